Background: an optimization exercise with open tools, aiming at small area. Do not read the settings as production practice.
At most, simulation tests tie the RTL to the original design; equivalence was not proved.
The runs stand in the order in which they began. Some may have run side by side, so a run need not build on the results above it, and the first need not be the original design.
The series may have gaps, and a smaller design here may also do less where the tests do not look.
For runs 2 to 4, only the layout was checked, not whether the RTL still works.
In runs 8 and 10 to 13 the design's own scripts or RTL, not TritonCTS, make the clock network.
No driver is modelled on the clock port, so clock power and skew are understated where the tree is cut down; a real chip needs a root buffer or a tree.
No activity file was given, so power comes from the tool's default toggle rates.

**flow/run.sh**
```bash
#!/bin/bash
# synth_recipe.tcl (not shown) runs the flow's synth.tcl, then flattens the netlist and writes it again
# the make line also repeats each setting of config.mk as NAME=value (left out here)
make -C /OpenROAD-flow-scripts/flow DESIGN_CONFIG=/design/flow/config.mk WORK_HOME=/design/flow/orfs CLKGATE_MAP_FILE= SYNTH_SCRIPT=/design/flow/synth_recipe.tcl finish
```
**flow/config.mk**
```make
export PLATFORM = sky130hd
export DESIGN_NAME = UP2_TOP
export DESIGN_NICKNAME = UP2_TOP
export VERILOG_FILES = /design/flow/design.v
export SDC_FILE = /design/flow/constraint.sdc
export NUM_CORES = 4
export LEC_CHECK = 0
export CAP_MARGIN = 20
export CORE_MARGIN = 2
export CORE_UTILIZATION = 40
export SLEW_MARGIN = 20
```
**flow/constraint.sdc**
```tcl
create_clock -name core_clock -period 8.0 [get_ports {MCLK}]
set_input_delay 1.6000 -clock core_clock [delete_from_list [all_inputs] [get_ports {MCLK}]]
set_output_delay 1.6000 -clock core_clock [all_outputs]
set_load 0.01 [all_outputs]
```
**flow/design.v**
```verilog
module prescaler (
	input clkin,
	input rst,
	output reg clkout
);
parameter F_OSC = 500/5;  
reg [31:0] counter;
always@(posedge clkin)
	if( rst )
		counter <= 0;
	else if( counter < (F_OSC - 1) )
		counter <= counter + 1;
	else
		counter <= 0;
always@(posedge clkin)
	if( rst )
		clkout <= 0;
	else if( counter < (F_OSC/2) )
		clkout <= 0;
	else
		clkout <= 1;
endmodule
module debouncer (
	input button,
	input clk,
	input rst,
	output reg bt_act
);
parameter F_CLK = 500;
parameter D_TIME = F_CLK/10;
reg [31:0] counter;
always@(posedge clk)
	if( rst | (button == 0) )
		counter <= 0;
	else 
		if( counter < D_TIME )
			counter <= counter + 1;
always@(posedge clk)
	if( rst )
		bt_act <= 0;
	else if( counter < D_TIME )
		bt_act <= 0;
	else bt_act <= 1;
endmodule
module dek7seg(
	input [3:0] data_in,
	output reg [6:0] disp
);
always@(data_in)
	case(data_in)
		4'h0: disp = 7'b0111111;
		4'h1: disp = 7'b0000110;
		4'h2: disp = 7'b1011011;
		4'h3: disp = 7'b1001111;
		4'h4: disp = 7'b1100110;
		4'h5: disp = 7'b1101101;
		4'h6: disp = 7'b1111101;
		4'h7: disp = 7'b0000111;
		4'h8: disp = 7'b1111111;
		4'h9: disp = 7'b1101111;
		4'hA: disp = 7'b1110111;
		4'hB: disp = 7'b1111100;
		4'hC: disp = 7'b0111001;
		4'hD: disp = 7'b1011110;
		4'hE: disp = 7'b1111001;
		4'hF: disp = 7'b1110001;
	endcase
endmodule
module Digits0to9(
	input clkin,
	input resetSignal,
	input plus,
	input minus,
	input stopSignal,
	input MCLK,
	input rst,
	output reg clkout,
	output reg [3:0] digit
);
parameter MIN_DIGIT = 0;
parameter MAX_DIGIT = 9;
reg prevPlus;
reg prevMinus;
reg prevClk;
always@(digit)
	if(digit <= (MAX_DIGIT/2))
		clkout = 0;
	else clkout = 1;
always@(posedge MCLK)
	if(rst)
		begin
			prevPlus <= 1;
			prevMinus <= 1;
			prevClk <= 0;
		end
	else
		begin
			prevPlus <= plus;
			prevMinus <= minus;
			prevClk <= clkin;
		end
always@(posedge MCLK)
	if(rst | (resetSignal == 0))
		begin
			digit <= 0;
		end
	else
		begin
			if(clkin == 0 & prevClk == 1 & stopSignal == 1)
				if (digit < MAX_DIGIT)
					digit <= digit + 1;
				else 
					digit <= MIN_DIGIT;
			if((plus == 0 & prevPlus == 1))
				if (digit < MAX_DIGIT)
					digit <= digit + 1;
				else 
					digit <= MIN_DIGIT;
			if(minus == 0 & prevMinus == 1)
				if (digit> MIN_DIGIT)
					digit <= digit - 1;
				else 
					digit <= MAX_DIGIT;
		end
endmodule
module Digits0to5(
	input clkin,
	input resetSignal,
	input plus,
	input minus,
	input stopSignal,
	input MCLK,
	input rst,
	output reg clkout,
	output reg [3:0] digit
);
parameter MIN_DIGIT = 0;
parameter MAX_DIGIT = 5;
reg prevPlus;
reg prevMinus;
reg prevClk;
always@(digit)
	if(digit <= (MAX_DIGIT/2))
		clkout = 0;
	else clkout = 1;
always@(posedge MCLK)
	if(rst)
		begin
			prevPlus <= 1;
			prevMinus <= 1;
			prevClk <= 0;
		end
	else
		begin
			prevPlus <= plus;
			prevMinus <= minus;
			prevClk <= clkin;
		end
always@(posedge MCLK)
	if(rst | (resetSignal == 0))
		begin
			digit <= 0;
		end
	else
		begin
			if(clkin == 0 & prevClk == 1 & stopSignal == 1)
				if (digit < MAX_DIGIT)
					digit <= digit + 1;
				else 
					digit <= MIN_DIGIT;
			if((plus == 0 & prevPlus == 1))
				if (digit < MAX_DIGIT)
					digit <= digit + 1;
				else 
					digit <= MIN_DIGIT;
			if(minus == 0 & prevMinus == 1)
				if (digit> MIN_DIGIT)
					digit <= digit - 1;
				else 
					digit <= MAX_DIGIT;
		end
endmodule
module Digits0to2(
	input clkin,
	input resetSignal,
	input plus,
	input minus,
	input stopSignal,
	input MCLK,
	input rst,
	output reg clkout,
	output reg [3:0] digit
);
parameter MIN_DIGIT = 0;
parameter MAX_DIGIT = 2;
reg prevPlus;
reg prevMinus;
reg prevClk;
always@(digit)
	if(digit <= (MAX_DIGIT/2))
		clkout = 0;
	else clkout = 1;
always@(posedge MCLK)
	if(rst)
		begin
			prevPlus <= 1;
			prevMinus <= 1;
			prevClk <= 0;
		end
	else
		begin
			prevPlus <= plus;
			prevMinus <= minus;
			prevClk <= clkin;
		end
always@(posedge MCLK)
	if(rst | (resetSignal == 0))
		begin
			digit <= 0;
		end
	else
		begin
			if(clkin == 0 & prevClk == 1 & stopSignal == 1)
				if (digit < MAX_DIGIT)
					digit <= digit + 1;
				else 
					digit <= MIN_DIGIT;
			if((plus == 0 & prevPlus == 1))
				if (digit < MAX_DIGIT)
					digit <= digit + 1;
				else 
					digit <= MIN_DIGIT;
			if(minus == 0 & prevMinus == 1)
				if (digit> MIN_DIGIT)
					digit <= digit - 1;
				else 
					digit <= MAX_DIGIT;
		end
endmodule
module DigitsForHoutUnits(
	input resetSignal,
	input clkin,
	input plus,
	input minus,
	input stopSignal,
	input [3:0] hTens,
	input MCLK,
	input rst,
	output reg clkout,
	output reg [3:0] digit
);
parameter MIN_DIGIT = 0;
parameter MAX_DIGIT = 9;
parameter CONDITIONAL_MAX_DIGIT = 3;
reg prevPlus;
reg prevMinus;
reg prevClk;
always@(digit, hTens)
	if(hTens == 2)
		if(digit < (CONDITIONAL_MAX_DIGIT/2 + 1))
			clkout = 0;
		else clkout = 1;
	else
		if(digit < (MAX_DIGIT/2 + 1))
			clkout = 0;
		else clkout = 1;
always@(posedge MCLK)
	if(rst)
		begin
			prevPlus <= 1;
			prevMinus <= 1;
			prevClk <= 0;
		end
	else
		begin
			prevPlus <= plus;
			prevMinus <= minus;
			prevClk <= clkin;
		end
always@(posedge MCLK)
	if(rst | (resetSignal == 0))
		begin
			digit <= 0;
		end
	else
		begin
			if(clkin == 0 & prevClk == 1 & stopSignal == 1)
				if(hTens == 2)
					if (digit < CONDITIONAL_MAX_DIGIT)
						digit <= digit + 1;
					else 
						digit <= MIN_DIGIT;
				else
					if (digit < MAX_DIGIT)
						digit <= digit + 1;
					else 
						digit <= MIN_DIGIT;
			if((plus == 0 & prevPlus == 1))
				if(hTens == 2)
					if (digit < CONDITIONAL_MAX_DIGIT)
						digit <= digit + 1;
					else 
						digit <= MIN_DIGIT;
				else
					if (digit < MAX_DIGIT)
						digit <= digit + 1;
					else 
						digit <= MIN_DIGIT;
			if(minus == 0 & prevMinus == 1)
				if(hTens == 2)
					if (digit > MIN_DIGIT)
						digit <= digit - 1;
					else 
						digit <= CONDITIONAL_MAX_DIGIT;
				else 
					if (digit> MIN_DIGIT)
						digit <= digit - 1;
					else 
						digit <= MAX_DIGIT;
		end
endmodule
module EventDispatcher(
	input MCLK,
	input rst,
	input modeBtn,
	input plusBtn,
	input minusBtn,
	input resetBtn,
	output reg resetSignal,
	output reg plusMinutesUnits,
	output reg minusMinutesUnits,
	output reg plusMinutesTesn,
	output reg minusMinutesTens,
	output reg plusHoursUnits,
	output reg minusHoursUnits,
	output reg plusHoursTens,
	output reg minusHoursTens,
	output reg stopSignal,
	output reg [2:0] st
);
reg [2:0] state;
reg prevMode;
always@ (state)
	st = state;
always@(state, resetBtn, plusBtn, minusBtn)
	begin
		resetSignal = resetBtn;
		plusMinutesUnits = 1;
		minusMinutesUnits = 1;
		plusMinutesTesn = 1;
		minusMinutesTens = 1;
		plusHoursUnits = 1;
		minusHoursUnits = 1;
		plusHoursTens = 1;
		minusHoursTens = 1;
		stopSignal = 1;
		if(state == 1)
			begin
				plusHoursTens = plusBtn;
				minusHoursTens = minusBtn;
				stopSignal = 0;
			end
		else if(state == 2)
			begin
				plusHoursUnits = plusBtn;
				minusHoursUnits = minusBtn;
				stopSignal = 0;
			end
		else if(state == 3)
			begin
				plusMinutesTesn = plusBtn;
				minusMinutesTens = minusBtn;
				stopSignal = 0;
			end
		else if(state == 4)
			begin
				plusMinutesUnits = plusBtn;
				minusMinutesUnits = minusBtn;
				stopSignal = 0;
			end
	end
always@(posedge MCLK)
	if(rst)
		prevMode <= 0;
	else
		prevMode <= modeBtn;
always@(posedge MCLK)
	if(rst | (resetBtn == 0))
		state <= 0;
	else if (prevMode == 1 & modeBtn == 0)
		begin
			if (state == 0)
				state <= 1;
			else if (state == 1)
				state <= 2;
			else if (state == 2)
				state <= 3;
			else if (state == 3)
				state <= 4;
			else if (state == 4)
				state <= 0;
		end
endmodule
module UP2_TOP
(
	MCLK,
	RST,
	FLEX_DIGIT_1,
	FLEX_DIGIT_2,
	LED,
	BT,
	DISP1,
	DISP2,
	DISP3,
	DISP4
);
input MCLK;	 
input RST;	 
output [6:0] FLEX_DIGIT_1;
output [6:0] FLEX_DIGIT_2;
output [15:0] LED;
input [3:0] BT;
output [6:0] DISP1;
output [6:0] DISP2;
output [6:0] DISP3;
output [6:0] DISP4;
wire plusBtn;
wire minusBtn;
wire modeBtn;
wire resetBtn;
wire [3:0] secUnits;
wire [3:0] secTens;
wire [3:0] minUnits;
wire [3:0] minTens;
wire [3:0] hUnits;
wire [3:0] hTens;
wire prescaledMCLK;
wire CLKFromSecUnits;
wire CLKFromSecTens;
wire CLKFromMinUnits;
wire CLKFromMinTens;
wire CLKFromHoursUnits;
wire CLKFromHoursTens;
prescaler prescalerMod(
	.clkin(MCLK),
	.rst(RST),
	.clkout(prescaledMCLK)
);
debouncer plusBtnDbncr(
	.clk(MCLK),
	.rst(RST),
	.button(BT[2]),
	.bt_act(plusBtn)
);
debouncer minusBtnDbncr(
	.clk(MCLK),
	.rst(RST),
	.button(BT[0]),
	.bt_act(minusBtn)
);
debouncer modeBtnDbncr(
	.clk(MCLK),
	.rst(RST),
	.button(BT[3]),
	.bt_act(modeBtn)
);
debouncer resetBtnDbncr(
	.clk(MCLK),
	.rst(RST),
	.button(BT[1]),
	.bt_act(resetBtn)
);
wire [6:0] NEG_FLEX_DIGIT_2;
dek7seg secUnitsDisp(
	.data_in(secUnits),
	.disp(NEG_FLEX_DIGIT_2)
);
assign FLEX_DIGIT_2 = ~NEG_FLEX_DIGIT_2;
wire [6:0] NEG_FLEX_DIGIT_1;
dek7seg secTensDisp(
	.data_in(secTens),
	.disp(NEG_FLEX_DIGIT_1)
);
assign FLEX_DIGIT_1 = ~NEG_FLEX_DIGIT_1;
dek7seg minsUnitsDisp(
	.data_in(minUnits),
	.disp(DISP4)
);
dek7seg minsTensDisp(
	.data_in(minTens),
	.disp(DISP3)
);
dek7seg hUnitsDisp(
	.data_in(hUnits),
	.disp(DISP2)
);
dek7seg hTensDisp(
	.data_in(hTens),
	.disp(DISP1)
);
wire resetSignal;
wire plusMinutesUnits;
wire minusMinutesUnits;
wire plusMinutesTens;
wire minusMinutesTens;
wire plusHoursUnits;
wire minusHoursUnits;
wire plusHoursTens;
wire minusHoursTens;
wire stopSignal;
wire [2:0] EventDispatcherState;
EventDispatcher EventDispatcherMod(
	.MCLK(MCLK),
	.rst(RST),
	.modeBtn(modeBtn),
	.plusBtn(plusBtn),
	.minusBtn(minusBtn),
	.resetBtn(resetBtn),
	.resetSignal(resetSignal),
	.plusMinutesUnits(plusMinutesUnits),
	.minusMinutesUnits(minusMinutesUnits),
	.plusMinutesTesn(plusMinutesTens),
	.minusMinutesTens(minusMinutesTens),
	.plusHoursUnits(plusHoursUnits),
	.minusHoursUnits(minusHoursUnits),
	.plusHoursTens(plusHoursTens),
	.minusHoursTens(minusHoursTens),
	.stopSignal(stopSignal),
	.st(EventDispatcherState)
);
Digits0to9 SecUnitsMod(
	.clkin(prescaledMCLK),
	.resetSignal(resetSignal),
	.plus(1'b1),
	.minus(1'b1),
	.stopSignal(stopSignal),
	.MCLK(MCLK),
	.rst(RST),
	.clkout(CLKFromSecUnits),
	.digit(secUnits)
);
Digits0to5 SecTensMod(
	.clkin(CLKFromSecUnits),
	.resetSignal(resetSignal),
	.plus(1'b1),
	.minus(1'b1),
	.stopSignal(stopSignal),
	.MCLK(MCLK),
	.rst(RST),
	.clkout(CLKFromSecTens),
	.digit(secTens)
);
Digits0to9 MinUnitsMod(
	.clkin(CLKFromSecTens),
	.resetSignal(resetSignal),
	.plus(plusMinutesUnits),
	.minus(minusMinutesUnits),
	.stopSignal(stopSignal),
	.MCLK(MCLK),
	.rst(RST),
	.clkout(CLKFromMinUnits),
	.digit(minUnits)
);
Digits0to5 MinTensMod(
	.clkin(CLKFromMinUnits),
	.resetSignal(resetSignal),
	.plus(plusMinutesTens),
	.minus(minusMinutesTens),
	.stopSignal(stopSignal),
	.MCLK(MCLK),
	.rst(RST),
	.clkout(CLKFromMinTens),
	.digit(minTens)
);
DigitsForHoutUnits DigitsForHoutUnitsMod(
	.clkin(CLKFromMinTens),
	.resetSignal(resetSignal),
	.plus(plusHoursUnits),
	.minus(minusHoursUnits),
	.stopSignal(stopSignal),
	.hTens(hTens),
	.MCLK(MCLK),
	.rst(RST),
	.clkout(CLKFromHoursUnits),
	.digit(hUnits)
);
Digits0to2 HoursTensMod(
	.clkin(CLKFromHoursUnits),
	.resetSignal(resetSignal),
	.plus(plusHoursTens),
	.minus(minusHoursTens),
	.stopSignal(stopSignal),
	.MCLK(MCLK),
	.rst(RST),
	.clkout(CLKFromHoursTens),
	.digit(hTens)
);
assign LED[15] = stopSignal;
assign LED[14] = resetSignal;
assign LED[13] = CLKFromSecUnits;
assign LED[12] = prescaledMCLK;
assign LED[11] = plusMinutesUnits;
assign LED[10] = minusMinutesUnits;
assign LED[9] = plusMinutesTens;
assign LED[8] = minusMinutesTens;
assign LED[7] = plusHoursUnits;
assign LED[6] = minusHoursUnits;
assign LED[5] = plusHoursTens;
assign LED[4] = minusHoursTens;
assign LED[3] = 0;
assign {LED[2], LED[1], LED[0]} = EventDispatcherState;
endmodule
```
==> flow_summary_export.csv, run 1 <==
group,metric,value,unit
critical_path,worst_setup_path_end_kind,"output port",
synth,synth_seq_area_share,0.488,
synth,yosysUniqueCellTypes,87,
synth,async_reset_ff_frac,0,
synth,synthMostInstantiatedCell,"sky130_fd_sc_hd__dfxtp_1",
critical_path,critical_path.startpoint_type,"register",
place,post_dp_cell_area,0.0112,mm^2
global_route,grt_remaining_overflow,0,
timing,fin_worst_skew,0.0150,ns
timing,worst_pin_slew,0.894,ns
finish,syn_to_final_growth,18.4,%
synth,synthesis.area,0.0102,mm^2
drt,totalWireLength,17600,um
finish,antenna_cells,0,
timing,unrepaired_setup_endpoints_after_global_routing,"no",
drt,drtAntennaViolNets,0,
global_route,globalRouteTotalUtil,0.135,
finish,area_of_combinational_cells_with_multiple_inputs,0.00481,mm^2
critical_path,critPathRequiredTime,6.40,ns
timing,final.period_utilization,0.500,
die,core_region_area,0.0251,mm^2
die,number_of_core_rows,58,
global_route,grt_max_degree,30,
global_route,antenna_found_initial,0,
global_route,grt_pass1_vias,6551,
finish,layout.core_utilization,0.481,
drt,route.detailed.drc,0,
clocking,cts_root_buffer,"sky130_fd_sc_hd__clkbuf_16",
critical_path,r2r_end,"DISP2[3]",
synth,post_synth_inst_count,1051,
synth,synth_area_leader_cell,"sky130_fd_sc_hd__dfxtp_1",
drt,dr.first_iter.drc_count,379,
synth,ys.flop_type,"sky130_fd_sc_hd__dfxtp_1",
critical_path,critPathKind,"reg -> out",
finish,area.sequential,0.00498,mm^2
drt,post_drt_wl_per_cell,11.9,um
finish,drive_above_1_share,0.0784,
drt,avgViaCountPerCell,4.74,
timing,timing.fmax,0.250,GHz
hold_path,hold_path.class,"reg -> reg",
critical_path,worst_ep_arrival_time,2.40,ns
clocking,tritoncts_clock_tree,"yes",
timing,relSlewSlack,0.400,
synth,post-synth-top-area-fraction,0.488,
critical_path,critPathMaxFanout,13,
drt,dr.pass1.iters,5,
timing,finalSetupViolCount,0,
hold_path,min-delay-start,"prescalerMod.counter[0]",
finish,fin_nets,1199,
hold_path,min_delay_worst_endpoint,"prescalerMod.counter[0]",
timing,post-route-worst-setup-slack,4.00,ns
die,ioPinCount,64,
critical_path,worst-r2r-cell-count,10,
finish,stdcell_area,0.0121,mm^2
synth,most_frequent_cells_after_synthesis,"249 x sky130_fd_sc_hd__dfxtp_1, 111 x sky130_fd_sc_hd__and2_1, 92 x sky130_fd_sc_hd__nor2_1",
timing,total_negative_setup_slacks,0,ns
clocking,clock-sinks,249,
run_status,outcome,"timing/DRC/antenna clean",
place,place.detailed.hpwl,12200,um
synth,synth.avg_cell_area,9.71,um^2
clocking,worstSkewPairLatency,0.54,ns
drt,route.vias.total,7004,
hold_path,worstHoldPathCells,1,
place,last_weighted_congestion_value_of_the_routability_driven_placer,0.819,
synth,ys_warn_count,8,
synth,yosys_register_bits,249,
synth,synth_enable_flop_cells,0,
run,count_of_max_cap_constraint_violations,0,
clocking,cts_max_path_buffers,3,
critical_path,worstReg2RegStart,"EventDispatcherMod.state[1]",
die,floorplan.die_area,0.0268,mm^2
finish,layout.filler_cells,2380,
clocking,postCtsSetupBuffers,0,
synth,synthTopCellsByArea,"sky130_fd_sc_hd__dfxtp_1 49%, sky130_fd_sc_hd__ha_1 7.8%, sky130_fd_sc_hd__and2_1 6.8%",
clocking,cts_inserted_buffers,27,
clocking,hold_buffer_count_at_cts,0,
place,placement.setup.worst_slack,3.66,ns
die,die_w,164,um
critical_path,worst-r2r-setup-slack,4.70,ns
global_route,grt_first_pass_wirelength,30600,um
die,initial_core_util,0.406,
timing,period_minus_slack,4.00,ns
clocking,cts.clk_slew.worst_paths,0.06,ns
clocking,cts.repair.resized,0,
die,die_height,164,um
place,count_of_port_buffers_added_during_placement,62,
clocking,htree_levels,1,
timing,timing_hold_violations_final,0,
timing,report.final.slew_viol_count,0,
## per-stage QoR
stage	instances	hold WS [ns]
floorplan	1076	0.413
global route	1478	0.463
CTS	1478	0.443
global placement	1430	0.430
detailed placement	1430	0.434
finish	1478	0.441
## flip-flops by register name, summed over array words and instances, names as in the netlist, 3 cells and up
name	count
resetBtnDbncr.counter	32
minusBtnDbncr.counter	32
plusBtnDbncr.counter	32
EventDispatcherMod.state	3
SecTensMod.digit	4
HoursTensMod.digit	4
modeBtnDbncr.counter	32
DigitsForHoutUnitsMod.digit	4
NEG_FLEX_DIGIT_1	7
DISP4	7
NEG_FLEX_DIGIT_2	7
DISP2	7
MinUnitsMod.digit	4
DISP3	7
DISP1	7
prescalerMod.counter	32
MinTensMod.digit	4
SecUnitsMod.digit	4
## worst max path at each step
stage                                startpoint  endpoint  cells after the start
floorplan                                   RST  DISP2[3]                      8
global placement                            RST  DISP4[0]                     10
detailed placement                          RST  DISP4[0]                     10
CTS                 EventDispatcherMod.state[1]    LED[7]                      3
global route        EventDispatcherMod.state[1]    LED[7]                      3
finish              EventDispatcherMod.state[1]    LED[7]                      3
## cells in the final DEF, fill, tap and decap left out, types with 4 or more instances in the layout
cell	synthesis	routed
sky130_fd_sc_hd__nand3_1	19	19
sky130_fd_sc_hd__and3_1	9	9
sky130_fd_sc_hd__nor2_1	92	92
sky130_fd_sc_hd__nand4_1	11	11
sky130_fd_sc_hd__dfxtp_1	249	249
sky130_fd_sc_hd__nand2_1	57	57
sky130_fd_sc_hd__or3_1	6	6
sky130_fd_sc_hd__ha_1	64	64
sky130_fd_sc_hd__o311a_1	4	4
sky130_fd_sc_hd__nor4_1	30	30
sky130_fd_sc_hd__clkbuf_8	0	7
sky130_fd_sc_hd__a31oi_1	13	13
sky130_fd_sc_hd__o21ai_1	13	13
sky130_fd_sc_hd__clkbuf_16	0	27
sky130_fd_sc_hd__and2_1	111	111
sky130_fd_sc_hd__o21ai_0	20	20
sky130_fd_sc_hd__a21oi_1	35	35
sky130_fd_sc_hd__o22ai_1	4	4
sky130_fd_sc_hd__clkinv_2	1	7
sky130_fd_sc_hd__inv_2	7	7
sky130_fd_sc_hd__o22a_1	7	7
sky130_fd_sc_hd__or2_2	5	5
sky130_fd_sc_hd__xor2_1	13	13
sky130_fd_sc_hd__a22oi_1	7	7
sky130_fd_sc_hd__nor2b_1	17	15
sky130_fd_sc_hd__a211oi_1	5	5
sky130_fd_sc_hd__clkdlybuf4s50_1	0	62
sky130_fd_sc_hd__and4_1	4	4
sky130_fd_sc_hd__buf_4	14	6
sky130_fd_sc_hd__mux2i_1	15	15
sky130_fd_sc_hd__nand2b_1	21	21
sky130_fd_sc_hd__inv_1	66	66
sky130_fd_sc_hd__xnor2_1	16	16
sky130_fd_sc_hd__nor3_1	14	14
sky130_fd_sc_hd__conb_1	1	26
## worst max-delay path, stage by stage, from the launching register on
cell	delay (ns)
sky130_fd_sc_hd__dfxtp_1	0.58
sky130_fd_sc_hd__nor4b_1	0.66
sky130_fd_sc_hd__inv_1	0.12
sky130_fd_sc_hd__clkdlybuf4s50_1	0.50
## per-layer routing
metal  routed length, um  track usage
met2                7810        0.220
met4                 321       0.0375
met1                8580        0.182
met3                 907       0.0293
met5                   0            0
## final cells by class
class	count	share of cell area
multi-input cells	709	0.398
clock inverters	11	0.0123
well taps	330	0.0342
flip-flops and latches	249	0.412
repair buffers	68	0.0551
inverters	74	0.0231
clock buffers	37	0.0648
## logic make-up (layout without fill, tap and decap cells)
logic type	count (synthesis)	in the layout	share of synthesized area
DFF	249	249	0.488
adders and majority gates	64	64	0.0785
xor gates and xnor gates	29	29	0.0249
muxes	20	20	0.0224
other	1	26	0.000367
buffers and inverters	118	190	0.0498
and+or+nand+nor	417	417	0.223
AOI/OAI and AO/OA	153	153	0.113
Power of run 1 is not shown: the default activity estimate is doubtful for this run.
==> inputs of run 2 (changes only) <==
==> flow/design.v (replaced) <==
module prescaler (input clk, input rst, output reg tick, output reg tickPrev);
reg [5:0] q; reg f; reg h;
wire [5:0] l = q ^ 6'd21;
always @* case ({l[0], l[1], l[3], l[5]})
    4'd0: f = 1'b1;
    4'd1: f = 1'b0;
    4'd2: f = 1'b0;
    4'd3: f = 1'b1;
    4'd4: f = 1'b1;
    4'd5: f = 1'b0;
    4'd6: f = 1'b1;
    4'd7: f = 1'b0;
    4'd8: f = 1'b0;
    4'd9: f = 1'b1;
    4'd10: f = 1'b0;
    4'd11: f = 1'b1;
    4'd12: f = 1'b1;
    4'd13: f = 1'b0;
    4'd14: f = 1'b1;
    4'd15: f = 1'b0;
  endcase
always @(posedge clk) begin
  if (rst) q <= 6'd51; else q <= {l[4:0], f} ^ 6'd21;
  h <= !rst & (h ^ (l == 6'd51));
  tick <= !rst & h;
  tickPrev <= !rst & tick;
end
endmodule
module debouncer (
	input button,
	input clk,
	input rst,
	output reg bt_act
);
reg [5:0] q;
reg f;
wire [5:0] r = q ^ 6'b010101;
always @*
	case ({r[2], r[3], r[4], r[5]})
		4'd0, 4'd1, 4'd3, 4'd5, 4'd7, 4'd8, 4'd10, 4'd13, 4'd15: f = 1'b0;
		default: f = 1'b1;
	endcase
wire done = (r == 6'd0);
always @(posedge clk) begin
	if (rst | !button) q <= 6'h1d ^ 6'b010101;
	else q <= {r[4:0], f} ^ 6'b010101;
	bt_act <= !rst & done;
end
endmodule
module dek7seg(
	input [3:0] data_in,
	output [6:0] disp
);
wire A = data_in[3], B = data_in[2], C = data_in[1], D = data_in[0];
assign disp[0] = A | C | (B & D) | (~B & ~D);
assign disp[1] = ~B | (~C & ~D) | (C & D);
assign disp[2] = B | ~C | D;
assign disp[3] = A | (~B & ~D) | (~B & C) | (C & ~D) | (B & ~C & D);
assign disp[4] = (~B & ~D) | (C & ~D);
assign disp[5] = A | (~C & ~D) | (B & ~C) | (B & ~D);
assign disp[6] = A | (~B & C) | (B & ~C) | (C & ~D);
endmodule
module UP2_TOP
(
	MCLK,
	RST,
	FLEX_DIGIT_1,
	FLEX_DIGIT_2,
	LED,
	BT,
	DISP1,
	DISP2,
	DISP3,
	DISP4
);
input MCLK;	 
input RST;	 
output [6:0] FLEX_DIGIT_1;
output [6:0] FLEX_DIGIT_2;
output [15:0] LED;
input [3:0] BT;
output [6:0] DISP1;
output [6:0] DISP2;
output [6:0] DISP3;
output [6:0] DISP4;
wire tick, tickPrev;
prescaler prescalerMod(.clk(MCLK), .rst(RST), .tick(tick), .tickPrev(tickPrev));
wire secEv = ~tick & tickPrev;
wire plusBtn, minusBtn, modeBtn, resetBtn;
debouncer plusDb (.clk(MCLK), .rst(RST), .button(BT[2]), .bt_act(plusBtn));
debouncer minusDb(.clk(MCLK), .rst(RST), .button(BT[0]), .bt_act(minusBtn));
debouncer modeDb (.clk(MCLK), .rst(RST), .button(BT[3]), .bt_act(modeBtn));
debouncer resetDb(.clk(MCLK), .rst(RST), .button(BT[1]), .bt_act(resetBtn));
reg plusPrev, minusPrev, modePrev;
always @(posedge MCLK) begin
	plusPrev <= plusBtn;
	minusPrev <= minusBtn;
	modePrev <= ~RST & modeBtn;
end
wire modeFall = modePrev & ~modeBtn;
reg [2:0] st;
reg ch;
wire [2:0] stn = !resetBtn ? 3'd0 : modeFall ? ((st == 3'd4) ? 3'd0 : st + 3'd1) : st;
always @(posedge MCLK) begin
	if (RST) st <= 3'd0;
	else st <= stn;
	ch <= (stn != st);
end
wire stop = (st == 3'd0);
wire s1 = (st == 3'd1), s2 = (st == 3'd2), s3 = (st == 3'd3), s4 = (st == 3'd4);
wire plusEv  = ~plusBtn & (ch | plusPrev);
wire minusEv = ~minusBtn & (ch | minusPrev);
reg [3:0] secU, minU, hU;
reg [2:0] secT, minT;
reg [1:0] hT;
reg pc1, pc2, pc3, pc4, pc5;
wire clr = RST | ~resetBtn;
wire cSecU = (secU > 4'd4);
wire cSecT = (secT > 3'd2);
wire cMinU = (minU > 4'd4);
wire cMinT = (minT > 3'd2);
wire h2 = (hT == 2'd2);
wire cHU = h2 ? (hU >= 4'd2) : (hU >= 4'd5);
always @(posedge MCLK)
	if (RST) {pc1, pc2, pc3, pc4, pc5} <= 5'd0;
	else {pc1, pc2, pc3, pc4, pc5} <= {cSecU, cSecT, cMinU, cMinT, cHU};
wire incSecU = secEv & stop;
wire incSecT = ~cSecU & pc1 & stop;
wire incMinU = (~cSecT & pc2 & stop) | (s4 & plusEv);
wire decMinU = s4 & minusEv;
wire incMinT = (~cMinU & pc3 & stop) | (s3 & plusEv);
wire decMinT = s3 & minusEv;
wire incHU   = (~cMinT & pc4 & stop) | (s2 & plusEv);
wire decHU   = s2 & minusEv;
wire incHT   = (~cHU & pc5 & stop) | (s1 & plusEv);
wire decHT   = s1 & minusEv;
always @(posedge MCLK) begin
	if (clr) secU <= 4'd0;
	else if (incSecU) secU <= (secU == 4'd9) ? 4'd0 : secU + 4'd1;
	if (clr) secT <= 3'd0;
	else if (incSecT) secT <= (secT == 3'd5) ? 3'd0 : secT + 3'd1;
	if (clr) minU <= 4'd0;
	else if (decMinU) minU <= (minU == 4'd0) ? 4'd9 : minU - 4'd1;
	else if (incMinU) minU <= (minU == 4'd9) ? 4'd0 : minU + 4'd1;
	if (clr) minT <= 3'd0;
	else if (decMinT) minT <= (minT == 3'd0) ? 3'd5 : minT - 3'd1;
	else if (incMinT) minT <= (minT == 3'd5) ? 3'd0 : minT + 3'd1;
	if (clr) hU <= 4'd0;
	else if (decHU) hU <= (hU == 4'd0) ? (h2 ? 4'd3 : 4'd9) : hU - 4'd1;
	else if (incHU) hU <= (hU >= (h2 ? 4'd3 : 4'd9)) ? 4'd0 : hU + 4'd1;
	if (clr) hT <= 2'd0;
	else if (decHT) hT <= (hT == 2'd0) ? 2'd2 : hT - 2'd1;
	else if (incHT) hT <= (hT == 2'd2) ? 2'd0 : hT + 2'd1;
end
wire [6:0] segSecU, segSecT;
dek7seg d0 (.data_in(secU), .disp(segSecU));
dek7seg d1 (.data_in({1'b0, secT}), .disp(segSecT));
dek7seg d2 (.data_in(minU), .disp(DISP4));
dek7seg d3 (.data_in({1'b0, minT}), .disp(DISP3));
dek7seg d4 (.data_in(hU), .disp(DISP2));
dek7seg d5 (.data_in({2'b00, hT}), .disp(DISP1));
assign FLEX_DIGIT_2 = ~segSecU;
assign FLEX_DIGIT_1 = ~segSecT;
assign LED[15] = stop;
assign LED[14] = resetBtn;
assign LED[13] = cSecU;
assign LED[12] = tick;
assign LED[11] = ~s4 | plusBtn;
assign LED[10] = ~s4 | minusBtn;
assign LED[9]  = ~s3 | plusBtn;
assign LED[8]  = ~s3 | minusBtn;
assign LED[7]  = ~s2 | plusBtn;
assign LED[6]  = ~s2 | minusBtn;
assign LED[5]  = ~s1 | plusBtn;
assign LED[4]  = ~s1 | minusBtn;
assign LED[3]  = 1'b0;
assign LED[2:0] = st;
endmodule
==> flow/flow/run.sh (new file) <==
#!/bin/bash
# Layout flow: the standard synthesis, then the combinational logic between
# the (unchanged) registers is re-mapped by ABC for area, then the standard
# ORFS flow from floorplan to finish with small port buffers and a lean clock tree.
set -euo pipefail
W=$(pwd)
R=$W/orfs/results/sky130hd/UP2_TOP/base
LIB=$FLOW_HOME/platforms/sky130hd/lib/sky130_fd_sc_hd__tt_025C_1v80.lib
source $W/flow/settings.sh

bash standard.sh "${EXTRA[@]}" synth > $W/log_1_synth.txt 2>&1
cp $R/1_2_yosys.v $W/std_1_2_yosys.v

# combinational cell models (sequential cells stay black boxes)
yosys -q -p "read_liberty -ignore_miss_func $LIB; write_verilog -noattr $W/all_cells.v" > $W/log_2_cells.txt 2>&1
python3 $W/flow/comb_cells.py $W/all_cells.v $W/comb_cells.v >> $W/log_2_cells.txt 2>&1

sed -e "s#@LIB@#$LIB#g" -e "s#@IN@#$W/std_1_2_yosys.v#g" -e "s#@OUT@#$W/reopt.v#g" \
    -e "s#@COMB@#$W/comb_cells.v#g" -e "s#@ABC@#$W/flow/area.abc#g" $W/flow/reopt.ys > $W/reopt_run.ys
yosys -s $W/reopt_run.ys > $W/log_3_reopt.txt 2>&1
cp $W/reopt.v $R/1_2_yosys.v
rm -f $R/1_synth.odb $R/1_synth.sdc

bash standard.sh "${EXTRA[@]}" finish > $W/log_4_finish.txt 2>&1
==> flow/flow/area.abc (new file) <==
strash
dch -f
map -a
mfs2
strash
dch -f
map -a
topo
==> flow/flow/comb_cells.py (new file) <==
import sys, re
src = open(sys.argv[1]).read()
mods = re.findall(r'(module\s+(\S+)\(.*?\nendmodule\n)', src, re.S)
out = []
for body, name in mods:
    if 'always' in body or re.search(r'\breg\b', body):
        continue
    out.append(body)
open(sys.argv[2], 'w').write('\n'.join(out))
print(len(out), 'combinational cell models of', len(mods))
==> flow/flow/reopt.ys (new file) <==
read_liberty -lib @LIB@
read_verilog @IN@
hierarchy -top UP2_TOP
techmap -map @COMB@
techmap
opt -purge
opt -purge
abc -script @ABC@ -liberty @LIB@ -dont_use sky130_fd_sc_hd__lpflow_bleeder_1 -dont_use sky130_fd_sc_hd__lpflow_clkbufkapwr_1 -dont_use sky130_fd_sc_hd__lpflow_clkbufkapwr_16 -dont_use sky130_fd_sc_hd__lpflow_clkbufkapwr_2 -dont_use sky130_fd_sc_hd__lpflow_clkbufkapwr_4 -dont_use sky130_fd_sc_hd__lpflow_clkbufkapwr_8 -dont_use sky130_fd_sc_hd__lpflow_clkinvkapwr_1 -dont_use sky130_fd_sc_hd__lpflow_clkinvkapwr_16 -dont_use sky130_fd_sc_hd__lpflow_clkinvkapwr_2 -dont_use sky130_fd_sc_hd__lpflow_clkinvkapwr_4 -dont_use sky130_fd_sc_hd__lpflow_clkinvkapwr_8 -dont_use sky130_fd_sc_hd__lpflow_decapkapwr_12 -dont_use sky130_fd_sc_hd__lpflow_decapkapwr_3 -dont_use sky130_fd_sc_hd__lpflow_decapkapwr_4 -dont_use sky130_fd_sc_hd__lpflow_decapkapwr_6 -dont_use sky130_fd_sc_hd__lpflow_decapkapwr_8 -dont_use sky130_fd_sc_hd__lpflow_inputiso0n_1 -dont_use sky130_fd_sc_hd__lpflow_inputiso0p_1 -dont_use sky130_fd_sc_hd__lpflow_inputiso1n_1 -dont_use sky130_fd_sc_hd__lpflow_inputiso1p_1 -dont_use sky130_fd_sc_hd__lpflow_inputisolatch_1 -dont_use sky130_fd_sc_hd__lpflow_isobufsrc_1 -dont_use sky130_fd_sc_hd__lpflow_isobufsrc_16 -dont_use sky130_fd_sc_hd__lpflow_isobufsrc_2 -dont_use sky130_fd_sc_hd__lpflow_isobufsrc_4 -dont_use sky130_fd_sc_hd__lpflow_isobufsrc_8 -dont_use sky130_fd_sc_hd__lpflow_isobufsrckapwr_16 -dont_use sky130_fd_sc_hd__lpflow_lsbuf_lh_hl_isowell_tap_1 -dont_use sky130_fd_sc_hd__lpflow_lsbuf_lh_hl_isowell_tap_2 -dont_use sky130_fd_sc_hd__lpflow_lsbuf_lh_hl_isowell_tap_4 -dont_use sky130_fd_sc_hd__lpflow_lsbuf_lh_isowell_4 -dont_use sky130_fd_sc_hd__lpflow_lsbuf_lh_isowell_tap_1 -dont_use sky130_fd_sc_hd__lpflow_lsbuf_lh_isowell_tap_2 -dont_use sky130_fd_sc_hd__lpflow_lsbuf_lh_isowell_tap_4 -dont_use sky130_fd_sc_hd__probe_p_8 -dont_use sky130_fd_sc_hd__probec_p_8 
opt_clean -purge
hilomap -singleton -hicell sky130_fd_sc_hd__conb_1 HI -locell sky130_fd_sc_hd__conb_1 LO
splitnets
opt_clean -purge
stat -liberty @LIB@
check -assert
write_verilog -noattr -nohex -nodec @OUT@
==> flow/flow/settings.sh (new file) <==
EXTRA=(
  "BUFFER_PORTS_ARGS=-buffer_cell sky130_fd_sc_hd__buf_1"
)
==> flow/standard.sh (new file) <==
#!/bin/bash
# synth_recipe.tcl (not shown) runs the flow's synth.tcl, then flattens the netlist and writes it again
# the make line also repeats each setting of config.mk as NAME=value (left out here)
make -C /OpenROAD-flow-scripts/flow DESIGN_CONFIG=/design/flow/config.mk WORK_HOME=/design/flow/orfs CLKGATE_MAP_FILE= SYNTH_SCRIPT=/design/flow/synth_recipe.tcl "${@:-finish}"
removed: flow/run.sh
==> run 2 against run 1 <==
  * Still clean on timing, DRC and antenna
  * Sequential share of layout area shrank 2.0 points
  * Non-clock buffer count shrank 7
  * Global-route usage grew 4.0 points
  * Synthesized area shrank 71%
  * Cell area shrank 71%
  * Maximum frequency grew 9.8%
  * Die area shrank 70%
  * Cell count shrank 60%
  * Clock skew shrank 0.0078 ns
  * Wire length shrank 62%
  * Critical path depth grew 3
  * Critical path type is now in -> reg
  * Critical endpoint is now secT[1]
  * Highest routed layer unchanged
==> flow_summary_export.csv, run 2 <==
group,metric,value,unit
run_status,outcome,"timing/DRC/antenna clean",
timing,report.final.slew_viol_count,0,
die,floorplan.die_area,0.00807,mm^2
critical_path,critPathMaxFanout,15,
synth,post_synth_inst_count,421,
drt,drtAntennaViolNets,0,
clocking,tritoncts_clock_tree,"yes",
drt,avgViaCountPerCell,4.87,
timing,worst_pin_slew,0.610,ns
clocking,htree_levels,3,
global_route,antenna_found_initial,0,
drt,dr.pass1.iters,4,
finish,syn_to_final_growth,19.5,%
timing,hold_ws,0.368,ns
critical_path,worst-r2r-setup-slack,5.56,ns
timing,total_negative_setup_slacks,0,ns
global_route,grt_first_pass_wirelength,11600,um
power_and_ir_drop,cellPowerDensity,194,mW/mm^2
finish,final_common_cell,"sky130_fd_sc_hd__nor2_1",
timing,relSlewSlack,0.594,
power_and_ir_drop,peakVddDrop,135,uV
clocking,worstSkewPairLatency,0.34,ns
timing,fin_worst_skew,0.00720,ns
drt,route.detailed.drc,0,
global_route,grt_max_degree,16,
timing,final.period_utilization,0.456,
drt,dr.first_iter.drc_count,93,
clocking,cts.clk_slew.worst_paths,0.07,ns
critical_path,worst_setup_path_end_kind,"register",
clocking,hold_buffer_count_at_cts,0,
timing,timing_hold_violations_final,0,
critical_path,worstReg2RegStart,"minusDb.bt_act",
critical_path,launch_point_of_the_critical_path,"RST",
timing,finalSetupViolCount,0,
critical_path,critical_path.startpoint_type,"input pin",
die,core_region_area,0.00718,mm^2
global_route,grt_remaining_overflow,0,
place,last_weighted_congestion_value_of_the_routability_driven_placer,0.874,
place,count_of_port_buffers_added_during_placement,61,
clocking,clock-sinks,69,
timing,unrepaired_setup_endpoints_after_global_routing,"no",
finish,fin_nets,498,
timing,period_minus_slack,3.64,ns
hold_path,worstHoldPathCells,0,
global_route,globalRouteTotalUtil,0.175,
drt,totalWireLength,6740,um
synth,synthesis.area,0.00295,mm^2
die,ioPinCount,64,
synth,synth.avg_cell_area,7.00,um^2
critical_path,worst_ep_arrival_time,3.87,ns
drt,post_drt_wl_per_cell,11.3,um
clocking,cts_inserted_buffers,9,
clocking,postCtsSetupBuffers,0,
finish,drive_above_1_share,0.0322,
die,die_height,89.8,um
power_and_ir_drop,p_leak,1.21,nW
run,count_of_max_cap_constraint_violations,0,
synth,ys_warn_count,3,
die,number_of_core_rows,31,
clocking,cts_max_path_buffers,2,
finish,mostFrequentLayoutCells,"97 x sky130_fd_sc_hd__nor2_1, 69 x sky130_fd_sc_hd__dfxtp_1, 67 x sky130_fd_sc_hd__clkinv_1",
critical_path,critPathKind,"in -> reg",
critical_path,critPathRequiredTime,8.22,ns
place,place.detailed.hpwl,5100,um
drt,route.vias.total,2901,
clocking,cts.repair.resized,0,
finish,antenna_cells,0,
clocking,cts_root_buffer,"sky130_fd_sc_hd__clkbuf_8",
timing,timing.fmax,0.274,GHz
global_route,grt_pass1_vias,2687,
critical_path,worst-r2r-cell-count,11,
hold_path,hold_path.class,"reg -> reg",
die,initial_core_util,0.410,
die,die_w,89.8,um
critical_path,r2r_end,"minU[3]",
critical_path,endpoint,"secT[1]",
-- run 2: layout make-up --
class / count / area (um^2)
clock buffers: 13 / 159
clock inverters: 3 / 67.6
fillers: 748 / 3650
inverters: 67 / 251
multi-input cells: 284 / 1310
flip-flops and latches: 69 / 1380
well taps: 99 / 124
repair buffers: 61 / 229
-- run 2: routing by layer --
metal  wire length, um  track usage
met5                 0            0
met4               154       0.0962
met3               290       0.0377
met2              3140        0.298
met1              3160        0.206
-- run 2: worst min-delay path by stage --
stage / slack (ns) / start / to
after floorplan: 0.34 / minusDb.bt_act / minusPrev
after global placement: 0.35 / minusDb.bt_act / minusPrev
after detailed placement: 0.35 / minusDb.bt_act / minusPrev
after CTS: 0.37 / minusDb.bt_act / minusPrev
after global routing: 0.38 / minusDb.bt_act / minusPrev
final: 0.37 / minusDb.bt_act / minusPrev
-- run 2: per-stage QoR --
stage | setup WS, ns | total power [mW] | std cells | area, um^2 | util
after CTS | 4.34 | 0.690 | 596 | 3520 | 0.491
after floorplan | 5.20 | 0.369 | 421 | 2950 | -
after global placement | 4.04 | 0.373 | 580 | 3290 | 0.459
final | 4.36 | 0.682 | 596 | 3520 | 0.491
after global routing | 4.08 | 0.707 | 596 | 3520 | 0.491
after detailed placement | 3.97 | 0.374 | 580 | 3290 | 0.459
-- run 2: power breakdown --
group          leakage (nW)  internal (mW)  switching [mW]
sequential            0.561          0.350         0.00443
clock                 0.110          0.193           0.123
combinational         0.539        0.00345         0.00736
-- run 2: worst max-delay path, cell delays in order --
cell and delay [ns]:
sky130_fd_sc_hd__buf_1 0.46, sky130_fd_sc_hd__clkinv_1 0.52, sky130_fd_sc_hd__nand2_1 0.59, sky130_fd_sc_hd__clkinv_1 0.39, sky130_fd_sc_hd__o21ai_0 0.20, sky130_fd_sc_hd__o21ai_0 0.10
==> inputs of run 3 (changes only) <==
==> flow/flow/settings.sh (replaced) <==
EXTRA=(
  "BUFFER_PORTS_ARGS=-buffer_cell sky130_fd_sc_hd__buf_1"
  "CTS_ARGS=-sink_clustering_enable -sink_clustering_size 25 -sink_clustering_max_diameter 500 -buf_list sky130_fd_sc_hd__clkbuf_4 -dont_use_dummy_load -repair_clock_nets"
)
--- a/flow/config.mk
+++ b/flow/config.mk
@@ -8,4 +8,4 @@
 export CAP_MARGIN = 20
 export CORE_MARGIN = 2
-export CORE_UTILIZATION = 40
+export CORE_UTILIZATION = 70
 export SLEW_MARGIN = 20
==> run 3 against run 2 <==
  * Still clean on timing, DRC and antenna
  * Non-clock buffer count did not move
  * Synthesized cell count unchanged
  * Global-route usage increased by 14 points
  * Combinational power is 6% higher
  * Register-to-register slack got worse by 0.10 ns
  * Core utilization rose by 33 points
  * Sequential share of layout area increased by 2.6 points
  * Die area shrank 41%
  * Via count grew 5.2%
  * Critical path depth is the same
  * Clock skew increased by 0.018 ns
  * Setup slack better by 0.027 ns
==> flow_summary_export.csv, run 3 <==
group,metric,value,unit
run_status,outcome,"timing/DRC/antenna clean",
timing,unrepaired_setup_endpoints_after_global_routing,"no",
timing,period_minus_slack,3.62,ns
power_and_ir_drop,power_frac_clock,0.297,
synth,ys_warn_count,3,
global_route,grt_max_degree,16,
power_and_ir_drop,switching_power,116,uW
clocking,hold_buffer_count_at_cts,0,
synth,post_synth_inst_count,421,
critical_path,cpMaxStageDelayCell,"sky130_fd_sc_hd__nand2_1",
global_route,globalRouteTotalUtil,0.313,
clocking,cts_root_buffer,"sky130_fd_sc_hd__clkbuf_4",
die,initial_core_util,0.731,
finish,fin_nets,498,
global_route,grt_first_pass_wirelength,11000,um
finish,drive_above_1_share,0.0224,
die,die_w,68.9,um
timing,timing.fmax,0.276,GHz
power_and_ir_drop,p_sw_frac,0.222,
clocking,htree_levels,3,
clocking,cts.clk_slew.worst_paths,0.11,ns
critical_path,critPathMaxFanout,15,
power_and_ir_drop,p_leak,1.14,nW
power_and_ir_drop,combPwrFrac,0.022,
timing,relSlewSlack,0.617,
hold_path,hold_path.class,"reg -> reg",
power_and_ir_drop,seq_power_share,0.681,
run,count_of_max_cap_constraint_violations,0,
finish,layout.core_utilization,0.819,
drt,totalWireLength,6980,um
die,ioPinCount,64,
place,last_weighted_congestion_value_of_the_routability_driven_placer,0.793,
synth,synthesis.area,0.00295,mm^2
place,dp_cells,531,
drt,dr.first_iter.drc_count,194,
clocking,tritoncts_clock_tree,"yes",
finish,syn_to_final_growth,12.1,%
die,die_height,68.9,um
timing,total_negative_setup_slacks,0,ns
power_and_ir_drop,cellPowerDensity,158,mW/mm^2
clocking,postCtsSetupBuffers,0,
drt,drtAntennaViolNets,0,
timing,report.final.slew_viol_count,0,
critical_path,cpPeakStageDelay,0.59,ns
synth,synth.avg_cell_area,7.00,um^2
power_and_ir_drop,peakVddDrop,150,uV
global_route,grt_remaining_overflow,0,
clocking,worstSkewPairLatency,0.40,ns
critical_path,critPathKind,"in -> reg",
power_and_ir_drop,internal_power,406,uW
finish,layout.filler_cells,305,
place,count_of_port_buffers_added_during_placement,61,
critical_path,path_cells,"buf_1, clkinv_1, nand2_1, clkinv_1, o21ai_0, o21ai_0",
drt,avgViaCountPerCell,5.65,
place,place.detailed.hpwl,5050,um
timing,timing_hold_violations_final,0,
drt,route.vias.total,3051,
critical_path,cpLargestDelayFamily,"buffers and inverters",
timing,final.period_utilization,0.452,
finish,mostFrequentLayoutCells,"97 x sky130_fd_sc_hd__nor2_1, 69 x sky130_fd_sc_hd__dfxtp_1, 67 x sky130_fd_sc_hd__clkinv_1",
timing,worst_pin_slew,0.569,ns
critical_path,critical_path_buf_inv_count,3,
finish,stdcell_area,0.00330,mm^2
drt,route.detailed.drc,0,
timing,finalSetupViolCount,0,
finish,final_common_cell,"sky130_fd_sc_hd__nor2_1",
critical_path,critPathRequiredTime,8.26,ns
clocking,cts_max_path_buffers,2,
global_route,antenna_found_initial,0,
die,number_of_core_rows,23,
critical_path,worst_ep_arrival_time,3.88,ns
die,core_region_area,0.00403,mm^2
finish,final_cell_count_no_fill,540,
place,post_dp_cell_area,0.00323,mm^2
drt,dr.pass1.iters,5,
finish,antenna_cells,0,
timing,fin_worst_skew,0.0247,ns
critical_path,critical_path.startpoint_type,"input pin",
global_route,grt_pass1_vias,2612,
critical_path,worst_setup_path_end_kind,"register",
die,floorplan.die_area,0.00474,mm^2
clocking,cts.repair.resized,0,
drt,post_drt_wl_per_cell,12.9,um
clocking,clock-sinks,69,
clocking,cts_inserted_buffers,9,
-- run 3: area by class of cell --
class	count	area, um^2	share of cell area
well taps	50	62.6	0.0190
inverters	67	251	0.0762
clock buffers	9	67.6	0.0205
flip-flops and latches	69	1380	0.418
repair buffers	61	229	0.0694
multi-input cells	284	1310	0.397
-- run 3: worst paths after layout --
| path | startpoint | to | slack [ns] | depth (start not counted) |
|---|---|---|---|---|
| setup / recovery | RST | secT[1] | 4.38 | 6 |
| hold / removal | minusDb.bt_act | minusPrev | 0.38 | 0 |
| setup reg to reg | ch | hU[3] | 5.46 | 9 |
| hold reg to reg | minusDb.bt_act | minusPrev | 0.38 | 0 |
-- run 3: power by group through the flow --
stage | sequential [mW] | clock [mW] | combinational (mW)
after floorplan | 0.362 | 0 | 0.00736
after global placement | 0.362 | 0 | 0.0103
after detailed placement | 0.363 | 0 | 0.0113
after CTS | 0.355 | 0.156 | 0.0114
after global routing | 0.356 | 0.170 | 0.0134
final | 0.355 | 0.155 | 0.0114
-- run 3: through the flow --
| stage | total power, mW | hold slack [ns] | setup WS [ns] |
|---|---|---|---|
| final | 0.522 | 0.381 | 4.38 |
| after global routing | 0.540 | 0.400 | 4.14 |
| after CTS | 0.522 | 0.388 | 4.45 |
| after detailed placement | 0.374 | 0.357 | 3.99 |
| after global placement | 0.373 | 0.353 | 4.15 |
| after floorplan | 0.369 | 0.338 | 5.20 |
-- run 3: routing by layer --
metal  wire length, um  global-route usage
met4               139               0.150
met3               365              0.0682
met1              2880               0.355
met5                 0                   0
met2              3600               0.554
==> inputs of run 4 (changes only) <==
==> flow/flow/settings.sh (replaced) <==
EXTRA=(
  "BUFFER_PORTS_ARGS=-buffer_cell sky130_fd_sc_hd__buf_1"
  "CTS_ARGS=-sink_clustering_enable -sink_clustering_size 40 -sink_clustering_max_diameter 500 -buf_list sky130_fd_sc_hd__clkbuf_8 -dont_use_dummy_load -repair_clock_nets"
)
--- a/flow/config.mk
+++ b/flow/config.mk
@@ -8,4 +8,4 @@
 export CAP_MARGIN = 20
 export CORE_MARGIN = 2
-export CORE_UTILIZATION = 70
+export CORE_UTILIZATION = 60
 export SLEW_MARGIN = 20
==> run 4 against run 3 <==
  * Clock power up 32%
  * Clock skew down 0.0045 ns
  * Via count shrank 4.6%
  * Combinational power down 7%
  * Cell count is 3.1% higher
  * Wire length decreased by 9.5%
  * Synthesized cell count is the same
  * Flip-flop and latch count did not move
  * Synthesized area is the same
  * Register-to-register slack improved by 0.15 ns
==> flow_summary_export.csv, run 4 <==
group,metric,value,unit
timing,timing_hold_violations_final,0,
critical_path,critical_path.startpoint_type,"input pin",
power_and_ir_drop,cellPowerDensity,169,mW/mm^2
critical_path,worst_ep_arrival_time,3.76,ns
run,count_of_max_cap_constraint_violations,0,
power_and_ir_drop,switching_power,117,uW
global_route,globalRouteTotalUtil,0.251,
place,place.detailed.hpwl,4800,um
clocking,htree_levels,3,
timing,period_minus_slack,3.56,ns
finish,antenna_cells,0,
timing,final.period_utilization,0.445,
power_and_ir_drop,p_leak,1.17,nW
timing,post-route-worst-setup-slack,4.44,ns
power_and_ir_drop,peakVddDrop,145,uV
critical_path,critPathMaxFanout,15,
finish,layout.filler_cells,402,
finish,fin_nets,498,
global_route,antenna_found_initial,0,
timing,total_negative_setup_slacks,0,ns
die,core_region_area,0.00472,mm^2
timing,finalSetupViolCount,0,
place,count_of_port_buffers_added_during_placement,61,
drt,route.detailed.drc,0,
critical_path,path_cells,"buf_1, clkinv_1, nand2_1, clkinv_1, o21ai_0, o21ai_0",
critical_path,critPathRequiredTime,8.21,ns
global_route,grt_pass1_vias,2513,
die,die_height,74.1,um
clocking,tritoncts_clock_tree,"yes",
critical_path,cpLargestDelayFamily,"buffers and inverters",
drt,drtAntennaViolNets,0,
critical_path,worst_setup_path_end_kind,"register",
place,placement.setup.worst_slack,4.07,ns
synth,ys_warn_count,3,
finish,final_common_cell,"sky130_fd_sc_hd__nor2_1",
finish,area.sequential,0.00138,mm^2
finish,syn_to_final_growth,14.7,%
clocking,cts_inserted_buffers,9,
power_and_ir_drop,power_frac_clock,0.359,
global_route,grt_remaining_overflow,0,
drt,route.vias.total,2910,
drt,dr.pass1.iters,5,
timing,report.final.slew_viol_count,0,
die,die_w,74.1,um
clocking,postCtsSetupBuffers,0,
critical_path,critPathKind,"in -> reg",
drt,dr.first_iter.drc_count,147,
critical_path,worst-r2r-setup-slack,5.61,ns
synth,synthesis.area,0.00295,mm^2
drt,avgViaCountPerCell,5.22,
drt,totalWireLength,6320,um
die,ioPinCount,64,
critical_path,cpPeakStageDelay,0.57,ns
clocking,cts.repair.resized,0,
die,number_of_core_rows,25,
clocking,cts_root_buffer,"sky130_fd_sc_hd__clkbuf_8",
power_and_ir_drop,seq_power_share,0.622,
global_route,grt_first_pass_wirelength,10700,um
timing,timing.fmax,0.281,GHz
clocking,cts_max_path_buffers,2,
synth,post_synth_inst_count,421,
hold_path,hold_path.class,"reg -> reg",
global_route,grt_max_degree,16,
clocking,hold_buffer_count_at_cts,0,
place,last_weighted_congestion_value_of_the_routability_driven_placer,0.867,
critical_path,cpMaxStageDelayCell,"sky130_fd_sc_hd__nand2_1",
die,initial_core_util,0.624,
clocking,worstSkewPairLatency,0.34,ns
power_and_ir_drop,combPwrFrac,0.019,
finish,area_of_combinational_cells_with_multiple_inputs,0.00131,mm^2
timing,relSlewSlack,0.624,
power_and_ir_drop,internal_power,454,uW
run_status,outcome,"timing/DRC/antenna clean",
synth,synth.avg_cell_area,7.00,um^2
finish,mostFrequentLayoutCells,"97 x sky130_fd_sc_hd__nor2_1, 69 x sky130_fd_sc_hd__dfxtp_1, 67 x sky130_fd_sc_hd__clkinv_1",
timing,worst_pin_slew,0.564,ns
clocking,clock-sinks,69,
power_and_ir_drop,p_sw_frac,0.204,
critical_path,critical_path_buf_inv_count,3,
clocking,cts.clk_slew.worst_paths,0.05,ns
drt,post_drt_wl_per_cell,11.3,um
die,floorplan.die_area,0.00549,mm^2
timing,fin_worst_skew,0.0202,ns
finish,drive_above_1_share,0.0224,
timing,unrepaired_setup_endpoints_after_global_routing,"no",
[run 4: cell count changes in the layout (fill, tap and decap cells not counted)]
cell / change
sky130_fd_sc_hd__clkbuf_4: -9
sky130_fd_sc_hd__clkbuf_8: +9
[run 4: per-layer routing]
metal | wire length (um) | up-vias | track usage
met5 | 0 | - | 0
met1 | 2940 | 1279 | 0.312
met2 | 2930 | 86 | 0.407
met3 | 350 | 11 | 0.0705
met4 | 102 | 0 | 0.117
li1 | - | 1534 | -
[run 4: worst reg2reg max path, delay by kind of cell, from the launching register on]
kind	cells	cell delay, ns
flops	1	0.33
compound gates	4	1.19
buf+inv	4	0.71
simple gates	1	0.06
[run 4: per-stage QoR]
stage / util / total power, mW / instance area, um^2 / hold slack (ns) / std cells
finish: 0.715 / 0.571 / 3380 / 0.357 / 557
global route: 0.715 / 0.590 / 3380 / 0.360 / 557
CTS: 0.715 / 0.578 / 3380 / 0.358 / 557
detailed placement: 0.689 / 0.374 / 3250 / 0.348 / 548
global placement: 0.689 / 0.373 / 3250 / 0.346 / 548
floorplan: - / 0.369 / 2950 / 0.338 / 421
[run 4: final timing paths]
check / from / end / cells after the start
setup / recovery: RST / secT[1] / 6
hold / removal: minusDb.bt_act / minusPrev / 0
setup reg to reg: minusDb.bt_act / hU[2] / 9
hold reg to reg: minusDb.bt_act / minusPrev / 0
[run 4: final cells by class]
| class | instances | share of cell area |
|---|---|---|
| Clock buffer | 9 | 0.0367 |
| Inverter | 67 | 0.0744 |
| Multi-Input combinational cell | 284 | 0.387 |
| Sequential cell | 69 | 0.409 |
| Tap cell | 67 | 0.0248 |
| Timing Repair Buffer | 61 | 0.0678 |
[run 4: power by group through the flow]
| stage | Combinational (mW) | Sequential (mW) | Clock (mW) |
|---|---|---|---|
| after detailed placement | 0.0108 | 0.363 | 0 |
| after global placement | 0.0104 | 0.363 | 0 |
| final | 0.0106 | 0.355 | 0.205 |
| after CTS | 0.0108 | 0.355 | 0.212 |
| after global routing | 0.0131 | 0.356 | 0.221 |
| after floorplan | 0.00736 | 0.362 | 0 |
==> inputs of run 5 (changes only) <==
--- a/flow/design.v
+++ b/flow/design.v
@@ -49,15 +49,22 @@
 endmodule
 module dek7seg(
-	input [3:0] data_in,
+	input [4:0] q,
 	output [6:0] disp
 );
-wire A = data_in[3], B = data_in[2], C = data_in[1], D = data_in[0];
-assign disp[0] = A | C | (B & D) | (~B & ~D);
-assign disp[1] = ~B | (~C & ~D) | (C & D);
-assign disp[2] = B | ~C | D;
-assign disp[3] = A | (~B & ~D) | (~B & C) | (C & ~D) | (B & ~C & D);
-assign disp[4] = (~B & ~D) | (C & ~D);
-assign disp[5] = A | (~C & ~D) | (B & ~C) | (B & ~D);
-assign disp[6] = A | (~B & C) | (B & ~C) | (C & ~D);
+wire a = ~((q[0] & ~q[1]) | (q[3] & ~q[4]));
+wire b = ~(q[4] & q[1]);
+wire c = ~q[1] | q[2];
+wire d = ~((~q[1] & (q[0] | q[2])) | (q[3] & ~q[4]));
+wire e = (~q[0] & (~q[4] | q[1])) | (~q[2] & (q[1] | q[3]));
+wire f = ~((q[0] & ~q[3]) | (q[2] & ~q[1]));
+wire g = q[1] | (q[4] & ~q[2]);
+assign disp = {g, f, e, d, c, b, a};
+endmodule
+module johnson7seg(
+	input [2:0] q,
+	output [6:0] disp
+);
+wire ad = ~(q[1] ^ q[0]);
+assign disp = {q[1] | q[2], ~q[0], ~q[2] & (q[1] | ~q[0]), ad, q[2] | ~q[1], ~q[2] | q[1], ad};
 endmodule
 module UP2_TOP
@@ -111,15 +118,15 @@
 wire plusEv  = ~plusBtn & (ch | plusPrev);
 wire minusEv = ~minusBtn & (ch | minusPrev);
-reg [3:0] secU, minU, hU;
+reg [4:0] secU, minU, hU;
 reg [2:0] secT, minT;
 reg [1:0] hT;
 reg pc1, pc2, pc3, pc4, pc5;
 wire clr = RST | ~resetBtn;
-wire cSecU = (secU > 4'd4);
-wire cSecT = (secT > 3'd2);
-wire cMinU = (minU > 4'd4);
-wire cMinT = (minT > 3'd2);
-wire h2 = (hT == 2'd2);
-wire cHU = h2 ? (hU >= 4'd2) : (hU >= 4'd5);
+wire cSecU = secU[4];
+wire cSecT = secT[2];
+wire cMinU = minU[4];
+wire cMinT = minT[2];
+wire h2 = hT[1];
+wire cHU = hU[4] | (h2 & hU[1]);
 always @(posedge MCLK)
 	if (RST) {pc1, pc2, pc3, pc4, pc5} <= 5'd0;
@@ -135,29 +142,31 @@
 wire incHT   = (~cHU & pc5 & stop) | (s1 & plusEv);
 wire decHT   = s1 & minusEv;
+wire nclr = ~clr;
+wire upSecU = incSecU & nclr, hdSecU = ~incSecU & nclr;
+wire upSecT = incSecT & nclr, hdSecT = ~incSecT & nclr;
+wire dnMinU = decMinU & nclr, upMinU = incMinU & ~decMinU & nclr, hdMinU = ~incMinU & ~decMinU & nclr;
+wire dnMinT = decMinT & nclr, upMinT = incMinT & ~decMinT & nclr, hdMinT = ~incMinT & ~decMinT & nclr;
+wire dnHU = decHU & nclr, upHU = incHU & ~decHU & nclr, hdHU = ~incHU & ~decHU & nclr;
+wire dnHT = decHT & nclr, upHT = incHT & ~decHT & nclr, hdHT = ~incHT & ~decHT & nclr;
+wire hUwrapUp = h2 & (hU[2] | hU[4]);
+wire hUwrapDn = h2 & ~hU[4] & ~hU[0];
+wire [4:0] hUup = hUwrapUp ? 5'b00000 : {hU[3:0], ~hU[4]};
+wire [4:0] hUdn = hUwrapDn ? 5'b00111 : {~hU[0], hU[4:1]};
 always @(posedge MCLK) begin
-	if (clr) secU <= 4'd0;
-	else if (incSecU) secU <= (secU == 4'd9) ? 4'd0 : secU + 4'd1;
-	if (clr) secT <= 3'd0;
-	else if (incSecT) secT <= (secT == 3'd5) ? 3'd0 : secT + 3'd1;
-	if (clr) minU <= 4'd0;
-	else if (decMinU) minU <= (minU == 4'd0) ? 4'd9 : minU - 4'd1;
-	else if (incMinU) minU <= (minU == 4'd9) ? 4'd0 : minU + 4'd1;
-	if (clr) minT <= 3'd0;
-	else if (decMinT) minT <= (minT == 3'd0) ? 3'd5 : minT - 3'd1;
-	else if (incMinT) minT <= (minT == 3'd5) ? 3'd0 : minT + 3'd1;
-	if (clr) hU <= 4'd0;
-	else if (decHU) hU <= (hU == 4'd0) ? (h2 ? 4'd3 : 4'd9) : hU - 4'd1;
-	else if (incHU) hU <= (hU >= (h2 ? 4'd3 : 4'd9)) ? 4'd0 : hU + 4'd1;
-	if (clr) hT <= 2'd0;
-	else if (decHT) hT <= (hT == 2'd0) ? 2'd2 : hT - 2'd1;
-	else if (incHT) hT <= (hT == 2'd2) ? 2'd0 : hT + 2'd1;
+	secU <= ({5{upSecU}} & {secU[3:0], ~secU[4]}) | ({5{hdSecU}} & secU);
+	secT <= ({3{upSecT}} & {secT[1:0], ~secT[2]}) | ({3{hdSecT}} & secT);
+	minU <= ({5{upMinU}} & {minU[3:0], ~minU[4]}) | ({5{dnMinU}} & {~minU[0], minU[4:1]}) | ({5{hdMinU}} & minU);
+	minT <= ({3{upMinT}} & {minT[1:0], ~minT[2]}) | ({3{dnMinT}} & {~minT[0], minT[2:1]}) | ({3{hdMinT}} & minT);
+	hU <= ({5{upHU}} & hUup) | ({5{dnHU}} & hUdn) | ({5{hdHU}} & hU);
+	hT <= ({2{upHT}} & {hT[0] & ~hT[1], ~hT[1]}) | ({2{dnHT}} & {~hT[0], ~hT[0] | hT[1]}) | ({2{hdHT}} & hT);
 end
 wire [6:0] segSecU, segSecT;
-dek7seg d0 (.data_in(secU), .disp(segSecU));
-dek7seg d1 (.data_in({1'b0, secT}), .disp(segSecT));
-dek7seg d2 (.data_in(minU), .disp(DISP4));
-dek7seg d3 (.data_in({1'b0, minT}), .disp(DISP3));
-dek7seg d4 (.data_in(hU), .disp(DISP2));
-dek7seg d5 (.data_in({2'b00, hT}), .disp(DISP1));
+dek7seg d0 (.q(secU), .disp(segSecU));
+dek7seg d2 (.q(minU), .disp(DISP4));
+dek7seg d4 (.q(hU), .disp(DISP2));
+johnson7seg d1 (.q(secT), .disp(segSecT));
+johnson7seg d3 (.q(minT), .disp(DISP3));
+wire hTa = ~hT[0] | hT[1];
+assign DISP1 = {hT[1], ~hT[0], hTa, hTa, ~hT[1], 1'b1, hTa};
 assign FLEX_DIGIT_2 = ~segSecU;
 assign FLEX_DIGIT_1 = ~segSecT;
==> flow/flow/run.sh (replaced) <==
#!/bin/bash
# Layout flow: the standard synthesis, then the combinational logic between
# the (unchanged) registers is re-mapped by ABC for area (several ABC scripts,
# smallest result kept), then the standard ORFS flow from floorplan to
# finish, with small port buffers and a lean clock tree (settings.sh).
set -euo pipefail
W=$(pwd)
R=$W/orfs/results/sky130hd/UP2_TOP/base
LIB=$FLOW_HOME/platforms/sky130hd/lib/sky130_fd_sc_hd__tt_025C_1v80.lib
source $W/flow/settings.sh

bash standard.sh "${EXTRA[@]}" synth > $W/log_1_synth.txt 2>&1
cp $R/1_2_yosys.v $W/std_1_2_yosys.v

# combinational cell models (sequential cells stay black boxes)
yosys -q -p "read_liberty -ignore_miss_func $LIB; write_verilog -noattr $W/all_cells.v" > $W/log_2_cells.txt 2>&1
python3 $W/flow/comb_cells.py $W/all_cells.v $W/comb_cells.v >> $W/log_2_cells.txt 2>&1

best=""; bestarea=1e18
for s in area area4 deepsyn; do
  sed -e "s#@LIB@#$LIB#g" -e "s#@IN@#$W/std_1_2_yosys.v#g" -e "s#@OUT@#$W/reopt_$s.v#g" \
      -e "s#@COMB@#$W/comb_cells.v#g" -e "s#@ABC@#$W/flow/$s.abc#g" $W/flow/reopt.ys > $W/reopt_$s.ys
  if yosys -s $W/reopt_$s.ys > $W/log_3_reopt_$s.txt 2>&1; then
    a=$(grep "Chip area for module" $W/log_3_reopt_$s.txt | tail -1 | awk '{print $NF}')
    sq=$(grep "used for sequential" $W/log_3_reopt_$s.txt | tail -1 | awk '{print $6}')
    echo "$s $a $sq" >> $W/log_3_choice.txt
    # a broken mapping shows as (almost) no combinational logic
    if python3 -c "import sys; a,s=float('$a'),float('$sq'); sys.exit(0 if a-s > 0.3*s and a < $bestarea else 1)"; then
      best=$s; bestarea=$a
    fi
  fi
done
echo "chosen: $best" >> $W/log_3_choice.txt
if [[ -n "$best" ]]; then cp $W/reopt_$best.v $R/1_2_yosys.v; fi
rm -f $R/1_synth.odb $R/1_synth.sdc

bash standard.sh "${EXTRA[@]}" finish > $W/log_4_finish.txt 2>&1
==> flow/flow/area4.abc (new file) <==
strash
dch -f
map -a
mfs2
strash
dch -f
map -a
mfs2
strash
dch -f
map -a
mfs2
strash
dch -f
map -a
topo
==> flow/flow/deepsyn.abc (new file) <==
strash
&get -n
&deepsyn -T 30
&put
dch -f
map -a
mfs2
strash
dch -f
map -a
topo
==> flow/flow/settings.sh (replaced) <==
EXTRA=(
  "BUFFER_PORTS_ARGS=-buffer_cell sky130_fd_sc_hd__buf_1"
  "CTS_ARGS=-sink_clustering_enable -sink_clustering_size 25 -sink_clustering_max_diameter 500 -buf_list sky130_fd_sc_hd__clkbuf_4 -dont_use_dummy_load -repair_clock_nets"
)
--- a/flow/config.mk
+++ b/flow/config.mk
@@ -8,4 +8,4 @@
 export CAP_MARGIN = 20
 export CORE_MARGIN = 2
-export CORE_UTILIZATION = 60
+export CORE_UTILIZATION = 65
 export SLEW_MARGIN = 20
==> run 5 against run 4 <==
  * Synthesized area rose by 14%
  * Combinational power is 13% higher
  * Cell count is 14% lower
  * Critical path depth shrank 1
  * Non-clock buffer count is 2 higher
  * Wire length fell by 4.4%
  * Maximum frequency rose by 6.6%
  * Core utilization fell by 2.9 points
  * Setup slack improved by 0.22 ns
==> flow_summary_export.csv, run 5 <==
group,metric,value,unit
finish,drive_above_1_share,0.0713,
drt,dr.first_iter.drc_count,101,
finish,final_common_cell,"sky130_fd_sc_hd__dfxtp_1",
synth,synthMostInstantiatedCell,"sky130_fd_sc_hd__dfxtp_1",
power_and_ir_drop,design_power_total,536,uW
global_route,antenna_found_initial,0,
finish,antenna_cells,0,
timing,finalSetupViolCount,0,
place,count_of_port_buffers_added_during_placement,61,
clocking,hold_buffer_count_at_cts,0,
drt,avgViaCountPerCell,5.30,
global_route,grt_remaining_overflow,0,
critical_path,worst_setup_path_end_kind,"output port",
critical_path,critical_path_buf_inv_count,2,
critical_path,critPathMaxFanout,9,
place,last_weighted_congestion_value_of_the_routability_driven_placer,0.830,
synth,synth-xor-area-share,0.00524,
place,dp_cells,468,
critical_path,worst_ep_arrival_time,1.74,ns
finish,fin_nets,422,
critical_path,critical_path.startpoint_type,"register",
synth,async_reset_ff_frac,0,
finish,final_cell_count_no_fill,477,
critical_path,critPathRequiredTime,6.40,ns
synth,adder_and_majority_gate_portion_of_the_synthesized_area,0.0262,
synth,synthesis.area,0.00334,mm^2
timing,timing_hold_violations_final,0,
place,place.detailed.hpwl,4460,um
die,core_region_area,0.00504,mm^2
synth,synth-simple-area-share,0.241,
die,ioPinCount,64,
global_route,grt_pass1_vias,2117,
synth,synth.avg_cell_area,8.87,um^2
synth,fraction_of_the_mapped_netlist_area_in_compound_gates,0.159,
clocking,cts_max_path_buffers,2,
timing,unrepaired_setup_endpoints_after_global_routing,"no",
global_route,globalRouteTotalUtil,0.215,
global_route,grt_max_degree,30,
critical_path,cpMaxStageDelayCell,"sky130_fd_sc_hd__dfxtp_1",
power_and_ir_drop,cellPowerDensity,155,mW/mm^2
die,floorplan.die_area,0.00573,mm^2
power_and_ir_drop,peakVddDrop,126,uV
synth,synth_enable_flop_cells,0,
critical_path,path_cells,"inv_1, ha_1, and2_1, nand2b_1, buf_1",
timing,relSlewSlack,0.623,
synth,most_frequent_cells_after_synthesis,"72 x sky130_fd_sc_hd__dfxtp_1, 53 x sky130_fd_sc_hd__nor2_1, 28 x sky130_fd_sc_hd__buf_4, 28 x sky130_fd_sc_hd__inv_1, 21 x sky130_fd_sc_hd__nand2b_1",
die,initial_core_util,0.663,
synth,post_synth_inst_count,377,
synth,muxShareOfSynthArea,0.0180,
timing,total_negative_setup_slacks,0,ns
drt,drtAntennaViolNets,0,
synth,synth_seq_area_share,0.431,
clocking,worstSkewPairLatency,0.38,ns
finish,mostFrequentLayoutCells,"72 x sky130_fd_sc_hd__dfxtp_1, 61 x sky130_fd_sc_hd__buf_1, 53 x sky130_fd_sc_hd__nor2_1",
power_and_ir_drop,p_leak,1.26,nW
drt,route.detailed.drc,0,
timing,period_minus_slack,3.34,ns
timing,worst_pin_slew,0.565,ns
run_status,outcome,"timing/DRC/antenna clean",
timing,fin_worst_skew,0.0405,ns
run,count_of_max_cap_constraint_violations,0,
timing,report.final.slew_viol_count,0,
die,die_w,75.7,um
critical_path,critPathKind,"reg -> out",
drt,route.vias.total,2527,
clocking,tritoncts_clock_tree,"yes",
clocking,postCtsSetupBuffers,0,
clocking,clock-sinks,72,
timing,timing.fmax,0.300,GHz
drt,post_drt_wl_per_cell,12.7,um
synth,ys_warn_count,3,
finish,syn_to_final_growth,3.44,%
critical_path,cpPeakStageDelay,0.47,ns
drt,totalWireLength,6040,um
clocking,cts.clk_slew.worst_paths,0.11,ns
clocking,htree_levels,3,
hold_path,hold_path.class,"reg -> reg",
drt,dr.pass1.iters,4,
die,number_of_core_rows,26,
synth,yosys_register_bits,72,
clocking,cts.repair.resized,0,
clocking,cts_inserted_buffers,9,
critical_path,worst-r2r-setup-slack,6.16,ns
global_route,grt_first_pass_wirelength,9450,um
synth,synth_top_family_by_area,"simple AND/OR/NAND/NOR gates",
timing,final.period_utilization,0.417,
synth,yosysUniqueCellTypes,58,
die,die_height,75.7,um
synth,synthTopCellsByArea,"sky130_fd_sc_hd__dfxtp_1 43%, sky130_fd_sc_hd__buf_4 6.3%, sky130_fd_sc_hd__nor2_1 6.0%",
synth,synth_area_leader_cell,"sky130_fd_sc_hd__dfxtp_1",
clocking,cts_root_buffer,"sky130_fd_sc_hd__clkbuf_4",
synth,post-synth-top-area-fraction,0.431,
finish,layout.core_utilization,0.686,
synth,ys.flop_type,"sky130_fd_sc_hd__dfxtp_1",
critical_path,cpLargestDelayFamily,"flip-flops",
==> run 5: power breakdown <==
| part | switching, mW | total, mW | internal (mW) |
|---|---|---|---|
| Clock | 0.102 | 0.154 | 0.0524 |
| Sequential | 0.00460 | 0.370 | 0.365 |
| Combinational | 0.00651 | 0.0120 | 0.00546 |
==> run 5: per-layer routing <==
| layer | GRT usage | routed length (um) |
|---|---|---|
| met5 | 0 | 0 |
| met4 | 0.0858 | 87 |
| met1 | 0.272 | 2770 |
| met2 | 0.357 | 2990 |
| met3 | 0.0476 | 186 |
==> run 5: final timing paths <==
kind                             to  depth (start not counted)         startpoint
setup / recovery            LED[11]                          5              st[0]
hold / removal    prescalerMod.q[3]                          1  prescalerMod.q[2]
setup reg to reg              hU[2]                          6              st[0]
hold reg to reg   prescalerMod.q[3]                          1  prescalerMod.q[2]
==> run 5: final cells by class <==
type                       count  area, um^2
timing repair buffer          63         244
inverter                      28         105
tap                           70        87.6
clock buffer                   9        67.6
sequential                    72        1440
multi-input combinational    235        1510
fill                         457        1580
==> run 5: cell families after synthesis <==
group,after synthesis
DFF,72
muxes,6
AOI/OAI and AO/OA,73
and+or+nand+nor,145
other,2
adders and majority gates,7
xor gates and xnor gates,2
buffers and inverters,70
==> run 5: metrics by stage <==
stage                     area (um^2)  hold slack [ns]  worst slack, ns
after global routing             3460            0.422             4.50
after CTS                        3460            0.398             4.65
after floorplan                  3340            0.370             5.18
after detailed placement         3390            0.385             5.08
after global placement           3390            0.378             5.10
final                            3460            0.391             4.66
==> inputs of run 6 (changes only) <==
==> flow/design.v (replaced) <==
module UP2_TOP
(
	MCLK,
	RST,
	FLEX_DIGIT_1,
	FLEX_DIGIT_2,
	LED,
	BT,
	DISP1,
	DISP2,
	DISP3,
	DISP4
);
input MCLK;	 
input RST;	 
output [6:0] FLEX_DIGIT_1;
output [6:0] FLEX_DIGIT_2;
output [15:0] LED;
input [3:0] BT;
output [6:0] DISP1;
output [6:0] DISP2;
output [6:0] DISP3;
output [6:0] DISP4;
localparam [5:0] P_PQ = 6'd21;
localparam P_PH = 1'd0, P_TICK = 1'd0, P_TICKP = 1'd1;
localparam [5:0] P_DQ0 = 6'd21, P_DQ1 = 6'd21, P_DQ2 = 6'd21, P_DQ3 = 6'd21;
localparam P_DB0 = 1'd0, P_DB1 = 1'd0, P_DB2 = 1'd0, P_DB3 = 1'd0;
localparam P_PLUSP = 1'd0, P_MINUSP = 1'd0, P_MODEP = 1'd0, P_CH = 1'd0;
localparam [2:0] P_ST = 3'd0;
localparam [4:0] P_PC = 5'd0;
localparam [4:0] P_SECU = 5'd0, P_MINU = 5'd4, P_HU = 5'd0;
localparam [2:0] P_SECT = 3'd0, P_MINT = 3'd1;
localparam [1:0] P_HT = 2'd0;
reg [5:0] pq_r;
reg ph_r, tick_r, tickPrev_r;
wire [5:0] l = pq_r ^ P_PQ;
wire ph = ph_r ^ P_PH;
wire tick = tick_r ^ P_TICK;
wire tickPrev = tickPrev_r ^ P_TICKP;
reg pf;
always @*
	case ({l[0], l[1], l[3], l[5]})
		4'd0, 4'd3, 4'd4, 4'd6, 4'd9, 4'd11, 4'd12, 4'd14: pf = 1'b1;
		default: pf = 1'b0;
	endcase
always @(posedge MCLK) begin
	pq_r <= (RST ? 6'h26 : {l[4:0], pf}) ^ P_PQ;
	ph_r <= (~RST & (ph ^ (l == 6'h33))) ^ P_PH;
	tick_r <= (~RST & ph) ^ P_TICK;
	tickPrev_r <= (~RST & tick) ^ P_TICKP;
end
wire secEv = ~tick & tickPrev;
wire [3:0] btn = {BT[1], BT[3], BT[0], BT[2]};
wire [23:0] P_DQ = {P_DQ3, P_DQ2, P_DQ1, P_DQ0};
wire [3:0] P_DB = {P_DB3, P_DB2, P_DB1, P_DB0};
reg [23:0] dq_r;
reg [3:0] db_r;
wire [23:0] dq = dq_r ^ P_DQ;
wire [3:0] db = db_r ^ P_DB;
genvar gi;
generate
	for (gi = 0; gi < 4; gi = gi + 1) begin : deb
		wire [5:0] r = dq[6*gi +: 6];
		reg f;
		always @*
			case ({r[2], r[3], r[4], r[5]})
				4'd0, 4'd1, 4'd3, 4'd5, 4'd7, 4'd8, 4'd10, 4'd13, 4'd15: f = 1'b0;
				default: f = 1'b1;
			endcase
		always @(posedge MCLK) begin
			dq_r[6*gi +: 6] <= ((RST | ~btn[gi]) ? 6'h1d : {r[4:0], f}) ^ P_DQ[6*gi +: 6];
			db_r[gi] <= (~RST & (r == 6'd0)) ^ P_DB[gi];
		end
	end
endgenerate
wire plusBtn = db[0], minusBtn = db[1], modeBtn = db[2], resetBtn = db[3];
reg plusPrev_r, minusPrev_r, modePrev_r;
wire plusPrev = plusPrev_r ^ P_PLUSP;
wire minusPrev = minusPrev_r ^ P_MINUSP;
wire modePrev = modePrev_r ^ P_MODEP;
always @(posedge MCLK) begin
	plusPrev_r <= plusBtn ^ P_PLUSP;
	minusPrev_r <= minusBtn ^ P_MINUSP;
	modePrev_r <= (~RST & modeBtn) ^ P_MODEP;
end
wire modeFall = modePrev & ~modeBtn;
reg [2:0] st_r;
reg ch_r;
wire [2:0] st = st_r ^ P_ST;
wire ch = ch_r ^ P_CH;
wire [2:0] stn = RST ? 3'd0 : ~resetBtn ? 3'd0 : modeFall ? ((st == 3'd4) ? 3'd0 : st + 3'd1) : st;
always @(posedge MCLK) begin
	st_r <= stn ^ P_ST;
	ch_r <= (stn != st) ^ P_CH;
end
wire stop = (st == 3'd0);
wire s1 = (st == 3'd1), s2 = (st == 3'd2), s3 = (st == 3'd3), s4 = (st == 3'd4);
wire plusEv  = ~plusBtn & (ch | plusPrev);
wire minusEv = ~minusBtn & (ch | minusPrev);
reg [4:0] secU_r, minU_r, hU_r;
reg [2:0] secT_r, minT_r;
reg [1:0] hT_r;
reg [4:0] pc_r;
wire [4:0] secU = secU_r ^ P_SECU, minU = minU_r ^ P_MINU, hU = hU_r ^ P_HU;
wire [2:0] secT = secT_r ^ P_SECT, minT = minT_r ^ P_MINT;
wire [1:0] hT = hT_r ^ P_HT;
wire [4:0] pc = pc_r ^ P_PC;
wire cSecU = secU[4];
wire cSecT = secT[2];
wire cMinU = minU[4];
wire cMinT = minT[2];
wire h2 = hT[1];
wire cHU = hU[4] | (h2 & hU[1]);
always @(posedge MCLK)
	pc_r <= (RST ? 5'd0 : {cSecU, cSecT, cMinU, cMinT, cHU}) ^ P_PC;
wire incSecU = secEv & stop;
wire incSecT = ~cSecU & pc[4] & stop;
wire incMinU = (~cSecT & pc[3] & stop) | (s4 & plusEv);
wire decMinU = s4 & minusEv;
wire incMinT = (~cMinU & pc[2] & stop) | (s3 & plusEv);
wire decMinT = s3 & minusEv;
wire incHU   = (~cMinT & pc[1] & stop) | (s2 & plusEv);
wire decHU   = s2 & minusEv;
wire incHT   = (~cHU & pc[0] & stop) | (s1 & plusEv);
wire decHT   = s1 & minusEv;
wire clr = RST | ~resetBtn;
wire nclr = ~clr;
wire upSecU = incSecU & nclr, hdSecU = ~incSecU & nclr;
wire upSecT = incSecT & nclr, hdSecT = ~incSecT & nclr;
wire dnMinU = decMinU & nclr, upMinU = incMinU & ~decMinU & nclr, hdMinU = ~incMinU & ~decMinU & nclr;
wire dnMinT = decMinT & nclr, upMinT = incMinT & ~decMinT & nclr, hdMinT = ~incMinT & ~decMinT & nclr;
wire dnHU = decHU & nclr, upHU = incHU & ~decHU & nclr, hdHU = ~incHU & ~decHU & nclr;
wire dnHT = decHT & nclr, upHT = incHT & ~decHT & nclr, hdHT = ~incHT & ~decHT & nclr;
wire hUwrapUp = h2 & (hU[2] | hU[4]);
wire hUwrapDn = h2 & ~hU[4] & ~hU[0];
wire [4:0] hUup = hUwrapUp ? 5'b00000 : {hU[3:0], ~hU[4]};
wire [4:0] hUdn = hUwrapDn ? 5'b00111 : {~hU[0], hU[4:1]};
always @(posedge MCLK) begin
	secU_r <= (({5{upSecU}} & {secU[3:0], ~secU[4]}) | ({5{hdSecU}} & secU)) ^ P_SECU;
	secT_r <= (({3{upSecT}} & {secT[1:0], ~secT[2]}) | ({3{hdSecT}} & secT)) ^ P_SECT;
	minU_r <= (({5{upMinU}} & {minU[3:0], ~minU[4]}) | ({5{dnMinU}} & {~minU[0], minU[4:1]}) | ({5{hdMinU}} & minU)) ^ P_MINU;
	minT_r <= (({3{upMinT}} & {minT[1:0], ~minT[2]}) | ({3{dnMinT}} & {~minT[0], minT[2:1]}) | ({3{hdMinT}} & minT)) ^ P_MINT;
	hU_r <= (({5{upHU}} & hUup) | ({5{dnHU}} & hUdn) | ({5{hdHU}} & hU)) ^ P_HU;
	hT_r <= (({2{upHT}} & {hT[0] & ~hT[1], ~hT[1]}) | ({2{dnHT}} & {~hT[0], ~hT[0] | hT[1]}) | ({2{hdHT}} & hT)) ^ P_HT;
end
function [6:0] seg10;	 
	input [4:0] q;
	reg a, b, c, d, e, f, g;
	begin
		a = ~((q[0] & ~q[1]) | (q[3] & ~q[4]));
		b = ~(q[4] & q[1]);
		c = ~q[1] | q[2];
		d = ~((~q[1] & (q[0] | q[2])) | (q[3] & ~q[4]));
		e = (~q[0] & (~q[4] | q[1])) | (~q[2] & (q[1] | q[3]));
		f = ~((q[0] & ~q[3]) | (q[2] & ~q[1]));
		g = q[1] | (q[4] & ~q[2]);
		seg10 = {g, f, e, d, c, b, a};
	end
endfunction
function [6:0] seg6;	 
	input [2:0] q;
	reg ad;
	begin
		ad = ~(q[1] ^ q[0]);
		seg6 = {q[1] | q[2], ~q[0], ~q[2] & (q[1] | ~q[0]), ad, q[2] | ~q[1], ~q[2] | q[1], ad};
	end
endfunction
assign FLEX_DIGIT_2 = ~seg10(secU);
assign FLEX_DIGIT_1 = ~seg6(secT);
assign DISP4 = seg10(minU);
assign DISP3 = seg6(minT);
assign DISP2 = seg10(hU);
wire hTa = ~hT[0] | hT[1];
assign DISP1 = {hT[1], ~hT[0], hTa, hTa, ~hT[1], 1'b1, hTa};
assign LED[15] = stop;
assign LED[14] = resetBtn;
assign LED[13] = cSecU;
assign LED[12] = tick;
assign LED[11] = ~s4 | plusBtn;
assign LED[10] = ~s4 | minusBtn;
assign LED[9]  = ~s3 | plusBtn;
assign LED[8]  = ~s3 | minusBtn;
assign LED[7]  = ~s2 | plusBtn;
assign LED[6]  = ~s2 | minusBtn;
assign LED[5]  = ~s1 | plusBtn;
assign LED[4]  = ~s1 | minusBtn;
assign LED[3]  = 1'b0;
assign LED[2:0] = st;
endmodule
--- a/flow/flow/run.sh
+++ b/flow/flow/run.sh
@@ -17,18 +17,10 @@
 python3 $W/flow/comb_cells.py $W/all_cells.v $W/comb_cells.v >> $W/log_2_cells.txt 2>&1
 
-best=""; bestarea=1e18
 for s in area area4 deepsyn; do
   sed -e "s#@LIB@#$LIB#g" -e "s#@IN@#$W/std_1_2_yosys.v#g" -e "s#@OUT@#$W/reopt_$s.v#g" \
       -e "s#@COMB@#$W/comb_cells.v#g" -e "s#@ABC@#$W/flow/$s.abc#g" $W/flow/reopt.ys > $W/reopt_$s.ys
-  if yosys -s $W/reopt_$s.ys > $W/log_3_reopt_$s.txt 2>&1; then
-    a=$(grep "Chip area for module" $W/log_3_reopt_$s.txt | tail -1 | awk '{print $NF}')
-    sq=$(grep "used for sequential" $W/log_3_reopt_$s.txt | tail -1 | awk '{print $6}')
-    echo "$s $a $sq" >> $W/log_3_choice.txt
-    # a broken mapping shows as (almost) no combinational logic
-    if python3 -c "import sys; a,s=float('$a'),float('$sq'); sys.exit(0 if a-s > 0.3*s and a < $bestarea else 1)"; then
-      best=$s; bestarea=$a
-    fi
-  fi
+  yosys -s $W/reopt_$s.ys > $W/log_3_reopt_$s.txt 2>&1 || true
 done
+best=$(python3 $W/flow/choose.py $W/log_3_reopt_*.txt 2>> $W/log_3_choice.txt)
 echo "chosen: $best" >> $W/log_3_choice.txt
 if [[ -n "$best" ]]; then cp $W/reopt_$best.v $R/1_2_yosys.v; fi
==> flow/flow/choose.py (new file) <==
import re, sys
# choose.py LOG... : print the name of the smallest valid re-mapped netlist
best = None
for log in sys.argv[1:]:
    t = open(log).read()
    a = re.findall(r"Chip area for module '.UP2_TOP': ([\d.]+)", t)
    s = re.findall(r"sequential elements: ([\d.]+)", t)
    if not a or not s:
        continue
    a, s = float(a[-1]), float(s[-1])
    name = re.search(r'log_3_reopt_(\w+)\.txt', log).group(1)
    print(name, a, s, file=sys.stderr)
    # a broken mapping shows as (almost) no combinational logic
    if a - s > 0.3 * s and (best is None or a < best[1]):
        best = (name, a)
print(best[0] if best else '')
==> run 6 against run 5 <==
  * Highest routed layer unchanged
  * Die area shrank 19%
  * Non-clock buffer count shrank 2
  * Critical path depth grew 4
  * Cell area shrank 13%
  * Largest cell class is now registers
  * Still clean on timing, DRC and antenna
  * Flip-flop and latch count is the same
  * Sequential power is essentially flat
  * Core utilization grew 7.4 points
==> flow_summary_export.csv, run 6 <==
group,metric,value,unit
clocking,cts.repair.resized,0,
hold_path,hold_path.class,"reg -> reg",
clocking,cts.clk_slew.worst_paths,0.11,ns
critical_path,critPathKind,"in -> reg",
drt,totalWireLength,5700,um
timing,fin_worst_skew,0.0294,ns
place,placement.setup.worst_slack,3.40,ns
clocking,hold_buffer_count_at_cts,0,
power_and_ir_drop,p_leak,1.04,nW
drt,post_drt_wl_per_cell,12.5,um
critical_path,path_depth,9,
finish,biggest_register,"dq_r",
global_route,grt_first_pass_wirelength,9180,um
timing,worst_pin_slew,0.829,ns
run_status,outcome,"timing/DRC/antenna clean",
place,last_weighted_congestion_value_of_the_routability_driven_placer,0.918,
synth,synthesis.area,0.00266,mm^2
clocking,postCtsSetupBuffers,0,
synth,ys_warn_count,1,
timing,final.period_utilization,0.524,
run,count_of_max_cap_constraint_violations,0,
synth,post_synth_inst_count,335,
critical_path,critPathRequiredTime,8.31,ns
drt,route.vias.total,2469,
drt,avgViaCountPerCell,5.43,
global_route,globalRouteTotalUtil,0.267,
critical_path,critPathMaxFanout,14,
finish,drive_above_1_share,0.0247,
critical_path,worst_ep_arrival_time,4.49,ns
finish,biggestRegsByFlops,"dq_r (24), pq_r (6)",
global_route,grt_max_degree,15,
timing,total_negative_setup_slacks,0,ns
timing,timing.fmax,0.239,GHz
power_and_ir_drop,cellPowerDensity,178,mW/mm^2
die,number_of_core_rows,23,
critical_path,path_cells,"buf_1, clkinv_1, nand2_1, clkinv_1, o21ai_0, nor2_1, nor3_1, a21oi_1, o22ai_1",
drt,drtAntennaViolNets,0,
finish,flip_flop_count_of_the_largest_register_after_layout,24,
critical_path,cpPeakStageDelay,0.54,ns
place,dp_cells,446,
timing,post-route-worst-setup-slack,3.81,ns
hold_path,worstHoldPathCells,0,
critical_path,cpMaxStageDelayCell,"sky130_fd_sc_hd__clkinv_1",
timing,period_minus_slack,4.19,ns
clocking,cts_root_buffer,"sky130_fd_sc_hd__clkbuf_4",
place,place.detailed.hpwl,4250,um
timing,unrepaired_setup_endpoints_after_global_routing,"no",
die,die_w,68.0,um
clocking,cts_max_path_buffers,2,
critical_path,critical_path.startpoint_type,"input pin",
critical_path,worst-r2r-cell-count,7,
finish,mostFrequentLayoutCells,"72 x sky130_fd_sc_hd__dfxtp_1, 61 x sky130_fd_sc_hd__buf_1, 55 x sky130_fd_sc_hd__nor2_1",
power_and_ir_drop,design_power_total,537,uW
clocking,clock-sinks,72,
die,die_height,68.0,um
drt,route.detailed.drc,0,
drt,dr.first_iter.drc_count,151,
drt,dr.pass1.iters,4,
clocking,worstSkewPairLatency,0.40,ns
finish,final_cell_count_no_fill,455,
power_and_ir_drop,peakVddDrop,162,uV
finish,syn_to_final_growth,13.5,%
critical_path,cpLargestDelayFamily,"buffers and inverters",
critical_path,worst_setup_path_end_kind,"register",
place,count_of_port_buffers_added_during_placement,61,
clocking,cts_inserted_buffers,9,
synth,synth.avg_cell_area,7.94,um^2
global_route,grt_remaining_overflow,0,
finish,antenna_cells,0,
critical_path,crit_path_frequent_cell,"sky130_fd_sc_hd__clkinv_1",
die,floorplan.die_area,0.00462,mm^2
critical_path,critical_path_buf_inv_count,3,
timing,relSlewSlack,0.443,
timing,hold_ws,0.341,ns
finish,final_common_cell,"sky130_fd_sc_hd__dfxtp_1",
die,core_region_area,0.00397,mm^2
die,ioPinCount,64,
global_route,grt_pass1_vias,2126,
clocking,tritoncts_clock_tree,"yes",
timing,finalSetupViolCount,0,
die,initial_core_util,0.670,
timing,timing_hold_violations_final,0,
timing,report.final.slew_viol_count,0,
global_route,antenna_found_initial,0,
finish,fin_nets,413,
clocking,htree_levels,3,
## run 6: path summary, 6_finish.rpt
| path | start | to | slack, ns |
|---|---|---|---|
| min | db_r[0] | plusPrev_r | 0.34 |
| max reg2reg | db_r[3] | hU_r[4] | 5.85 |
| max | RST | hU_r[4] | 3.81 |
| min reg2reg | db_r[0] | plusPrev_r | 0.34 |
## run 6: area by class of cell
class / instances / area (um^2)
Sequential cell: 72 / 1440
Timing Repair Buffer: 61 / 229
Inverter: 49 / 184
Clock buffer: 9 / 67.6
Fill cell: 342 / 952
Tap cell: 50 / 62.6
Multi-Input combinational cell: 214 / 1030
## run 6: per-layer routing
layer | up-vias | track usage | share of wire
met4 | 0 | 0.145 | 0.016
met3 | 8 | 0.0543 | 0.066
li1 | 1274 | - | -
met1 | 1108 | 0.340 | 0.45
met2 | 79 | 0.425 | 0.47
met5 | - | 0 | 0
## run 6: metrics by stage
step / area (um^2) / utilization
floorplan: 2660 / -
global placement: 2950 / 0.743
detailed placement: 2950 / 0.743
CTS: 3020 / 0.760
global route: 3020 / 0.760
finish: 3020 / 0.760
## run 6: where the power goes
group	internal, mW	leakage (nW)	switching, mW
clock	0.0523	0.0414	0.103
sequential	0.365	0.586	0.00442
combinational	0.00366	0.411	0.00829
==> inputs of run 7 (changes only) <==
--- a/flow/design.v
+++ b/flow/design.v
@@ -22,14 +22,14 @@
 output [6:0] DISP3;
 output [6:0] DISP4;
-localparam [5:0] P_PQ = 6'd21;
+localparam [5:0] P_PQ = 6'd17;
 localparam P_PH = 1'd0, P_TICK = 1'd0, P_TICKP = 1'd1;
 localparam [5:0] P_DQ0 = 6'd21, P_DQ1 = 6'd21, P_DQ2 = 6'd21, P_DQ3 = 6'd21;
 localparam P_DB0 = 1'd0, P_DB1 = 1'd0, P_DB2 = 1'd0, P_DB3 = 1'd0;
-localparam P_PLUSP = 1'd0, P_MINUSP = 1'd0, P_MODEP = 1'd0, P_CH = 1'd0;
-localparam [2:0] P_ST = 3'd0;
+localparam P_PLUSP = 1'd0, P_MINUSP = 1'd0, P_MODEP = 1'd0;
+localparam [2:0] P_ST = 3'd4;
 localparam [4:0] P_PC = 5'd0;
-localparam [4:0] P_SECU = 5'd0, P_MINU = 5'd4, P_HU = 5'd0;
-localparam [2:0] P_SECT = 3'd0, P_MINT = 3'd1;
-localparam [1:0] P_HT = 2'd0;
+localparam [4:0] P_SECU = 5'd0, P_MINU = 5'd20, P_HU = 5'd8;
+localparam [2:0] P_SECT = 3'd0, P_MINT = 3'd3;
+localparam [1:0] P_HT = 2'd1;
 reg [5:0] pq_r;
 reg ph_r, tick_r, tickPrev_r;
@@ -75,4 +75,5 @@
 endgenerate
 wire plusBtn = db[0], minusBtn = db[1], modeBtn = db[2], resetBtn = db[3];
+wire stChange;
 reg plusPrev_r, minusPrev_r, modePrev_r;
 wire plusPrev = plusPrev_r ^ P_PLUSP;
@@ -80,22 +81,20 @@
 wire modePrev = modePrev_r ^ P_MODEP;
 always @(posedge MCLK) begin
-	plusPrev_r <= plusBtn ^ P_PLUSP;
-	minusPrev_r <= minusBtn ^ P_MINUSP;
+	plusPrev_r <= (plusBtn | stChange) ^ P_PLUSP;
+	minusPrev_r <= (minusBtn | stChange) ^ P_MINUSP;
 	modePrev_r <= (~RST & modeBtn) ^ P_MODEP;
 end
 wire modeFall = modePrev & ~modeBtn;
 reg [2:0] st_r;
-reg ch_r;
 wire [2:0] st = st_r ^ P_ST;
-wire ch = ch_r ^ P_CH;
 wire [2:0] stn = RST ? 3'd0 : ~resetBtn ? 3'd0 : modeFall ? ((st == 3'd4) ? 3'd0 : st + 3'd1) : st;
 always @(posedge MCLK) begin
 	st_r <= stn ^ P_ST;
-	ch_r <= (stn != st) ^ P_CH;
 end
+assign stChange = (stn != st);
 wire stop = (st == 3'd0);
 wire s1 = (st == 3'd1), s2 = (st == 3'd2), s3 = (st == 3'd3), s4 = (st == 3'd4);
-wire plusEv  = ~plusBtn & (ch | plusPrev);
-wire minusEv = ~minusBtn & (ch | minusPrev);
+wire plusEv  = ~plusBtn & plusPrev;
+wire minusEv = ~minusBtn & minusPrev;
 reg [4:0] secU_r, minU_r, hU_r;
 reg [2:0] secT_r, minT_r;
--- a/flow/flow/run.sh
+++ b/flow/flow/run.sh
@@ -27,3 +27,9 @@
 rm -f $R/1_synth.odb $R/1_synth.sdc
 
-bash standard.sh "${EXTRA[@]}" finish > $W/log_4_finish.txt 2>&1
+if [[ -n "${NBUF:-}" ]]; then
+  bash standard.sh "${EXTRA[@]}" place > $W/log_4_place.txt 2>&1
+  R=$R LIB=$LIB CLKPORT=MCLK NBUF=$NBUF BUFCELL=$BUFCELL \
+    openroad -no_init -exit $W/flow/cts_manual.tcl > $W/log_5_cts.txt 2>&1
+  cp $R/4_1_cts.odb $R/4_cts.odb
+fi
+bash standard.sh "${EXTRA[@]}" finish > $W/log_6_finish.txt 2>&1
==> flow/flow/cts_manual.tcl (new file) <==
# Clock tree: the clock port drives NBUF clock buffers, each driving the
# flip-flops of one group (groups split by position, balanced in count).
# Replaces TritonCTS's H-tree, which for this small design builds 9 buffers.
read_liberty $::env(LIB)
read_db $::env(R)/3_place.odb
read_sdc $::env(R)/3_place.sdc
source $::env(FLOW_HOME)/platforms/sky130hd/setRC.tcl

set nbuf $::env(NBUF)
set bufname $::env(BUFCELL)
set block [ord::get_db_block]
set db [ord::get_db]
set clknet [$block findNet $::env(CLKPORT)]
set sinks {}
foreach it [$clknet getITerms] {
  set inst [$it getInst]
  set bb [$inst getBBox]
  lappend sinks [list $it [expr {([$bb xMin] + [$bb xMax]) / 2}] [expr {([$bb yMin] + [$bb yMax]) / 2}]]
}
set n [llength $sinks]
puts "clock sinks: $n, buffers: $nbuf"
# split: sort by y, cut into nbuf bands of equal count
set sinks [lsort -integer -index 2 $sinks]
set master [$db findMaster $bufname]
set per [expr {int(ceil(double($n) / $nbuf))}]
for {set g 0} {$g < $nbuf} {incr g} {
  set grp [lrange $sinks [expr {$g * $per}] [expr {($g + 1) * $per - 1}]]
  if {[llength $grp] == 0} continue
  set inst [odb::dbInst_create $block $master "clkbuf_man_$g"]
  set net [odb::dbNet_create $block "clknet_man_$g"]
  $net setSigType CLOCK
  set sx 0; set sy 0
  foreach s $grp {
    set it [lindex $s 0]
    $it disconnect
    $it connect $net
    incr sx [lindex $s 1]; incr sy [lindex $s 2]
  }
  [$inst findITerm A] connect $clknet
  [$inst findITerm X] connect $net
  $inst setLocation [expr {$sx / [llength $grp]}] [expr {$sy / [llength $grp]}]
  $inst setPlacementStatus PLACED
  puts "group $g: [llength $grp] sinks"
}
set_propagated_clock [all_clocks]
detailed_placement
check_placement -verbose
estimate_parasitics -placement
report_clock_skew
report_checks -path_delay min_max -format full_clock_expanded -group_path_count 1
report_check_types -max_slew -max_capacitance -violators
write_db $::env(R)/4_1_cts.odb
write_sdc $::env(R)/4_cts.sdc
==> flow/flow/settings.sh (replaced) <==
EXTRA=(
  "BUFFER_PORTS_ARGS=-buffer_cell sky130_fd_sc_hd__buf_1"
  "CTS_ARGS=-sink_clustering_enable -sink_clustering_size 25 -sink_clustering_max_diameter 500 -buf_list sky130_fd_sc_hd__clkbuf_4 -dont_use_dummy_load -repair_clock_nets"
)
# manual clock tree (cts_manual.tcl): NBUF buffers of type BUFCELL
NBUF=
BUFCELL=sky130_fd_sc_hd__clkbuf_4
==> run 7 against run 6 <==
  * First-iteration DRC count is 35% lower
  * Synthesized cell count decreased by 0.90%
  * Clock skew up 0.0037 ns
  * Global-route usage down 1.5 points
  * Critical path depth did not move
  * Sequential power down 1%
  * Combinational power up 31%
  * Flip-flop and latch count fell by 1
  * Setup slack gained 0.31 ns
  * Cell area is 0.75% lower
==> flow_summary_export.csv, run 7 <==
group,metric,value,unit
global_route,grtUsageMet2,0.406,
die,core_region_area,0.00394,mm^2
clocking,htree_levels,3,
place,dp_cells,443,
timing,timing.fmax,0.258,GHz
timing,timing_hold_violations_final,0,
critical_path,cpPeakStageDelay,0.51,ns
die,ioPinCount,64,
clocking,clock-sinks,71,
synth,ys_warn_count,1,
global_route,grt_max_degree,17,
synth,post_synth_inst_count,332,
global_route,grt_util_met3,0.0483,
drt,totalWireLength,5320,um
die,die_w,67.7,um
die,initial_core_util,0.669,
die,number_of_core_rows,23,
power_and_ir_drop,cellPowerDensity,178,mW/mm^2
global_route,grt_remaining_overflow,0,
power_and_ir_drop,p_leak,1.06,nW
critical_path,critPathKind,"in -> reg",
finish,final_cell_count_no_fill,452,
critical_path,path_cells,"buf_1, clkinv_1, nand2_1, clkinv_1, nand2_1, nor2_1, nor3_1, nand2_1, o2111ai_1",
finish,drive_above_1_share,0.0224,
drt,avgViaCountPerCell,5.33,
finish,syn_to_final_growth,13.6,%
timing,finalSetupViolCount,0,
synth,synthesis.area,0.00264,mm^2
critical_path,worst-r2r-cell-count,10,
critical_path,critPathRequiredTime,8.30,ns
clocking,cts_inserted_buffers,9,
timing,period_minus_slack,3.88,ns
synth,synth.avg_cell_area,7.94,um^2
finish,flip_flop_count_of_the_largest_register_after_layout,24,
place,place.detailed.hpwl,4000,um
global_route,grt_pass1_vias,2078,
timing,relSlewSlack,0.616,
critical_path,crit_path_frequent_cell,"sky130_fd_sc_hd__nand2_1",
critical_path,worst_setup_path_end_kind,"register",
critical_path,critical_path.startpoint_type,"input pin",
drt,route.vias.total,2409,
clocking,tritoncts_clock_tree,"yes",
die,die_height,67.7,um
finish,biggest_register,"dq_r",
timing,worst_pin_slew,0.572,ns
place,last_weighted_congestion_value_of_the_routability_driven_placer,0.853,
timing,post-route-worst-setup-slack,4.12,ns
hold_path,hold_path.class,"reg -> reg",
critical_path,worst-r2r-setup-slack,5.88,ns
clocking,cts.clk_slew.worst_paths,0.11,ns
finish,fin_nets,410,
timing,total_negative_setup_slacks,0,ns
timing,report.final.slew_viol_count,0,
clocking,cts.repair.resized,0,
clocking,hold_buffer_count_at_cts,0,
global_route,grt_first_pass_wirelength,8630,um
finish,antenna_cells,0,
global_route,busiest_layer,"met2",
critical_path,critPathMaxFanout,16,
drt,dr.first_iter.drc_count,98,
clocking,worstSkewPairLatency,0.40,ns
global_route,globalRouteTotalUtil,0.251,
critical_path,cpMaxStageDelayCell,"sky130_fd_sc_hd__clkinv_1",
finish,final_common_cell,"sky130_fd_sc_hd__dfxtp_1",
drt,route.detailed.drc,0,
clocking,cts_root_buffer,"sky130_fd_sc_hd__clkbuf_4",
critical_path,r2r_end,"hU_r[3]",
run,count_of_max_cap_constraint_violations,0,
critical_path,launch_point_of_the_critical_path,"RST",
clocking,postCtsSetupBuffers,0,
drt,post_drt_wl_per_cell,11.8,um
timing,unrepaired_setup_endpoints_after_global_routing,"no",
finish,mostFrequentLayoutCells,"71 x sky130_fd_sc_hd__dfxtp_1, 61 x sky130_fd_sc_hd__buf_1, 56 x sky130_fd_sc_hd__nor2_1",
drt,dr.pass1.iters,5,
finish,biggestRegsByFlops,"dq_r (24), pq_r (6)",
critical_path,worstReg2RegStart,"st_r[1]",
run_status,outcome,"timing/DRC/antenna clean",
global_route,antenna_found_initial,0,
critical_path,worst_ep_arrival_time,4.18,ns
die,floorplan.die_area,0.00458,mm^2
place,placement.setup.worst_slack,3.76,ns
global_route,global_route.usage.met1,0.320,
drt,drtAntennaViolNets,0,
clocking,cts_max_path_buffers,2,
critical_path,endpoint,"hU_r[2]",
power_and_ir_drop,peakVddDrop,162,uV
timing,fin_worst_skew,0.0331,ns
timing,final.period_utilization,0.485,
place,count_of_port_buffers_added_during_placement,61,
run 7: worst min path at each step:
stage	from	cells after the start	to
after floorplan	pq_r[4]	1	pq_r[5]
after global placement	pq_r[4]	1	pq_r[5]
after detailed placement	pq_r[4]	1	pq_r[5]
after CTS	dq_r[16]	1	dq_r[17]
after global routing	dq_r[16]	1	dq_r[17]
final	dq_r[16]	1	dq_r[17]
run 7: report_power, final:
group / total, mW / leakage [nW] / internal [mW] / switching, mW
logic: 0.0157 / 0.438 / 0.00470 / 0.0110
registers: 0.366 / 0.578 / 0.361 / 0.00508
clock network: 0.152 / 0.0414 / 0.0523 / 0.100
total: 0.534 / 1.06 / 0.418 / 0.116
run 7: layout make-up:
cell class,count,area [um^2]
Tap cell,50,62.6
Timing Repair Buffer,61,229
Clock buffer,9,67.6
Fill cell,331,946
Sequential cell,71,1420
Inverter,49,184
Multi-Input combinational cell,212,1030
run 7: critical path, delay by kind of cell:
kind	cells	cell delay (ns)
AND/OR/NAND/NOR	5	1.30
buffers and inverters	3	1.16
AO/OA/AOI/OAI	1	0.12
run 7: routing by layer:
layer	wire, um	vias up
met3	318	14
met2	2370	80
li1	-	1256
met4	129	0
met5	0	-
met1	2500	1059
run 7: stage by stage:
step / cell area (um^2) / util / power (mW) / hold slack (ns)
floorplan: 2640 / - / 0.383 / 0.366
global placement: 2930 / 0.743 / 0.389 / 0.383
detailed placement: 2930 / 0.743 / 0.390 / 0.387
CTS: 3000 / 0.760 / 0.536 / 0.390
global route: 3000 / 0.760 / 0.553 / 0.422
finish: 3000 / 0.760 / 0.534 / 0.390
==> inputs of run 8 (changes only) <==
--- a/flow/flow/settings.sh
+++ b/flow/flow/settings.sh
@@ -4,4 +4,4 @@
 )
 # manual clock tree (cts_manual.tcl): NBUF buffers of type BUFCELL
-NBUF=
-BUFCELL=sky130_fd_sc_hd__clkbuf_4
+NBUF=2
+BUFCELL=sky130_fd_sc_hd__clkbuf_16
==> run 8 against run 7 <==
  * Still clean
  * Core utilization is 0.44 points lower
  * Total power is 4.5% lower
  * Cell count is 1.5% lower
  * Die area stayed put
  * Sequential power hardly changed
  * Largest power group unchanged
  * Setup slack worse by 0.22 ns
==> flow_summary_export.csv, run 8 <==
group,metric,value,unit
timing,final.period_utilization,0.513,
drt,route.vias.total,2387,
synth,post_synth_inst_count,332,
run_status,outcome,"timing/DRC/antenna clean",
critical_path,worstReg2RegStart,"st_r[1]",
critical_path,cpPeakStageDelay,0.52,ns
critical_path,critPathMaxFanout,16,
critical_path,worst_ep_arrival_time,4.20,ns
finish,final_cell_count_no_fill,445,
critical_path,critical_path_buf_inv_count,3,
global_route,grt_pass1_vias,2005,
drt,avgViaCountPerCell,5.36,
clocking,worstSkewPairLatency,0.18,ns
timing,timing_hold_violations_final,0,
global_route,grt_first_pass_wirelength,8360,um
timing,report.final.slew_viol_count,0,
global_route,grt_remaining_overflow,0,
critical_path,critical_path.startpoint_type,"input pin",
drt,post_drt_wl_per_cell,11.5,um
timing,worst_pin_slew,0.576,ns
place,dp_cells,443,
finish,area_of_combinational_cells_with_multiple_inputs,0.00103,mm^2
critical_path,worst_setup_path_end_kind,"register",
drt,dr.first_iter.drc_count,140,
finish,biggestRegsByFlops,"dq_r (24), pq_r (6)",
power_and_ir_drop,switching_power,97.6,uW
critical_path,cpLargestDelayFamily,"simple AND/OR/NAND/NOR gates",
finish,layout.filler_cells,332,
global_route,globalRouteTotalUtil,0.226,
critical_path,critPathRequiredTime,8.10,ns
drt,route.detailed.drc,0,
synth,synthesis.area,0.00264,mm^2
run,count_of_max_cap_constraint_violations,0,
critical_path,crit_path_frequent_cell,"sky130_fd_sc_hd__nand2_1",
global_route,antenna_found_initial,0,
power_and_ir_drop,design_power_total,510,uW
global_route,grt_max_degree,37,
place,last_weighted_congestion_value_of_the_routability_driven_placer,0.853,
power_and_ir_drop,seq_power_share,0.718,
timing,hold_ws,0.417,ns
power_and_ir_drop,combPwrFrac,0.031,
critical_path,path_cells,"buf_1, clkinv_1, nand2_1, clkinv_1, nand2_1, nor2_1, nor3_1, nand2_1, o2111ai_1",
finish,syn_to_final_growth,13.0,%
die,core_region_area,0.00394,mm^2
hold_path,min-delay-start,"pq_r[4]",
critical_path,cpMaxStageDelayCell,"sky130_fd_sc_hd__clkinv_1",
finish,final_common_cell,"sky130_fd_sc_hd__dfxtp_1",
finish,mostFrequentLayoutCells,"71 x sky130_fd_sc_hd__dfxtp_1, 61 x sky130_fd_sc_hd__buf_1, 56 x sky130_fd_sc_hd__nor2_1",
hold_path,hold_path.class,"reg -> reg",
die,die_w,67.7,um
drt,drtAntennaViolNets,0,
power_and_ir_drop,power_frac_clock,0.252,
clocking,cts.clk_slew.worst_paths,0.12,ns
timing,relSlewSlack,0.613,
critical_path,launch_point_of_the_critical_path,"RST",
finish,biggest_register,"dq_r",
drt,totalWireLength,5110,um
die,floorplan.die_area,0.00458,mm^2
synth,synth.avg_cell_area,7.94,um^2
timing,total_negative_setup_slacks,0,ns
drt,dr.pass1.iters,4,
power_and_ir_drop,peakVddDrop,144,uV
place,place.detailed.hpwl,4000,um
critical_path,critPathKind,"in -> reg",
die,initial_core_util,0.669,
power_and_ir_drop,p_sw_frac,0.191,
timing,timing.fmax,0.244,GHz
place,count_of_port_buffers_added_during_placement,61,
timing,fin_worst_skew,0.0105,ns
die,number_of_core_rows,23,
finish,fin_nets,403,
timing,unrepaired_setup_endpoints_after_global_routing,"no",
synth,ys_warn_count,1,
timing,period_minus_slack,4.10,ns
power_and_ir_drop,cellPowerDensity,171,mW/mm^2
power_and_ir_drop,p_leak,1.04,nW
finish,antenna_cells,0,
die,ioPinCount,64,
power_and_ir_drop,internal_power,413,uW
timing,finalSetupViolCount,0,
finish,flip_flop_count_of_the_largest_register_after_layout,24,
die,die_height,67.7,um
finish,drive_above_1_share,0.00506,
finish,area.sequential,0.00142,mm^2
## run 8: area by class of cell
cell class                 count  area share
sequential                    71       0.477
buffer                         2      0.0168
multi-input combinational    212       0.346
tap                           50      0.0210
timing repair buffer          61      0.0769
inverter                      49      0.0617
## run 8: per-stage QoR
step	worst slack [ns]	util	instance area, um^2
2_1_floorplan	4.90	-	2640
6_report	3.90	0.756	2980
3_3_place_gp	3.89	0.743	2930
5_1_grt	3.50	0.756	2980
3_5_place_dp	3.76	0.743	2930
## run 8: power by group through the flow
stage	registers [mW]	logic, mW	clock network, mW
finish	0.366	0.0156	0.129
global route	0.368	0.0187	0.142
detailed placement	0.374	0.0157	0
global placement	0.374	0.0151	0
floorplan	0.373	0.0105	0
## run 8: path summary, 6_finish.rpt
check             endpoint  slack (ns)  cells after the start
hold reg to reg    pq_r[5]        0.42                      1
setup / recovery   hU_r[0]        3.90                      9
setup reg to reg   hU_r[3]        5.92                     10
hold / removal     pq_r[5]        0.42                      1
## run 8: per-layer routing
metal	up-vias	track usage	routed length (um)
li1	1244	-	-
met1	1066	0.314	2410
met2	71	0.398	2370
met3	6	0.0133	276
met4	0	0.0306	56
met5	-	0	0
==> inputs of run 9 (changes only) <==
--- a/flow/flow/run.sh
+++ b/flow/flow/run.sh
@@ -29,5 +29,5 @@
 if [[ -n "${NBUF:-}" ]]; then
   bash standard.sh "${EXTRA[@]}" place > $W/log_4_place.txt 2>&1
-  R=$R LIB=$LIB CLKPORT=MCLK NBUF=$NBUF BUFCELL=$BUFCELL \
+  R=$R LIB=$LIB CLKPORT=MCLK NBUF=$NBUF BUFCELL=$BUFCELL SPLIT=${SPLIT:-y} \
     openroad -no_init -exit $W/flow/cts_manual.tcl > $W/log_5_cts.txt 2>&1
   cp $R/4_1_cts.odb $R/4_cts.odb
--- a/flow/flow/cts_manual.tcl
+++ b/flow/flow/cts_manual.tcl
@@ -20,6 +20,7 @@
 set n [llength $sinks]
 puts "clock sinks: $n, buffers: $nbuf"
-# split: sort by y, cut into nbuf bands of equal count
-set sinks [lsort -integer -index 2 $sinks]
+# split: sort by x or y, cut into nbuf bands of equal count
+set axis [expr {$::env(SPLIT) eq "x" ? 1 : 2}]
+set sinks [lsort -integer -index $axis $sinks]
 set master [$db findMaster $bufname]
 set per [expr {int(ceil(double($n) / $nbuf))}]
==> flow/flow/settings.sh (replaced) <==
EXTRA=(
  "BUFFER_PORTS_ARGS=-buffer_cell sky130_fd_sc_hd__buf_1"
  "CTS_ARGS=-sink_clustering_enable -sink_clustering_size 25 -sink_clustering_max_diameter 500 -buf_list sky130_fd_sc_hd__clkbuf_2 -root_buf sky130_fd_sc_hd__clkbuf_4 -dont_use_dummy_load -repair_clock_nets"
)
# manual clock tree (cts_manual.tcl): NBUF buffers of type BUFCELL
NBUF=
BUFCELL=sky130_fd_sc_hd__clkbuf_4
==> run 9 against run 8 <==
  * Still clean on timing, DRC and antenna
  * Setup slack improved by 0.22 ns
  * Core utilization rose by 0.44 points
  * Global-route usage rose by 2.5 points
  * Register-to-register slack got worse by 0.04 ns
==> flow_summary_export.csv, run 9 <==
group,metric,value,unit
run_status,outcome,"timing/DRC/antenna clean",
clocking,cts_max_path_buffers,2,
power_and_ir_drop,combPwrFrac,0.029,
critical_path,crit_path_frequent_cell,"sky130_fd_sc_hd__nand2_1",
hold_path,worstHoldPathCells,1,
timing,report.final.slew_viol_count,0,
timing,finalSetupViolCount,0,
clocking,cts.repair.resized,0,
die,die_w,67.7,um
power_and_ir_drop,cellPowerDensity,178,mW/mm^2
critical_path,critical_path.startpoint_type,"input pin",
clocking,cts.clk_slew.worst_paths,0.11,ns
critical_path,cpLargestDelayFamily,"simple AND/OR/NAND/NOR gates",
clocking,cts_inserted_buffers,9,
power_and_ir_drop,internal_power,418,uW
timing,fin_worst_skew,0.0331,ns
timing,timing.fmax,0.258,GHz
drt,avgViaCountPerCell,5.33,
clocking,cts_root_buffer,"sky130_fd_sc_hd__clkbuf_4",
timing,relSlewSlack,0.616,
drt,totalWireLength,5320,um
die,floorplan.die_area,0.00458,mm^2
finish,antenna_cells,0,
power_and_ir_drop,switching_power,116,uW
finish,biggestRegsByFlops,"dq_r (24), pq_r (6)",
timing,hold_ws,0.390,ns
critical_path,critPathRequiredTime,8.30,ns
clocking,hold_buffer_count_at_cts,0,
power_and_ir_drop,power_frac_clock,0.285,
die,number_of_core_rows,23,
clocking,postCtsSetupBuffers,0,
global_route,antenna_found_initial,0,
finish,flip_flop_count_of_the_largest_register_after_layout,24,
power_and_ir_drop,seq_power_share,0.685,
drt,dr.pass1.iters,5,
finish,drive_above_1_share,0.0224,
critical_path,critical_path_buf_inv_count,3,
hold_path,min-delay-start,"dq_r[16]",
finish,syn_to_final_growth,13.6,%
global_route,grt_remaining_overflow,0,
timing,total_negative_setup_slacks,0,ns
critical_path,critPathKind,"in -> reg",
critical_path,worstReg2RegStart,"st_r[1]",
timing,period_minus_slack,3.88,ns
finish,fin_nets,410,
place,last_weighted_congestion_value_of_the_routability_driven_placer,0.853,
global_route,grt_max_degree,17,
hold_path,min_delay_worst_endpoint,"dq_r[17]",
critical_path,cpPeakStageDelay,0.51,ns
power_and_ir_drop,p_leak,1.06,nW
hold_path,hold_path.class,"reg -> reg",
die,ioPinCount,64,
critical_path,worst-r2r-setup-slack,5.88,ns
power_and_ir_drop,p_sw_frac,0.218,
place,count_of_port_buffers_added_during_placement,61,
synth,synth.avg_cell_area,7.94,um^2
clocking,htree_levels,3,
critical_path,cpMaxStageDelayCell,"sky130_fd_sc_hd__clkinv_1",
drt,route.vias.total,2409,
finish,final_common_cell,"sky130_fd_sc_hd__dfxtp_1",
place,place.detailed.hpwl,4000,um
run,count_of_max_cap_constraint_violations,0,
critical_path,worst_setup_path_end_kind,"register",
die,die_height,67.7,um
drt,route.detailed.drc,0,
clocking,tritoncts_clock_tree,"yes",
critical_path,path_cells,"buf_1, clkinv_1, nand2_1, clkinv_1, nand2_1, nor2_1, nor3_1, nand2_1, o2111ai_1",
timing,timing_hold_violations_final,0,
critical_path,worst_ep_arrival_time,4.18,ns
critical_path,r2r_end,"hU_r[3]",
clocking,worstSkewPairLatency,0.40,ns
global_route,grt_first_pass_wirelength,8630,um
timing,final.period_utilization,0.485,
finish,mostFrequentLayoutCells,"71 x sky130_fd_sc_hd__dfxtp_1, 61 x sky130_fd_sc_hd__buf_1, 56 x sky130_fd_sc_hd__nor2_1",
die,core_region_area,0.00394,mm^2
clocking,clock-sinks,71,
drt,drtAntennaViolNets,0,
global_route,globalRouteTotalUtil,0.251,
synth,post_synth_inst_count,332,
timing,worst_pin_slew,0.572,ns
critical_path,worst-r2r-cell-count,10,
die,initial_core_util,0.669,
power_and_ir_drop,peakVddDrop,162,uV
critical_path,critPathMaxFanout,16,
drt,post_drt_wl_per_cell,11.8,um
timing,unrepaired_setup_endpoints_after_global_routing,"no",
global_route,grt_pass1_vias,2078,
synth,synthesis.area,0.00264,mm^2
synth,ys_warn_count,1,
finish,biggest_register,"dq_r",
drt,dr.first_iter.drc_count,98,
## run 9: how the worst max path moves through the flow
stage / from / to / slack, ns / cells after the start
2_1_floorplan: RST / hU_r[0] / 4.90 / 8
3_3_place_gp: RST / hU_r[3] / 3.89 / 8
3_5_place_dp: RST / hU_r[0] / 3.76 / 9
4_1_cts: RST / hU_r[0] / 4.15 / 9
5_1_grt: RST / hU_r[0] / 3.69 / 9
6_report: RST / hU_r[2] / 4.12 / 9
## run 9: layout make-up
type | instances | area (um^2)
Inverter | 49 | 184
Multi-Input combinational cell | 212 | 1030
Sequential cell | 71 | 1420
Fill cell | 331 | 946
Tap cell | 50 | 62.6
Clock buffer | 9 | 67.6
Timing Repair Buffer | 61 | 229
## run 9: stage by stage
step	total power, mW	std cells	setup WS, ns	area, um^2	util
2_1_floorplan	0.383	332	4.90	2640	-
3_3_place_gp	0.389	443	3.89	2930	0.743
3_5_place_dp	0.390	443	3.76	2930	0.743
4_1_cts	0.536	452	4.15	3000	0.760
5_1_grt	0.553	452	3.69	3000	0.760
6_report	0.534	452	4.12	3000	0.760
## run 9: per-layer routing
metal	vias up	part of all wire	wire length, um	GRT usage
met5	-	0	0	0
met4	0	0.024	129	0.128
met3	14	0.060	318	0.0483
met2	80	0.45	2370	0.406
met1	1059	0.47	2500	0.320
li1	1256	-	-	-
## run 9: worst register-to-register path: cells and delay by family, from the launching register on
| kind | cells | cell delay [ns] |
|---|---|---|
| flops | 1 | 0.39 |
| compound gates | 1 | 0.20 |
| buf+inv | 3 | 0.37 |
| simple gates | 6 | 1.06 |
## run 9: power by group through the flow
stage | sequential, mW | clock (mW) | combinational [mW]
after floorplan | 0.373 | 0 | 0.0105
after global placement | 0.374 | 0 | 0.0151
after detailed placement | 0.374 | 0 | 0.0157
after CTS | 0.366 | 0.154 | 0.0158
after global routing | 0.367 | 0.167 | 0.0187
final | 0.366 | 0.152 | 0.0157
==> inputs of run 10 (changes only) <==
==> flow/flow/settings.sh (replaced) <==
EXTRA=(
  "BUFFER_PORTS_ARGS=-buffer_cell sky130_fd_sc_hd__buf_1"
  "CTS_ARGS=-sink_clustering_enable -sink_clustering_size 25 -sink_clustering_max_diameter 500 -buf_list sky130_fd_sc_hd__clkbuf_4 -dont_use_dummy_load -repair_clock_nets"
)
# manual clock tree (cts_manual.tcl): NBUF buffers of type BUFCELL
NBUF=2
SPLIT=x
BUFCELL=sky130_fd_sc_hd__clkbuf_16
--- a/flow/config.mk
+++ b/flow/config.mk
@@ -8,4 +8,4 @@
 export CAP_MARGIN = 20
 export CORE_MARGIN = 2
-export CORE_UTILIZATION = 65
+export CORE_UTILIZATION = 75
 export SLEW_MARGIN = 20
==> run 10 against run 9 <==
  * Total power is 4.2% lower
  * Flip-flop and latch count is the same
  * Critical path type unchanged
  * Synthesized cell count unchanged
  * Cell area decreased by 0.75%
  * Sequential power is essentially flat
==> flow_summary_export.csv, run 10 <==
group,metric,value,unit
run_status,outcome,"timing/DRC/antenna clean",
timing,period_minus_slack,4.24,ns
finish,flip_flop_count_of_the_largest_register_after_layout,24,
place,last_weighted_congestion_value_of_the_routability_driven_placer,0.904,
critical_path,critPathKind,"in -> reg",
finish,layout.filler_cells,191,
timing,timing.fmax,0.236,GHz
synth,synthesis.area,0.00264,mm^2
die,core_region_area,0.00336,mm^2
place,count_of_port_buffers_added_during_placement,61,
timing,unrepaired_setup_endpoints_after_global_routing,"no",
finish,area.sequential,0.00142,mm^2
drt,dr.pass1.iters,5,
die,floorplan.die_area,0.00401,mm^2
synth,ys_warn_count,1,
synth,post_synth_inst_count,332,
hold_path,hold_path.class,"reg -> reg",
drt,route.detailed.drc,0,
synth,synth.avg_cell_area,7.94,um^2
finish,mostFrequentLayoutCells,"71 x sky130_fd_sc_hd__dfxtp_1, 61 x sky130_fd_sc_hd__buf_1, 56 x sky130_fd_sc_hd__nor2_1",
drt,route.vias.total,2531,
power_and_ir_drop,combPwrFrac,0.032,
finish,antenna_cells,0,
drt,drtAntennaViolNets,0,
die,die_w,63.3,um
finish,biggestRegsByFlops,"dq_r (24), pq_r (6)",
timing,fin_worst_skew,0.00327,ns
power_and_ir_drop,internal_power,413,uW
finish,fin_nets,403,
critical_path,critPathRequiredTime,8.10,ns
global_route,globalRouteTotalUtil,0.286,
finish,stdcell_area,0.00297,mm^2
finish,drive_above_1_share,0.00506,
timing,timing_hold_violations_final,0,
drt,avgViaCountPerCell,5.74,
drt,dr.first_iter.drc_count,280,
run,count_of_max_cap_constraint_violations,0,
timing,hold_ws,0.414,ns
power_and_ir_drop,p_sw_frac,0.193,
die,initial_core_util,0.784,
place,place.detailed.hpwl,4190,um
finish,area_of_combinational_cells_with_multiple_inputs,0.00103,mm^2
critical_path,worst_ep_arrival_time,4.34,ns
clocking,cts.clk_slew.worst_paths,0.12,ns
global_route,antenna_found_initial,0,
timing,relSlewSlack,0.560,
finish,biggest_register,"dq_r",
die,die_height,63.3,um
timing,final.period_utilization,0.530,
die,number_of_core_rows,21,
finish,final_common_cell,"sky130_fd_sc_hd__dfxtp_1",
timing,worst_pin_slew,0.660,ns
critical_path,critPathMaxFanout,16,
global_route,grt_max_degree,37,
drt,totalWireLength,5580,um
clocking,worstSkewPairLatency,0.18,ns
drt,post_drt_wl_per_cell,12.6,um
finish,syn_to_final_growth,12.8,%
critical_path,critical_path.startpoint_type,"input pin",
power_and_ir_drop,power_frac_clock,0.252,
die,ioPinCount,64,
power_and_ir_drop,cellPowerDensity,172,mW/mm^2
timing,total_negative_setup_slacks,0,ns
timing,report.final.slew_viol_count,0,
timing,finalSetupViolCount,0,
critical_path,worst_setup_path_end_kind,"register",
global_route,grt_first_pass_wirelength,9760,um
global_route,grt_pass1_vias,2352,
power_and_ir_drop,switching_power,98.8,uW
place,post_dp_cell_area,0.00292,mm^2
power_and_ir_drop,seq_power_share,0.716,
power_and_ir_drop,peakVddDrop,191,uV
global_route,grt_remaining_overflow,0,
power_and_ir_drop,p_leak,1.04,nW
## run 10: changes by cell type in the layout (fill, tap and decap cells not counted)
cell and delta:
sky130_fd_sc_hd__clkbuf_4 -9, sky130_fd_sc_hd__clkbuf_16 +2
## run 10: final timing paths
path / startpoint / endpoint / slack [ns] / cells after the start
hold / removal: dq_r[16] / dq_r[17] / 0.41 / 1
hold reg to reg: dq_r[16] / dq_r[17] / 0.41 / 1
setup / recovery: RST / hU_r[1] / 3.76 / 9
setup reg to reg: st_r[1] / hU_r[3] / 5.90 / 10
## run 10: metal layers
| layer | share of wire | global-route usage | wire, um | vias up |
|---|---|---|---|---|
| met4 | 0.019 | 0.0571 | 106 | 0 |
| met1 | 0.42 | 0.357 | 2360 | 1153 |
| met2 | 0.49 | 0.540 | 2740 | 116 |
| met3 | 0.066 | 0.0250 | 369 | 16 |
| li1 | - | - | - | 1246 |
| met5 | 0 | 0 | 0 | - |
## run 10: cell type report
cell class              count  share of cell area
plain buffers               2              0.0168
inverters                  49              0.0618
multi-input cells         212               0.347
flip-flops and latches     71               0.478
well taps                  46              0.0194
repair buffers             61              0.0770
## run 10: worst max-delay path, cell delays in order
cell,delay [ns]
sky130_fd_sc_hd__buf_1,0.49
sky130_fd_sc_hd__clkinv_1,0.57
sky130_fd_sc_hd__nand2_1,0.46
sky130_fd_sc_hd__clkinv_1,0.23
sky130_fd_sc_hd__nand2_1,0.15
sky130_fd_sc_hd__nor2_1,0.14
sky130_fd_sc_hd__nor3_1,0.43
sky130_fd_sc_hd__nand2_1,0.13
sky130_fd_sc_hd__o2111ai_1,0.13
## run 10: power groups by stage
| stage | clock network (mW) | logic, mW | registers (mW) |
|---|---|---|---|
| 2_1_floorplan | 0 | 0.0105 | 0.373 |
| 3_3_place_gp | 0 | 0.0150 | 0.374 |
| 3_5_place_dp | 0 | 0.0161 | 0.374 |
| 5_1_grt | 0.141 | 0.0184 | 0.367 |
| 6_report | 0.129 | 0.0162 | 0.367 |
## run 10: per-stage QoR
step                 util  power, mW  instances  setup WS (ns)
floorplan               -      0.383        332           4.90
global placement    0.869      0.389        439           3.88
detailed placement  0.869      0.390        439           3.63
global route        0.884      0.527        441           3.53
finish              0.884      0.512        441           3.76
==> inputs of run 11 (changes only) <==
--- a/flow/config.mk
+++ b/flow/config.mk
@@ -8,4 +8,4 @@
 export CAP_MARGIN = 20
 export CORE_MARGIN = 2
-export CORE_UTILIZATION = 75
+export CORE_UTILIZATION = 65
 export SLEW_MARGIN = 20
==> run 11 against run 10 <==
  * Still clean
  * Sequential share of layout area shrank 0.080 points
  * Setup slack gained 0.16 ns
  * Core utilization shrank 13 points
  * Clock skew grew 0.0049 ns
  * Wire length shrank 7.0%
  * Global-route usage shrank 5.6 points
  * Total power shrank 0.18%
  * Cell area grew 0.17%
  * Register-to-register slack lost 0.02 ns
  * Critical path depth is the same
  * Cell count grew 0.91%
  * Critical path type unchanged
  * Largest cell class unchanged
  * Largest power group unchanged
  * Highest routed layer unchanged
==> flow_summary_export.csv, run 11 <==
group,metric,value,unit
run_status,outcome,"timing/DRC/antenna clean",
drt,dr.pass1.iters,4,
finish,mostFrequentLayoutCells,"71 x sky130_fd_sc_hd__dfxtp_1, 61 x sky130_fd_sc_hd__buf_1, 56 x sky130_fd_sc_hd__nor2_1",
drt,route.detailed.drc,0,
place,place.detailed.hpwl,4000,um
finish,drive_above_1_share,0.00506,
global_route,grt_remaining_overflow,0,
finish,layout.filler_cells,337,
die,die_w,67.7,um
critical_path,worst-r2r-setup-slack,5.88,ns
critical_path,worst_ep_arrival_time,4.18,ns
hold_path,hold_path.class,"reg -> reg",
timing,fin_worst_skew,0.00819,ns
global_route,globalRouteTotalUtil,0.230,
drt,avgViaCountPerCell,5.32,
synth,post_synth_inst_count,332,
synth,ys_warn_count,1,
die,floorplan.die_area,0.00458,mm^2
global_route,grt_first_pass_wirelength,8510,um
timing,final.period_utilization,0.510,
finish,final_common_cell,"sky130_fd_sc_hd__dfxtp_1",
timing,unrepaired_setup_endpoints_after_global_routing,"no",
drt,dr.first_iter.drc_count,123,
die,number_of_core_rows,23,
finish,final_cell_count_no_fill,445,
place,count_of_port_buffers_added_during_placement,61,
die,die_height,67.7,um
critical_path,critPathMaxFanout,16,
drt,totalWireLength,5180,um
place,last_weighted_congestion_value_of_the_routability_driven_placer,0.853,
finish,flip_flop_count_of_the_largest_register_after_layout,24,
power_and_ir_drop,cellPowerDensity,171,mW/mm^2
timing,period_minus_slack,4.08,ns
critical_path,path_cells,"buf_1, clkinv_1, nand2_1, clkinv_1, nand2_1, nor2_1, nor3_1, nand2_1, o2111ai_1",
timing,timing.fmax,0.245,GHz
drt,drtAntennaViolNets,0,
die,initial_core_util,0.669,
clocking,cts.clk_slew.worst_paths,0.12,ns
critical_path,worst_setup_path_end_kind,"register",
critical_path,critPathRequiredTime,8.10,ns
critical_path,critical_path.startpoint_type,"input pin",
timing,relSlewSlack,0.606,
synth,synthesis.area,0.00264,mm^2
finish,biggest_register,"dq_r",
critical_path,critPathKind,"in -> reg",
finish,fin_nets,403,
critical_path,critical_path_buf_inv_count,3,
finish,biggestRegsByFlops,"dq_r (24), pq_r (6)",
critical_path,cpMaxStageDelayCell,"sky130_fd_sc_hd__clkinv_1",
drt,post_drt_wl_per_cell,11.6,um
global_route,grt_pass1_vias,2026,
power_and_ir_drop,design_power_total,511,uW
finish,syn_to_final_growth,13.0,%
place,dp_cells,443,
finish,antenna_cells,0,
critical_path,cpPeakStageDelay,0.51,ns
critical_path,crit_path_frequent_cell,"sky130_fd_sc_hd__nand2_1",
clocking,worstSkewPairLatency,0.18,ns
timing,finalSetupViolCount,0,
die,ioPinCount,64,
global_route,grt_max_degree,37,
run,count_of_max_cap_constraint_violations,0,
timing,timing_hold_violations_final,0,
timing,worst_pin_slew,0.586,ns
critical_path,cpLargestDelayFamily,"simple AND/OR/NAND/NOR gates",
die,core_region_area,0.00394,mm^2
global_route,antenna_found_initial,0,
timing,total_negative_setup_slacks,0,ns
power_and_ir_drop,p_leak,1.04,nW
timing,report.final.slew_viol_count,0,
power_and_ir_drop,peakVddDrop,222,uV
drt,route.vias.total,2368,
synth,synth.avg_cell_area,7.94,um^2
## run 11: area by class of cell
class                      instances  area, um^2  area share
buffer                             2        50.0      0.0168
tap                               50        62.6      0.0210
multi-input combinational        212        1030       0.346
sequential                        71        1420       0.477
inverter                          49         184      0.0617
timing repair buffer              61         229      0.0769
## run 11: worst paths after layout
check                from      end  depth (start not counted)
setup / recovery      RST  hU_r[2]                          9
hold / removal    pq_r[4]  pq_r[5]                          1
setup reg to reg  st_r[1]  hU_r[3]                         10
hold reg to reg   pq_r[4]  pq_r[5]                          1
## run 11: power by group
| group | switching (mW) | internal [mW] |
|---|---|---|
| registers | 0.00510 | 0.361 |
| clock network | 0.0817 | 0.0469 |
| logic | 0.0111 | 0.00470 |
| total | 0.0979 | 0.413 |
## run 11: stage by stage
step	utilization	setup WS [ns]	hold WS (ns)	cell area [um^2]
after floorplan	-	4.90	0.366	2640
final	0.756	3.92	0.414	2980
after global routing	0.756	3.49	0.427	2980
after detailed placement	0.743	3.76	0.387	2930
after global placement	0.743	3.89	0.383	2930
## run 11: layer usage
| metal | track usage | vias up | routed length, um |
|---|---|---|---|
| met1 | 0.314 | 1061 | 2450 |
| met5 | 0 | - | 0 |
| met2 | 0.412 | 62 | 2400 |
| met4 | 0.0255 | 0 | 44 |
| li1 | - | 1241 | - |
| met3 | 0.0150 | 4 | 295 |
==> inputs of run 12 (changes only) <==
--- a/flow/design.v
+++ b/flow/design.v
@@ -22,14 +22,14 @@
 output [6:0] DISP3;
 output [6:0] DISP4;
-localparam [5:0] P_PQ = 6'd17;
+localparam [5:0] P_PQ = 6'd21;
 localparam P_PH = 1'd0, P_TICK = 1'd0, P_TICKP = 1'd1;
-localparam [5:0] P_DQ0 = 6'd21, P_DQ1 = 6'd21, P_DQ2 = 6'd21, P_DQ3 = 6'd21;
-localparam P_DB0 = 1'd0, P_DB1 = 1'd0, P_DB2 = 1'd0, P_DB3 = 1'd0;
+localparam [5:0] P_DQ0 = 6'd17, P_DQ1 = 6'd53, P_DQ2 = 6'd21, P_DQ3 = 6'd21;
+localparam P_DB0 = 1'd0, P_DB1 = 1'd0, P_DB2 = 1'd1, P_DB3 = 1'd0;
 localparam P_PLUSP = 1'd0, P_MINUSP = 1'd0, P_MODEP = 1'd0;
 localparam [2:0] P_ST = 3'd4;
-localparam [4:0] P_PC = 5'd0;
+localparam [4:0] P_PC = 5'd1;
 localparam [4:0] P_SECU = 5'd0, P_MINU = 5'd20, P_HU = 5'd8;
 localparam [2:0] P_SECT = 3'd0, P_MINT = 3'd3;
-localparam [1:0] P_HT = 2'd1;
+localparam [1:0] P_HT = 2'd3;
 reg [5:0] pq_r;
 reg ph_r, tick_r, tickPrev_r;
==> run 12 against run 11 <==
  * Still clean
  * Synthesized cell count fell by 0.60%
  * Critical path depth is the same
  * Synthesized area fell by 0.28%
  * Worst hold slack got worse by 0.0021 ns
  * Register-to-register slack got worse by 0.07 ns
  * Wire length up 1.9%
  * Clock power about the same
  * Core utilization down 0.19 points
  * Cell count decreased by 0.45%
  * First-iteration DRC count increased by 26%
  * Critical endpoint is now hU_r[4]
  * Largest power group unchanged
==> flow_summary_export.csv, run 12 <==
group,metric,value,unit
critical_path,critPathMaxFanout,17,
die,floorplan.die_area,0.00457,mm^2
die,number_of_core_rows,23,
synth,post_synth_inst_count,330,
drt,route.detailed.drc,0,
die,initial_core_util,0.667,
critical_path,worst-r2r-cell-count,11,
timing,worst_pin_slew,0.594,ns
critical_path,critical_path.startpoint_type,"input pin",
synth,ys_warn_count,1,
timing,unrepaired_setup_endpoints_after_global_routing,"no",
global_route,grt_remaining_overflow,0,
die,die_w,67.6,um
run,count_of_max_cap_constraint_violations,0,
power_and_ir_drop,switching_power,98.3,uW
power_and_ir_drop,power_frac_clock,0.251,
synth,synthesis.area,0.00263,mm^2
drt,drtAntennaViolNets,0,
clocking,cts.clk_slew.worst_paths,0.12,ns
finish,biggestRegsByFlops,"dq_r (24), pq_r (6)",
critical_path,worst_ep_arrival_time,4.29,ns
timing,timing.fmax,0.239,GHz
global_route,globalRouteTotalUtil,0.229,
finish,flip_flop_count_of_the_largest_register_after_layout,24,
hold_path,min-delay-start,"pq_r[4]",
finish,antenna_cells,0,
global_route,grt_max_degree,37,
timing,finalSetupViolCount,0,
place,last_weighted_congestion_value_of_the_routability_driven_placer,0.836,
timing,fin_worst_skew,0.00814,ns
power_and_ir_drop,p_sw_frac,0.192,
timing,hold_ws,0.412,ns
critical_path,launch_point_of_the_critical_path,"RST",
timing,report.final.slew_viol_count,0,
run_status,outcome,"timing/DRC/antenna clean",
die,die_height,67.6,um
hold_path,hold_path.class,"reg -> reg",
finish,layout.filler_cells,318,
power_and_ir_drop,combPwrFrac,0.033,
finish,mostFrequentLayoutCells,"71 x sky130_fd_sc_hd__dfxtp_1, 61 x sky130_fd_sc_hd__buf_1, 50 x sky130_fd_sc_hd__nand2_1",
place,dp_cells,441,
finish,fin_nets,401,
power_and_ir_drop,peakVddDrop,215,uV
drt,totalWireLength,5280,um
drt,dr.first_iter.drc_count,155,
drt,post_drt_wl_per_cell,11.9,um
timing,timing_hold_violations_final,0,
global_route,grt_pass1_vias,1997,
place,count_of_port_buffers_added_during_placement,61,
finish,syn_to_final_growth,13.0,%
drt,dr.pass1.iters,4,
critical_path,critPathKind,"in -> reg",
critical_path,worst-r2r-setup-slack,5.81,ns
place,place.detailed.hpwl,4100,um
hold_path,worstHoldPathCells,1,
timing,final.period_utilization,0.522,
die,ioPinCount,64,
power_and_ir_drop,p_leak,1.04,nW
finish,final_cell_count_no_fill,443,
timing,relSlewSlack,0.601,
finish,drive_above_1_share,0.00763,
power_and_ir_drop,cellPowerDensity,172,mW/mm^2
drt,avgViaCountPerCell,5.47,
finish,final_common_cell,"sky130_fd_sc_hd__dfxtp_1",
global_route,antenna_found_initial,0,
critical_path,worst_setup_path_end_kind,"register",
drt,route.vias.total,2424,
critical_path,critPathRequiredTime,8.11,ns
hold_path,min_delay_worst_endpoint,"pq_r[5]",
timing,period_minus_slack,4.18,ns
critical_path,worstReg2RegStart,"st_r[1]",
synth,synth.avg_cell_area,7.97,um^2
finish,area_of_combinational_cells_with_multiple_inputs,0.00103,mm^2
power_and_ir_drop,internal_power,414,uW
power_and_ir_drop,design_power_total,512,uW
die,core_region_area,0.00394,mm^2
global_route,grt_first_pass_wirelength,8410,um
finish,area.sequential,0.00142,mm^2
critical_path,r2r_end,"hU_r[4]",
finish,biggest_register,"dq_r",
power_and_ir_drop,seq_power_share,0.715,
clocking,worstSkewPairLatency,0.18,ns
timing,total_negative_setup_slacks,0,ns
run 12: layer usage:
layer	part of all wire	global-route usage	vias to the layer above
met5	0	0	-
met4	0.012	0.0383	0
met3	0.065	0.0200	7
met2	0.48	0.422	89
met1	0.44	0.295	1092
li1	-	-	1236
run 12: critical path: stages:
cell and delay, ns:
sky130_fd_sc_hd__buf_1 0.39, sky130_fd_sc_hd__clkinv_1 0.54, sky130_fd_sc_hd__nand2_1 0.47, sky130_fd_sc_hd__clkinv_1 0.27
sky130_fd_sc_hd__nand2_1 0.19, sky130_fd_sc_hd__nor2_1 0.12, sky130_fd_sc_hd__nor3_1 0.44, sky130_fd_sc_hd__a22oi_1 0.17
sky130_fd_sc_hd__o21ai_0 0.10
run 12: power groups by stage:
stage | Clock (mW) | Sequential, mW | Combinational [mW]
global route | 0.141 | 0.367 | 0.0202
floorplan | 0 | 0.373 | 0.0116
finish | 0.129 | 0.366 | 0.0171
global placement | 0 | 0.374 | 0.0163
detailed placement | 0 | 0.374 | 0.0169
run 12: how the worst max path moves through the flow:
stage                   end  slack [ns]
floorplan           hU_r[4]        4.83
global placement    hU_r[4]        3.82
detailed placement  hU_r[4]        3.61
global route        hU_r[4]        3.46
finish              hU_r[4]        3.82
run 12: cell type report:
class,instances,share of cell area
multi-input cells,211,0.346
flip-flops and latches,71,0.478
plain buffers,2,0.0168
inverters,48,0.0606
well taps,50,0.0211
repair buffers,61,0.0771
run 12: stage by stage:
step	worst slack, ns	area (um^2)	utilization
5_1_grt	3.46	2970	0.754
6_report	3.82	2970	0.754
2_1_floorplan	4.83	2630	-
3_3_place_gp	3.82	2920	0.741
3_5_place_dp	3.61	2920	0.741
==> inputs of run 13 (changes only) <==
--- a/flow/flow/run.sh
+++ b/flow/flow/run.sh
@@ -17,9 +17,18 @@
 python3 $W/flow/comb_cells.py $W/all_cells.v $W/comb_cells.v >> $W/log_2_cells.txt 2>&1
 
-for s in area area4 deepsyn; do
+for s in area area4 deepsyn deepsyn1 deepsyn2 deepsyn3; do
   sed -e "s#@LIB@#$LIB#g" -e "s#@IN@#$W/std_1_2_yosys.v#g" -e "s#@OUT@#$W/reopt_$s.v#g" \
       -e "s#@COMB@#$W/comb_cells.v#g" -e "s#@ABC@#$W/flow/$s.abc#g" $W/flow/reopt.ys > $W/reopt_$s.ys
-  yosys -s $W/reopt_$s.ys > $W/log_3_reopt_$s.txt 2>&1 || true
+  (yosys -s $W/reopt_$s.ys > $W/log_3_reopt_$s.txt 2>&1 || true) &
 done
+# also: Yosys's own synthesis of the RTL re-mapped the same way, with its
+# flip-flops renamed to the standard synthesis's (matched by register name)
+sed -e "s#@LIB@#$LIB#g" -e "s#@IN@#$W/design.v#g" -e "s#@OUT@#$W/alt_raw.v#g" \
+    -e "s#@ABC@#$W/flow/deepsyn.abc#g" $W/flow/alt.ys > $W/alt.ys
+(yosys -s $W/alt.ys > $W/log_3_alt.txt 2>&1 || true) &
+wait
+if [[ -f $W/alt_raw.v ]] && python3 $W/flow/qmap.py $W/alt_raw.v $W/std_1_2_yosys.v $W/reopt_alt.v >> $W/log_3_alt.txt 2>&1; then
+  cp $W/log_3_alt.txt $W/log_3_reopt_alt.txt
+fi
 best=$(python3 $W/flow/choose.py $W/log_3_reopt_*.txt 2>> $W/log_3_choice.txt)
 echo "chosen: $best" >> $W/log_3_choice.txt
==> flow/flow/alt.ys (new file) <==
read_verilog -sv @IN@
synth -flatten -top UP2_TOP -nofsm -noshare
dfflibmap -liberty @LIB@ -dont_use sky130_fd_sc_hd__lpflow_bleeder_1 -dont_use sky130_fd_sc_hd__lpflow_clkbufkapwr_1 -dont_use sky130_fd_sc_hd__lpflow_clkbufkapwr_16 -dont_use sky130_fd_sc_hd__lpflow_clkbufkapwr_2 -dont_use sky130_fd_sc_hd__lpflow_clkbufkapwr_4 -dont_use sky130_fd_sc_hd__lpflow_clkbufkapwr_8 -dont_use sky130_fd_sc_hd__lpflow_clkinvkapwr_1 -dont_use sky130_fd_sc_hd__lpflow_clkinvkapwr_16 -dont_use sky130_fd_sc_hd__lpflow_clkinvkapwr_2 -dont_use sky130_fd_sc_hd__lpflow_clkinvkapwr_4 -dont_use sky130_fd_sc_hd__lpflow_clkinvkapwr_8 -dont_use sky130_fd_sc_hd__lpflow_decapkapwr_12 -dont_use sky130_fd_sc_hd__lpflow_decapkapwr_3 -dont_use sky130_fd_sc_hd__lpflow_decapkapwr_4 -dont_use sky130_fd_sc_hd__lpflow_decapkapwr_6 -dont_use sky130_fd_sc_hd__lpflow_decapkapwr_8 -dont_use sky130_fd_sc_hd__lpflow_inputiso0n_1 -dont_use sky130_fd_sc_hd__lpflow_inputiso0p_1 -dont_use sky130_fd_sc_hd__lpflow_inputiso1n_1 -dont_use sky130_fd_sc_hd__lpflow_inputiso1p_1 -dont_use sky130_fd_sc_hd__lpflow_inputisolatch_1 -dont_use sky130_fd_sc_hd__lpflow_isobufsrc_1 -dont_use sky130_fd_sc_hd__lpflow_isobufsrc_16 -dont_use sky130_fd_sc_hd__lpflow_isobufsrc_2 -dont_use sky130_fd_sc_hd__lpflow_isobufsrc_4 -dont_use sky130_fd_sc_hd__lpflow_isobufsrc_8 -dont_use sky130_fd_sc_hd__lpflow_isobufsrckapwr_16 -dont_use sky130_fd_sc_hd__lpflow_lsbuf_lh_hl_isowell_tap_1 -dont_use sky130_fd_sc_hd__lpflow_lsbuf_lh_hl_isowell_tap_2 -dont_use sky130_fd_sc_hd__lpflow_lsbuf_lh_hl_isowell_tap_4 -dont_use sky130_fd_sc_hd__lpflow_lsbuf_lh_isowell_4 -dont_use sky130_fd_sc_hd__lpflow_lsbuf_lh_isowell_tap_1 -dont_use sky130_fd_sc_hd__lpflow_lsbuf_lh_isowell_tap_2 -dont_use sky130_fd_sc_hd__lpflow_lsbuf_lh_isowell_tap_4 -dont_use sky130_fd_sc_hd__probe_p_8 -dont_use sky130_fd_sc_hd__probec_p_8 
opt
abc -script @ABC@ -liberty @LIB@ -dont_use sky130_fd_sc_hd__lpflow_bleeder_1 -dont_use sky130_fd_sc_hd__lpflow_clkbufkapwr_1 -dont_use sky130_fd_sc_hd__lpflow_clkbufkapwr_16 -dont_use sky130_fd_sc_hd__lpflow_clkbufkapwr_2 -dont_use sky130_fd_sc_hd__lpflow_clkbufkapwr_4 -dont_use sky130_fd_sc_hd__lpflow_clkbufkapwr_8 -dont_use sky130_fd_sc_hd__lpflow_clkinvkapwr_1 -dont_use sky130_fd_sc_hd__lpflow_clkinvkapwr_16 -dont_use sky130_fd_sc_hd__lpflow_clkinvkapwr_2 -dont_use sky130_fd_sc_hd__lpflow_clkinvkapwr_4 -dont_use sky130_fd_sc_hd__lpflow_clkinvkapwr_8 -dont_use sky130_fd_sc_hd__lpflow_decapkapwr_12 -dont_use sky130_fd_sc_hd__lpflow_decapkapwr_3 -dont_use sky130_fd_sc_hd__lpflow_decapkapwr_4 -dont_use sky130_fd_sc_hd__lpflow_decapkapwr_6 -dont_use sky130_fd_sc_hd__lpflow_decapkapwr_8 -dont_use sky130_fd_sc_hd__lpflow_inputiso0n_1 -dont_use sky130_fd_sc_hd__lpflow_inputiso0p_1 -dont_use sky130_fd_sc_hd__lpflow_inputiso1n_1 -dont_use sky130_fd_sc_hd__lpflow_inputiso1p_1 -dont_use sky130_fd_sc_hd__lpflow_inputisolatch_1 -dont_use sky130_fd_sc_hd__lpflow_isobufsrc_1 -dont_use sky130_fd_sc_hd__lpflow_isobufsrc_16 -dont_use sky130_fd_sc_hd__lpflow_isobufsrc_2 -dont_use sky130_fd_sc_hd__lpflow_isobufsrc_4 -dont_use sky130_fd_sc_hd__lpflow_isobufsrc_8 -dont_use sky130_fd_sc_hd__lpflow_isobufsrckapwr_16 -dont_use sky130_fd_sc_hd__lpflow_lsbuf_lh_hl_isowell_tap_1 -dont_use sky130_fd_sc_hd__lpflow_lsbuf_lh_hl_isowell_tap_2 -dont_use sky130_fd_sc_hd__lpflow_lsbuf_lh_hl_isowell_tap_4 -dont_use sky130_fd_sc_hd__lpflow_lsbuf_lh_isowell_4 -dont_use sky130_fd_sc_hd__lpflow_lsbuf_lh_isowell_tap_1 -dont_use sky130_fd_sc_hd__lpflow_lsbuf_lh_isowell_tap_2 -dont_use sky130_fd_sc_hd__lpflow_lsbuf_lh_isowell_tap_4 -dont_use sky130_fd_sc_hd__probe_p_8 -dont_use sky130_fd_sc_hd__probec_p_8 
opt_clean -purge
hilomap -singleton -hicell sky130_fd_sc_hd__conb_1 HI -locell sky130_fd_sc_hd__conb_1 LO
splitnets
opt_clean -purge
stat -liberty @LIB@
check -assert
write_verilog -noattr -nohex -nodec @OUT@
==> flow/flow/deepsyn1.abc (new file) <==
strash
&get -n
&deepsyn -T 30 -S 1
&put
dch -f
map -a
mfs2
strash
dch -f
map -a
topo
==> flow/flow/deepsyn2.abc (new file) <==
strash
&get -n
&deepsyn -T 30 -S 2
&put
dch -f
map -a
mfs2
strash
dch -f
map -a
topo
==> flow/flow/deepsyn3.abc (new file) <==
strash
&get -n
&deepsyn -T 30 -S 3
&put
dch -f
map -a
mfs2
strash
dch -f
map -a
topo
==> flow/flow/qmap.py (new file) <==
import re, sys
def flops(path):
    t = open(path).read()
    res = {}
    for m in re.finditer(r'(sky130_fd_sc_hd__df\w+)\s+(\\\S+|\S+)\s*\((.*?)\);', t, re.S):
        cell, name, body = m.groups()
        q = re.search(r'\.Q\(\s*(.*?)\s*\)\s*[,)]?', body + ')').group(1).strip()
        res[q.lstrip('\\').strip()] = (cell, name)
    return t, res
alt_t, alt = flops(sys.argv[1])
std_t, std0 = flops(sys.argv[2])
# index the standard netlist's flops by register name (instance name before '$')
std = {}
for q, (cell, name) in std0.items():
    std[name.lstrip('\\').split('$')[0]] = (cell, name)
miss = [q for q in alt if q not in std or std[q][0] != alt[q][0]]
print('alt', len(alt), 'std', len(std), 'unmatched', len(miss), miss[:5], file=sys.stderr)
if miss or len(alt) != len(std):
    sys.exit(1)
for q, (cell, name) in alt.items():
    new = std[q][1]
    alt_t = re.sub(r'(%s\s+)%s(\s*\()' % (re.escape(cell), re.escape(name)), lambda m: m.group(1) + new + ' ' + m.group(2).lstrip(), alt_t, count=1)
open(sys.argv[3], 'w').write(alt_t)
==> run 13 against run 12 <==
  * Cell area stayed put
  * Largest power group unchanged
  * Clock power hardly changed
  * Flip-flop and latch count stayed put
  * Sequential power hardly changed
  * Critical path type unchanged
  * Worst hold slack stayed put
  * Synthesized cell count stayed put
  * Cell count stayed put
  * Combinational power hardly changed
  * Critical endpoint unchanged
  * Sequential share of layout area stayed put
  * Via count stayed put
  * Setup slack stayed put
  * Critical path depth stayed put
==> flow_summary_export.csv, run 13 <==
group,metric,value,unit
critical_path,critPathKind,"in -> reg",
hold_path,min-delay-start,"pq_r[4]",
die,die_w,67.6,um
global_route,globalRouteTotalUtil,0.229,
clocking,worstSkewPairLatency,0.18,ns
critical_path,critPathRequiredTime,8.11,ns
timing,timing_hold_violations_final,0,
drt,avgViaCountPerCell,5.47,
power_and_ir_drop,cellPowerDensity,172,mW/mm^2
critical_path,worstReg2RegStart,"st_r[1]",
hold_path,worstHoldPathCells,1,
finish,biggest_register,"dq_r",
drt,route.detailed.drc,0,
global_route,grt_remaining_overflow,0,
run_status,outcome,"timing/DRC/antenna clean",
timing,worst_pin_slew,0.594,ns
finish,drive_above_1_share,0.00763,
place,post_dp_cell_area,0.00292,mm^2
die,initial_core_util,0.667,
run,count_of_max_cap_constraint_violations,0,
place,count_of_port_buffers_added_during_placement,61,
finish,stdcell_area,0.00297,mm^2
timing,total_negative_setup_slacks,0,ns
drt,route.vias.total,2424,
synth,synth.avg_cell_area,7.97,um^2
timing,final.period_utilization,0.522,
finish,antenna_cells,0,
critical_path,worst_setup_path_end_kind,"register",
finish,final_common_cell,"sky130_fd_sc_hd__dfxtp_1",
timing,finalSetupViolCount,0,
place,last_weighted_congestion_value_of_the_routability_driven_placer,0.836,
hold_path,hold_path.class,"reg -> reg",
drt,dr.pass1.iters,4,
finish,mostFrequentLayoutCells,"71 x sky130_fd_sc_hd__dfxtp_1, 61 x sky130_fd_sc_hd__buf_1, 50 x sky130_fd_sc_hd__nand2_1",
place,place.detailed.hpwl,4100,um
clocking,cts.clk_slew.worst_paths,0.12,ns
drt,dr.first_iter.drc_count,155,
timing,relSlewSlack,0.601,
timing,report.final.slew_viol_count,0,
finish,flip_flop_count_of_the_largest_register_after_layout,24,
power_and_ir_drop,p_leak,1.04,nW
finish,syn_to_final_growth,13.0,%
critical_path,worst_ep_arrival_time,4.29,ns
synth,synthesis.area,0.00263,mm^2
timing,timing.fmax,0.239,GHz
power_and_ir_drop,peakVddDrop,215,uV
die,core_region_area,0.00394,mm^2
critical_path,launch_point_of_the_critical_path,"RST",
drt,totalWireLength,5280,um
global_route,grt_first_pass_wirelength,8410,um
finish,fin_nets,401,
global_route,grt_pass1_vias,1997,
critical_path,worst-r2r-cell-count,11,
die,floorplan.die_area,0.00457,mm^2
place,placement.setup.worst_slack,3.61,ns
finish,biggestRegsByFlops,"dq_r (24), pq_r (6)",
drt,drtAntennaViolNets,0,
die,number_of_core_rows,23,
global_route,grt_max_degree,37,
synth,post_synth_inst_count,330,
synth,ys_warn_count,1,
global_route,antenna_found_initial,0,
timing,fin_worst_skew,0.00814,ns
critical_path,critical_path.startpoint_type,"input pin",
critical_path,critPathMaxFanout,17,
finish,layout.filler_cells,318,
timing,post-route-worst-setup-slack,3.82,ns
die,die_height,67.6,um
timing,period_minus_slack,4.18,ns
timing,unrepaired_setup_endpoints_after_global_routing,"no",
drt,post_drt_wl_per_cell,11.9,um
timing,hold_ws,0.412,ns
die,ioPinCount,64,
run 13: where the power goes:
group | total (mW) | switching, mW | internal (mW) | leakage, nW
combinational | 0.0171 | 0.0117 | 0.00539 | 0.435
sequential | 0.366 | 0.00485 | 0.361 | 0.578
clock | 0.129 | 0.0817 | 0.0469 | 0.0246
run 13: worst max-delay path: stages:
cell	delay [ns]
sky130_fd_sc_hd__buf_1	0.39
sky130_fd_sc_hd__clkinv_1	0.54
sky130_fd_sc_hd__nand2_1	0.47
sky130_fd_sc_hd__clkinv_1	0.27
sky130_fd_sc_hd__nand2_1	0.19
sky130_fd_sc_hd__nor2_1	0.12
sky130_fd_sc_hd__nor3_1	0.44
sky130_fd_sc_hd__a22oi_1	0.17
sky130_fd_sc_hd__o21ai_0	0.10
run 13: area by class of cell:
type	instances	area, um^2	share of cell area
plain buffers	2	50.0	0.0168
well taps	50	62.6	0.0211
multi-input cells	211	1030	0.346
inverters	48	180	0.0606
flip-flops and latches	71	1420	0.478
repair buffers	61	229	0.0771
run 13: path summary, 6_finish.rpt:
| kind | to | slack, ns |
|---|---|---|
| max | hU_r[4] | 3.82 |
| min | pq_r[5] | 0.41 |
| max reg2reg | hU_r[4] | 5.81 |
| min reg2reg | pq_r[5] | 0.41 |
run 13: layer usage:
metal | global-route usage | vias to the layer above | share of wire
met5 | 0 | - | 0
met4 | 0.0383 | 0 | 0.012
met3 | 0.0200 | 7 | 0.065
met2 | 0.422 | 89 | 0.48
met1 | 0.295 | 1092 | 0.44
li1 | - | 1236 | -
run 13: per-stage QoR:
step	cells	total power, mW	util
5_1_grt	443	0.529	0.754
2_1_floorplan	330	0.385	-
3_3_place_gp	441	0.390	0.741
6_report	443	0.512	0.754
3_5_place_dp	441	0.391	0.741

==> afterwards: timing with drivers on the ports <==
How much do the figures lean on ideal ports? The routed layouts below were timed once more, with nothing changed but the port constraints.
Step 1: set_driving_cell puts a clkbuf_16 on MCLK and a buf_2 on each other input, an assumption about the parent block.
Step 2 also shifts input and output timing later by t, the mid clock arrival at the registers, as if the neighbouring blocks saw the same clock.
a / b / c = ideal / step 1 / step 2; a / b = the first two.
run	t, ns	setup WS [ns]	worst hold slack (ns)	cell pins on the clock port's net
run 1	0.577	3.998 / 3.954 / 3.651	0.441 / 0.441 / 0.441	1
run 2	0.363	4.355 / 4.361 / 3.998	0.368 / 0.368 / 0.368	1
run 3	0.417	4.382 / 4.380 / 3.963	0.381 / 0.381 / 0.381	1
run 4	0.355	4.443 / 4.447 / 4.091	0.357 / 0.357 / 0.357	1
run 5	0.386	4.662 / 4.636 / 5.023	0.391 / 0.391 / 0.391	1
run 6	0.416	3.811 / 3.813 / 3.396	0.341 / 0.341 / 0.341	1
run 7	0.411	4.120 / 4.121 / 3.710	0.390 / 0.390 / 0.390	1
run 8	0.222	3.899 / 3.922 / 3.700	0.417 / 0.417 / 0.417	2
run 9	0.411	4.120 / 4.121 / 3.710	0.390 / 0.390 / 0.390	1
run 10	0.219	3.759 / 3.780 / 3.561	0.414 / 0.414 / 0.414	2
run 11	0.217	3.923 / 3.942 / 3.725	0.414 / 0.414 / 0.414	2
run 12	0.219	3.821 / 3.841 / 3.622	0.412 / 0.412 / 0.412	2
run 13	0.219	3.821 / 3.841 / 3.622	0.412 / 0.412 / 0.412	2
After both steps every run listed still meets setup and hold. For run 3, which loses most, drivers alone change the setup slack by -0.002 ns; drivers and shift together by -0.419 ns.
